Source: an optimization exercise on an open RTL-to-GDS flow (aim: small area). Production flows keep margins and buffers that such runs may drop. The RTL was checked by simulation tests, not by an equivalence proof against the original design. Order is by start time. A run may have started before the one above it ended, and the first run may already hold edits. The series may have gaps, and a smaller design here may also do less where the tests do not look. The clock port is modelled as an ideal driver, which makes a skipped or thinned clock tree look cheaper than it is; a real chip needs a root buffer or a tree. Power is estimated from default activity; no workload was simulated.

[constraint.sdc]
create_clock -name core_clock -period 8.0 [get_ports {clk}]
set_input_delay 1.6000 -clock core_clock [delete_from_list [all_inputs] [get_ports {clk}]]
set_output_delay 1.6000 -clock core_clock [all_outputs]
set_load 0.01 [all_outputs]
[design.v]
module berger_zero_faulty_memory(
    input clk,
    input rst,
    input [7:0] input_data,
    input [3:0] input_addr,
    input wr_en,
    input [11:0] unidirectional_fault_mask,
    input fault_enable,
    input fault_zero_to_one,
    output [7:0] output_data,
    output zero_to_one_error
);
    reg  [7:0]  data [0:15];
    reg  [15:0] valid;
    wire [15:0] dec = 16'd1 << input_addr;
    always @(posedge clk or posedge rst) begin
        if (rst)
            valid <= 16'd0;
        else if (wr_en)
            valid <= valid | dec;
    end
    genvar k;
    generate
        for (k = 0; k < 16; k = k + 1) begin : word
            always @(posedge clk) begin
                if (wr_en && dec[k])
                    data[k] <= input_data;
            end
        end
    endgenerate
    wire [15:0] sel = dec & valid;
    reg  [7:0]  rd;
    integer i;
    always @(*) begin
        rd = 8'd0;
        for (i = 0; i < 16; i = i + 1)
            rd = rd | ({8{sel[i]}} & data[i]);
    end
    wire v = |sel;
    wire [3:0] ones_rd = rd[0] + rd[1] + rd[2] + rd[3] + rd[4] + rd[5] + rd[6] + rd[7];
    wire [3:0] zeros_rd = 4'd8 - ones_rd;
    wire [11:0] word_rd = {rd, zeros_rd[3] & v, zeros_rd[2:0]};
    wire [11:0] f = {12{fault_enable}} & unidirectional_fault_mask;
    wire [11:0] c = (word_rd & ~f) | (f & {12{fault_zero_to_one}});
    wire [3:0] ones_c = c[4] + c[5] + c[6] + c[7] + c[8] + c[9] + c[10] + c[11];
    assign output_data = c[11:4];
    assign zero_to_one_error = (4'd8 - ones_c) != c[3:0];
endmodule
[run.sh]
#!/bin/bash
# synth_recipe.tcl (not shown) runs the flow's synth.tcl, then flattens the netlist and writes it again
# the make line also repeats each setting of config.mk as NAME=value (left out here)
make -C /OpenROAD-flow-scripts/flow DESIGN_CONFIG=/design/flow/config.mk WORK_HOME=/design/flow/orfs CLKGATE_MAP_FILE= SYNTH_SCRIPT=/design/flow/synth_recipe.tcl finish
[config.mk]
export PLATFORM = sky130hd
export DESIGN_NAME = berger_zero_faulty_memory
export DESIGN_NICKNAME = berger_zero_faulty_memory
export VERILOG_FILES = /design/flow/design.v
export SDC_FILE = /design/flow/constraint.sdc
export NUM_CORES = 4
export LEC_CHECK = 0
export ABC_AREA = 1
export CAP_MARGIN = 20
export CORE_MARGIN = 2
export CORE_UTILIZATION = 40
export SLEW_MARGIN = 20
==> flow_metrics.py, run 1 <==
metrics = {
    "timing": {
        "hold_violations": 0,
        "drv_slew": 0,
        "fin_setup_tns_ns": 0,
        "fmax_mhz": 131.5,
        "slew-limit-headroom_pct": 21.90,
        "post-route-period-util_pct": 95.09,
        "setup_viol": 0,
        "layout_min_cycle_time_ns": 7.607,
        "rsz0062_at_grt": "no",
        "tightestPinTransition_ns": 1.167,
        "skew_ns": 0,
    },
    "floorplan": {
        "core_mm2": 0.01526,
        "die_y_um": 129.2,
        "rows": 45,
        "fp.dieW_um": 129.2,
        "initial_core_util_pct": 41.10,
        "ios": 38,
        "die_area_mm2": 0.01670,
    },
    "power_and_ir_drop": {
        "power_mw": 1.901,
        "power_switching_uw": 478.2,
        "p_int_mw": 1.423,
        "power_frac_seq_pct": 44.6,
        "p_per_area_mw_per_mm2": 247.1,
        "combPwrFrac_pct": 14.3,
        "swShare_pct": 25.16,
        "peakVddDrop_mv": 0.1401,
        "p_leak_nw": 3.072,
        "pwr-share-clk_pct": 41.1,
    },
    "outcome": {
        "outcome": "no timing/DRC/antenna violations",
    },
    "drt": {
        "routed_wl_mm": 16.16,
        "detail_route.wl_per_cell_um": 18.54,
        "ant_nets": 0,
        "vias": 4433,
        "vias_per_cell": 5.084,
        "remaining_drc_errors": 0,
        "dr.pass1.iters": 6,
        "drtIter0Drc": 436,
    },
    "final_layout": {
        "multi_input_area_mm2": 0.001737,
        "n_fill_cell": 1332,
        "area_delta_synth_final_pct": 22.65,
        "finalNonFillerCells": 872,
        "post-route-util_pct": 50.41,
        "num-nets-final": 693,
        "drive_gt1_share_pct": 14.83,
        "ff_latch_area_mm2": 0.004244,
        "antennaDiodeCount": 0,
    },
    "logic_synthesis": {
        "ys_top_cells_by_area": "edfxtp_1, nand2_1, dfrtp_1",
        "yosysWarnings": 2,
        "synth_area_mm2": 0.006271,
        "ys_seq_area_share_pct": 67.68,
        "synth_area_per_cell_um2": 11.02,
        "netlist_instances": 569,
        "yosysTopAreaCellShare_pct": 61.29,
        "yosys.area.top_type": "edfxtp_1",
        "synth_cell_type_count": 24,
        "syn_nets": 614,
        "synth-seq-cells": 144,
    },
    "global_routing": {
        "grt_pass1_wl_mm": 24.63,
        "grtUsageMet3_pct": 3.220,
        "track_usage_pct": 20.38,
        "grt_use_met1_pct": 27.48,
        "use_met2_pct": 33.25,
        "grt-ovfl-total": 0,
        "grt_pass1_vias": 4372,
        "grt_max_degree": 26,
        "grt_busiest_layer": "met2",
        "antenna_found_initial": 0,
    },
    "clock_tree": {
        "clockBufferDepth": 2,
        "clock_latency_ns": 0.42,
        "cts_sinks": 144,
        "cts_root_buf": "clkbuf_16",
        "cts_max_level": 4,
        "cts_buffers": 17,
        "cts_tree": "built",
        "clk_pin_slew_worst_paths_ns": 0.06,
    },
    "worst_setup_path": {
        "startpoint_type": "input port",
        "slowest_stage": "fa_1",
        "required_ns": 6.40,
        "path_cells": "dlymetal6s2s_1, buf_6, nand4_1, nor2_2, buf_4, nand2_1, nand4_1, nor2_1, nand2_1, inv_1, fa_1, ha_1, inv_1, fa_1, inv_1, fa_1, ha_1, a21oi_1, a31oi_1, xor2_1, nor3_1, nand3_1, clkdlybuf4s50_1",
        "max_stage_delay_ns": 0.54,
        "critPathMaxFanout": 13,
        "worst_setup_path_end_kind": "output port",
        "arrival_ns": 6.01,
        "path_class": "in -> out",
    },
    "min_path": {
        "hp-class": "reg -> reg",
    },
    "placed_design": {
        "portBuffers": 37,
        "place_hpwl_mm": 11.09,
        "dp_cells": 837,
        "gp_congestion": 0.8921,
    },
    "flow_run": {
        "drv_cap": 0,
    },
}
-- cells in the final DEF, fill, tap and decap left out, types with 4 or more instances in the layout --
master	instances
ha_1	8
or2_2	7
nor2_1	51
inv_2	17
o21ai_0	11
fa_1	8
nand4_1	37
nand3_1	20
dfrtp_1	16
buf_4	29
edfxtp_1	128
nor3_1	5
inv_1	51
clkbuf_16	17
clkdlybuf4s50_1	33
nor2_2	5
a21oi_1	7
clkinv_4	4
nand2_1	177
-- path summary, 6_finish.rpt --
kind                                    start                end  cells after the start  slack [ns]
worst min register to register      valid[13]          valid[13]                      2        0.47
worst max-delay path            input_addr[3]  zero_to_one_error                     23        0.39
min in group asynchronous                 rst          valid[11]                      2        1.58
max in group asynchronous                 rst           valid[4]                      2        5.98
worst max register to register       valid[3]           valid[3]                      1        7.19
worst min-delay path                valid[13]          valid[13]                      2        0.47
-- cells by family (layout without fill, tap and decap cells) --
kind of cell | count (synthesis) | count (layout) | synth area share (%)
compound gates | 24 | 24 | 2.055
xor+xnor | 3 | 3 | 0.4191
fa+ha+maj | 16 | 16 | 4.150
buf+inv | 77 | 169 | 4.709
flops | 144 | 144 | 67.68
simple gates | 305 | 305 | 20.99
-- Yosys cell counts --
library cell	n
a21boi_0	1
a21boi_1	1
a21oi_1	7
a31oi_1	3
buf_2	2
buf_4	1
clkbuf_1	5
dfrtp_1	16
edfxtp_1	128
fa_1	8
ha_1	8
inv_1	52
inv_2	17
nand2_1	177
nand3_1	20
nand4_1	37
nor2_1	51
nor2_2	6
nor2_4	2
nor3_1	5
o21ai_0	11
o21ai_1	1
or2_2	7
xor2_1	3
-- area by class of cell --
class	count	share of cell area (%)
sequential	144	55.18
multi-input combinational	348	22.58
timing repair buffer	68	7.776
clock buffer	18	5.580
tap	211	3.433
inverter	69	3.400
clock inverter	14	2.050
-- critical path: cells and delay by family --
| kind | cells | cell delay, ns |
|---|---|---|
| AND/OR/NAND/NOR | 8 | 0.93 |
| XOR/XNOR | 1 | 0.18 |
| AO/OA/AOI/OAI | 2 | 0.19 |
| buffers and inverters | 7 | 1.25 |
| adder cells (fa/ha/maj) | 5 | 1.86 |
-- power groups by stage --
stage,sequential [mW],clock (mW),combinational [mW]
final,0.847,0.782,0.272
after floorplan,0.859,0,0.167
after global routing,0.848,0.819,0.309
after CTS,0.847,0.785,0.274
after global placement,0.862,0,0.267
after detailed placement,0.862,0,0.272
-- routing by layer --
layer | wire, um | part of all wire (%) | vias to the layer above
li1 | - | - | 2074
met1 | 6995 | 43 | 2147
met2 | 7622 | 47 | 179
met3 | 1086 | 6.7 | 33
met4 | 459 | 2.8 | 0
met5 | 0 | 0 | -
-- sequential cells by signal (all words and copies together), names as in the netlist --
register / count
data: 128
valid: 16
-- through the flow --
step / cell area, um^2 / hold slack (ns) / setup slack [ns]
after floorplan: 6271 / 0.4376 / 1.374
after global placement: 7072 / 0.4482 / -0.08455
after detailed placement: 7083 / 0.4560 / -0.08589
after CTS: 7666 / 0.4702 / 0.06201
after global routing: 7691 / 0.4808 / 0.09976
final: 7691 / 0.4669 / 0.3929
-- repair_timing --
item | CTS | global route
resized for setup | 4 | 10
hold buffers | 0 | 0
gates cloned | 0 | 0
hold endpoints to repair | 0 | 0
setup endpoints to repair | 1 | 1
pin swaps | 0 | 1
buffers inserted | 0 | 3
==> run 2, diff against run 1 <==
--- a/config.mk
+++ b/config.mk
@@ -6,7 +6,10 @@
 export NUM_CORES = 4
 export LEC_CHECK = 0
 export ABC_AREA = 1
-export CAP_MARGIN = 20
+export CAP_MARGIN = 0
 export CORE_MARGIN = 2
-export CORE_UTILIZATION = 40
-export SLEW_MARGIN = 20
+export CORE_UTILIZATION = 60
+export CTS_BUF_LIST = sky130_fd_sc_hd__clkbuf_8
+export CTS_CLUSTER_DIAMETER = 100
+export CTS_CLUSTER_SIZE = 40
+export SLEW_MARGIN = 0
==> run 2 against run 1 <==
Effect of this change: combinational power decreased by 2%; via count decreased by 1.8%; flip-flop and latch count unchanged; largest power group unchanged; count of clock-buffer cells in the layout decreased by 1; final cell count decreased by 9.7%; final area decreased by 4.7%; non-clock buffer count decreased by 10; critical path type unchanged; register-to-register slack about the same; still clean; clock power decreased by 29%.
==> flow_metrics.py, run 2 <==
metrics = {
    "outcome": {
        "outcome": "no timing/DRC/antenna violations",
    },
    "logic_synthesis": {
        "yosys.area.top_type": "edfxtp_1",
        "synth-seq-cells": 144,
        "yosysWarnings": 2,
        "syn_nets": 614,
        "async_flop_share_pct": 11.11,
        "synth_cell_type_count": 24,
        "synth-edff-count": 128,
        "synth_area_per_cell_um2": 11.02,
        "yosysTopAreaCellShare_pct": 61.29,
        "synth_top_cells_by_count": "nand2_1, edfxtp_1, inv_1",
        "ys_seq_area_share_pct": 67.68,
        "synthMostInstantiatedCell": "nand2_1",
        "ys.flop_type": "edfxtp_1",
        "synth_area_mm2": 0.006271,
        "ys_top_cells_by_area": "edfxtp_1, nand2_1, dfrtp_1",
        "netlist_instances": 569,
    },
    "worst_setup_path": {
        "cp_num_cells": 23,
        "critPathBufInv": 6,
        "path_cells": "clkbuf_2, nand2_1, nor2_2, nand3_1, inv_2, nand2_1, nand4_1, nor2_1, nand2_1, inv_1, fa_1, ha_1, inv_1, fa_1, inv_1, fa_1, ha_1, a21oi_1, a31oi_1, xor2_1, nor3_1, nand3_1, clkdlybuf4s50_1",
        "max_stage_delay_ns": 0.55,
        "startpoint_type": "input port",
        "r2r-start": "valid[2]",
        "critPathMaxFanout": 8,
        "rrSetupSlack_ns": 7.18,
        "critical_path.endpoint": "zero_to_one_error",
        "rr_worst_depth": 1,
        "path_delay_family": "adder cells",
        "path_class": "in -> out",
        "required_ns": 6.40,
        "worst_setup_path_end_kind": "output port",
        "crit_start": "input_addr[1]",
        "slowest_stage": "fa_1",
        "r2r-end": "valid[2]",
        "arrival_ns": 6.06,
    },
    "flow_run": {
        "drv_cap": 0,
    },
    "clock_tree": {
        "cts_buffers": 17,
        "clockBufferDepth": 2,
        "cts_max_level": 4,
        "clk_pin_slew_worst_paths_ns": 0.08,
        "cts_tree": "built",
        "cts_root_buf": "clkbuf_8",
        "postCtsHoldBufs": 0,
        "clock_latency_ns": 0.44,
        "cts_sinks": 144,
    },
    "final_layout": {
        "final_common_cell": "nand2_1",
        "largest_reg_flops": 128,
        "final_cell_area_mm2": 0.007333,
        "num-nets-final": 683,
        "max_flop_register": "data",
        "drive_gt1_share_pct": 13.67,
        "finalNonFillerCells": 787,
        "area_delta_synth_final_pct": 16.94,
        "top_regs": "data: 128 flops, valid: 16 flops",
        "post-route-util_pct": 71.68,
        "most-common-layout-cells": "nand2_1, edfxtp_1, nor2_1",
        "antennaDiodeCount": 0,
    },
    "placed_design": {
        "gp_congestion": 0.9248,
        "place_ws_ns": -0.1337,
        "dpl-instance-area_mm2": 0.006918,
        "dp_cells": 753,
        "place_hpwl_mm": 10.62,
        "portBuffers": 37,
    },
    "timing": {
        "skew_ns": 0,
        "slew-limit-headroom_pct": 25.66,
        "post-route-period-util_pct": 95.72,
        "fmax_mhz": 130.6,
        "layout_setup_ws_ns": 0.3420,
        "timing.hold.ws_ns": 0.4752,
        "drv_slew": 0,
        "hold_violations": 0,
        "layout_min_cycle_time_ns": 7.658,
        "setup_viol": 0,
        "rsz0062_at_grt": "no",
        "tightestPinTransition_ns": 1.111,
    },
    "floorplan": {
        "die_y_um": 106.2,
        "initial_core_util_pct": 61.29,
        "fp.dieW_um": 106.2,
        "ios": 38,
        "rows": 37,
        "die_area_mm2": 0.01129,
        "core_mm2": 0.01023,
    },
    "global_routing": {
        "grt_pass1_wl_mm": 23.70,
        "track_usage_pct": 29.67,
        "grt-ovfl-total": 0,
        "grt_pass1_vias": 4198,
        "grt_max_degree": 26,
        "antenna_found_initial": 0,
    },
    "drt": {
        "vias": 4355,
        "dr.pass1.iters": 8,
        "vias_per_cell": 5.534,
        "remaining_drc_errors": 0,
        "ant_nets": 0,
        "routed_wl_mm": 15.44,
        "drtIter0Drc": 551,
        "detail_route.wl_per_cell_um": 19.62,
    },
    "min_path": {
        "hp-class": "reg -> reg",
        "holdPathStages": 2,
    },
    "power_and_ir_drop": {
        "peakVddDrop_mv": 0.1635,
        "p_per_area_mw_per_mm2": 227.0,
        "p_leak_nw": 2.941,
    },
}
run 2: stage by stage:
| stage | setup TNS (ns) | power [mW] |
|---|---|---|
| after floorplan | 0 | 1.026 |
| after global placement | -0.05465 | 1.119 |
| after detailed placement | -0.1337 | 1.127 |
| after CTS | 0 | 1.671 |
| after global routing | 0 | 1.740 |
| final | 0 | 1.664 |
run 2: worst min-delay path, cell delays in order, from the launching register on:
cell and delay [ns]:
dfrtp_1 0.33, inv_1 0.05, o21ai_0 0.06
run 2: cell type report:
class / instances / area [um^2]
clock buffers: 17 / 234.0
clock inverters: 15 / 147.6
fillers: 749 / 2898
inverters: 69 / 261.5
multi-input cells: 348 / 1737
flip-flops and latches: 144 / 4244
well taps: 136 / 170.2
repair buffers: 58 / 539.3
run 2: kinds of logic after synthesis:
| family | after synthesis | share of synthesized area, % |
|---|---|---|
| adder cells (fa/ha/maj) | 16 | 4.150 |
| flip-flops | 144 | 67.68 |
| XOR/XNOR | 3 | 0.4191 |
| AO/OA/AOI/OAI | 24 | 2.055 |
| buffers and inverters | 77 | 4.709 |
| AND/OR/NAND/NOR | 305 | 20.99 |
run 2: per-layer routing:
metal	track usage [%]	part of all wire, %	vias to the layer above
met5	0	0	-
met4	9.492	1.5	0
met3	8.155	8.9	21
li1	-	-	2056
met2	45.42	47	215
met1	41.86	42	2063
run 2: how the worst min path moves through the flow:
| stage | startpoint | end |
|---|---|---|
| after floorplan | valid[13] | valid[13] |
| after global routing | valid[0] | valid[0] |
| after CTS | valid[8] | valid[8] |
| after global placement | valid[13] | valid[13] |
| final | valid[13] | valid[13] |
| after detailed placement | valid[0] | valid[0] |
run 2: report_power, final:
group	switching (mW)	internal (mW)	leakage (nW)
combinational	0.149	0.116	1.44
clock	0.299	0.255	0.194
sequential	0.00698	0.838	1.31
run 2: repair_timing:
action | 4_1_cts | 5_1_grt
buffers inserted | 1 | 1
pin swaps | 1 | 1
endpoints found under the setup margin | 1 | 1
gates resized for setup | 4 | 10
==> run 3, diff against run 2 <==
==> flow/run.sh (new file) <==
#!/bin/bash
# Standard synthesis, then an area re-mapping of the combinational logic
# (flip-flops untouched), then the standard layout with small port buffers
# and a clock tree without dummy loads.
set -euo pipefail
HERE=$(pwd)
R=$HERE/orfs/results/sky130hd/berger_zero_faulty_memory/base
LIB=$FLOW_HOME/platforms/sky130hd/lib/sky130_fd_sc_hd__tt_025C_1v80.lib

bash standard.sh synth > synth_standard.log 2>&1
cp $R/1_2_yosys.v $HERE/standard_1_2_yosys.v

LIB=$LIB IN_V=$HERE/standard_1_2_yosys.v OUT_V=$R/1_2_yosys.v \
  ABC_SCRIPT=$HERE/flow/area.abc STAT_OUT=$HERE/reabc_stat.txt \
  yosys -c $HERE/flow/reabc.tcl > reabc.log 2>&1
rm -f $R/1_synth.odb $R/1_synth.sdc

export BUFFER_PORTS_ARGS="-buffer_cell sky130_fd_sc_hd__buf_1"
export CTS_ARGS="-sink_clustering_enable -repair_clock_nets -dont_use_dummy_load -buf_list sky130_fd_sc_hd__clkbuf_8 -sink_clustering_size 24 -sink_clustering_max_diameter 60"
bash standard.sh > layout.log 2>&1
==> flow/area.abc (new file) <==
strash
dc2
dch -f
amap
topo
==> flow/reabc.tcl (new file) <==
yosys -import
# Re-map the combinational logic of the standard synthesis netlist for area.
# The flip-flops, and their instance names and cell types, are kept exactly
# as the standard synthesis made them.
set lib $::env(LIB)
read_liberty -ignore_miss_func $lib
read_verilog $::env(IN_V)
hierarchy -top $::env(FLOW_TOP)
setattr -mod -set keep_hierarchy 1 sky130_fd_sc_hd__*df* sky130_fd_sc_hd__*dl*
flatten
blackbox sky130_fd_sc_hd__*
opt_clean -purge
opt -fast
abc -liberty $lib -script $::env(ABC_SCRIPT) -dont_use *probe* -dont_use *lpflow*
opt_clean -purge
setundef -zero
hilomap -singleton -hicell sky130_fd_sc_hd__conb_1 HI -locell sky130_fd_sc_hd__conb_1 LO
insbuf -buf sky130_fd_sc_hd__buf_4 A X
splitnets
# left out here: clean up, hide names made inside functions
tee -o $::env(STAT_OUT) stat -liberty $lib
write_verilog -noattr -nohex -nodec $::env(OUT_V)
==> standard.sh (new file) <==
#!/bin/bash
# synth_recipe.tcl (not shown) runs the flow's synth.tcl, then flattens the netlist and writes it again
# the make line also repeats each setting of config.mk as NAME=value (left out here)
make -C /OpenROAD-flow-scripts/flow DESIGN_CONFIG=/design/flow/config.mk WORK_HOME=/design/flow/orfs CLKGATE_MAP_FILE= SYNTH_SCRIPT=/design/flow/synth_recipe.tcl "${@:-finish}"
==> config.mk (replaced) <==
export PLATFORM = sky130hd
export DESIGN_NAME = berger_zero_faulty_memory
export DESIGN_NICKNAME = berger_zero_faulty_memory
export VERILOG_FILES = /design/flow/design.v
export SDC_FILE = /design/flow/constraint.sdc
export NUM_CORES = 4
export LEC_CHECK = 0
export ABC_AREA = 1
export CAP_MARGIN = 20
export CORE_MARGIN = 2
export CORE_UTILIZATION = 40
export SLEW_MARGIN = 20
removed: run.sh
==> run 3 against run 2 <==
Effect of this change: count of clock-buffer cells in the layout unchanged; maximum frequency up 2.6%; via count down 9.2%; clock skew unchanged; hold slack better by 0.0014 ns; worst setup slack better by 0.19 ns; critical path depth up 1; largest power group unchanged.
==> flow_metrics.py, run 3 <==
metrics = {
    "outcome": {
        "outcome": "no timing/DRC/antenna violations",
    },
    "timing": {
        "fmax_mhz": 133.9,
        "post-route-period-util_pct": 93.34,
        "setup_viol": 0,
        "layout_setup_ws_ns": 0.5331,
        "tightestPinTransition_ns": 1.079,
        "slew-limit-headroom_pct": 27.78,
        "layout_min_cycle_time_ns": 7.467,
        "drv_slew": 0,
        "skew_ns": 0,
        "hold_violations": 0,
    },
    "drt": {
        "vias": 3954,
        "vias_per_cell": 5.901,
        "routed_wl_mm": 15.04,
        "dr.pass1.iters": 5,
        "remaining_drc_errors": 0,
        "detail_route.wl_per_cell_um": 22.45,
        "drtIter0Drc": 395,
        "ant_nets": 0,
    },
    "clock_tree": {
        "clock_latency_ns": 0.43,
        "clockBufferDepth": 2,
        "cts_tree": "built",
        "cts_sinks": 144,
        "cts_root_buf": "clkbuf_8",
        "cts_max_level": 4,
        "cts_buffers": 17,
        "clk_pin_slew_worst_paths_ns": 0.05,
    },
    "final_layout": {
        "final_cell_area_mm2": 0.006535,
        "antennaDiodeCount": 0,
        "largest_reg_flops": 128,
        "num-nets-final": 521,
        "multi_input_area_mm2": 0.001444,
        "top_regs": "data: 128 flops, valid: 16 flops",
        "final_common_cell": "edfxtp_1",
        "n_fill_cell": 1250,
        "drive_gt1_share_pct": 10.20,
        "ff_latch_area_mm2": 0.004244,
        "max_flop_register": "data",
        "area_delta_synth_final_pct": 13.69,
        "most-common-layout-cells": "edfxtp_1, nand2_1, nor2_1",
    },
    "power_and_ir_drop": {
        "power_mw": 1.480,
        "combPwrFrac_pct": 14.4,
        "power_frac_seq_pct": 57.9,
        "p_leak_nw": 2.106,
        "pwr-share-clk_pct": 27.7,
        "peakVddDrop_mv": 0.1325,
        "power_switching_uw": 372.4,
        "p_per_area_mw_per_mm2": 226.5,
        "swShare_pct": 25.16,
        "p_int_mw": 1.108,
    },
    "worst_setup_path": {
        "critPathBufInv": 6,
        "max_stage_delay_ns": 0.77,
        "critPathMaxFanout": 9,
        "r2r-start": "valid[3]",
        "crit_top_cell": "nand2_1",
        "path_class": "in -> out",
        "path_cells": "buf_1, inv_2, nand4_1, nor2b_1, a222oi_1, nand4_1, a2111oi_1, buf_4, clkinv_1, nor2_1, a21oi_1, nor2_1, a21oi_1, nand2_1, and2_0, or2_0, o21ai_0, nand2_1, o32ai_1, o221ai_1, a211o_1, clkinv_1, nand2_1, buf_1",
        "critical_path.endpoint": "zero_to_one_error",
        "rrSetupSlack_ns": 7.27,
        "worst_setup_path_end_kind": "output port",
        "startpoint_type": "input port",
        "arrival_ns": 5.87,
        "rr_worst_depth": 1,
        "slowest_stage": "nor2b_1",
        "crit_start": "input_addr[3]",
        "r2r-end": "valid[3]",
        "required_ns": 6.40,
        "path_delay_family": "simple AND/OR/NAND/NOR gates",
        "cp_num_cells": 24,
    },
    "placed_design": {
        "portBuffers": 37,
        "place_ws_ns": 0.2280,
        "gp_congestion": 0.8514,
        "dpl-instance-area_mm2": 0.006266,
        "place_hpwl_mm": 10.22,
    },
    "global_routing": {
        "antenna_found_initial": 0,
        "grt_pass1_wl_mm": 22.57,
        "grt_busiest_layer": "met2",
        "grt_pass1_vias": 3908,
        "track_usage_pct": 20.97,
        "grtUsageMet3_pct": 3.892,
        "grt_max_degree": 17,
        "grt-ovfl-total": 0,
        "grt_use_met1_pct": 27.77,
        "use_met2_pct": 34.41,
    },
    "floorplan": {
        "rows": 43,
        "initial_core_util_pct": 41.25,
        "core_mm2": 0.01393,
        "die_y_um": 123.9,
        "fp.dieW_um": 123.9,
        "die_area_mm2": 0.01535,
        "ios": 38,
    },
    "logic_synthesis": {
        "yosysWarnings": 2,
        "synth_area_per_cell_um2": 13.85,
        "netlist_instances": 415,
        "syn_nets": 444,
        "synth_area_mm2": 0.005748,
    },
    "flow_run": {
        "drv_cap": 0,
    },
    "min_path": {
        "hp-class": "reg -> reg",
    },
}
-- run 3: power by group through the flow --
stage | combinational [mW] | clock, mW | sequential [mW]
6_report | 0.213 | 0.410 | 0.857
5_1_grt | 0.244 | 0.438 | 0.860
4_1_cts | 0.208 | 0.413 | 0.857
3_5_place_dp | 0.207 | 0 | 0.873
3_3_place_gp | 0.199 | 0 | 0.872
2_1_floorplan | 0.139 | 0 | 0.869
-- run 3: per-layer routing --
layer  part of all wire, %  vias to the layer above
met5                     0                        -
met4                   2.3                        0
met3                   7.1                       29
met2                    49                      177
met1                    42                     1961
li1                      -                     1787
-- run 3: worst min-delay path by stage --
stage	from	to	slack, ns	cells past startpoint
2_1_floorplan	valid[0]	valid[0]	0.44	1
3_3_place_gp	valid[7]	valid[7]	0.45	1
3_5_place_dp	valid[5]	valid[5]	0.46	1
4_1_cts	valid[5]	valid[5]	0.48	1
5_1_grt	valid[10]	valid[10]	0.50	1
6_report	valid[10]	valid[10]	0.48	1
-- run 3: per-stage QoR --
step	utilization (%)	hold slack [ns]	TNS (ns)	cells
after global placement	44.78	0.4526	0	649
final	46.90	0.4766	0	670
after CTS	46.65	0.4754	0	668
after floorplan	-	0.4350	0	415
after detailed placement	44.97	0.4597	0	651
after global routing	46.90	0.4955	-0.02327	670
-- run 3: timing repair --
action	4_1_cts	5_1_grt
endpoints found under the hold margin	0	0
setup buffers	0	0
gates resized for setup	0	13
setup endpoints to repair	0	1
hold buffers	0	0
-- run 3: cell type report --
class                           instances  area share [%]
Sequential cell                       144           64.94
Clock buffer                           17           3.580
Multi-Input combinational cell        248           22.09
Timing Repair Buffer                   58           4.614
Tap cell                              180           3.446
Inverter                               23           1.321
==> run 4, diff against run 3 <==
--- a/flow/run.sh
+++ b/flow/run.sh
@@ -16,5 +16,7 @@
 rm -f $R/1_synth.odb $R/1_synth.sdc
 
 export BUFFER_PORTS_ARGS="-buffer_cell sky130_fd_sc_hd__buf_1"
-export CTS_ARGS="-sink_clustering_enable -repair_clock_nets -dont_use_dummy_load -buf_list sky130_fd_sc_hd__clkbuf_8 -sink_clustering_size 24 -sink_clustering_max_diameter 60"
+export CTS_ARGS="-sink_clustering_enable -repair_clock_nets -dont_use_dummy_load -root_buf sky130_fd_sc_hd__clkbuf_16 -buf_list sky130_fd_sc_hd__clkbuf_4"
+export POST_CTS_TCL=$HERE/flow/post_cts.tcl
+export CTS_UPSIZE_FANOUT=12
 bash standard.sh > layout.log 2>&1
==> flow/post_cts.tcl (new file) <==
# Clock leaf buffers that drive many flip-flops get a stronger cell, to keep
# the slew at the flip-flops' clock pins low; then re-legalize the placement.
foreach inst [get_cells clkbuf_*] {
  if {[get_property $inst ref_name] ne "sky130_fd_sc_hd__clkbuf_4"} { continue }
  set out [get_pins -of_objects $inst -filter "direction==output"]
  set loads [get_pins -of_objects [get_nets -of_objects $out] -filter "direction==input"]
  if {[llength $loads] >= $::env(CTS_UPSIZE_FANOUT)} {
    puts "post_cts: [get_full_name $inst] fanout [llength $loads] -> clkbuf_8"
    replace_cell $inst sky130_fd_sc_hd__clkbuf_8
  }
}
detailed_placement
check_placement -verbose
estimate_parasitics -placement
--- a/config.mk
+++ b/config.mk
@@ -6,7 +6,8 @@
 export NUM_CORES = 4
 export LEC_CHECK = 0
 export ABC_AREA = 1
-export CAP_MARGIN = 20
+export CAP_MARGIN = 0
 export CORE_MARGIN = 2
-export CORE_UTILIZATION = 40
-export SLEW_MARGIN = 20
+export CORE_UTILIZATION = 60
+export GPL_TIMING_DRIVEN = 0
+export SLEW_MARGIN = 0
==> run 4 against run 3 <==
Effect of this change: global-route usage rose by 8.5 points; power fell by 5.8%; worst setup slack got worse by 0.070 ns; utilization rose by 21 points; die area fell by 32%; register-to-register slack barely moved; synthesized area did not move; combinational power fell by 4%; clock power fell by 18%; flip-flop and latch count did not move; final area fell by 4.2%; critical endpoint unchanged; largest cell class unchanged.
==> flow_metrics.py, run 4 <==
metrics = {
    "timing": {
        "layout_min_cycle_time_ns": 7.537,
        "rsz0062_at_grt": "no",
        "layout_setup_ws_ns": 0.4629,
        "post-route-period-util_pct": 94.21,
        "hold_violations": 0,
        "skew_ns": 0,
        "slew-limit-headroom_pct": 11.50,
        "setup_viol": 0,
        "tightestPinTransition_ns": 1.323,
        "drv_slew": 0,
        "fmax_mhz": 132.7,
    },
    "floorplan": {
        "die_area_mm2": 0.01038,
        "rows": 35,
        "initial_core_util_pct": 61.91,
        "die_y_um": 101.9,
        "core_mm2": 0.009284,
        "ios": 38,
        "fp.dieW_um": 101.9,
    },
    "global_routing": {
        "grt_pass1_vias": 3575,
        "grt_max_degree": 17,
        "grt-ovfl-total": 0,
        "grt_pass1_wl_mm": 21.05,
        "antenna_found_initial": 0,
        "track_usage_pct": 29.49,
    },
    "min_path": {
        "hp-class": "reg -> reg",
        "holdPathStages": 1,
    },
    "logic_synthesis": {
        "netlist_instances": 415,
        "synth_area_mm2": 0.005748,
        "yosysWarnings": 2,
        "synth_area_per_cell_um2": 13.85,
        "syn_nets": 444,
    },
    "final_layout": {
        "most-common-layout-cells": "edfxtp_1, nand2_1, nor2_1",
        "num-nets-final": 500,
        "drive_gt1_share_pct": 5.970,
        "area_delta_synth_final_pct": 8.947,
        "largest_reg_flops": 128,
        "top_regs": "data: 128 flops, valid: 16 flops",
        "max_flop_register": "data",
        "final_common_cell": "edfxtp_1",
        "antennaDiodeCount": 0,
    },
    "worst_setup_path": {
        "rrSetupSlack_ns": 7.26,
        "arrival_ns": 5.94,
        "critPathMaxFanout": 9,
        "startpoint_type": "input port",
        "required_ns": 6.40,
        "worst_setup_path_end_kind": "output port",
        "path_class": "in -> out",
        "rr_worst_depth": 1,
    },
    "drt": {
        "routed_wl_mm": 14.09,
        "detail_route.wl_per_cell_um": 23.56,
        "vias_per_cell": 6.339,
        "vias": 3791,
        "remaining_drc_errors": 0,
        "dr.pass1.iters": 7,
        "ant_nets": 0,
        "drtIter0Drc": 410,
    },
    "power_and_ir_drop": {
        "power_mw": 1.395,
        "p_per_area_mw_per_mm2": 222.7,
        "p_leak_nw": 1.973,
        "peakVddDrop_mv": 0.1437,
    },
    "placed_design": {
        "place_ws_ns": -0.3021,
        "gp_congestion": 0.8305,
        "place_hpwl_mm": 8.870,
        "portBuffers": 37,
    },
    "flow_run": {
        "drv_cap": 0,
    },
    "clock_tree": {
        "cts_tree": "built",
        "clock_latency_ns": 0.36,
        "clk_pin_slew_worst_paths_ns": 0.07,
        "cts_sinks": 144,
    },
    "outcome": {
        "outcome": "no timing/DRC/antenna violations",
    },
}
## run 4: final cells by class
class | instances | area, um^2
clock buffers | 17 | 157.7
fillers | 755 | 3022
inverters | 23 | 86.33
multi-input cells | 248 | 1474
flip-flops and latches | 144 | 4244
repair buffers | 37 | 138.9
well taps | 129 | 161.4
## run 4: per-layer routing
metal	global-route usage [%]	part of all wire, %	vias to the layer above
met2	45.19	47	180
met3	6.088	8.6	21
met1	43.24	42	1847
met5	0	0	-
met4	9.846	1.8	0
li1	-	-	1743
## run 4: per-stage QoR
stage / util, % / TNS (ns) / instance area, um^2 / hold WS [ns] / instances
5_1_grt: 67.45 / 0 / 6262 / 0.4900 / 598
3_5_place_dp: 65.15 / -0.3021 / 6048 / 0.4591 / 581
6_report: 67.45 / 0 / 6262 / 0.4727 / 598
2_1_floorplan: - / 0 / 5748 / 0.4350 / 415
3_3_place_gp: 65.15 / -0.2145 / 6048 / 0.4511 / 581
## run 4: path summary, 6_finish.rpt
kind / endpoint / from
max in group asynchronous: valid[15] / rst
setup reg to reg: valid[12] / valid[12]
hold reg to reg: valid[3] / valid[3]
min in group asynchronous: valid[0] / rst
setup / recovery: zero_to_one_error / input_addr[1]
hold / removal: valid[3] / valid[3]
## run 4: where the power goes
part           total, mW  internal, mW  switching (mW)  leakage [nW]
Clock              0.335         0.127           0.208        0.0911
Combinational      0.205        0.0708           0.134         0.562
Sequential         0.856         0.846         0.00945          1.32
Total               1.39          1.04           0.351          1.97
## run 4: worst max-delay path, stage by stage
cell	delay [ns]
buf_1	0.19
inv_2	0.18
nand3_1	0.11
nor2_1	0.95
a222oi_1	0.20
nand4_1	0.22
a2111oi_4	0.07
clkinv_1	0.11
nor2_1	0.06
a21oi_1	0.14
nor2_1	0.06
a21oi_1	0.16
nand2_1	0.10
and2_0	0.16
or2_0	0.24
o21ai_0	0.21
nand2_1	0.12
o32ai_1	0.38
o221ai_1	0.19
a211o_1	0.26
clkinv_1	0.04
nand2_1	0.04
buf_1	0.12
==> run 5, diff against run 4 <==
==> flow/run.sh (replaced) <==
#!/bin/bash
# Standard synthesis; then the combinational logic is replaced by a
# hand-mapped netlist (flow/hand.v, made by gen/hand.py) when that netlist's
# flip-flops are exactly the standard synthesis's (names and cell types),
# else by an area re-mapping of the standard netlist's own logic. Then the
# standard layout with small port buffers and a small clock tree.
set -euo pipefail
HERE=$(pwd)
R=$HERE/orfs/results/sky130hd/berger_zero_faulty_memory/base
LIB=$FLOW_HOME/platforms/sky130hd/lib/sky130_fd_sc_hd__tt_025C_1v80.lib

bash standard.sh synth > synth_standard.log 2>&1
cp $R/1_2_yosys.v $HERE/standard_1_2_yosys.v

bash flow/flops.sh $HERE/standard_1_2_yosys.v > flops_standard.txt
bash flow/flops.sh $HERE/flow/hand.v > flops_hand.txt
if [[ -s flops_standard.txt ]] && cmp -s flops_standard.txt flops_hand.txt; then
  echo "using flow/hand.v" > netlist_choice.log
  cp $HERE/flow/hand.v $R/1_2_yosys.v
else
  echo "flip-flops differ; using the area re-mapping" > netlist_choice.log
  LIB=$LIB IN_V=$HERE/standard_1_2_yosys.v OUT_V=$R/1_2_yosys.v \
    ABC_SCRIPT=$HERE/flow/area.abc STAT_OUT=$HERE/reabc_stat.txt \
    yosys -c $HERE/flow/reabc.tcl > reabc.log 2>&1
fi
rm -f $R/1_synth.odb $R/1_synth.sdc

export BUFFER_PORTS_ARGS="-buffer_cell sky130_fd_sc_hd__buf_1"
export CTS_ARGS="-sink_clustering_enable -repair_clock_nets -dont_use_dummy_load -root_buf sky130_fd_sc_hd__clkbuf_16 -buf_list sky130_fd_sc_hd__clkbuf_4"
export POST_CTS_TCL=$HERE/flow/post_cts.tcl
export CTS_UPSIZE_FANOUT=12
bash standard.sh > layout.log 2>&1
==> flow/flops.sh (new file) <==
#!/bin/bash
# Lists a netlist's flip-flops as "cell instance", sorted.
grep -oE 'sky130_fd_sc_hd__(e?df[a-z]*|sdf[a-z]*)_[0-9]+ +\\?[^ (]+' "$1" | sed -E 's/_[0-9]+ +/ /' | sort
==> flow/hand.v (new file) <==
module berger_zero_faulty_memory(clk, rst, input_data, input_addr, wr_en, unidirectional_fault_mask, fault_enable, fault_zero_to_one, output_data, zero_to_one_error);
  input clk;
  input rst;
  input [7:0] input_data;
  input [3:0] input_addr;
  input wr_en;
  input [11:0] unidirectional_fault_mask;
  input fault_enable;
  input fault_zero_to_one;
  output [7:0] output_data;
  output zero_to_one_error;
  wire \data[0][0] ;
  wire \data[0][1] ;
  wire \data[0][2] ;
  wire \data[0][3] ;
  wire \data[0][4] ;
  wire \data[0][5] ;
  wire \data[0][6] ;
  wire \data[0][7] ;
  wire \data[10][0] ;
  wire \data[10][1] ;
  wire \data[10][2] ;
  wire \data[10][3] ;
  wire \data[10][4] ;
  wire \data[10][5] ;
  wire \data[10][6] ;
  wire \data[10][7] ;
  wire \data[11][0] ;
  wire \data[11][1] ;
  wire \data[11][2] ;
  wire \data[11][3] ;
  wire \data[11][4] ;
  wire \data[11][5] ;
  wire \data[11][6] ;
  wire \data[11][7] ;
  wire \data[12][0] ;
  wire \data[12][1] ;
  wire \data[12][2] ;
  wire \data[12][3] ;
  wire \data[12][4] ;
  wire \data[12][5] ;
  wire \data[12][6] ;
  wire \data[12][7] ;
  wire \data[13][0] ;
  wire \data[13][1] ;
  wire \data[13][2] ;
  wire \data[13][3] ;
  wire \data[13][4] ;
  wire \data[13][5] ;
  wire \data[13][6] ;
  wire \data[13][7] ;
  wire \data[14][0] ;
  wire \data[14][1] ;
  wire \data[14][2] ;
  wire \data[14][3] ;
  wire \data[14][4] ;
  wire \data[14][5] ;
  wire \data[14][6] ;
  wire \data[14][7] ;
  wire \data[15][0] ;
  wire \data[15][1] ;
  wire \data[15][2] ;
  wire \data[15][3] ;
  wire \data[15][4] ;
  wire \data[15][5] ;
  wire \data[15][6] ;
  wire \data[15][7] ;
  wire \data[1][0] ;
  wire \data[1][1] ;
  wire \data[1][2] ;
  wire \data[1][3] ;
  wire \data[1][4] ;
  wire \data[1][5] ;
  wire \data[1][6] ;
  wire \data[1][7] ;
  wire \data[2][0] ;
  wire \data[2][1] ;
  wire \data[2][2] ;
  wire \data[2][3] ;
  wire \data[2][4] ;
  wire \data[2][5] ;
  wire \data[2][6] ;
  wire \data[2][7] ;
  wire \data[3][0] ;
  wire \data[3][1] ;
  wire \data[3][2] ;
  wire \data[3][3] ;
  wire \data[3][4] ;
  wire \data[3][5] ;
  wire \data[3][6] ;
  wire \data[3][7] ;
  wire \data[4][0] ;
  wire \data[4][1] ;
  wire \data[4][2] ;
  wire \data[4][3] ;
  wire \data[4][4] ;
  wire \data[4][5] ;
  wire \data[4][6] ;
  wire \data[4][7] ;
  wire \data[5][0] ;
  wire \data[5][1] ;
  wire \data[5][2] ;
  wire \data[5][3] ;
  wire \data[5][4] ;
  wire \data[5][5] ;
  wire \data[5][6] ;
  wire \data[5][7] ;
  wire \data[6][0] ;
  wire \data[6][1] ;
  wire \data[6][2] ;
  wire \data[6][3] ;
  wire \data[6][4] ;
  wire \data[6][5] ;
  wire \data[6][6] ;
  wire \data[6][7] ;
  wire \data[7][0] ;
  wire \data[7][1] ;
  wire \data[7][2] ;
  wire \data[7][3] ;
  wire \data[7][4] ;
  wire \data[7][5] ;
  wire \data[7][6] ;
  wire \data[7][7] ;
  wire \data[8][0] ;
  wire \data[8][1] ;
  wire \data[8][2] ;
  wire \data[8][3] ;
  wire \data[8][4] ;
  wire \data[8][5] ;
  wire \data[8][6] ;
  wire \data[8][7] ;
  wire \data[9][0] ;
  wire \data[9][1] ;
  wire \data[9][2] ;
  wire \data[9][3] ;
  wire \data[9][4] ;
  wire \data[9][5] ;
  wire \data[9][6] ;
  wire \data[9][7] ;
  wire \valid[0] ;
  wire \valid[10] ;
  wire \valid[11] ;
  wire \valid[12] ;
  wire \valid[13] ;
  wire \valid[14] ;
  wire \valid[15] ;
  wire \valid[1] ;
  wire \valid[2] ;
  wire \valid[3] ;
  wire \valid[4] ;
  wire \valid[5] ;
  wire \valid[6] ;
  wire \valid[7] ;
  wire \valid[8] ;
  wire \valid[9] ;
  wire h1;
  wire h101;
  wire h103;
  wire h105;
  wire h107;
  wire h109;
  wire h11;
  wire h111;
  wire h113;
  wire h115;
  wire h117;
  wire h119;
  wire h121;
  wire h123;
  wire h125;
  wire h127;
  wire h129;
  wire h13;
  wire h131;
  wire h133;
  wire h135;
  wire h137;
  wire h139;
  wire h141;
  wire h143;
  wire h145;
  wire h147;
  wire h149;
  wire h15;
  wire h151;
  wire h153;
  wire h155;
  wire h157;
  wire h159;
  wire h161;
  wire h163;
  wire h165;
  wire h167;
  wire h169;
  wire h17;
  wire h171;
  wire h173;
  wire h175;
  wire h177;
  wire h179;
  wire h181;
  wire h183;
  wire h185;
  wire h187;
  wire h189;
  wire h19;
  wire h191;
  wire h193;
  wire h195;
  wire h197;
  wire h199;
  wire h201;
  wire h203;
  wire h205;
  wire h207;
  wire h209;
  wire h21;
  wire h211;
  wire h213;
  wire h215;
  wire h217;
  wire h219;
  wire h221;
  wire h223;
  wire h225;
  wire h227;
  wire h229;
  wire h23;
  wire h231;
  wire h233;
  wire h235;
  wire h237;
  wire h239;
  wire h241;
  wire h243;
  wire h245;
  wire h247;
  wire h249;
  wire h25;
  wire h251;
  wire h253;
  wire h255;
  wire h257;
  wire h259;
  wire h261;
  wire h263;
  wire h265;
  wire h267;
  wire h269;
  wire h27;
  wire h271;
  wire h273;
  wire h275;
  wire h277;
  wire h279;
  wire h281;
  wire h283;
  wire h285;
  wire h287;
  wire h289;
  wire h29;
  wire h291;
  wire h293;
  wire h294;
  wire h296;
  wire h297;
  wire h299;
  wire h3;
  wire h300;
  wire h302;
  wire h303;
  wire h305;
  wire h306;
  wire h308;
  wire h309;
  wire h31;
  wire h311;
  wire h312;
  wire h314;
  wire h316;
  wire h318;
  wire h320;
  wire h322;
  wire h324;
  wire h326;
  wire h328;
  wire h33;
  wire h330;
  wire h332;
  wire h334;
  wire h336;
  wire h338;
  wire h340;
  wire h342;
  wire h344;
  wire h346;
  wire h348;
  wire h35;
  wire h350;
  wire h352;
  wire h354;
  wire h356;
  wire h358;
  wire h360;
  wire h362;
  wire h364;
  wire h366;
  wire h368;
  wire h37;
  wire h370;
  wire h372;
  wire h374;
  wire h376;
  wire h378;
  wire h380;
  wire h382;
  wire h384;
  wire h386;
  wire h388;
  wire h39;
  wire h390;
  wire h392;
  wire h393;
  wire h395;
  wire h396;
  wire h398;
  wire h399;
  wire h401;
  wire h402;
  wire h404;
  wire h406;
  wire h408;
  wire h41;
  wire h410;
  wire h412;
  wire h414;
  wire h416;
  wire h418;
  wire h420;
  wire h422;
  wire h424;
  wire h43;
  wire h45;
  wire h47;
  wire h49;
  wire h5;
  wire h51;
  wire h53;
  wire h55;
  wire h57;
  wire h59;
  wire h61;
  wire h63;
  wire h65;
  wire h67;
  wire h69;
  wire h7;
  wire h71;
  wire h73;
  wire h75;
  wire h77;
  wire h79;
  wire h81;
  wire h83;
  wire h85;
  wire h87;
  wire h89;
  wire h9;
  wire h91;
  wire h93;
  wire h95;
  wire h97;
  wire h99;
  sky130_fd_sc_hd__inv_1 g2 (.A(input_addr[0]), .Y(h1));
  sky130_fd_sc_hd__inv_1 g4 (.A(input_addr[1]), .Y(h3));
  sky130_fd_sc_hd__inv_1 g6 (.A(input_addr[2]), .Y(h5));
  sky130_fd_sc_hd__inv_1 g8 (.A(input_addr[3]), .Y(h7));
  sky130_fd_sc_hd__nand2_1 g10 (.A(h1), .B(h3), .Y(h9));
  sky130_fd_sc_hd__nand2_1 g12 (.A(input_addr[0]), .B(h3), .Y(h11));
  sky130_fd_sc_hd__nand2_1 g14 (.A(h1), .B(input_addr[1]), .Y(h13));
  sky130_fd_sc_hd__nand2_1 g16 (.A(input_addr[0]), .B(input_addr[1]), .Y(h15));
  sky130_fd_sc_hd__nand3_1 g18 (.A(wr_en), .B(h5), .C(h7), .Y(h17));
  sky130_fd_sc_hd__nand3_1 g20 (.A(wr_en), .B(input_addr[2]), .C(h7), .Y(h19));
  sky130_fd_sc_hd__nand3_1 g22 (.A(wr_en), .B(h5), .C(input_addr[3]), .Y(h21));
  sky130_fd_sc_hd__nand3_1 g24 (.A(wr_en), .B(input_addr[2]), .C(input_addr[3]), .Y(h23));
  sky130_fd_sc_hd__nand2_1 g26 (.A(h5), .B(h7), .Y(h25));
  sky130_fd_sc_hd__nand2_1 g28 (.A(input_addr[2]), .B(h7), .Y(h27));
  sky130_fd_sc_hd__nand2_1 g30 (.A(h5), .B(input_addr[3]), .Y(h29));
  sky130_fd_sc_hd__nand2_1 g32 (.A(input_addr[2]), .B(input_addr[3]), .Y(h31));
  sky130_fd_sc_hd__inv_1 g34 (.A(rst), .Y(h33));
  sky130_fd_sc_hd__nor2_1 g36 (.A(h9), .B(h17), .Y(h35));
  sky130_fd_sc_hd__edfxtp_1 \data[0][0]$_DFFE_PP_  (.CLK(clk), .D(input_data[0]), .DE(h35), .Q(\data[0][0] ));
  sky130_fd_sc_hd__edfxtp_1 \data[0][1]$_DFFE_PP_  (.CLK(clk), .D(input_data[1]), .DE(h35), .Q(\data[0][1] ));
  sky130_fd_sc_hd__edfxtp_1 \data[0][2]$_DFFE_PP_  (.CLK(clk), .D(input_data[2]), .DE(h35), .Q(\data[0][2] ));
  sky130_fd_sc_hd__edfxtp_1 \data[0][3]$_DFFE_PP_  (.CLK(clk), .D(input_data[3]), .DE(h35), .Q(\data[0][3] ));
  sky130_fd_sc_hd__edfxtp_1 \data[0][4]$_DFFE_PP_  (.CLK(clk), .D(input_data[4]), .DE(h35), .Q(\data[0][4] ));
  sky130_fd_sc_hd__edfxtp_1 \data[0][5]$_DFFE_PP_  (.CLK(clk), .D(input_data[5]), .DE(h35), .Q(\data[0][5] ));
  sky130_fd_sc_hd__edfxtp_1 \data[0][6]$_DFFE_PP_  (.CLK(clk), .D(input_data[6]), .DE(h35), .Q(\data[0][6] ));
  sky130_fd_sc_hd__edfxtp_1 \data[0][7]$_DFFE_PP_  (.CLK(clk), .D(input_data[7]), .DE(h35), .Q(\data[0][7] ));
  sky130_fd_sc_hd__or2_1 g38 (.A(\valid[0] ), .B(h35), .X(h37));
  sky130_fd_sc_hd__dfrtp_1 \valid[0]$_DFFE_PP0P_  (.CLK(clk), .D(h37), .RESET_B(h33), .Q(\valid[0] ));
  sky130_fd_sc_hd__nor2_1 g40 (.A(h9), .B(h25), .Y(h39));
  sky130_fd_sc_hd__nor2_1 g42 (.A(h11), .B(h17), .Y(h41));
  sky130_fd_sc_hd__edfxtp_1 \data[1][0]$_DFFE_PP_  (.CLK(clk), .D(input_data[0]), .DE(h41), .Q(\data[1][0] ));
  sky130_fd_sc_hd__edfxtp_1 \data[1][1]$_DFFE_PP_  (.CLK(clk), .D(input_data[1]), .DE(h41), .Q(\data[1][1] ));
  sky130_fd_sc_hd__edfxtp_1 \data[1][2]$_DFFE_PP_  (.CLK(clk), .D(input_data[2]), .DE(h41), .Q(\data[1][2] ));
  sky130_fd_sc_hd__edfxtp_1 \data[1][3]$_DFFE_PP_  (.CLK(clk), .D(input_data[3]), .DE(h41), .Q(\data[1][3] ));
  sky130_fd_sc_hd__edfxtp_1 \data[1][4]$_DFFE_PP_  (.CLK(clk), .D(input_data[4]), .DE(h41), .Q(\data[1][4] ));
  sky130_fd_sc_hd__edfxtp_1 \data[1][5]$_DFFE_PP_  (.CLK(clk), .D(input_data[5]), .DE(h41), .Q(\data[1][5] ));
  sky130_fd_sc_hd__edfxtp_1 \data[1][6]$_DFFE_PP_  (.CLK(clk), .D(input_data[6]), .DE(h41), .Q(\data[1][6] ));
  sky130_fd_sc_hd__edfxtp_1 \data[1][7]$_DFFE_PP_  (.CLK(clk), .D(input_data[7]), .DE(h41), .Q(\data[1][7] ));
  sky130_fd_sc_hd__or2_1 g44 (.A(\valid[1] ), .B(h41), .X(h43));
  sky130_fd_sc_hd__dfrtp_1 \valid[1]$_DFFE_PP0P_  (.CLK(clk), .D(h43), .RESET_B(h33), .Q(\valid[1] ));
  sky130_fd_sc_hd__nor2_1 g46 (.A(h11), .B(h25), .Y(h45));
  sky130_fd_sc_hd__nor2_1 g48 (.A(h13), .B(h17), .Y(h47));
  sky130_fd_sc_hd__edfxtp_1 \data[2][0]$_DFFE_PP_  (.CLK(clk), .D(input_data[0]), .DE(h47), .Q(\data[2][0] ));
  sky130_fd_sc_hd__edfxtp_1 \data[2][1]$_DFFE_PP_  (.CLK(clk), .D(input_data[1]), .DE(h47), .Q(\data[2][1] ));
  sky130_fd_sc_hd__edfxtp_1 \data[2][2]$_DFFE_PP_  (.CLK(clk), .D(input_data[2]), .DE(h47), .Q(\data[2][2] ));
  sky130_fd_sc_hd__edfxtp_1 \data[2][3]$_DFFE_PP_  (.CLK(clk), .D(input_data[3]), .DE(h47), .Q(\data[2][3] ));
  sky130_fd_sc_hd__edfxtp_1 \data[2][4]$_DFFE_PP_  (.CLK(clk), .D(input_data[4]), .DE(h47), .Q(\data[2][4] ));
  sky130_fd_sc_hd__edfxtp_1 \data[2][5]$_DFFE_PP_  (.CLK(clk), .D(input_data[5]), .DE(h47), .Q(\data[2][5] ));
  sky130_fd_sc_hd__edfxtp_1 \data[2][6]$_DFFE_PP_  (.CLK(clk), .D(input_data[6]), .DE(h47), .Q(\data[2][6] ));
  sky130_fd_sc_hd__edfxtp_1 \data[2][7]$_DFFE_PP_  (.CLK(clk), .D(input_data[7]), .DE(h47), .Q(\data[2][7] ));
  sky130_fd_sc_hd__or2_1 g50 (.A(\valid[2] ), .B(h47), .X(h49));
  sky130_fd_sc_hd__dfrtp_1 \valid[2]$_DFFE_PP0P_  (.CLK(clk), .D(h49), .RESET_B(h33), .Q(\valid[2] ));
  sky130_fd_sc_hd__nor2_1 g52 (.A(h13), .B(h25), .Y(h51));
  sky130_fd_sc_hd__nor2_1 g54 (.A(h15), .B(h17), .Y(h53));
  sky130_fd_sc_hd__edfxtp_1 \data[3][0]$_DFFE_PP_  (.CLK(clk), .D(input_data[0]), .DE(h53), .Q(\data[3][0] ));
  sky130_fd_sc_hd__edfxtp_1 \data[3][1]$_DFFE_PP_  (.CLK(clk), .D(input_data[1]), .DE(h53), .Q(\data[3][1] ));
  sky130_fd_sc_hd__edfxtp_1 \data[3][2]$_DFFE_PP_  (.CLK(clk), .D(input_data[2]), .DE(h53), .Q(\data[3][2] ));
  sky130_fd_sc_hd__edfxtp_1 \data[3][3]$_DFFE_PP_  (.CLK(clk), .D(input_data[3]), .DE(h53), .Q(\data[3][3] ));
  sky130_fd_sc_hd__edfxtp_1 \data[3][4]$_DFFE_PP_  (.CLK(clk), .D(input_data[4]), .DE(h53), .Q(\data[3][4] ));
  sky130_fd_sc_hd__edfxtp_1 \data[3][5]$_DFFE_PP_  (.CLK(clk), .D(input_data[5]), .DE(h53), .Q(\data[3][5] ));
  sky130_fd_sc_hd__edfxtp_1 \data[3][6]$_DFFE_PP_  (.CLK(clk), .D(input_data[6]), .DE(h53), .Q(\data[3][6] ));
  sky130_fd_sc_hd__edfxtp_1 \data[3][7]$_DFFE_PP_  (.CLK(clk), .D(input_data[7]), .DE(h53), .Q(\data[3][7] ));
  sky130_fd_sc_hd__or2_1 g56 (.A(\valid[3] ), .B(h53), .X(h55));
  sky130_fd_sc_hd__dfrtp_1 \valid[3]$_DFFE_PP0P_  (.CLK(clk), .D(h55), .RESET_B(h33), .Q(\valid[3] ));
  sky130_fd_sc_hd__nor2_1 g58 (.A(h15), .B(h25), .Y(h57));
  sky130_fd_sc_hd__nor2_1 g60 (.A(h9), .B(h19), .Y(h59));
  sky130_fd_sc_hd__edfxtp_1 \data[4][0]$_DFFE_PP_  (.CLK(clk), .D(input_data[0]), .DE(h59), .Q(\data[4][0] ));
  sky130_fd_sc_hd__edfxtp_1 \data[4][1]$_DFFE_PP_  (.CLK(clk), .D(input_data[1]), .DE(h59), .Q(\data[4][1] ));
  sky130_fd_sc_hd__edfxtp_1 \data[4][2]$_DFFE_PP_  (.CLK(clk), .D(input_data[2]), .DE(h59), .Q(\data[4][2] ));
  sky130_fd_sc_hd__edfxtp_1 \data[4][3]$_DFFE_PP_  (.CLK(clk), .D(input_data[3]), .DE(h59), .Q(\data[4][3] ));
  sky130_fd_sc_hd__edfxtp_1 \data[4][4]$_DFFE_PP_  (.CLK(clk), .D(input_data[4]), .DE(h59), .Q(\data[4][4] ));
  sky130_fd_sc_hd__edfxtp_1 \data[4][5]$_DFFE_PP_  (.CLK(clk), .D(input_data[5]), .DE(h59), .Q(\data[4][5] ));
  sky130_fd_sc_hd__edfxtp_1 \data[4][6]$_DFFE_PP_  (.CLK(clk), .D(input_data[6]), .DE(h59), .Q(\data[4][6] ));
  sky130_fd_sc_hd__edfxtp_1 \data[4][7]$_DFFE_PP_  (.CLK(clk), .D(input_data[7]), .DE(h59), .Q(\data[4][7] ));
  sky130_fd_sc_hd__or2_1 g62 (.A(\valid[4] ), .B(h59), .X(h61));
  sky130_fd_sc_hd__dfrtp_1 \valid[4]$_DFFE_PP0P_  (.CLK(clk), .D(h61), .RESET_B(h33), .Q(\valid[4] ));
  sky130_fd_sc_hd__nor2_1 g64 (.A(h9), .B(h27), .Y(h63));
  sky130_fd_sc_hd__nor2_1 g66 (.A(h11), .B(h19), .Y(h65));
  sky130_fd_sc_hd__edfxtp_1 \data[5][0]$_DFFE_PP_  (.CLK(clk), .D(input_data[0]), .DE(h65), .Q(\data[5][0] ));
  sky130_fd_sc_hd__edfxtp_1 \data[5][1]$_DFFE_PP_  (.CLK(clk), .D(input_data[1]), .DE(h65), .Q(\data[5][1] ));
  sky130_fd_sc_hd__edfxtp_1 \data[5][2]$_DFFE_PP_  (.CLK(clk), .D(input_data[2]), .DE(h65), .Q(\data[5][2] ));
  sky130_fd_sc_hd__edfxtp_1 \data[5][3]$_DFFE_PP_  (.CLK(clk), .D(input_data[3]), .DE(h65), .Q(\data[5][3] ));
  sky130_fd_sc_hd__edfxtp_1 \data[5][4]$_DFFE_PP_  (.CLK(clk), .D(input_data[4]), .DE(h65), .Q(\data[5][4] ));
  sky130_fd_sc_hd__edfxtp_1 \data[5][5]$_DFFE_PP_  (.CLK(clk), .D(input_data[5]), .DE(h65), .Q(\data[5][5] ));
  sky130_fd_sc_hd__edfxtp_1 \data[5][6]$_DFFE_PP_  (.CLK(clk), .D(input_data[6]), .DE(h65), .Q(\data[5][6] ));
  sky130_fd_sc_hd__edfxtp_1 \data[5][7]$_DFFE_PP_  (.CLK(clk), .D(input_data[7]), .DE(h65), .Q(\data[5][7] ));
  sky130_fd_sc_hd__or2_1 g68 (.A(\valid[5] ), .B(h65), .X(h67));
  sky130_fd_sc_hd__dfrtp_1 \valid[5]$_DFFE_PP0P_  (.CLK(clk), .D(h67), .RESET_B(h33), .Q(\valid[5] ));
  sky130_fd_sc_hd__nor2_1 g70 (.A(h11), .B(h27), .Y(h69));
  sky130_fd_sc_hd__nor2_1 g72 (.A(h13), .B(h19), .Y(h71));
  sky130_fd_sc_hd__edfxtp_1 \data[6][0]$_DFFE_PP_  (.CLK(clk), .D(input_data[0]), .DE(h71), .Q(\data[6][0] ));
  sky130_fd_sc_hd__edfxtp_1 \data[6][1]$_DFFE_PP_  (.CLK(clk), .D(input_data[1]), .DE(h71), .Q(\data[6][1] ));
  sky130_fd_sc_hd__edfxtp_1 \data[6][2]$_DFFE_PP_  (.CLK(clk), .D(input_data[2]), .DE(h71), .Q(\data[6][2] ));
  sky130_fd_sc_hd__edfxtp_1 \data[6][3]$_DFFE_PP_  (.CLK(clk), .D(input_data[3]), .DE(h71), .Q(\data[6][3] ));
  sky130_fd_sc_hd__edfxtp_1 \data[6][4]$_DFFE_PP_  (.CLK(clk), .D(input_data[4]), .DE(h71), .Q(\data[6][4] ));
  sky130_fd_sc_hd__edfxtp_1 \data[6][5]$_DFFE_PP_  (.CLK(clk), .D(input_data[5]), .DE(h71), .Q(\data[6][5] ));
  sky130_fd_sc_hd__edfxtp_1 \data[6][6]$_DFFE_PP_  (.CLK(clk), .D(input_data[6]), .DE(h71), .Q(\data[6][6] ));
  sky130_fd_sc_hd__edfxtp_1 \data[6][7]$_DFFE_PP_  (.CLK(clk), .D(input_data[7]), .DE(h71), .Q(\data[6][7] ));
  sky130_fd_sc_hd__or2_1 g74 (.A(\valid[6] ), .B(h71), .X(h73));
  sky130_fd_sc_hd__dfrtp_1 \valid[6]$_DFFE_PP0P_  (.CLK(clk), .D(h73), .RESET_B(h33), .Q(\valid[6] ));
  sky130_fd_sc_hd__nor2_1 g76 (.A(h13), .B(h27), .Y(h75));
  sky130_fd_sc_hd__nor2_1 g78 (.A(h15), .B(h19), .Y(h77));
  sky130_fd_sc_hd__edfxtp_1 \data[7][0]$_DFFE_PP_  (.CLK(clk), .D(input_data[0]), .DE(h77), .Q(\data[7][0] ));
  sky130_fd_sc_hd__edfxtp_1 \data[7][1]$_DFFE_PP_  (.CLK(clk), .D(input_data[1]), .DE(h77), .Q(\data[7][1] ));
  sky130_fd_sc_hd__edfxtp_1 \data[7][2]$_DFFE_PP_  (.CLK(clk), .D(input_data[2]), .DE(h77), .Q(\data[7][2] ));
  sky130_fd_sc_hd__edfxtp_1 \data[7][3]$_DFFE_PP_  (.CLK(clk), .D(input_data[3]), .DE(h77), .Q(\data[7][3] ));
  sky130_fd_sc_hd__edfxtp_1 \data[7][4]$_DFFE_PP_  (.CLK(clk), .D(input_data[4]), .DE(h77), .Q(\data[7][4] ));
  sky130_fd_sc_hd__edfxtp_1 \data[7][5]$_DFFE_PP_  (.CLK(clk), .D(input_data[5]), .DE(h77), .Q(\data[7][5] ));
  sky130_fd_sc_hd__edfxtp_1 \data[7][6]$_DFFE_PP_  (.CLK(clk), .D(input_data[6]), .DE(h77), .Q(\data[7][6] ));
  sky130_fd_sc_hd__edfxtp_1 \data[7][7]$_DFFE_PP_  (.CLK(clk), .D(input_data[7]), .DE(h77), .Q(\data[7][7] ));
  sky130_fd_sc_hd__or2_1 g80 (.A(\valid[7] ), .B(h77), .X(h79));
  sky130_fd_sc_hd__dfrtp_1 \valid[7]$_DFFE_PP0P_  (.CLK(clk), .D(h79), .RESET_B(h33), .Q(\valid[7] ));
  sky130_fd_sc_hd__nor2_1 g82 (.A(h15), .B(h27), .Y(h81));
  sky130_fd_sc_hd__nor2_1 g84 (.A(h9), .B(h21), .Y(h83));
  sky130_fd_sc_hd__edfxtp_1 \data[8][0]$_DFFE_PP_  (.CLK(clk), .D(input_data[0]), .DE(h83), .Q(\data[8][0] ));
  sky130_fd_sc_hd__edfxtp_1 \data[8][1]$_DFFE_PP_  (.CLK(clk), .D(input_data[1]), .DE(h83), .Q(\data[8][1] ));
  sky130_fd_sc_hd__edfxtp_1 \data[8][2]$_DFFE_PP_  (.CLK(clk), .D(input_data[2]), .DE(h83), .Q(\data[8][2] ));
  sky130_fd_sc_hd__edfxtp_1 \data[8][3]$_DFFE_PP_  (.CLK(clk), .D(input_data[3]), .DE(h83), .Q(\data[8][3] ));
  sky130_fd_sc_hd__edfxtp_1 \data[8][4]$_DFFE_PP_  (.CLK(clk), .D(input_data[4]), .DE(h83), .Q(\data[8][4] ));
  sky130_fd_sc_hd__edfxtp_1 \data[8][5]$_DFFE_PP_  (.CLK(clk), .D(input_data[5]), .DE(h83), .Q(\data[8][5] ));
  sky130_fd_sc_hd__edfxtp_1 \data[8][6]$_DFFE_PP_  (.CLK(clk), .D(input_data[6]), .DE(h83), .Q(\data[8][6] ));
  sky130_fd_sc_hd__edfxtp_1 \data[8][7]$_DFFE_PP_  (.CLK(clk), .D(input_data[7]), .DE(h83), .Q(\data[8][7] ));
  sky130_fd_sc_hd__or2_1 g86 (.A(\valid[8] ), .B(h83), .X(h85));
  sky130_fd_sc_hd__dfrtp_1 \valid[8]$_DFFE_PP0P_  (.CLK(clk), .D(h85), .RESET_B(h33), .Q(\valid[8] ));
  sky130_fd_sc_hd__nor2_1 g88 (.A(h9), .B(h29), .Y(h87));
  sky130_fd_sc_hd__nor2_1 g90 (.A(h11), .B(h21), .Y(h89));
  sky130_fd_sc_hd__edfxtp_1 \data[9][0]$_DFFE_PP_  (.CLK(clk), .D(input_data[0]), .DE(h89), .Q(\data[9][0] ));
  sky130_fd_sc_hd__edfxtp_1 \data[9][1]$_DFFE_PP_  (.CLK(clk), .D(input_data[1]), .DE(h89), .Q(\data[9][1] ));
  sky130_fd_sc_hd__edfxtp_1 \data[9][2]$_DFFE_PP_  (.CLK(clk), .D(input_data[2]), .DE(h89), .Q(\data[9][2] ));
  sky130_fd_sc_hd__edfxtp_1 \data[9][3]$_DFFE_PP_  (.CLK(clk), .D(input_data[3]), .DE(h89), .Q(\data[9][3] ));
  sky130_fd_sc_hd__edfxtp_1 \data[9][4]$_DFFE_PP_  (.CLK(clk), .D(input_data[4]), .DE(h89), .Q(\data[9][4] ));
  sky130_fd_sc_hd__edfxtp_1 \data[9][5]$_DFFE_PP_  (.CLK(clk), .D(input_data[5]), .DE(h89), .Q(\data[9][5] ));
  sky130_fd_sc_hd__edfxtp_1 \data[9][6]$_DFFE_PP_  (.CLK(clk), .D(input_data[6]), .DE(h89), .Q(\data[9][6] ));
  sky130_fd_sc_hd__edfxtp_1 \data[9][7]$_DFFE_PP_  (.CLK(clk), .D(input_data[7]), .DE(h89), .Q(\data[9][7] ));
  sky130_fd_sc_hd__or2_1 g92 (.A(\valid[9] ), .B(h89), .X(h91));
  sky130_fd_sc_hd__dfrtp_1 \valid[9]$_DFFE_PP0P_  (.CLK(clk), .D(h91), .RESET_B(h33), .Q(\valid[9] ));
  sky130_fd_sc_hd__nor2_1 g94 (.A(h11), .B(h29), .Y(h93));
  sky130_fd_sc_hd__nor2_1 g96 (.A(h13), .B(h21), .Y(h95));
  sky130_fd_sc_hd__edfxtp_1 \data[10][0]$_DFFE_PP_  (.CLK(clk), .D(input_data[0]), .DE(h95), .Q(\data[10][0] ));
  sky130_fd_sc_hd__edfxtp_1 \data[10][1]$_DFFE_PP_  (.CLK(clk), .D(input_data[1]), .DE(h95), .Q(\data[10][1] ));
  sky130_fd_sc_hd__edfxtp_1 \data[10][2]$_DFFE_PP_  (.CLK(clk), .D(input_data[2]), .DE(h95), .Q(\data[10][2] ));
  sky130_fd_sc_hd__edfxtp_1 \data[10][3]$_DFFE_PP_  (.CLK(clk), .D(input_data[3]), .DE(h95), .Q(\data[10][3] ));
  sky130_fd_sc_hd__edfxtp_1 \data[10][4]$_DFFE_PP_  (.CLK(clk), .D(input_data[4]), .DE(h95), .Q(\data[10][4] ));
  sky130_fd_sc_hd__edfxtp_1 \data[10][5]$_DFFE_PP_  (.CLK(clk), .D(input_data[5]), .DE(h95), .Q(\data[10][5] ));
  sky130_fd_sc_hd__edfxtp_1 \data[10][6]$_DFFE_PP_  (.CLK(clk), .D(input_data[6]), .DE(h95), .Q(\data[10][6] ));
  sky130_fd_sc_hd__edfxtp_1 \data[10][7]$_DFFE_PP_  (.CLK(clk), .D(input_data[7]), .DE(h95), .Q(\data[10][7] ));
  sky130_fd_sc_hd__or2_1 g98 (.A(\valid[10] ), .B(h95), .X(h97));
  sky130_fd_sc_hd__dfrtp_1 \valid[10]$_DFFE_PP0P_  (.CLK(clk), .D(h97), .RESET_B(h33), .Q(\valid[10] ));
  sky130_fd_sc_hd__nor2_1 g100 (.A(h13), .B(h29), .Y(h99));
  sky130_fd_sc_hd__nor2_1 g102 (.A(h15), .B(h21), .Y(h101));
  sky130_fd_sc_hd__edfxtp_1 \data[11][0]$_DFFE_PP_  (.CLK(clk), .D(input_data[0]), .DE(h101), .Q(\data[11][0] ));
  sky130_fd_sc_hd__edfxtp_1 \data[11][1]$_DFFE_PP_  (.CLK(clk), .D(input_data[1]), .DE(h101), .Q(\data[11][1] ));
  sky130_fd_sc_hd__edfxtp_1 \data[11][2]$_DFFE_PP_  (.CLK(clk), .D(input_data[2]), .DE(h101), .Q(\data[11][2] ));
  sky130_fd_sc_hd__edfxtp_1 \data[11][3]$_DFFE_PP_  (.CLK(clk), .D(input_data[3]), .DE(h101), .Q(\data[11][3] ));
  sky130_fd_sc_hd__edfxtp_1 \data[11][4]$_DFFE_PP_  (.CLK(clk), .D(input_data[4]), .DE(h101), .Q(\data[11][4] ));
  sky130_fd_sc_hd__edfxtp_1 \data[11][5]$_DFFE_PP_  (.CLK(clk), .D(input_data[5]), .DE(h101), .Q(\data[11][5] ));
  sky130_fd_sc_hd__edfxtp_1 \data[11][6]$_DFFE_PP_  (.CLK(clk), .D(input_data[6]), .DE(h101), .Q(\data[11][6] ));
  sky130_fd_sc_hd__edfxtp_1 \data[11][7]$_DFFE_PP_  (.CLK(clk), .D(input_data[7]), .DE(h101), .Q(\data[11][7] ));
  sky130_fd_sc_hd__or2_1 g104 (.A(\valid[11] ), .B(h101), .X(h103));
  sky130_fd_sc_hd__dfrtp_1 \valid[11]$_DFFE_PP0P_  (.CLK(clk), .D(h103), .RESET_B(h33), .Q(\valid[11] ));
  sky130_fd_sc_hd__nor2_1 g106 (.A(h15), .B(h29), .Y(h105));
  sky130_fd_sc_hd__nor2_1 g108 (.A(h9), .B(h23), .Y(h107));
  sky130_fd_sc_hd__edfxtp_1 \data[12][0]$_DFFE_PP_  (.CLK(clk), .D(input_data[0]), .DE(h107), .Q(\data[12][0] ));
  sky130_fd_sc_hd__edfxtp_1 \data[12][1]$_DFFE_PP_  (.CLK(clk), .D(input_data[1]), .DE(h107), .Q(\data[12][1] ));
  sky130_fd_sc_hd__edfxtp_1 \data[12][2]$_DFFE_PP_  (.CLK(clk), .D(input_data[2]), .DE(h107), .Q(\data[12][2] ));
  sky130_fd_sc_hd__edfxtp_1 \data[12][3]$_DFFE_PP_  (.CLK(clk), .D(input_data[3]), .DE(h107), .Q(\data[12][3] ));
  sky130_fd_sc_hd__edfxtp_1 \data[12][4]$_DFFE_PP_  (.CLK(clk), .D(input_data[4]), .DE(h107), .Q(\data[12][4] ));
  sky130_fd_sc_hd__edfxtp_1 \data[12][5]$_DFFE_PP_  (.CLK(clk), .D(input_data[5]), .DE(h107), .Q(\data[12][5] ));
  sky130_fd_sc_hd__edfxtp_1 \data[12][6]$_DFFE_PP_  (.CLK(clk), .D(input_data[6]), .DE(h107), .Q(\data[12][6] ));
  sky130_fd_sc_hd__edfxtp_1 \data[12][7]$_DFFE_PP_  (.CLK(clk), .D(input_data[7]), .DE(h107), .Q(\data[12][7] ));
  sky130_fd_sc_hd__or2_1 g110 (.A(\valid[12] ), .B(h107), .X(h109));
  sky130_fd_sc_hd__dfrtp_1 \valid[12]$_DFFE_PP0P_  (.CLK(clk), .D(h109), .RESET_B(h33), .Q(\valid[12] ));
  sky130_fd_sc_hd__nor2_1 g112 (.A(h9), .B(h31), .Y(h111));
  sky130_fd_sc_hd__nor2_1 g114 (.A(h11), .B(h23), .Y(h113));
  sky130_fd_sc_hd__edfxtp_1 \data[13][0]$_DFFE_PP_  (.CLK(clk), .D(input_data[0]), .DE(h113), .Q(\data[13][0] ));
  sky130_fd_sc_hd__edfxtp_1 \data[13][1]$_DFFE_PP_  (.CLK(clk), .D(input_data[1]), .DE(h113), .Q(\data[13][1] ));
  sky130_fd_sc_hd__edfxtp_1 \data[13][2]$_DFFE_PP_  (.CLK(clk), .D(input_data[2]), .DE(h113), .Q(\data[13][2] ));
  sky130_fd_sc_hd__edfxtp_1 \data[13][3]$_DFFE_PP_  (.CLK(clk), .D(input_data[3]), .DE(h113), .Q(\data[13][3] ));
  sky130_fd_sc_hd__edfxtp_1 \data[13][4]$_DFFE_PP_  (.CLK(clk), .D(input_data[4]), .DE(h113), .Q(\data[13][4] ));
  sky130_fd_sc_hd__edfxtp_1 \data[13][5]$_DFFE_PP_  (.CLK(clk), .D(input_data[5]), .DE(h113), .Q(\data[13][5] ));
  sky130_fd_sc_hd__edfxtp_1 \data[13][6]$_DFFE_PP_  (.CLK(clk), .D(input_data[6]), .DE(h113), .Q(\data[13][6] ));
  sky130_fd_sc_hd__edfxtp_1 \data[13][7]$_DFFE_PP_  (.CLK(clk), .D(input_data[7]), .DE(h113), .Q(\data[13][7] ));
  sky130_fd_sc_hd__or2_1 g116 (.A(\valid[13] ), .B(h113), .X(h115));
  sky130_fd_sc_hd__dfrtp_1 \valid[13]$_DFFE_PP0P_  (.CLK(clk), .D(h115), .RESET_B(h33), .Q(\valid[13] ));
  sky130_fd_sc_hd__nor2_1 g118 (.A(h11), .B(h31), .Y(h117));
  sky130_fd_sc_hd__nor2_1 g120 (.A(h13), .B(h23), .Y(h119));
  sky130_fd_sc_hd__edfxtp_1 \data[14][0]$_DFFE_PP_  (.CLK(clk), .D(input_data[0]), .DE(h119), .Q(\data[14][0] ));
  sky130_fd_sc_hd__edfxtp_1 \data[14][1]$_DFFE_PP_  (.CLK(clk), .D(input_data[1]), .DE(h119), .Q(\data[14][1] ));
  sky130_fd_sc_hd__edfxtp_1 \data[14][2]$_DFFE_PP_  (.CLK(clk), .D(input_data[2]), .DE(h119), .Q(\data[14][2] ));
  sky130_fd_sc_hd__edfxtp_1 \data[14][3]$_DFFE_PP_  (.CLK(clk), .D(input_data[3]), .DE(h119), .Q(\data[14][3] ));
  sky130_fd_sc_hd__edfxtp_1 \data[14][4]$_DFFE_PP_  (.CLK(clk), .D(input_data[4]), .DE(h119), .Q(\data[14][4] ));
  sky130_fd_sc_hd__edfxtp_1 \data[14][5]$_DFFE_PP_  (.CLK(clk), .D(input_data[5]), .DE(h119), .Q(\data[14][5] ));
  sky130_fd_sc_hd__edfxtp_1 \data[14][6]$_DFFE_PP_  (.CLK(clk), .D(input_data[6]), .DE(h119), .Q(\data[14][6] ));
  sky130_fd_sc_hd__edfxtp_1 \data[14][7]$_DFFE_PP_  (.CLK(clk), .D(input_data[7]), .DE(h119), .Q(\data[14][7] ));
  sky130_fd_sc_hd__or2_1 g122 (.A(\valid[14] ), .B(h119), .X(h121));
  sky130_fd_sc_hd__dfrtp_1 \valid[14]$_DFFE_PP0P_  (.CLK(clk), .D(h121), .RESET_B(h33), .Q(\valid[14] ));
  sky130_fd_sc_hd__nor2_1 g124 (.A(h13), .B(h31), .Y(h123));
  sky130_fd_sc_hd__nor2_1 g126 (.A(h15), .B(h23), .Y(h125));
  sky130_fd_sc_hd__edfxtp_1 \data[15][0]$_DFFE_PP_  (.CLK(clk), .D(input_data[0]), .DE(h125), .Q(\data[15][0] ));
  sky130_fd_sc_hd__edfxtp_1 \data[15][1]$_DFFE_PP_  (.CLK(clk), .D(input_data[1]), .DE(h125), .Q(\data[15][1] ));
  sky130_fd_sc_hd__edfxtp_1 \data[15][2]$_DFFE_PP_  (.CLK(clk), .D(input_data[2]), .DE(h125), .Q(\data[15][2] ));
  sky130_fd_sc_hd__edfxtp_1 \data[15][3]$_DFFE_PP_  (.CLK(clk), .D(input_data[3]), .DE(h125), .Q(\data[15][3] ));
  sky130_fd_sc_hd__edfxtp_1 \data[15][4]$_DFFE_PP_  (.CLK(clk), .D(input_data[4]), .DE(h125), .Q(\data[15][4] ));
  sky130_fd_sc_hd__edfxtp_1 \data[15][5]$_DFFE_PP_  (.CLK(clk), .D(input_data[5]), .DE(h125), .Q(\data[15][5] ));
  sky130_fd_sc_hd__edfxtp_1 \data[15][6]$_DFFE_PP_  (.CLK(clk), .D(input_data[6]), .DE(h125), .Q(\data[15][6] ));
  sky130_fd_sc_hd__edfxtp_1 \data[15][7]$_DFFE_PP_  (.CLK(clk), .D(input_data[7]), .DE(h125), .Q(\data[15][7] ));
  sky130_fd_sc_hd__or2_1 g128 (.A(\valid[15] ), .B(h125), .X(h127));
  sky130_fd_sc_hd__dfrtp_1 \valid[15]$_DFFE_PP0P_  (.CLK(clk), .D(h127), .RESET_B(h33), .Q(\valid[15] ));
  sky130_fd_sc_hd__nor2_1 g130 (.A(h15), .B(h31), .Y(h129));
  sky130_fd_sc_hd__a222oi_1 g132 (.A1(h39), .A2(\valid[0] ), .B1(h45), .B2(\valid[1] ), .C1(h51), .C2(\valid[2] ), .Y(h131));
  sky130_fd_sc_hd__a222oi_1 g134 (.A1(h57), .A2(\valid[3] ), .B1(h63), .B2(\valid[4] ), .C1(h69), .C2(\valid[5] ), .Y(h133));
  sky130_fd_sc_hd__a222oi_1 g136 (.A1(h75), .A2(\valid[6] ), .B1(h81), .B2(\valid[7] ), .C1(h87), .C2(\valid[8] ), .Y(h135));
  sky130_fd_sc_hd__a222oi_1 g138 (.A1(h93), .A2(\valid[9] ), .B1(h99), .B2(\valid[10] ), .C1(h105), .C2(\valid[11] ), .Y(h137));
  sky130_fd_sc_hd__a222oi_1 g140 (.A1(h111), .A2(\valid[12] ), .B1(h117), .B2(\valid[13] ), .C1(h123), .C2(\valid[14] ), .Y(h139));
  sky130_fd_sc_hd__nand2_1 g142 (.A(h129), .B(\valid[15] ), .Y(h141));
  sky130_fd_sc_hd__nand3_1 g144 (.A(h131), .B(h133), .C(h135), .Y(h143));
  sky130_fd_sc_hd__nand3_1 g146 (.A(h137), .B(h139), .C(h141), .Y(h145));
  sky130_fd_sc_hd__or2_1 g148 (.A(h143), .B(h145), .X(h147));
  sky130_fd_sc_hd__a222oi_1 g150 (.A1(h39), .A2(\data[0][0] ), .B1(h45), .B2(\data[1][0] ), .C1(h51), .C2(\data[2][0] ), .Y(h149));
  sky130_fd_sc_hd__a222oi_1 g152 (.A1(h57), .A2(\data[3][0] ), .B1(h63), .B2(\data[4][0] ), .C1(h69), .C2(\data[5][0] ), .Y(h151));
  sky130_fd_sc_hd__a222oi_1 g154 (.A1(h75), .A2(\data[6][0] ), .B1(h81), .B2(\data[7][0] ), .C1(h87), .C2(\data[8][0] ), .Y(h153));
  sky130_fd_sc_hd__a222oi_1 g156 (.A1(h93), .A2(\data[9][0] ), .B1(h99), .B2(\data[10][0] ), .C1(h105), .C2(\data[11][0] ), .Y(h155));
  sky130_fd_sc_hd__a222oi_1 g158 (.A1(h111), .A2(\data[12][0] ), .B1(h117), .B2(\data[13][0] ), .C1(h123), .C2(\data[14][0] ), .Y(h157));
  sky130_fd_sc_hd__nand2_1 g160 (.A(h129), .B(\data[15][0] ), .Y(h159));
  sky130_fd_sc_hd__nand3_1 g162 (.A(h149), .B(h151), .C(h153), .Y(h161));
  sky130_fd_sc_hd__nand3_1 g164 (.A(h155), .B(h157), .C(h159), .Y(h163));
  sky130_fd_sc_hd__o21ai_0 g166 (.A1(h161), .A2(h163), .B1(h147), .Y(h165));
  sky130_fd_sc_hd__a222oi_1 g168 (.A1(h39), .A2(\data[0][1] ), .B1(h45), .B2(\data[1][1] ), .C1(h51), .C2(\data[2][1] ), .Y(h167));
  sky130_fd_sc_hd__a222oi_1 g170 (.A1(h57), .A2(\data[3][1] ), .B1(h63), .B2(\data[4][1] ), .C1(h69), .C2(\data[5][1] ), .Y(h169));
  sky130_fd_sc_hd__a222oi_1 g172 (.A1(h75), .A2(\data[6][1] ), .B1(h81), .B2(\data[7][1] ), .C1(h87), .C2(\data[8][1] ), .Y(h171));
  sky130_fd_sc_hd__a222oi_1 g174 (.A1(h93), .A2(\data[9][1] ), .B1(h99), .B2(\data[10][1] ), .C1(h105), .C2(\data[11][1] ), .Y(h173));
  sky130_fd_sc_hd__a222oi_1 g176 (.A1(h111), .A2(\data[12][1] ), .B1(h117), .B2(\data[13][1] ), .C1(h123), .C2(\data[14][1] ), .Y(h175));
  sky130_fd_sc_hd__nand2_1 g178 (.A(h129), .B(\data[15][1] ), .Y(h177));
  sky130_fd_sc_hd__nand3_1 g180 (.A(h167), .B(h169), .C(h171), .Y(h179));
  sky130_fd_sc_hd__nand3_1 g182 (.A(h173), .B(h175), .C(h177), .Y(h181));
  sky130_fd_sc_hd__o21ai_0 g184 (.A1(h179), .A2(h181), .B1(h147), .Y(h183));
  sky130_fd_sc_hd__a222oi_1 g186 (.A1(h39), .A2(\data[0][2] ), .B1(h45), .B2(\data[1][2] ), .C1(h51), .C2(\data[2][2] ), .Y(h185));
  sky130_fd_sc_hd__a222oi_1 g188 (.A1(h57), .A2(\data[3][2] ), .B1(h63), .B2(\data[4][2] ), .C1(h69), .C2(\data[5][2] ), .Y(h187));
  sky130_fd_sc_hd__a222oi_1 g190 (.A1(h75), .A2(\data[6][2] ), .B1(h81), .B2(\data[7][2] ), .C1(h87), .C2(\data[8][2] ), .Y(h189));
  sky130_fd_sc_hd__a222oi_1 g192 (.A1(h93), .A2(\data[9][2] ), .B1(h99), .B2(\data[10][2] ), .C1(h105), .C2(\data[11][2] ), .Y(h191));
  sky130_fd_sc_hd__a222oi_1 g194 (.A1(h111), .A2(\data[12][2] ), .B1(h117), .B2(\data[13][2] ), .C1(h123), .C2(\data[14][2] ), .Y(h193));
  sky130_fd_sc_hd__nand2_1 g196 (.A(h129), .B(\data[15][2] ), .Y(h195));
  sky130_fd_sc_hd__nand3_1 g198 (.A(h185), .B(h187), .C(h189), .Y(h197));
  sky130_fd_sc_hd__nand3_1 g200 (.A(h191), .B(h193), .C(h195), .Y(h199));
  sky130_fd_sc_hd__o21ai_0 g202 (.A1(h197), .A2(h199), .B1(h147), .Y(h201));
  sky130_fd_sc_hd__a222oi_1 g204 (.A1(h39), .A2(\data[0][3] ), .B1(h45), .B2(\data[1][3] ), .C1(h51), .C2(\data[2][3] ), .Y(h203));
  sky130_fd_sc_hd__a222oi_1 g206 (.A1(h57), .A2(\data[3][3] ), .B1(h63), .B2(\data[4][3] ), .C1(h69), .C2(\data[5][3] ), .Y(h205));
  sky130_fd_sc_hd__a222oi_1 g208 (.A1(h75), .A2(\data[6][3] ), .B1(h81), .B2(\data[7][3] ), .C1(h87), .C2(\data[8][3] ), .Y(h207));
  sky130_fd_sc_hd__a222oi_1 g210 (.A1(h93), .A2(\data[9][3] ), .B1(h99), .B2(\data[10][3] ), .C1(h105), .C2(\data[11][3] ), .Y(h209));
  sky130_fd_sc_hd__a222oi_1 g212 (.A1(h111), .A2(\data[12][3] ), .B1(h117), .B2(\data[13][3] ), .C1(h123), .C2(\data[14][3] ), .Y(h211));
  sky130_fd_sc_hd__nand2_1 g214 (.A(h129), .B(\data[15][3] ), .Y(h213));
  sky130_fd_sc_hd__nand3_1 g216 (.A(h203), .B(h205), .C(h207), .Y(h215));
  sky130_fd_sc_hd__nand3_1 g218 (.A(h209), .B(h211), .C(h213), .Y(h217));
  sky130_fd_sc_hd__o21ai_0 g220 (.A1(h215), .A2(h217), .B1(h147), .Y(h219));
  sky130_fd_sc_hd__a222oi_1 g222 (.A1(h39), .A2(\data[0][4] ), .B1(h45), .B2(\data[1][4] ), .C1(h51), .C2(\data[2][4] ), .Y(h221));
  sky130_fd_sc_hd__a222oi_1 g224 (.A1(h57), .A2(\data[3][4] ), .B1(h63), .B2(\data[4][4] ), .C1(h69), .C2(\data[5][4] ), .Y(h223));
  sky130_fd_sc_hd__a222oi_1 g226 (.A1(h75), .A2(\data[6][4] ), .B1(h81), .B2(\data[7][4] ), .C1(h87), .C2(\data[8][4] ), .Y(h225));
  sky130_fd_sc_hd__a222oi_1 g228 (.A1(h93), .A2(\data[9][4] ), .B1(h99), .B2(\data[10][4] ), .C1(h105), .C2(\data[11][4] ), .Y(h227));
  sky130_fd_sc_hd__a222oi_1 g230 (.A1(h111), .A2(\data[12][4] ), .B1(h117), .B2(\data[13][4] ), .C1(h123), .C2(\data[14][4] ), .Y(h229));
  sky130_fd_sc_hd__nand2_1 g232 (.A(h129), .B(\data[15][4] ), .Y(h231));
  sky130_fd_sc_hd__nand3_1 g234 (.A(h221), .B(h223), .C(h225), .Y(h233));
  sky130_fd_sc_hd__nand3_1 g236 (.A(h227), .B(h229), .C(h231), .Y(h235));
  sky130_fd_sc_hd__o21ai_0 g238 (.A1(h233), .A2(h235), .B1(h147), .Y(h237));
  sky130_fd_sc_hd__a222oi_1 g240 (.A1(h39), .A2(\data[0][5] ), .B1(h45), .B2(\data[1][5] ), .C1(h51), .C2(\data[2][5] ), .Y(h239));
  sky130_fd_sc_hd__a222oi_1 g242 (.A1(h57), .A2(\data[3][5] ), .B1(h63), .B2(\data[4][5] ), .C1(h69), .C2(\data[5][5] ), .Y(h241));
  sky130_fd_sc_hd__a222oi_1 g244 (.A1(h75), .A2(\data[6][5] ), .B1(h81), .B2(\data[7][5] ), .C1(h87), .C2(\data[8][5] ), .Y(h243));
  sky130_fd_sc_hd__a222oi_1 g246 (.A1(h93), .A2(\data[9][5] ), .B1(h99), .B2(\data[10][5] ), .C1(h105), .C2(\data[11][5] ), .Y(h245));
  sky130_fd_sc_hd__a222oi_1 g248 (.A1(h111), .A2(\data[12][5] ), .B1(h117), .B2(\data[13][5] ), .C1(h123), .C2(\data[14][5] ), .Y(h247));
  sky130_fd_sc_hd__nand2_1 g250 (.A(h129), .B(\data[15][5] ), .Y(h249));
  sky130_fd_sc_hd__nand3_1 g252 (.A(h239), .B(h241), .C(h243), .Y(h251));
  sky130_fd_sc_hd__nand3_1 g254 (.A(h245), .B(h247), .C(h249), .Y(h253));
  sky130_fd_sc_hd__o21ai_0 g256 (.A1(h251), .A2(h253), .B1(h147), .Y(h255));
  sky130_fd_sc_hd__a222oi_1 g258 (.A1(h39), .A2(\data[0][6] ), .B1(h45), .B2(\data[1][6] ), .C1(h51), .C2(\data[2][6] ), .Y(h257));
  sky130_fd_sc_hd__a222oi_1 g260 (.A1(h57), .A2(\data[3][6] ), .B1(h63), .B2(\data[4][6] ), .C1(h69), .C2(\data[5][6] ), .Y(h259));
  sky130_fd_sc_hd__a222oi_1 g262 (.A1(h75), .A2(\data[6][6] ), .B1(h81), .B2(\data[7][6] ), .C1(h87), .C2(\data[8][6] ), .Y(h261));
  sky130_fd_sc_hd__a222oi_1 g264 (.A1(h93), .A2(\data[9][6] ), .B1(h99), .B2(\data[10][6] ), .C1(h105), .C2(\data[11][6] ), .Y(h263));
  sky130_fd_sc_hd__a222oi_1 g266 (.A1(h111), .A2(\data[12][6] ), .B1(h117), .B2(\data[13][6] ), .C1(h123), .C2(\data[14][6] ), .Y(h265));
  sky130_fd_sc_hd__nand2_1 g268 (.A(h129), .B(\data[15][6] ), .Y(h267));
  sky130_fd_sc_hd__nand3_1 g270 (.A(h257), .B(h259), .C(h261), .Y(h269));
  sky130_fd_sc_hd__nand3_1 g272 (.A(h263), .B(h265), .C(h267), .Y(h271));
  sky130_fd_sc_hd__o21ai_0 g274 (.A1(h269), .A2(h271), .B1(h147), .Y(h273));
  sky130_fd_sc_hd__a222oi_1 g276 (.A1(h39), .A2(\data[0][7] ), .B1(h45), .B2(\data[1][7] ), .C1(h51), .C2(\data[2][7] ), .Y(h275));
  sky130_fd_sc_hd__a222oi_1 g278 (.A1(h57), .A2(\data[3][7] ), .B1(h63), .B2(\data[4][7] ), .C1(h69), .C2(\data[5][7] ), .Y(h277));
  sky130_fd_sc_hd__a222oi_1 g280 (.A1(h75), .A2(\data[6][7] ), .B1(h81), .B2(\data[7][7] ), .C1(h87), .C2(\data[8][7] ), .Y(h279));
  sky130_fd_sc_hd__a222oi_1 g282 (.A1(h93), .A2(\data[9][7] ), .B1(h99), .B2(\data[10][7] ), .C1(h105), .C2(\data[11][7] ), .Y(h281));
  sky130_fd_sc_hd__a222oi_1 g284 (.A1(h111), .A2(\data[12][7] ), .B1(h117), .B2(\data[13][7] ), .C1(h123), .C2(\data[14][7] ), .Y(h283));
  sky130_fd_sc_hd__nand2_1 g286 (.A(h129), .B(\data[15][7] ), .Y(h285));
  sky130_fd_sc_hd__nand3_1 g288 (.A(h275), .B(h277), .C(h279), .Y(h287));
  sky130_fd_sc_hd__nand3_1 g290 (.A(h281), .B(h283), .C(h285), .Y(h289));
  sky130_fd_sc_hd__o21ai_0 g292 (.A1(h287), .A2(h289), .B1(h147), .Y(h291));
  sky130_fd_sc_hd__fa_1 g295 (.A(h165), .B(h183), .CIN(h201), .SUM(h293), .COUT(h294));
  sky130_fd_sc_hd__fa_1 g298 (.A(h219), .B(h237), .CIN(h255), .SUM(h296), .COUT(h297));
  sky130_fd_sc_hd__fa_1 g301 (.A(h293), .B(h296), .CIN(h273), .SUM(h299), .COUT(h300));
  sky130_fd_sc_hd__ha_1 g304 (.A(h299), .B(h291), .SUM(h302), .COUT(h303));
  sky130_fd_sc_hd__fa_1 g307 (.A(h294), .B(h297), .CIN(h300), .SUM(h305), .COUT(h306));
  sky130_fd_sc_hd__ha_1 g310 (.A(h305), .B(h303), .SUM(h308), .COUT(h309));
  sky130_fd_sc_hd__ha_1 g313 (.A(h306), .B(h309), .SUM(h311), .COUT(h312));
  sky130_fd_sc_hd__and2_1 g315 (.A(h147), .B(h312), .X(h314));
  sky130_fd_sc_hd__and2b_1 g317 (.A_N(fault_zero_to_one), .B(fault_enable), .X(h316));
  sky130_fd_sc_hd__and2_1 g319 (.A(fault_enable), .B(fault_zero_to_one), .X(h318));
  sky130_fd_sc_hd__and2_1 g321 (.A(unidirectional_fault_mask[4]), .B(h316), .X(h320));
  sky130_fd_sc_hd__nand2_1 g323 (.A(unidirectional_fault_mask[4]), .B(h318), .Y(h322));
  sky130_fd_sc_hd__o21ai_0 g325 (.A1(h165), .A2(h320), .B1(h322), .Y(h324));
  sky130_fd_sc_hd__and2_1 g327 (.A(unidirectional_fault_mask[5]), .B(h316), .X(h326));
  sky130_fd_sc_hd__nand2_1 g329 (.A(unidirectional_fault_mask[5]), .B(h318), .Y(h328));
  sky130_fd_sc_hd__o21ai_0 g331 (.A1(h183), .A2(h326), .B1(h328), .Y(h330));
  sky130_fd_sc_hd__and2_1 g333 (.A(unidirectional_fault_mask[6]), .B(h316), .X(h332));
  sky130_fd_sc_hd__nand2_1 g335 (.A(unidirectional_fault_mask[6]), .B(h318), .Y(h334));
  sky130_fd_sc_hd__o21ai_0 g337 (.A1(h201), .A2(h332), .B1(h334), .Y(h336));
  sky130_fd_sc_hd__and2_1 g339 (.A(unidirectional_fault_mask[7]), .B(h316), .X(h338));
  sky130_fd_sc_hd__nand2_1 g341 (.A(unidirectional_fault_mask[7]), .B(h318), .Y(h340));
  sky130_fd_sc_hd__o21ai_0 g343 (.A1(h219), .A2(h338), .B1(h340), .Y(h342));
  sky130_fd_sc_hd__and2_1 g345 (.A(unidirectional_fault_mask[8]), .B(h316), .X(h344));
  sky130_fd_sc_hd__nand2_1 g347 (.A(unidirectional_fault_mask[8]), .B(h318), .Y(h346));
  sky130_fd_sc_hd__o21ai_0 g349 (.A1(h237), .A2(h344), .B1(h346), .Y(h348));
  sky130_fd_sc_hd__and2_1 g351 (.A(unidirectional_fault_mask[9]), .B(h316), .X(h350));
  sky130_fd_sc_hd__nand2_1 g353 (.A(unidirectional_fault_mask[9]), .B(h318), .Y(h352));
  sky130_fd_sc_hd__o21ai_0 g355 (.A1(h255), .A2(h350), .B1(h352), .Y(h354));
  sky130_fd_sc_hd__and2_1 g357 (.A(unidirectional_fault_mask[10]), .B(h316), .X(h356));
  sky130_fd_sc_hd__nand2_1 g359 (.A(unidirectional_fault_mask[10]), .B(h318), .Y(h358));
  sky130_fd_sc_hd__o21ai_0 g361 (.A1(h273), .A2(h356), .B1(h358), .Y(h360));
  sky130_fd_sc_hd__and2_1 g363 (.A(unidirectional_fault_mask[11]), .B(h316), .X(h362));
  sky130_fd_sc_hd__nand2_1 g365 (.A(unidirectional_fault_mask[11]), .B(h318), .Y(h364));
  sky130_fd_sc_hd__o21ai_0 g367 (.A1(h291), .A2(h362), .B1(h364), .Y(h366));
  sky130_fd_sc_hd__and2_1 g369 (.A(unidirectional_fault_mask[0]), .B(h318), .X(h368));
  sky130_fd_sc_hd__nand2_1 g371 (.A(unidirectional_fault_mask[0]), .B(h316), .Y(h370));
  sky130_fd_sc_hd__o21ai_0 g373 (.A1(h302), .A2(h368), .B1(h370), .Y(h372));
  sky130_fd_sc_hd__and2_1 g375 (.A(unidirectional_fault_mask[1]), .B(h318), .X(h374));
  sky130_fd_sc_hd__nand2_1 g377 (.A(unidirectional_fault_mask[1]), .B(h316), .Y(h376));
  sky130_fd_sc_hd__o21ai_0 g379 (.A1(h308), .A2(h374), .B1(h376), .Y(h378));
  sky130_fd_sc_hd__and2_1 g381 (.A(unidirectional_fault_mask[2]), .B(h318), .X(h380));
  sky130_fd_sc_hd__nand2_1 g383 (.A(unidirectional_fault_mask[2]), .B(h316), .Y(h382));
  sky130_fd_sc_hd__o21ai_0 g385 (.A1(h311), .A2(h380), .B1(h382), .Y(h384));
  sky130_fd_sc_hd__and2_1 g387 (.A(unidirectional_fault_mask[3]), .B(h318), .X(h386));
  sky130_fd_sc_hd__nand2_1 g389 (.A(unidirectional_fault_mask[3]), .B(h316), .Y(h388));
  sky130_fd_sc_hd__o21ai_0 g391 (.A1(h314), .A2(h386), .B1(h388), .Y(h390));
  sky130_fd_sc_hd__fa_1 g394 (.A(h324), .B(h330), .CIN(h336), .SUM(h392), .COUT(h393));
  sky130_fd_sc_hd__fa_1 g397 (.A(h342), .B(h348), .CIN(h354), .SUM(h395), .COUT(h396));
  sky130_fd_sc_hd__fa_1 g400 (.A(h392), .B(h395), .CIN(h360), .SUM(h398), .COUT(h399));
  sky130_fd_sc_hd__fa_1 g403 (.A(h393), .B(h396), .CIN(h399), .SUM(h401), .COUT(h402));
  sky130_fd_sc_hd__xor2_1 g405 (.A(h398), .B(h366), .X(h404));
  sky130_fd_sc_hd__or2_1 g407 (.A(h398), .B(h366), .X(h406));
  sky130_fd_sc_hd__xor2_1 g409 (.A(h401), .B(h406), .X(h408));
  sky130_fd_sc_hd__nor2_1 g411 (.A(h401), .B(h406), .Y(h410));
  sky130_fd_sc_hd__xor2_1 g413 (.A(h402), .B(h410), .X(h412));
  sky130_fd_sc_hd__and2b_1 g415 (.A_N(h402), .B(h410), .X(h414));
  sky130_fd_sc_hd__xnor2_1 g417 (.A(h404), .B(h372), .Y(h416));
  sky130_fd_sc_hd__xnor2_1 g419 (.A(h408), .B(h378), .Y(h418));
  sky130_fd_sc_hd__xor2_1 g421 (.A(h412), .B(h384), .X(h420));
  sky130_fd_sc_hd__xnor2_1 g423 (.A(h414), .B(h390), .Y(h422));
  sky130_fd_sc_hd__or4_1 g425 (.A(h416), .B(h418), .C(h420), .D(h422), .X(h424));
  assign output_data[0] = h324;
  assign output_data[1] = h330;
  assign output_data[2] = h336;
  assign output_data[3] = h342;
  assign output_data[4] = h348;
  assign output_data[5] = h354;
  assign output_data[6] = h360;
  assign output_data[7] = h366;
  assign zero_to_one_error = h424;
endmodule
==> run 5 against run 4 <==
Effect of this change: critical path type unchanged; final cell count down 14%; die area decreased by 1.8%; hold slack got worse by 0.0024 ns; register-to-register slack improved by 0.02 ns; non-clock buffer count stayed put; highest routed layer unchanged; synthesized area fell by 1.9%; sequential power about the same; via count shrank 11%; power up 4.4%.
==> flow_metrics.py, run 5 <==
metrics = {
    "timing": {
        "layout_min_cycle_time_ns": 7.827,
        "tightestPinTransition_ns": 0.8360,
        "drv_slew": 0,
        "setup_viol": 0,
        "skew_ns": 0,
        "slew-limit-headroom_pct": 44.06,
        "rsz0062_at_grt": "no",
        "hold_violations": 0,
        "fmax_mhz": 127.8,
        "fin_setup_tns_ns": 0,
        "post-route-period-util_pct": 97.83,
    },
    "final_layout": {
        "top_regs": "data: 128 flops, valid: 16 flops",
        "multi_input_area_mm2": 0.001441,
        "largest_reg_flops": 128,
        "max_flop_register": "data",
        "finalNonFillerCells": 516,
        "area_delta_synth_final_pct": 9.121,
        "antennaDiodeCount": 0,
        "post-route-util_pct": 66.90,
        "final_common_cell": "edfxtp_1",
        "final_cell_area_mm2": 0.006152,
        "drive_gt1_share_pct": 8.889,
        "ff_latch_area_mm2": 0.004244,
        "num-nets-final": 447,
        "most-common-layout-cells": "edfxtp_1, a222oi_1, buf_1",
        "n_fill_cell": 668,
    },
    "worst_setup_path": {
        "required_ns": 6.40,
        "max_stage_delay_ns": 0.52,
        "path_class": "in -> out",
        "rrSetupSlack_ns": 7.28,
        "r2r-end": "valid[2]",
        "slowest_stage": "a222oi_1",
        "worst_setup_path_end_kind": "output port",
        "crit_top_cell": "fa_1",
        "path_cells": "buf_1, inv_1, nand2_4, nor2_2, a222oi_1, nand3_1, or2_4, o21ai_1, fa_1, fa_1, fa_1, ha_1, ha_1, o21ai_1, xor2_1, or4_1, buf_1",
        "critical_path.endpoint": "zero_to_one_error",
        "r2r-start": "valid[2]",
        "critPathBufInv": 3,
        "path_delay_family": "adder cells",
        "crit_start": "input_addr[1]",
        "startpoint_type": "input port",
        "cp_num_cells": 17,
        "arrival_ns": 6.23,
        "rr_worst_depth": 1,
        "critPathMaxFanout": 9,
    },
    "flow_run": {
        "drv_cap": 0,
    },
    "logic_synthesis": {
        "synth_area_per_cell_um2": 16.06,
        "syn_nets": 391,
        "yosysWarnings": 2,
        "synth_area_mm2": 0.005638,
        "netlist_instances": 351,
    },
    "power_and_ir_drop": {
        "peakVddDrop_mv": 0.1390,
        "p_leak_nw": 1.980,
        "p_per_area_mw_per_mm2": 236.8,
        "power_mw": 1.457,
    },
    "floorplan": {
        "ios": 38,
        "fp.dieW_um": 100.9,
        "die_area_mm2": 0.01019,
        "rows": 35,
        "core_mm2": 0.009196,
        "initial_core_util_pct": 61.31,
        "die_y_um": 100.9,
    },
    "clock_tree": {
        "clock_latency_ns": 0.35,
        "clk_pin_slew_worst_paths_ns": 0.09,
        "cts_sinks": 144,
        "cts_tree": "built",
    },
    "drt": {
        "vias": 3367,
        "routed_wl_mm": 12.33,
        "dr.pass1.iters": 9,
        "detail_route.wl_per_cell_um": 23.90,
        "drtIter0Drc": 437,
        "vias_per_cell": 6.525,
        "remaining_drc_errors": 0,
        "ant_nets": 0,
    },
    "placed_design": {
        "dp_cells": 499,
        "portBuffers": 37,
        "dpl-instance-area_mm2": 0.005916,
        "gp_congestion": 0.8503,
        "place_hpwl_mm": 8.072,
    },
    "global_routing": {
        "grt_pass1_vias": 3167,
        "grt_pass1_wl_mm": 18.22,
        "track_usage_pct": 25.88,
        "grt_max_degree": 17,
        "grt-ovfl-total": 0,
        "antenna_found_initial": 0,
    },
    "outcome": {
        "outcome": "no timing/DRC/antenna violations",
    },
    "min_path": {
        "hp-class": "reg -> reg",
    },
}
[run 5: worst min-delay path by stage]
stage | startpoint | to | cells past startpoint
floorplan | valid[0] | valid[0] | 1
global placement | valid[3] | valid[3] | 1
detailed placement | valid[4] | valid[4] | 1
global route | valid[4] | valid[4] | 1
finish | valid[15] | valid[15] | 1
[run 5: where the power goes]
part	internal, mW	leakage, nW	total, mW	switching, mW
combinational	0.109	0.564	0.254	0.145
clock	0.138	0.0963	0.346	0.208
sequential	0.846	1.32	0.856	0.0100
total	1.09	1.98	1.46	0.364
[run 5: area by class of cell]
type	count	share of cell area, %
inverters	5	0.3051
flip-flops and latches	144	68.99
multi-input cells	202	23.43
clock buffers	17	2.766
repair buffers	37	2.257
well taps	111	2.257
[run 5: metal layers]
metal	GRT usage (%)	routed length, um	part of all wire [%]
met1	38.99	5335	43
met2	37.69	5640	46
met3	6.796	1079	8.8
met4	8.004	276	2.2
met5	0	0	0
[run 5: through the flow]
| stage | setup slack (ns) | hold WS, ns |
|---|---|---|
| 2_1_floorplan | 0.8533 | 0.4332 |
| 3_3_place_gp | -0.08088 | 0.4474 |
| 6_report | 0.1733 | 0.4703 |
| 5_1_grt | 0.002420 | 0.4827 |
| 3_5_place_dp | -0.06977 | 0.4525 |
==> run 6, diff against run 5 <==
--- a/flow/hand.v
+++ b/flow/hand.v
@@ -305,11 +305,13 @@
   wire h362;
   wire h364;
   wire h366;
-  wire h368;
+  wire h367;
+  wire h369;
   wire h37;
   wire h370;
   wire h372;
-  wire h374;
+  wire h373;
+  wire h375;
   wire h376;
   wire h378;
   wire h380;
@@ -320,25 +322,10 @@
   wire h39;
   wire h390;
   wire h392;
-  wire h393;
-  wire h395;
+  wire h394;
   wire h396;
   wire h398;
-  wire h399;
-  wire h401;
-  wire h402;
-  wire h404;
-  wire h406;
-  wire h408;
   wire h41;
-  wire h410;
-  wire h412;
-  wire h414;
-  wire h416;
-  wire h418;
-  wire h420;
-  wire h422;
-  wire h424;
   wire h43;
   wire h45;
   wire h47;
@@ -668,67 +655,54 @@
   sky130_fd_sc_hd__fa_1 g307 (.A(h294), .B(h297), .CIN(h300), .SUM(h305), .COUT(h306));
   sky130_fd_sc_hd__ha_1 g310 (.A(h305), .B(h303), .SUM(h308), .COUT(h309));
   sky130_fd_sc_hd__ha_1 g313 (.A(h306), .B(h309), .SUM(h311), .COUT(h312));
-  sky130_fd_sc_hd__and2_1 g315 (.A(h147), .B(h312), .X(h314));
-  sky130_fd_sc_hd__and2b_1 g317 (.A_N(fault_zero_to_one), .B(fault_enable), .X(h316));
-  sky130_fd_sc_hd__and2_1 g319 (.A(fault_enable), .B(fault_zero_to_one), .X(h318));
-  sky130_fd_sc_hd__and2_1 g321 (.A(unidirectional_fault_mask[4]), .B(h316), .X(h320));
-  sky130_fd_sc_hd__nand2_1 g323 (.A(unidirectional_fault_mask[4]), .B(h318), .Y(h322));
-  sky130_fd_sc_hd__o21ai_0 g325 (.A1(h165), .A2(h320), .B1(h322), .Y(h324));
-  sky130_fd_sc_hd__and2_1 g327 (.A(unidirectional_fault_mask[5]), .B(h316), .X(h326));
-  sky130_fd_sc_hd__nand2_1 g329 (.A(unidirectional_fault_mask[5]), .B(h318), .Y(h328));
-  sky130_fd_sc_hd__o21ai_0 g331 (.A1(h183), .A2(h326), .B1(h328), .Y(h330));
-  sky130_fd_sc_hd__and2_1 g333 (.A(unidirectional_fault_mask[6]), .B(h316), .X(h332));
-  sky130_fd_sc_hd__nand2_1 g335 (.A(unidirectional_fault_mask[6]), .B(h318), .Y(h334));
-  sky130_fd_sc_hd__o21ai_0 g337 (.A1(h201), .A2(h332), .B1(h334), .Y(h336));
-  sky130_fd_sc_hd__and2_1 g339 (.A(unidirectional_fault_mask[7]), .B(h316), .X(h338));
-  sky130_fd_sc_hd__nand2_1 g341 (.A(unidirectional_fault_mask[7]), .B(h318), .Y(h340));
-  sky130_fd_sc_hd__o21ai_0 g343 (.A1(h219), .A2(h338), .B1(h340), .Y(h342));
-  sky130_fd_sc_hd__and2_1 g345 (.A(unidirectional_fault_mask[8]), .B(h316), .X(h344));
-  sky130_fd_sc_hd__nand2_1 g347 (.A(unidirectional_fault_mask[8]), .B(h318), .Y(h346));
-  sky130_fd_sc_hd__o21ai_0 g349 (.A1(h237), .A2(h344), .B1(h346), .Y(h348));
-  sky130_fd_sc_hd__and2_1 g351 (.A(unidirectional_fault_mask[9]), .B(h316), .X(h350));
-  sky130_fd_sc_hd__nand2_1 g353 (.A(unidirectional_fault_mask[9]), .B(h318), .Y(h352));
-  sky130_fd_sc_hd__o21ai_0 g355 (.A1(h255), .A2(h350), .B1(h352), .Y(h354));
-  sky130_fd_sc_hd__and2_1 g357 (.A(unidirectional_fault_mask[10]), .B(h316), .X(h356));
-  sky130_fd_sc_hd__nand2_1 g359 (.A(unidirectional_fault_mask[10]), .B(h318), .Y(h358));
-  sky130_fd_sc_hd__o21ai_0 g361 (.A1(h273), .A2(h356), .B1(h358), .Y(h360));
-  sky130_fd_sc_hd__and2_1 g363 (.A(unidirectional_fault_mask[11]), .B(h316), .X(h362));
-  sky130_fd_sc_hd__nand2_1 g365 (.A(unidirectional_fault_mask[11]), .B(h318), .Y(h364));
-  sky130_fd_sc_hd__o21ai_0 g367 (.A1(h291), .A2(h362), .B1(h364), .Y(h366));
-  sky130_fd_sc_hd__and2_1 g369 (.A(unidirectional_fault_mask[0]), .B(h318), .X(h368));
-  sky130_fd_sc_hd__nand2_1 g371 (.A(unidirectional_fault_mask[0]), .B(h316), .Y(h370));
-  sky130_fd_sc_hd__o21ai_0 g373 (.A1(h302), .A2(h368), .B1(h370), .Y(h372));
-  sky130_fd_sc_hd__and2_1 g375 (.A(unidirectional_fault_mask[1]), .B(h318), .X(h374));
-  sky130_fd_sc_hd__nand2_1 g377 (.A(unidirectional_fault_mask[1]), .B(h316), .Y(h376));
-  sky130_fd_sc_hd__o21ai_0 g379 (.A1(h308), .A2(h374), .B1(h376), .Y(h378));
-  sky130_fd_sc_hd__and2_1 g381 (.A(unidirectional_fault_mask[2]), .B(h318), .X(h380));
-  sky130_fd_sc_hd__nand2_1 g383 (.A(unidirectional_fault_mask[2]), .B(h316), .Y(h382));
-  sky130_fd_sc_hd__o21ai_0 g385 (.A1(h311), .A2(h380), .B1(h382), .Y(h384));
-  sky130_fd_sc_hd__and2_1 g387 (.A(unidirectional_fault_mask[3]), .B(h318), .X(h386));
-  sky130_fd_sc_hd__nand2_1 g389 (.A(unidirectional_fault_mask[3]), .B(h316), .Y(h388));
-  sky130_fd_sc_hd__o21ai_0 g391 (.A1(h314), .A2(h386), .B1(h388), .Y(h390));
-  sky130_fd_sc_hd__fa_1 g394 (.A(h324), .B(h330), .CIN(h336), .SUM(h392), .COUT(h393));
-  sky130_fd_sc_hd__fa_1 g397 (.A(h342), .B(h348), .CIN(h354), .SUM(h395), .COUT(h396));
-  sky130_fd_sc_hd__fa_1 g400 (.A(h392), .B(h395), .CIN(h360), .SUM(h398), .COUT(h399));
-  sky130_fd_sc_hd__fa_1 g403 (.A(h393), .B(h396), .CIN(h399), .SUM(h401), .COUT(h402));
-  sky130_fd_sc_hd__xor2_1 g405 (.A(h398), .B(h366), .X(h404));
-  sky130_fd_sc_hd__or2_1 g407 (.A(h398), .B(h366), .X(h406));
-  sky130_fd_sc_hd__xor2_1 g409 (.A(h401), .B(h406), .X(h408));
-  sky130_fd_sc_hd__nor2_1 g411 (.A(h401), .B(h406), .Y(h410));
-  sky130_fd_sc_hd__xor2_1 g413 (.A(h402), .B(h410), .X(h412));
-  sky130_fd_sc_hd__and2b_1 g415 (.A_N(h402), .B(h410), .X(h414));
-  sky130_fd_sc_hd__xnor2_1 g417 (.A(h404), .B(h372), .Y(h416));
-  sky130_fd_sc_hd__xnor2_1 g419 (.A(h408), .B(h378), .Y(h418));
-  sky130_fd_sc_hd__xor2_1 g421 (.A(h412), .B(h384), .X(h420));
-  sky130_fd_sc_hd__xnor2_1 g423 (.A(h414), .B(h390), .Y(h422));
-  sky130_fd_sc_hd__or4_1 g425 (.A(h416), .B(h418), .C(h420), .D(h422), .X(h424));
-  assign output_data[0] = h324;
-  assign output_data[1] = h330;
-  assign output_data[2] = h336;
-  assign output_data[3] = h342;
-  assign output_data[4] = h348;
-  assign output_data[5] = h354;
-  assign output_data[6] = h360;
-  assign output_data[7] = h366;
-  assign zero_to_one_error = h424;
+  sky130_fd_sc_hd__and2b_1 g315 (.A_N(fault_zero_to_one), .B(fault_enable), .X(h314));
+  sky130_fd_sc_hd__and2_1 g317 (.A(fault_enable), .B(fault_zero_to_one), .X(h316));
+  sky130_fd_sc_hd__a21oi_1 g319 (.A1(unidirectional_fault_mask[4]), .A2(h314), .B1(h165), .Y(h318));
+  sky130_fd_sc_hd__a21o_1 g321 (.A1(unidirectional_fault_mask[4]), .A2(h316), .B1(h318), .X(h320));
+  sky130_fd_sc_hd__a21oi_1 g323 (.A1(unidirectional_fault_mask[5]), .A2(h314), .B1(h183), .Y(h322));
+  sky130_fd_sc_hd__a21o_1 g325 (.A1(unidirectional_fault_mask[5]), .A2(h316), .B1(h322), .X(h324));
+  sky130_fd_sc_hd__a21oi_1 g327 (.A1(unidirectional_fault_mask[6]), .A2(h314), .B1(h201), .Y(h326));
+  sky130_fd_sc_hd__a21o_1 g329 (.A1(unidirectional_fault_mask[6]), .A2(h316), .B1(h326), .X(h328));
+  sky130_fd_sc_hd__a21oi_1 g331 (.A1(unidirectional_fault_mask[7]), .A2(h314), .B1(h219), .Y(h330));
+  sky130_fd_sc_hd__a21o_1 g333 (.A1(unidirectional_fault_mask[7]), .A2(h316), .B1(h330), .X(h332));
+  sky130_fd_sc_hd__a21oi_1 g335 (.A1(unidirectional_fault_mask[8]), .A2(h314), .B1(h237), .Y(h334));
+  sky130_fd_sc_hd__a21o_1 g337 (.A1(unidirectional_fault_mask[8]), .A2(h316), .B1(h334), .X(h336));
+  sky130_fd_sc_hd__a21oi_1 g339 (.A1(unidirectional_fault_mask[9]), .A2(h314), .B1(h255), .Y(h338));
+  sky130_fd_sc_hd__a21o_1 g341 (.A1(unidirectional_fault_mask[9]), .A2(h316), .B1(h338), .X(h340));
+  sky130_fd_sc_hd__a21oi_1 g343 (.A1(unidirectional_fault_mask[10]), .A2(h314), .B1(h273), .Y(h342));
+  sky130_fd_sc_hd__a21o_1 g345 (.A1(unidirectional_fault_mask[10]), .A2(h316), .B1(h342), .X(h344));
+  sky130_fd_sc_hd__a21oi_1 g347 (.A1(unidirectional_fault_mask[11]), .A2(h314), .B1(h291), .Y(h346));
+  sky130_fd_sc_hd__a21o_1 g349 (.A1(unidirectional_fault_mask[11]), .A2(h316), .B1(h346), .X(h348));
+  sky130_fd_sc_hd__nand2_1 g351 (.A(unidirectional_fault_mask[0]), .B(h314), .Y(h350));
+  sky130_fd_sc_hd__a22oi_1 g353 (.A1(unidirectional_fault_mask[0]), .A2(h316), .B1(h302), .B2(h350), .Y(h352));
+  sky130_fd_sc_hd__nand2_1 g355 (.A(unidirectional_fault_mask[1]), .B(h314), .Y(h354));
+  sky130_fd_sc_hd__a22oi_1 g357 (.A1(unidirectional_fault_mask[1]), .A2(h316), .B1(h308), .B2(h354), .Y(h356));
+  sky130_fd_sc_hd__nand2_1 g359 (.A(unidirectional_fault_mask[2]), .B(h314), .Y(h358));
+  sky130_fd_sc_hd__a22oi_1 g361 (.A1(unidirectional_fault_mask[2]), .A2(h316), .B1(h311), .B2(h358), .Y(h360));
+  sky130_fd_sc_hd__nand2_1 g363 (.A(unidirectional_fault_mask[3]), .B(h314), .Y(h362));
+  sky130_fd_sc_hd__a32oi_1 g365 (.A1(h147), .A2(h312), .A3(h362), .B1(unidirectional_fault_mask[3]), .B2(h316), .Y(h364));
+  sky130_fd_sc_hd__fa_1 g368 (.A(h320), .B(h324), .CIN(h328), .SUM(h366), .COUT(h367));
+  sky130_fd_sc_hd__fa_1 g371 (.A(h332), .B(h336), .CIN(h340), .SUM(h369), .COUT(h370));
+  sky130_fd_sc_hd__fa_1 g374 (.A(h366), .B(h369), .CIN(h344), .SUM(h372), .COUT(h373));
+  sky130_fd_sc_hd__fa_1 g377 (.A(h367), .B(h370), .CIN(h373), .SUM(h375), .COUT(h376));
+  sky130_fd_sc_hd__xor2_1 g379 (.A(h372), .B(h348), .X(h378));
+  sky130_fd_sc_hd__or2_1 g381 (.A(h372), .B(h348), .X(h380));
+  sky130_fd_sc_hd__xor2_1 g383 (.A(h375), .B(h380), .X(h382));
+  sky130_fd_sc_hd__nor2_1 g385 (.A(h375), .B(h380), .Y(h384));
+  sky130_fd_sc_hd__xor2_1 g387 (.A(h376), .B(h384), .X(h386));
+  sky130_fd_sc_hd__and2b_1 g389 (.A_N(h376), .B(h384), .X(h388));
+  sky130_fd_sc_hd__xnor2_1 g391 (.A(h378), .B(h352), .Y(h390));
+  sky130_fd_sc_hd__xnor2_1 g393 (.A(h382), .B(h356), .Y(h392));
+  sky130_fd_sc_hd__xor2_1 g395 (.A(h386), .B(h360), .X(h394));
+  sky130_fd_sc_hd__xnor2_1 g397 (.A(h388), .B(h364), .Y(h396));
+  sky130_fd_sc_hd__or4_1 g399 (.A(h390), .B(h392), .C(h394), .D(h396), .X(h398));
+  assign output_data[0] = h320;
+  assign output_data[1] = h324;
+  assign output_data[2] = h328;
+  assign output_data[3] = h332;
+  assign output_data[4] = h336;
+  assign output_data[5] = h340;
+  assign output_data[6] = h344;
+  assign output_data[7] = h348;
+  assign zero_to_one_error = h398;
 endmodule
==> run 6 against run 5 <==
Effect of this change: still clean on timing, DRC and antenna; die area shrank 0.68%; final cell count shrank 2.5%; sequential power is essentially flat; count of clock-buffer cells in the layout is the same; register-to-register slack lost 0.02 ns; largest cell class unchanged.
==> flow_metrics.py, run 6 <==
metrics = {
    "worst_setup_path": {
        "worst_setup_path_end_kind": "output port",
        "slowest_stage": "a222oi_1",
        "crit_top_cell": "fa_1",
        "startpoint_type": "input port",
        "arrival_ns": 6.14,
        "path_class": "in -> out",
        "critPathMaxFanout": 9,
        "max_stage_delay_ns": 0.57,
        "path_cells": "buf_1, inv_1, nand2_4, nor2_2, a222oi_1, nand3_1, or2_4, o21ai_1, fa_1, fa_1, fa_1, ha_1, ha_1, a22oi_1, xor2_1, or4_1, buf_1",
        "required_ns": 6.40,
    },
    "outcome": {
        "outcome": "no timing/DRC/antenna violations",
    },
    "power_and_ir_drop": {
        "power_switching_uw": 360.6,
        "p_int_mw": 1.092,
        "power_frac_seq_pct": 59.0,
        "p_leak_nw": 2.010,
        "combPwrFrac_pct": 17.6,
        "pwr-share-clk_pct": 23.4,
        "power_mw": 1.452,
        "p_per_area_mw_per_mm2": 238.0,
        "swShare_pct": 24.83,
        "peakVddDrop_mv": 0.1519,
    },
    "global_routing": {
        "antenna_found_initial": 0,
        "grt_pass1_vias": 3258,
        "track_usage_pct": 25.84,
        "grt-ovfl-total": 0,
        "grt_pass1_wl_mm": 18.37,
        "grt_max_degree": 17,
    },
    "clock_tree": {
        "cts_sinks": 144,
        "clk_pin_slew_worst_paths_ns": 0.07,
        "cts_tree": "built",
        "clock_latency_ns": 0.34,
    },
    "drt": {
        "drtIter0Drc": 326,
        "routed_wl_mm": 12.22,
        "ant_nets": 0,
        "dr.pass1.iters": 9,
        "detail_route.wl_per_cell_um": 24.29,
        "remaining_drc_errors": 0,
        "vias": 3319,
        "vias_per_cell": 6.598,
    },
    "logic_synthesis": {
        "yosysWarnings": 2,
        "synth_area_mm2": 0.005598,
        "syn_nets": 378,
        "netlist_instances": 338,
        "synth_area_per_cell_um2": 16.56,
    },
    "timing": {
        "layout_min_cycle_time_ns": 7.745,
        "slew-limit-headroom_pct": 40.04,
        "timing.hold.ws_ns": 0.4700,
        "layout_setup_ws_ns": 0.2554,
        "tightestPinTransition_ns": 0.8995,
        "hold_violations": 0,
        "skew_ns": 0,
        "setup_viol": 0,
        "post-route-period-util_pct": 96.81,
        "drv_slew": 0,
        "fmax_mhz": 129.1,
    },
    "final_layout": {
        "ff_latch_area_mm2": 0.004244,
        "drive_gt1_share_pct": 9.949,
        "num-nets-final": 434,
        "area_delta_synth_final_pct": 8.985,
        "n_fill_cell": 678,
        "final_common_cell": "edfxtp_1",
        "multi_input_area_mm2": 0.001394,
        "final_cell_area_mm2": 0.006101,
        "most-common-layout-cells": "edfxtp_1, a222oi_1, buf_1",
        "max_flop_register": "data",
        "largest_reg_flops": 128,
        "top_regs": "data: 128 flops, valid: 16 flops",
        "antennaDiodeCount": 0,
    },
    "floorplan": {
        "fp.dieW_um": 100.6,
        "die_area_mm2": 0.01012,
        "rows": 35,
        "ios": 38,
        "die_y_um": 100.6,
        "initial_core_util_pct": 61.16,
        "core_mm2": 0.009153,
    },
    "placed_design": {
        "place_ws_ns": -0.01599,
        "gp_congestion": 0.7979,
        "place_hpwl_mm": 8.083,
        "dpl-instance-area_mm2": 0.005876,
        "portBuffers": 37,
    },
    "min_path": {
        "hp-class": "reg -> reg",
    },
    "flow_run": {
        "drv_cap": 0,
    },
}
==> run 6: cell type report <==
class | instances | area share (%)
Multi-Input combinational cell | 189 | 22.85
Clock buffer | 17 | 2.687
Sequential cell | 144 | 69.57
Tap cell | 111 | 2.276
Inverter | 5 | 0.3076
Timing Repair Buffer | 37 | 2.317
==> run 6: metrics by stage <==
stage	instances	util [%]	setup TNS, ns
after global placement	486	64.20	-0.05896
final	503	66.66	0
after detailed placement	486	64.20	-0.01599
after global routing	503	66.66	-0.0006226
after floorplan	338	-	0
==> run 6: power by group through the flow <==
stage / clock network, mW / logic (mW) / registers (mW)
floorplan: 0 / 0.184 / 0.870
global placement: 0 / 0.247 / 0.872
detailed placement: 0 / 0.253 / 0.873
global route: 0.375 / 0.292 / 0.860
finish: 0.340 / 0.256 / 0.857
==> run 6: worst paths after layout <==
check,from,endpoint,slack [ns],cells after the start
max,input_addr[0],zero_to_one_error,0.26,17
min,valid[0],valid[0],0.47,1
max reg2reg,valid[1],valid[1],7.26,1
min reg2reg,valid[0],valid[0],0.47,1
max in group asynchronous,rst,valid[0],6.23,2
min in group asynchronous,rst,valid[14],1.31,2
==> run 6: per-layer routing <==
layer	track usage (%)	up-vias	wire, um
met3	7.559	17	892
met2	39.90	122	6056
met5	0	-	0
met4	8.535	0	183
met1	35.87	1681	5087
li1	-	1499	-
==> run 6: worst max-delay path, delay by kind of cell <==
| family | cells | cell delay [ns] |
|---|---|---|
| buffers and inverters | 3 | 0.43 |
| AOI/OAI and AO/OA | 3 | 0.93 |
| adders and majority gates | 5 | 1.86 |
| and+or+nand+nor | 5 | 1.24 |
| xor gates and xnor gates | 1 | 0.09 |
==> run 7, diff against run 6 <==
--- a/flow/hand.v
+++ b/flow/hand.v
@@ -310,10 +310,10 @@
   wire h37;
   wire h370;
   wire h372;
-  wire h373;
-  wire h375;
+  wire h374;
   wire h376;
-  wire h378;
+  wire h377;
+  wire h379;
   wire h380;
   wire h382;
   wire h384;
@@ -650,8 +650,8 @@
   sky130_fd_sc_hd__o21ai_0 g292 (.A1(h287), .A2(h289), .B1(h147), .Y(h291));
   sky130_fd_sc_hd__fa_1 g295 (.A(h165), .B(h183), .CIN(h201), .SUM(h293), .COUT(h294));
   sky130_fd_sc_hd__fa_1 g298 (.A(h219), .B(h237), .CIN(h255), .SUM(h296), .COUT(h297));
-  sky130_fd_sc_hd__fa_1 g301 (.A(h293), .B(h296), .CIN(h273), .SUM(h299), .COUT(h300));
-  sky130_fd_sc_hd__ha_1 g304 (.A(h299), .B(h291), .SUM(h302), .COUT(h303));
+  sky130_fd_sc_hd__ha_1 g301 (.A(h273), .B(h291), .SUM(h299), .COUT(h300));
+  sky130_fd_sc_hd__fa_1 g304 (.A(h293), .B(h296), .CIN(h299), .SUM(h302), .COUT(h303));
   sky130_fd_sc_hd__fa_1 g307 (.A(h294), .B(h297), .CIN(h300), .SUM(h305), .COUT(h306));
   sky130_fd_sc_hd__ha_1 g310 (.A(h305), .B(h303), .SUM(h308), .COUT(h309));
   sky130_fd_sc_hd__ha_1 g313 (.A(h306), .B(h309), .SUM(h311), .COUT(h312));
@@ -683,19 +683,19 @@
   sky130_fd_sc_hd__a32oi_1 g365 (.A1(h147), .A2(h312), .A3(h362), .B1(unidirectional_fault_mask[3]), .B2(h316), .Y(h364));
   sky130_fd_sc_hd__fa_1 g368 (.A(h320), .B(h324), .CIN(h328), .SUM(h366), .COUT(h367));
   sky130_fd_sc_hd__fa_1 g371 (.A(h332), .B(h336), .CIN(h340), .SUM(h369), .COUT(h370));
-  sky130_fd_sc_hd__fa_1 g374 (.A(h366), .B(h369), .CIN(h344), .SUM(h372), .COUT(h373));
-  sky130_fd_sc_hd__fa_1 g377 (.A(h367), .B(h370), .CIN(h373), .SUM(h375), .COUT(h376));
-  sky130_fd_sc_hd__xor2_1 g379 (.A(h372), .B(h348), .X(h378));
-  sky130_fd_sc_hd__or2_1 g381 (.A(h372), .B(h348), .X(h380));
-  sky130_fd_sc_hd__xor2_1 g383 (.A(h375), .B(h380), .X(h382));
-  sky130_fd_sc_hd__nor2_1 g385 (.A(h375), .B(h380), .Y(h384));
-  sky130_fd_sc_hd__xor2_1 g387 (.A(h376), .B(h384), .X(h386));
-  sky130_fd_sc_hd__and2b_1 g389 (.A_N(h376), .B(h384), .X(h388));
-  sky130_fd_sc_hd__xnor2_1 g391 (.A(h378), .B(h352), .Y(h390));
-  sky130_fd_sc_hd__xnor2_1 g393 (.A(h382), .B(h356), .Y(h392));
-  sky130_fd_sc_hd__xor2_1 g395 (.A(h386), .B(h360), .X(h394));
-  sky130_fd_sc_hd__xnor2_1 g397 (.A(h388), .B(h364), .Y(h396));
-  sky130_fd_sc_hd__or4_1 g399 (.A(h390), .B(h392), .C(h394), .D(h396), .X(h398));
+  sky130_fd_sc_hd__xnor2_1 g373 (.A(h344), .B(h348), .Y(h372));
+  sky130_fd_sc_hd__or2_1 g375 (.A(h344), .B(h348), .X(h374));
+  sky130_fd_sc_hd__fa_1 g378 (.A(h366), .B(h369), .CIN(h372), .SUM(h376), .COUT(h377));
+  sky130_fd_sc_hd__fa_1 g381 (.A(h367), .B(h370), .CIN(h374), .SUM(h379), .COUT(h380));
+  sky130_fd_sc_hd__xor2_1 g383 (.A(h379), .B(h377), .X(h382));
+  sky130_fd_sc_hd__nor2_1 g385 (.A(h379), .B(h377), .Y(h384));
+  sky130_fd_sc_hd__xor2_1 g387 (.A(h380), .B(h384), .X(h386));
+  sky130_fd_sc_hd__and2b_1 g389 (.A_N(h380), .B(h384), .X(h388));
+  sky130_fd_sc_hd__xnor2_1 g391 (.A(h376), .B(h352), .Y(h390));
+  sky130_fd_sc_hd__xor2_1 g393 (.A(h382), .B(h356), .X(h392));
+  sky130_fd_sc_hd__xnor2_1 g395 (.A(h386), .B(h360), .Y(h394));
+  sky130_fd_sc_hd__xor2_1 g397 (.A(h388), .B(h364), .X(h396));
+  sky130_fd_sc_hd__nand4_1 g399 (.A(h390), .B(h392), .C(h394), .D(h396), .Y(h398));
   assign output_data[0] = h320;
   assign output_data[1] = h324;
   assign output_data[2] = h328;
==> run 7 against run 6 <==
Effect of this change: still clean on timing, DRC and antenna; synthesized area barely moved; combinational power fell by 16%; synthesized cell count did not move; sequential power barely moved; sequential share of layout area rose by 0.72 points; power fell by 3.4%; die area barely moved; register-to-register slack barely moved; hold slack got worse by 0.0025 ns; global-route usage fell by 0.66 points; critical path type unchanged; largest power group unchanged.
==> flow_metrics.py, run 7 <==
metrics = {
    "outcome": {
        "outcome": "no timing/DRC/antenna violations",
    },
    "flow_run": {
        "drv_cap": 0,
    },
    "worst_setup_path": {
        "rrSetupSlack_ns": 7.26,
        "r2r-end": "valid[11]",
        "critical_path.endpoint": "zero_to_one_error",
        "path_delay_family": "adder cells",
        "path_cells": "buf_1, inv_1, nand2_1, nor2_1, a222oi_1, nand3_1, or2_1, o21ai_0, fa_1, fa_1, ha_1, ha_1, a32oi_1, xor2_1, nand4_1, buf_1",
        "required_ns": 6.40,
        "slowest_stage": "a222oi_1",
        "max_stage_delay_ns": 0.61,
        "startpoint_type": "input port",
        "cp_num_cells": 16,
        "crit_start": "input_addr[0]",
        "rr_worst_depth": 1,
        "worst_setup_path_end_kind": "output port",
        "path_class": "in -> out",
        "critPathBufInv": 3,
        "r2r-start": "valid[11]",
        "critPathMaxFanout": 9,
        "arrival_ns": 5.65,
    },
    "logic_synthesis": {
        "netlist_instances": 338,
        "syn_nets": 378,
        "synth_area_mm2": 0.005597,
        "synth_area_per_cell_um2": 16.56,
        "yosysWarnings": 2,
    },
    "final_layout": {
        "ff_latch_area_mm2": 0.004244,
        "num-nets-final": 434,
        "most-common-layout-cells": "edfxtp_1, a222oi_1, buf_1",
        "largest_reg_flops": 128,
        "top_regs": "data: 128 flops, valid: 16 flops",
        "antennaDiodeCount": 0,
        "max_flop_register": "data",
        "n_fill_cell": 678,
        "area_delta_synth_final_pct": 7.892,
        "drive_gt1_share_pct": 4.337,
        "multi_input_area_mm2": 0.001334,
        "final_common_cell": "edfxtp_1",
    },
    "drt": {
        "detail_route.wl_per_cell_um": 23.44,
        "vias_per_cell": 6.473,
        "dr.pass1.iters": 6,
        "drtIter0Drc": 441,
        "vias": 3256,
        "routed_wl_mm": 11.79,
        "remaining_drc_errors": 0,
        "ant_nets": 0,
    },
    "power_and_ir_drop": {
        "p_per_area_mw_per_mm2": 232.4,
        "p_leak_nw": 1.993,
        "p_int_mw": 1.068,
        "power_switching_uw": 335.0,
        "power_frac_seq_pct": 61.0,
        "peakVddDrop_mv": 0.1661,
        "combPwrFrac_pct": 15.3,
        "pwr-share-clk_pct": 23.7,
        "swShare_pct": 23.87,
    },
    "global_routing": {
        "antenna_found_initial": 0,
        "grt_pass1_wl_mm": 17.76,
        "grt_max_degree": 17,
        "grt-ovfl-total": 0,
        "track_usage_pct": 25.18,
        "grt_pass1_vias": 3131,
    },
    "clock_tree": {
        "cts_tree": "built",
        "clk_pin_slew_worst_paths_ns": 0.08,
        "clock_latency_ns": 0.34,
        "cts_sinks": 144,
    },
    "floorplan": {
        "rows": 35,
        "die_area_mm2": 0.01012,
        "core_mm2": 0.009153,
        "fp.dieW_um": 100.6,
        "initial_core_util_pct": 61.15,
        "die_y_um": 100.6,
        "ios": 38,
    },
    "timing": {
        "skew_ns": 0,
        "rsz0062_at_grt": "no",
        "timing.hold.ws_ns": 0.4675,
        "layout_setup_ws_ns": 0.7467,
        "setup_viol": 0,
        "post-route-period-util_pct": 90.67,
        "fmax_mhz": 137.9,
        "layout_min_cycle_time_ns": 7.253,
        "tightestPinTransition_ns": 0.8709,
        "hold_violations": 0,
        "fin_setup_tns_ns": 0,
        "drv_slew": 0,
        "slew-limit-headroom_pct": 41.73,
    },
    "min_path": {
        "hp-class": "reg -> reg",
    },
    "placed_design": {
        "gp_congestion": 0.8051,
        "place_ws_ns": 0.7753,
        "place_hpwl_mm": 7.871,
        "portBuffers": 37,
    },
}
-- run 7: layout make-up --
class                           count  share of cell area, %
Multi-Input combinational cell    189                  22.09
Timing Repair Buffer               37                  2.300
Sequential cell                   144                  70.29
Inverter                            5                 0.3108
Clock buffer                       17                  2.714
Tap cell                          111                  2.300
-- run 7: layer usage --
metal / vias up / GRT usage, % / routed length, um / part of all wire (%)
li1: 1496 / - / - / -
met1: 1630 / 35.78 / 4992 / 42
met2: 124 / 39.08 / 5924 / 50
met3: 6 / 6.449 / 789 / 6.7
met4: 0 / 7.587 / 85 / 0.72
met5: - / 0 / 0 / 0
-- run 7: power groups by stage --
stage / clock, mW / combinational (mW) / sequential [mW]
after floorplan: 0 / 0.154 / 0.870
after global placement: 0 / 0.214 / 0.872
after detailed placement: 0 / 0.218 / 0.873
after global routing: 0.373 / 0.240 / 0.859
final: 0.332 / 0.215 / 0.856
-- run 7: per-stage QoR --
stage / cell area (um^2) / power, mW / cells / util, %
after floorplan: 5597 / 1.023 / 338 / -
after global routing: 6038 / 1.472 / 503 / 65.97
after detailed placement: 5874 / 1.091 / 486 / 64.18
final: 6038 / 1.403 / 503 / 65.97
after global placement: 5874 / 1.086 / 486 / 64.18
-- run 7: how the worst min path moves through the flow --
stage / to / startpoint / cells after the start / slack [ns]
after floorplan: valid[0] / valid[0] / 1 / 0.43
after global placement: valid[12] / valid[12] / 1 / 0.45
after detailed placement: valid[3] / valid[3] / 1 / 0.45
after global routing: valid[2] / valid[2] / 1 / 0.49
final: valid[0] / valid[0] / 1 / 0.47
==> run 8, diff against run 7 <==
--- a/flow/run.sh
+++ b/flow/run.sh
@@ -3,7 +3,8 @@
 # hand-mapped netlist (flow/hand.v, made by gen/hand.py) when that netlist's
 # flip-flops are exactly the standard synthesis's (names and cell types),
 # else by an area re-mapping of the standard netlist's own logic. Then the
-# standard layout with small port buffers and a small clock tree.
+# standard layout with small port buffers and a two-level clock tree of
+# eight leaf buffers (flow/post_cts.tcl rebuilds the tree CTS makes).
 set -euo pipefail
 HERE=$(pwd)
 R=$HERE/orfs/results/sky130hd/berger_zero_faulty_memory/base
@@ -28,5 +29,7 @@
 export BUFFER_PORTS_ARGS="-buffer_cell sky130_fd_sc_hd__buf_1"
 export CTS_ARGS="-sink_clustering_enable -repair_clock_nets -dont_use_dummy_load -root_buf sky130_fd_sc_hd__clkbuf_16 -buf_list sky130_fd_sc_hd__clkbuf_4"
 export POST_CTS_TCL=$HERE/flow/post_cts.tcl
-export CTS_UPSIZE_FANOUT=12
+export CTS_LEAVES=8 CTS_COLS=2
+export CTS_LEAF_CELL=sky130_fd_sc_hd__clkbuf_8 CTS_LEAF_CELL_BIG=sky130_fd_sc_hd__clkbuf_16
+export CTS_ROOT_CELL=sky130_fd_sc_hd__clkbuf_4 CTS_SLEW_LIMIT=0.115
 bash standard.sh > layout.log 2>&1
==> flow/post_cts.tcl (replaced) <==
# Rebuild the clock tree's leaf level: the flip-flops are split by place
# into CTS_LEAVES groups of equal size (CTS_COLS columns), each driven by one
# leaf buffer (CTS_LEAF_CELL) at the group's centre; the root buffer
# (CTS_ROOT_CELL) drives the leaves. Every flip-flop stays two buffers from
# the clock port.
set nleaves $::env(CTS_LEAVES)
set ncol $::env(CTS_COLS)
set db [ord::get_db]
set block [ord::get_db_block]
proc out_net {inst} {
  foreach it [$inst getITerms] {
    if {[$it isOutputSignal]} { return [$it getNet] }
  }
  return "NULL"
}
proc loads {net} {
  set r {}
  foreach it [$net getITerms] { if {[$it isInputSignal]} { lappend r $it } }
  return $r
}
set clknet [$block findNet clk]
set roots [loads $clknet]
if {[llength $roots] != 1} { error "post_cts: expected one root clock buffer" }
set root [[lindex $roots 0] getInst]
set rootnet [out_net $root]
set leaves {}
foreach it [loads $rootnet] { lappend leaves [$it getInst] }
if {[llength $leaves] < $nleaves} { error "post_cts: only [llength $leaves] leaves" }
set sinks {}
foreach leaf $leaves {
  foreach it [loads [out_net $leaf]] {
    set bb [[$it getInst] getBBox]
    lappend sinks [list $it [expr {([$bb xMin] + [$bb xMax]) / 2}] [expr {([$bb yMin] + [$bb yMax]) / 2}]]
  }
}
set nrow [expr {$nleaves / $ncol}]
set sorted [lsort -integer -index 1 $sinks]
set n [llength $sorted]
set groups {}
for {set c 0} {$c < $ncol} {incr c} {
  set col [lrange $sorted [expr {$c * $n / $ncol}] [expr {($c + 1) * $n / $ncol - 1}]]
  set col [lsort -integer -index 2 $col]
  set m [llength $col]
  for {set r 0} {$r < $nrow} {incr r} {
    lappend groups [lrange $col [expr {$r * $m / $nrow}] [expr {($r + 1) * $m / $nrow - 1}]]
  }
}
set leafmaster [$db findMaster $::env(CTS_LEAF_CELL)]
set i 0
foreach g $groups {
  set leaf [lindex $leaves $i]
  incr i
  set lnet [out_net $leaf]
  set sx 0; set sy 0
  foreach s $g { set sx [expr {$sx + [lindex $s 1]}]; set sy [expr {$sy + [lindex $s 2]}] }
  set cx [expr {$sx / [llength $g]}]
  set cy [expr {$sy / [llength $g]}]
  $leaf swapMaster $leafmaster
  $leaf setLocation [expr {$cx - [[$leaf getMaster] getWidth] / 2}] $cy
  $leaf setPlacementStatus PLACED
  foreach s $g {
    set it [lindex $s 0]
    if {[[$it getNet] getName] ne [$lnet getName]} {
      $it disconnect
      $it connect $lnet
    }
  }
  puts "post_cts: [$leaf getName] drives [llength $g] flip-flops at ($cx, $cy)"
}
foreach leaf [lrange $leaves $nleaves end] {
  set lnet [out_net $leaf]
  if {[llength [loads $lnet]] != 0} { error "post_cts: leaf still has loads" }
  set name [$leaf getName]
  odb::dbInst_destroy $leaf
  odb::dbNet_destroy $lnet
  puts "post_cts: removed $name"
}
$root swapMaster [$db findMaster $::env(CTS_ROOT_CELL)]
detailed_placement
estimate_parasitics -placement

# A leaf whose flip-flops' clock slew (as estimated here) is over
# CTS_SLEW_LIMIT (ns) gets the next larger buffer.
set bigger [$db findMaster $::env(CTS_LEAF_CELL_BIG)]
set changed 0
foreach leaf [lrange $leaves 0 [expr {$nleaves - 1}]] {
  set worst 0
  foreach it [loads [out_net $leaf]] {
    set p [get_pins "[[$it getInst] getName]/[[$it getMTerm] getName]"]
    foreach e {rise fall} { set s [get_property $p slew_max_$e]; if {$s > $worst} { set worst $s } }
  }
  puts "post_cts: [$leaf getName] worst estimated clock slew $worst"
  if {$worst > $::env(CTS_SLEW_LIMIT)} {
    $leaf swapMaster $bigger
    set changed 1
    puts "post_cts: [$leaf getName] -> [$bigger getName]"
  }
}
if {$changed} {
  detailed_placement
  estimate_parasitics -placement
}
check_placement -verbose
==> run 8 against run 7 <==
Effect of this change: final area fell by 0.77%; sequential share of layout area rose by 0.54 points; maximum frequency fell by 0.47%; clock power fell by 14%; worst setup slack got worse by 0.034 ns; highest routed layer unchanged; critical path type unchanged; first-iteration DRC count fell by 22%; largest cell class unchanged; largest power group unchanged.
==> flow_metrics.py, run 8 <==
metrics = {
    "outcome": {
        "outcome": "no timing/DRC/antenna violations",
    },
    "final_layout": {
        "top_regs": "data: 128 flops, valid: 16 flops",
        "finalNonFillerCells": 495,
        "largest_reg_flops": 128,
        "num-nets-final": 426,
        "most-common-layout-cells": "edfxtp_1, a222oi_1, buf_1",
        "final_common_cell": "edfxtp_1",
        "antennaDiodeCount": 0,
        "area_delta_synth_final_pct": 7.065,
        "post-route-util_pct": 65.47,
        "max_flop_register": "data",
        "drive_gt1_share_pct": 2.344,
    },
    "power_and_ir_drop": {
        "combPwrFrac_pct": 15.8,
        "p_int_mw": 1.031,
        "p_leak_nw": 1.962,
        "power_frac_seq_pct": 63.0,
        "p_per_area_mw_per_mm2": 226.6,
        "swShare_pct": 24.05,
        "pwr-share-clk_pct": 21.2,
        "peakVddDrop_mv": 0.1464,
        "power_switching_uw": 326.6,
    },
    "flow_run": {
        "drv_cap": 0,
    },
    "drt": {
        "detail_route.wl_per_cell_um": 23.71,
        "dr.pass1.iters": 9,
        "remaining_drc_errors": 0,
        "routed_wl_mm": 11.74,
        "drtIter0Drc": 344,
        "vias": 3235,
        "ant_nets": 0,
        "vias_per_cell": 6.535,
    },
    "timing": {
        "fin_setup_tns_ns": 0,
        "slew-limit-headroom_pct": 43.16,
        "tightestPinTransition_ns": 0.8494,
        "hold_violations": 0,
        "setup_viol": 0,
        "skew_ns": 0,
        "post-route-period-util_pct": 91.10,
        "rsz0062_at_grt": "no",
        "drv_slew": 0,
        "fmax_mhz": 137.2,
        "layout_min_cycle_time_ns": 7.288,
    },
    "worst_setup_path": {
        "worst_setup_path_end_kind": "output port",
        "required_ns": 6.40,
        "startpoint_type": "input port",
        "critPathBufInv": 3,
        "slowest_stage": "a222oi_1",
        "critPathMaxFanout": 9,
        "path_delay_family": "adder cells",
        "path_cells": "buf_1, inv_1, nand2_1, nor2_1, a222oi_1, nand3_1, or2_1, o21ai_0, fa_1, fa_1, ha_1, ha_1, a32oi_1, xor2_1, nand4_1, buf_1",
        "path_class": "in -> out",
        "max_stage_delay_ns": 0.60,
        "arrival_ns": 5.69,
    },
    "global_routing": {
        "grt_max_degree": 19,
        "grt-ovfl-total": 0,
        "grt_pass1_vias": 3072,
        "track_usage_pct": 24.66,
        "antenna_found_initial": 0,
        "grt_pass1_wl_mm": 17.61,
    },
    "floorplan": {
        "core_mm2": 0.009153,
        "ios": 38,
        "fp.dieW_um": 100.6,
        "die_y_um": 100.6,
        "rows": 35,
        "initial_core_util_pct": 61.15,
        "die_area_mm2": 0.01012,
    },
    "logic_synthesis": {
        "synth_area_per_cell_um2": 16.56,
        "synth_area_mm2": 0.005597,
        "syn_nets": 378,
        "yosysWarnings": 2,
        "netlist_instances": 338,
    },
    "clock_tree": {
        "clock_latency_ns": 0.45,
        "cts_sinks": 144,
        "clk_pin_slew_worst_paths_ns": 0.10,
    },
    "placed_design": {
        "dp_cells": 486,
        "gp_congestion": 0.8051,
        "place_hpwl_mm": 7.871,
        "portBuffers": 37,
    },
    "min_path": {
        "hp-class": "reg -> reg",
    },
}
==> run 8: final cells by class <==
| type | count | area (um^2) |
|---|---|---|
| Sequential cell | 144 | 4244 |
| Inverter | 5 | 18.77 |
| Fill cell | 685 | 3161 |
| Clock buffer | 9 | 117.6 |
| Multi-Input combinational cell | 189 | 1334 |
| Timing Repair Buffer | 37 | 138.9 |
| Tap cell | 111 | 138.9 |
==> run 8: layer usage <==
layer  global-route usage [%]  vias to the layer above  part of all wire (%)
li1                         -                     1473                     -
met2                    39.13                      130                    50
met1                    35.88                     1621                    42
met3                    3.745                       11                   6.3
met4                    7.798                        0                   1.3
met5                        0                        -                     0
==> run 8: power by group through the flow <==
stage,combinational (mW),sequential [mW],clock (mW)
5_1_grt,0.240,0.859,0.320
2_1_floorplan,0.154,0.870,0
3_3_place_gp,0.214,0.872,0
6_report,0.214,0.856,0.287
3_5_place_dp,0.218,0.873,0
==> run 8: final timing paths <==
path                       cells after the start  slack (ns)     startpoint                 to
max in group asynchronous                      2        6.33            rst           valid[9]
setup / recovery                              16        0.71  input_addr[0]  zero_to_one_error
setup reg to reg                               1        7.26      valid[11]          valid[11]
hold reg to reg                                1        0.47       valid[0]           valid[0]
hold / removal                                 1        0.47       valid[0]           valid[0]
min in group asynchronous                      2        1.21            rst           valid[7]
==> run 8: through the flow <==
stage               area [um^2]  power (mW)  worst slack (ns)  hold slack [ns]
finish                     5992       1.358            0.7122           0.4715
global route               5992       1.419            0.4433           0.4910
floorplan                  5597       1.023             1.738           0.4332
global placement           5874       1.086            0.7472           0.4464
detailed placement         5874       1.091            0.7753           0.4504

## what the ideal ports hide
How much do the figures lean on ideal ports? The routed layouts below were timed once more, with nothing changed but the port constraints.
Step 1 assumes that a clkbuf_16 drives the clock port and a buf_2 every other input.
Step 2 adds t to the input delays and takes it off the output delays; t is the mean of the earliest and latest rising clock arrival at the registers after step 1. Input paths then give back, and output paths get back, about the clock's delay inside the block.
Slacks: ideal / step 1 / step 2; pairs: ideal / step 1.
run | t (ns) | slack for setup (ns) | worst setup path at the end
run 1 | 0.457 | 0.393 / 0.370 / 0.370 | input to output
run 2 | 0.474 | 0.342 / 0.318 / 0.318 | input to output
run 3 | 0.462 | 0.533 / 0.512 / 0.512 | input to output
run 4 | 0.383 | 0.463 / 0.440 / 0.440 | input to output
run 5 | 0.383 | 0.173 / 0.150 / 0.150 | input to output
run 6 | 0.388 | 0.255 / 0.232 / 0.232 | input to output
run 7 | 0.375 | 0.747 / 0.725 / 0.725 | input to output
run 8 | 0.485 | 0.712 / 0.690 / 0.690 | input to output
After both steps setup and hold are still met in every run listed. The setup slack of run 2, which loses most, moves by -0.024 ns with the drivers and by -0.024 ns with both steps.
